Background: an optimization exercise with open tools, aiming at small area. Do not read the settings as production practice. RTL that was checked went through simulation tests only; none was proved equivalent to the original. The runs stand in the order in which they began. Some may have run side by side, so a run need not build on the results above it, and the first need not be the original design. Not every run is shown, and edits may drop behaviour that the tests do not exercise. For runs 9 and 10, only the layout was checked, not whether the RTL still works. Power is estimated from default activity; no workload was simulated.

===== run.sh =====
#!/bin/bash
# synth_recipe.tcl (not shown) runs the flow's synth.tcl, then flattens the netlist and writes it again
# the make line also repeats each setting of config.mk as NAME=value (left out here)
make -C /OpenROAD-flow-scripts/flow DESIGN_CONFIG=/design/flow/config.mk WORK_HOME=/design/flow/orfs CLKGATE_MAP_FILE= SYNTH_SCRIPT=/design/flow/synth_recipe.tcl finish

===== config.mk =====
export PLATFORM = sky130hd
export DESIGN_NAME = vpx_brd_ctrl_core
export DESIGN_NICKNAME = vpx_brd_ctrl_core
export VERILOG_FILES = /design/flow/design.v
export SDC_FILE = /design/flow/constraint.sdc
export NUM_CORES = 4
export LEC_CHECK = 0
export CAP_MARGIN = 20
export CORE_MARGIN = 2
export CORE_UTILIZATION = 40
export SLEW_MARGIN = 20

===== constraint.sdc =====
create_clock -name core_clock -period 20.0 [get_ports {clk}]
set_input_delay 4.0000 -clock core_clock [delete_from_list [all_inputs] [get_ports {clk}]]
set_output_delay 4.0000 -clock core_clock [all_outputs]
set_load 0.01 [all_outputs]

===== design.v =====
`timescale 1ns / 1ps
`timescale 1ns / 1ps
module reset_req_s
 (
	input  wire		clk,
	input  wire		rst_n,
	input  wire		resetfull_req_n,	 
	input  wire		sreset_req_n,		 
	input  wire		cs_por_n,			 
	input  wire		cs_resetfull_n,		 
	input  wire		cs_reset_n,			 
	input  wire		cs_resetstat_n,		 
	output wire		resetfull_out_n,	 
	output wire		reset_out_n			 
 );
localparam	IDLE    = 4'd0;
localparam	RF_CHK  = 4'd1;
localparam	RF_AS0  = 4'd2;
localparam	RF_AS   = 4'd3;
localparam	RF_DLY  = 4'd4;
localparam	RF_REL0 = 4'd5;
localparam	RF_REL  = 4'd6;
localparam	SR_CHK  = 4'd7;
localparam	SR_AS0  = 4'd8;
localparam	SR_AS   = 4'd9;
localparam	SR_DLY  = 4'd10;
localparam	SR_REL0 = 4'd11;
localparam	SR_REL  = 4'd12;
reg		[3:0]	st;
reg		[14:0]	cnt;
wire	chk_done = cnt[11] & cnt[8] & cnt[7] & cnt[6] & cnt[2];			 
wire	dly_done = cnt[14] & cnt[13] & cnt[8] & cnt[7] & cnt[5] & cnt[3];	 
wire	rel_done = cnt[6] & cnt[5] & cnt[2];								 
wire	cs_run  = cs_por_n & cs_resetfull_n & cs_reset_n;
wire	cs_rel  = cs_run & cs_resetstat_n;
wire	cs_rfd  = cs_por_n & ~cs_resetfull_n & cs_reset_n & ~cs_resetstat_n;
wire	cs_srd  = cs_por_n & cs_resetfull_n & ~cs_reset_n & ~cs_resetstat_n;
assign	resetfull_out_n = ~(st == RF_AS || st == RF_DLY || st == RF_REL0);
assign	reset_out_n     = ~(st == SR_AS || st == SR_DLY || st == SR_REL0);
always @(posedge clk or negedge rst_n) begin
	if(~rst_n) begin
		st  <= IDLE;
		cnt <= 15'd0;
	end
	else begin
		case (st)
		IDLE: begin
			cnt <= 15'd0;
			if(~resetfull_req_n)
				st <= RF_CHK;
			else if(~sreset_req_n)
				st <= SR_CHK;
		end
		RF_CHK: begin
			if(cs_run) begin
				if(chk_done) begin
					st  <= RF_AS0;
					cnt <= 15'd0;
				end
				else
					cnt <= cnt + 1'b1;
			end
			else
				cnt <= 15'd0;
		end
		RF_AS0, RF_AS: begin
			cnt <= 15'd0;
			st  <= resetfull_req_n ? RF_DLY : RF_AS;
		end
		RF_DLY: begin
			if(cs_rfd) begin
				if(dly_done) begin
					st  <= RF_REL0;
					cnt <= 15'd0;
				end
				else
					cnt <= cnt + 1'b1;
			end
			else
				cnt <= 15'd0;
		end
		RF_REL0, RF_REL: begin
			st <= RF_REL;
			if(cs_rel) begin
				if(rel_done) begin
					st  <= IDLE;
					cnt <= 15'd0;
				end
				else
					cnt <= cnt + 1'b1;
			end
			else
				cnt <= 15'd0;
		end
		SR_CHK: begin
			if(~resetfull_req_n)
				st <= RF_CHK;
			else if(cs_run) begin
				if(chk_done) begin
					st  <= SR_AS0;
					cnt <= 15'd0;
				end
				else
					cnt <= cnt + 1'b1;
			end
			else
				cnt <= 15'd0;
		end
		SR_AS0, SR_AS: begin
			cnt <= 15'd0;
			st  <= sreset_req_n ? SR_DLY : SR_AS;
		end
		SR_DLY: begin
			if(cs_srd) begin
				if(dly_done) begin
					st  <= SR_REL0;
					cnt <= 15'd0;
				end
				else
					cnt <= cnt + 1'b1;
			end
			else
				cnt <= 15'd0;
		end
		SR_REL0, SR_REL: begin
			st <= SR_REL;
			if(cs_rel) begin
				if(rel_done) begin
					st  <= IDLE;
					cnt <= 15'd0;
				end
				else
					cnt <= cnt + 1'b1;
			end
			else
				cnt <= 15'd0;
		end
		default: begin
			st  <= IDLE;
			cnt <= 15'd0;
		end
		endcase
	end
end
endmodule
`timescale 1ns / 1ps
module ad9516_rom (
	input wire [6:0] r,
	input wire [4:0] b,
	output wire sa,
	output wire sb
);
function [23:0] ad_rom_a;
	input [6:0] r;
	begin
		case (r)
			7'd0: ad_rom_a = 24'h000099;
			7'd1: ad_rom_a = 24'h000100;
			7'd2: ad_rom_a = 24'h000200;
			7'd3: ad_rom_a = 24'h000341;
			7'd4: ad_rom_a = 24'h000400;
			7'd5: ad_rom_a = 24'h00107C;
			7'd6: ad_rom_a = 24'h00110A;
			7'd7: ad_rom_a = 24'h001200;
			7'd8: ad_rom_a = 24'h001300;
			7'd9: ad_rom_a = 24'h00140F;
			7'd10: ad_rom_a = 24'h001500;
			7'd11: ad_rom_a = 24'h001605;
			7'd12: ad_rom_a = 24'h001702;
			7'd13: ad_rom_a = 24'h001806;
			7'd14: ad_rom_a = 24'h001940;
			7'd15: ad_rom_a = 24'h001A00;
			7'd16: ad_rom_a = 24'h001BA0;
			7'd17: ad_rom_a = 24'h001C22;
			7'd18: ad_rom_a = 24'h001D08;
			7'd19: ad_rom_a = 24'h001E00;
			7'd20: ad_rom_a = 24'h001F00;
			7'd21: ad_rom_a = 24'h00A001;
			7'd22: ad_rom_a = 24'h00A100;
			7'd23: ad_rom_a = 24'h00A200;
			7'd24: ad_rom_a = 24'h00A301;
			7'd25: ad_rom_a = 24'h00A400;
			7'd26: ad_rom_a = 24'h00A500;
			7'd27: ad_rom_a = 24'h00A601;
			7'd28: ad_rom_a = 24'h00A700;
			7'd29: ad_rom_a = 24'h00A800;
			7'd30: ad_rom_a = 24'h00A901;
			7'd31: ad_rom_a = 24'h00AA00;
			7'd32: ad_rom_a = 24'h00AB00;
			7'd33: ad_rom_a = 24'h00F008;
			7'd34: ad_rom_a = 24'h00F108;
			7'd35: ad_rom_a = 24'h00F208;
			7'd36: ad_rom_a = 24'h00F308;
			7'd37: ad_rom_a = 24'h00F408;
			7'd38: ad_rom_a = 24'h00F508;
			7'd39: ad_rom_a = 24'h014002;
			7'd40: ad_rom_a = 24'h014102;
			7'd41: ad_rom_a = 24'h014202;
			7'd42: ad_rom_a = 24'h014302;
			7'd43: ad_rom_a = 24'h019022;
			7'd44: ad_rom_a = 24'h019100;
			7'd45: ad_rom_a = 24'h019200;
			7'd46: ad_rom_a = 24'h019311;
			7'd47: ad_rom_a = 24'h019400;
			7'd48: ad_rom_a = 24'h019500;
			7'd49: ad_rom_a = 24'h019611;
			7'd50: ad_rom_a = 24'h019700;
			7'd51: ad_rom_a = 24'h019800;
			7'd52: ad_rom_a = 24'h019911;
			7'd53: ad_rom_a = 24'h019A00;
			7'd54: ad_rom_a = 24'h019B00;
			7'd55: ad_rom_a = 24'h019C20;
			7'd56: ad_rom_a = 24'h019D00;
			7'd57: ad_rom_a = 24'h019E11;
			7'd58: ad_rom_a = 24'h019F00;
			7'd59: ad_rom_a = 24'h01A000;
			7'd60: ad_rom_a = 24'h01A120;
			7'd61: ad_rom_a = 24'h01A200;
			7'd62: ad_rom_a = 24'h01A300;
			7'd63: ad_rom_a = 24'h01E004;
			7'd64: ad_rom_a = 24'h01E102;
			7'd65: ad_rom_a = 24'h023000;
			7'd66: ad_rom_a = 24'h023100;
			7'd67: ad_rom_a = 24'h023201;
			7'd68: ad_rom_a = 24'h001807;
			7'd69: ad_rom_a = 24'h023201;
			default: ad_rom_a = 24'h000000;
		endcase
	end
endfunction
function [23:0] ad_rom_d;
	input [6:0] r;
	begin
		case (r)
			7'd8: ad_rom_d = 24'h00000A;
			7'd43: ad_rom_d = 24'h000033;
			7'd46: ad_rom_d = 24'h000003;
			7'd57: ad_rom_d = 24'h000003;
			7'd63: ad_rom_d = 24'h000006;
			default: ad_rom_d = 24'h000000;
		endcase
	end
endfunction
wire [23:0] wa = ad_rom_a(r);
wire [23:0] wd = ad_rom_d(r);
assign sa = wa[b];
assign sb = wa[b] ^ wd[b];
endmodule
`timescale 1ns / 1ps
module dsp_spi
 (
	input  wire			clk,			 
	input  wire			rst_n,
	input  wire			DSP_SSEL1,
	input  wire			DSP_SCK1,
	input  wire			DSP_MOSI1,
	output reg			DSP_MISO1,
	input  wire	[15:0]	gpio_i,			 
	input  wire			st_phy_int,		 
	input  wire	[4:0]	st_rst,			 
	input  wire	[2:0]	st_misc,		 
	output reg	[3:0]	led_reg,		 
	output reg			phy_reg,		 
	output reg	[3:0]	misc_reg		 
 );
reg			[1:0]	ssel_s;
reg			[2:0]	sck_s;
reg			[1:0]	mosi_s;
reg 		[4:0] 	spi_c;
reg					rw;
reg			[6:0]	addr;
reg			[3:0]	data_w;
reg			[2:0]	wr_cng;
reg			[7:0]	data_r_hold;
reg			[7:0]	pre_r;
wire				ssel     = ssel_s[1];
wire				sck_fall =  sck_s[2] & ~sck_s[1];
wire				sck_rise = ~sck_s[2] &  sck_s[1];
wire				mosi     = mosi_s[1];
wire				rdy          = (spi_c == 5'h8) & rw;
wire				wr_event_cng = spi_c[4] & ~rw;		 
wire				wr_event     = wr_cng[1] ^ wr_cng[2];
always @(posedge clk or negedge rst_n) begin
	if(~rst_n) begin
		ssel_s <= 2'b11;
		sck_s  <= 3'b000;
		wr_cng <= 3'b000;
	end
	else begin
		ssel_s <= {ssel_s[0], DSP_SSEL1};
		sck_s  <= {sck_s[1:0], DSP_SCK1};
		wr_cng <= {wr_cng[1:0], wr_event_cng};
	end
end
always @(posedge clk)
	mosi_s <= {mosi_s[0], DSP_MOSI1};
always @(posedge clk or negedge rst_n) begin
	if(~rst_n) begin
		spi_c  <= 5'h0;
		rw     <= 1'b0;
		addr   <= 7'h0;
		data_w <= 4'h0;
	end
	else if(ssel)
		spi_c <= 5'h0;
	else if(sck_fall) begin
		spi_c <= spi_c[4] ? 5'h0 : spi_c + 1'b1;
		if(spi_c == 5'h0) begin
			rw     <= mosi;
			addr   <= 7'h0;
			data_w <= 4'h0;
		end
		else if(spi_c[4:3] == 2'b00)
			addr <= {addr[5:0], mosi};
		else if(~spi_c[4] & ~rw)
			data_w <= {data_w[2:0], mosi};
	end
end
always @(posedge clk or negedge rst_n) begin
	if(~rst_n) begin
		led_reg  <= 4'b0;
		phy_reg  <= 1'b1;
		misc_reg <= 4'b0011;
	end
	else if(wr_event) begin
		case(addr)
			7'h0: led_reg  <= data_w;
			7'h1: phy_reg  <= data_w[1];
			7'h7: misc_reg <= data_w;
			default: ;
		endcase
	end
end
wire		[2:0]	addr_nx = sck_fall ? {addr[1:0], mosi} : addr[2:0];
always @(posedge clk) begin
	case(addr_nx)
		3'd1: pre_r <= {gpio_i[7:1], st_phy_int};
		3'd3: pre_r <= gpio_i[15:8];
		3'd6: pre_r <= {gpio_i[7:5], st_rst};
		3'd7: pre_r <= {gpio_i[7], st_misc, gpio_i[3:0]};
		default: pre_r <= gpio_i[7:0];
	endcase
end
reg			[7:0]	data_r;
always @(*) begin
	if(addr[6:3] != 4'h0)
		data_r = 8'h0;
	else begin
		case(addr[2:0])
			3'd0: data_r = {4'h0, led_reg};
			3'd1: data_r = {6'h0, phy_reg, pre_r[0]};
			3'd4: data_r = 8'h2b;
			3'd5: data_r = 8'h08;
			3'd6: data_r = {3'h0, pre_r[4:0]};
			3'd7: data_r = {1'b0, pre_r[6:4], misc_reg};
			default: data_r = pre_r;
		endcase
	end
end
always @(posedge clk or negedge rst_n) begin
	if(~rst_n)
		data_r_hold <= 8'h0;
	else if(rdy)
		data_r_hold <= data_r;
end
always @(posedge clk or negedge rst_n) begin
	if(~rst_n)
		DSP_MISO1 <= 1'b0;
	else if(ssel)
		DSP_MISO1 <= 1'b0;
	else if(sck_rise) begin
		if(spi_c[4:3] == 2'b01) begin
			if(rw)
				DSP_MISO1 <= data_r_hold[~spi_c[2:0]];
		end
		else
			DSP_MISO1 <= 1'b0;
	end
end
endmodule
`timescale 1ns / 1ps
 `timescale 1ns / 1ps
module vpx_brd_ctrl_core
 (
	clk,   						 
	rst_n,						 
	vcc1p0_pgood_i,
	vcc3p3_fmc_pgood_i,
	vcc_vadj_fmc_pgood_i,
	vcc1p2_pgood_i,
	vcc1p8_fpga_pgood_i,
	vcc1p5_fpga_pgood_i,
	vcc0p75_fpga_pgood_i,
	vcc1p0_mgtavcc_pgood_i,
	vcc1p2_mgtavtt_pgood_i,
	vcc3p3_pgood_i,
	dspa_sspcs1_i,		  			 
	dspa_sspck_i,					 
	dspa_sspmiso_o,					 
	dspa_sspmosi_i,         		 
	dspb_sspcs1_i,		  			 
	dspb_sspck_i,					 
	dspb_sspmiso_o,					 
	dspb_sspmosi_i,         		 
	vcc2p5_pgood_i,			
	vcc1p8_dsp_pgood_i,     
	vcc1p5_dsp_pgood_i,	    
	vcc0p75_dsp_pgood_i,	
	sys_pgood_o,			
	vcc2p5_en_o,			
	vcc1p8_dsp_en_o,        
	vcc1p5_dsp_en_o,				
	vcc0p75_dsp_en_o,		
	dspa_gpio_i,					 
	dspa_gpio_o,					 
	dspa_gpio_en,					 
	dspb_gpio_i,					 
	dspb_gpio_o,					 
	dspb_gpio_en,					 
	full_reset_i,					 
	dspa_warm_reset_i,				 
	dspb_warm_reset_i,				 
	fpga_rst_i,						 
	fpga_rst_o,						 
	dspa_trgrstz_i, 				 
	dspb_trgrstz_i, 				 
	dspa_debug_led_o,				 
	dspb_debug_led_o,				 
	dspa_porz_o,					 
	dspa_resetfullz_o,				 
	dspa_resetz_o,					 
	dspa_lresetz_o,					 
	dspa_coresel_o,					 
	dspa_resetstat_n_i,				 
	dspa_nmiz_o,					 
	dspa_lresetnmienz_o,			 
	dspa_bootcomplete_i,             
	dspa_paclksel_o,				 
	dspa_hout_i,					 
	dspa_sysclkout_i,				 
	dspa_timi0_o,					 
	dspb_porz_o,					 
	dspb_resetfullz_o,				 
	dspb_resetz_o,					 
	dspb_lresetz_o,					 
	dspb_coresel_o,					 
	dspb_resetstat_n_i,				 
	dspb_nmiz_o,					 
	dspb_lresetnmienz_o,			 
	dspb_bootcomplete_i,             
	dspb_paclksel_o,				 
	dspb_hout_i,					 
	dspb_sysclkout_i,				 
	dspb_timi0_o,					 
	dspa_phy_int_n_i,				 
	dspa_phy_rst_n_o,				 
	dspb_phy_int_n_i,				 
	dspb_phy_rst_n_o,				 
	dspa_ucd9222_pg1_i,				 
	dspa_ucd9222_pg2_i,				 
	dspa_ucd9222_ena1_o,   			 
	dspa_ucd9222_ena2_o,			 
	dspa_pgucd9222_i,				 
	dspa_ucd9222_rst_n_o,			 
	dspb_ucd9222_pg1_i,				 
	dspb_ucd9222_pg2_i,				 
	dspb_ucd9222_ena1_o,   			 
	dspb_ucd9222_ena2_o,			 
	dspb_pgucd9222_i,				 
	dspb_ucd9222_rst_n_o,			 
	dspa_pca9306_en_o,				 
	dspb_pca9306_en_o,				 
	dspa_nand_wp_o,					 
	dspa_nor_wp_n_o,				 
	dspa_eeprom_wp_o,				 
	dspb_nand_wp_o,					 
	dspb_nor_wp_n_o,				 
	dspb_eeprom_wp_o,				 
    dspa_vid_oe_n_o, 
	dspb_vid_oe_n_o, 
	ad9516_1_clock_reset_o,
	ad9516_1_cs_o, 
	ad9516_1_pd_o,
	ad9516_1_refsel_o,
	ad9516_1_sclk_o,
	ad9516_1_sdi_o,
	ad9516_1_ld_i,
	ad9516_2_clock_reset_o,
	ad9516_2_cs_o, 
	ad9516_2_pd_o,
	ad9516_2_refsel_o,
	ad9516_2_sclk_o,
	ad9516_2_sdi_o,
	ad9516_2_ld_i,
	sp3an_debug_led_o,
	front_led_o,
	sw_fsel_o,
	sw_qfg_o,
	srio_rst_n_o,
	sw_spd_o,
	fmc1_pg_c2m_o,
	fmc2_pg_c2m_o,
	dspa_tsip0_fsa0_o,
	dspa_tsip0_clka0_o,
	dspb_tsip0_fsa0_o,
	dspb_tsip0_clka0_o
 );
input			clk;
input			rst_n;
input   		vcc1p0_pgood_i;
input   		vcc3p3_fmc_pgood_i;
input   		vcc_vadj_fmc_pgood_i;
input   		vcc1p2_pgood_i;
input   		vcc1p8_fpga_pgood_i;
input   		vcc1p5_fpga_pgood_i;
input   		vcc0p75_fpga_pgood_i;
input   		vcc1p0_mgtavcc_pgood_i;
input   		vcc1p2_mgtavtt_pgood_i;
input   		vcc3p3_pgood_i;
input			dspa_sspcs1_i;
input			dspa_sspck_i;
output			dspa_sspmiso_o;
input			dspa_sspmosi_i;
input			dspb_sspcs1_i;
input			dspb_sspck_i;
output			dspb_sspmiso_o;
input			dspb_sspmosi_i;
input			vcc2p5_pgood_i;
input			vcc1p8_dsp_pgood_i;
input			vcc1p5_dsp_pgood_i;
input			vcc0p75_dsp_pgood_i;
output			sys_pgood_o;
output			vcc2p5_en_o;
output			vcc1p8_dsp_en_o;
output			vcc1p5_dsp_en_o;
output			vcc0p75_dsp_en_o;
reg				vcc2p5_en_o;
reg				vcc1p8_dsp_en_o;
reg				vcc1p5_dsp_en_o;
reg				vcc0p75_dsp_en_o;
input	[15:0]	dspa_gpio_i;
output	[15:0]	dspa_gpio_o;
output			dspa_gpio_en;
reg   			dspa_gpio_en;
input	[15:0]	dspb_gpio_i;
output	[15:0]	dspb_gpio_o;
output			dspb_gpio_en;
reg   			dspb_gpio_en;
input			full_reset_i;
input			dspa_warm_reset_i;
input			dspb_warm_reset_i;
input			fpga_rst_i;
input       	dspa_trgrstz_i;
input       	dspb_trgrstz_i;
output			fpga_rst_o;
wire			full_reset_i_f;
wire			dspa_warm_reset_i_f;
wire			dspb_warm_reset_i_f;
wire			fpga_rst_i_f;
output	[3:0]	dspa_debug_led_o;
output	[3:0]	dspb_debug_led_o;
output			dspa_porz_o;
output			dspa_resetfullz_o;
output			dspa_resetz_o;
output			dspa_lresetz_o;
input			dspa_resetstat_n_i;
output			dspa_lresetnmienz_o;
output	[3:0]	dspa_coresel_o;
output			dspa_nmiz_o;
output			dspa_paclksel_o;
input			dspa_hout_i;
input			dspa_bootcomplete_i;
input			dspa_sysclkout_i;
output 			dspa_timi0_o; 
output			dspb_porz_o;
output			dspb_resetfullz_o;
output			dspb_resetz_o;
output			dspb_lresetz_o;
input			dspb_resetstat_n_i;
output			dspb_lresetnmienz_o;
output	[3:0]	dspb_coresel_o;
output			dspb_nmiz_o;
output			dspb_paclksel_o;
input			dspb_hout_i;
input			dspb_bootcomplete_i;
input			dspb_sysclkout_i;
output 			dspb_timi0_o; 
input			dspa_phy_int_n_i;
output			dspa_phy_rst_n_o;
input			dspb_phy_int_n_i;
output			dspb_phy_rst_n_o;
input			dspa_ucd9222_pg1_i;
input			dspa_ucd9222_pg2_i;
output			dspa_ucd9222_ena1_o;
output			dspa_ucd9222_ena2_o;
input			dspa_pgucd9222_i;
output			dspa_ucd9222_rst_n_o;
input			dspb_ucd9222_pg1_i;
input			dspb_ucd9222_pg2_i;
output			dspb_ucd9222_ena1_o;
output			dspb_ucd9222_ena2_o;
input			dspb_pgucd9222_i;
output			dspb_ucd9222_rst_n_o;
output			dspa_pca9306_en_o;
output			dspb_pca9306_en_o;
output			dspa_nand_wp_o;
output			dspa_nor_wp_n_o;
output			dspa_eeprom_wp_o;
output			dspb_nand_wp_o;
output			dspb_nor_wp_n_o;
output			dspb_eeprom_wp_o;
output 			dspa_vid_oe_n_o;
output 			dspb_vid_oe_n_o;
output			ad9516_1_clock_reset_o;
output			ad9516_1_cs_o;
output			ad9516_1_pd_o;
output			ad9516_1_refsel_o;
output			ad9516_1_sclk_o;
output			ad9516_1_sdi_o;
input			ad9516_1_ld_i;
output			ad9516_2_clock_reset_o;
output			ad9516_2_cs_o;
output			ad9516_2_pd_o;
output			ad9516_2_refsel_o;
output			ad9516_2_sclk_o;
output			ad9516_2_sdi_o;
input			ad9516_2_ld_i;
wire			ad9516_1_cfg_done;
wire			ad9516_2_cfg_done;
output	[7:0]	sp3an_debug_led_o;
output	[1:0]	front_led_o;
output	[1:0]	sw_fsel_o;
output	[7:0]	sw_qfg_o;
output			srio_rst_n_o;
output	[2:0]	sw_spd_o;
reg				srio_rst_n_o;
output			fmc1_pg_c2m_o;
output			fmc2_pg_c2m_o;
output			dspa_tsip0_fsa0_o;
output			dspa_tsip0_clka0_o;
output			dspb_tsip0_fsa0_o;
output			dspb_tsip0_clka0_o;
reg				ir_run;			 
reg				ir_rel;			 
reg				fpga_ireset_n;
reg		[11:0]	dcnt;
wire			dcnt_wrap = dcnt[11] & dcnt[8] & dcnt[7] & dcnt[6] & dcnt[2];	 
wire			dcnt_lo0  = (dcnt[11:4] == 8'h0);
wire			dcnt_is2  = dcnt_lo0 & (dcnt[3:0] == 4'd2);
wire			dcnt_is3  = dcnt_lo0 & (dcnt[3:0] == 4'd3);
wire			dcnt_is10 = dcnt_lo0 & (dcnt[3:0] == 4'd10);
always @(posedge clk or negedge rst_n) begin
	if(~rst_n) begin
		ir_run <= 1'b0;
		ir_rel <= 1'b0;
		fpga_ireset_n <= 1'b0;
		dcnt <= 12'hfff;
	end
	else begin
		ir_run <= 1'b1;
		if(ir_run & dcnt_wrap)
			ir_rel <= 1'b1;
		if(ir_rel)
			fpga_ireset_n <= 1'b1;
		if(dcnt_wrap | (ir_rel & ~fpga_ireset_n))
			dcnt <= 12'h0;
		else
			dcnt <= dcnt + 1'b1;
	end
end
reg				dclk;
wire			sample_en = dcnt_wrap & ~dclk;
always @(posedge clk or negedge fpga_ireset_n) begin
	if(~fpga_ireset_n)
		dclk <= 1'b0;
	else if(dcnt_wrap)
		dclk <= ~dclk;
end
reg		[3:0]	smp_full, smp_wa, smp_wb, smp_frst;
always @(posedge clk or negedge fpga_ireset_n) begin
	if(~fpga_ireset_n) begin
		smp_full <= 4'hf;
		smp_wa   <= 4'hf;
		smp_wb   <= 4'hf;
		smp_frst <= 4'hf;
	end
	else if(sample_en) begin
		smp_full <= {smp_full[2:0], full_reset_i};
		smp_wa   <= {smp_wa[2:0],   dspa_warm_reset_i};
		smp_wb   <= {smp_wb[2:0],   dspb_warm_reset_i};
		smp_frst <= {smp_frst[2:0], fpga_rst_i};
	end
end
reg				resetfull_req_n;	 
reg				wra_f;				 
reg				wrb_f;				 
reg				frst_f;				 
reg				fpga_rst_o_r;		 
always @(posedge clk or negedge fpga_ireset_n) begin
	if(~fpga_ireset_n) begin
		resetfull_req_n <= 1'b1;
		wra_f <= 1'b1;
		wrb_f <= 1'b1;
		frst_f <= 1'b1;
		fpga_rst_o_r <= 1'b1;
	end
	else begin
		if(dcnt_is3)
			resetfull_req_n <= (&smp_full) | (resetfull_req_n & (|smp_full));
		if(dcnt_is2) begin
			wra_f  <= (&smp_wa)   | (wra_f  & (|smp_wa));
			wrb_f  <= (&smp_wb)   | (wrb_f  & (|smp_wb));
			frst_f <= (&smp_frst) | (frst_f & (|smp_frst));
		end
		if(dcnt_is3 & ~frst_f)
			fpga_rst_o_r <= 1'b0;
		else if(dcnt_is10 & frst_f)
			fpga_rst_o_r <= 1'b1;
	end
end
assign fpga_rst_o = fpga_rst_o_r;
reg				trga_s1, trga_s2, trgb_s1, trgb_s2;
reg				dspa_softreset_req_n, dspb_softreset_req_n;
reg		[1:0]	dspa_resetstat_nd, dspb_resetstat_nd;
always @(posedge clk or negedge fpga_ireset_n) begin
	if(~fpga_ireset_n) begin
		trga_s1 <= 1'b1;
		trga_s2 <= 1'b1;
		trgb_s1 <= 1'b1;
		trgb_s2 <= 1'b1;
		dspa_softreset_req_n <= 1'b1;
		dspb_softreset_req_n <= 1'b1;
		dspa_resetstat_nd <= 2'b00;
		dspb_resetstat_nd <= 2'b00;
	end
	else begin
		trga_s1 <= dspa_trgrstz_i;
		trga_s2 <= trga_s1;
		trgb_s1 <= dspb_trgrstz_i;
		trgb_s2 <= trgb_s1;
		dspa_softreset_req_n <= wra_f & trga_s2;
		dspb_softreset_req_n <= wrb_f & trgb_s2;
		dspa_resetstat_nd <= {dspa_resetstat_nd[0], dspa_resetstat_n_i};
		dspb_resetstat_nd <= {dspb_resetstat_nd[0], dspb_resetstat_n_i};
	end
end
reg				full_s1, frst_s1, wa_s1, wb_s1;
reg				phya_s1, phyb_s1;
reg				boota_s1, sysa_s1, houta_s1, bootb_s1, sysb_s1, houtb_s1;
always @(posedge clk) begin
	full_s1  <= full_reset_i;
	frst_s1  <= fpga_rst_i;
	wa_s1    <= dspa_warm_reset_i;
	wb_s1    <= dspb_warm_reset_i;
	phya_s1  <= dspa_phy_int_n_i;
	phyb_s1  <= dspb_phy_int_n_i;
	boota_s1 <= dspa_bootcomplete_i;
	sysa_s1  <= dspa_sysclkout_i;
	houta_s1 <= dspa_hout_i;
	bootb_s1 <= dspb_bootcomplete_i;
	sysb_s1  <= dspb_sysclkout_i;
	houtb_s1 <= dspb_hout_i;
end
reg				pgm_d0, pgm_d1;
reg				v2p5_d0, v2p5_d1, ucd_d0, ucd_d1, v1p8_d0, v1p8_d1;
reg				v1p5_d0, v1p5_d1, v075_d0, v075_d1;
reg				pg_ex_dsp, all_power;
always @(posedge clk or negedge fpga_ireset_n) begin
	if(~fpga_ireset_n) begin
		pgm_d0 <= 1'b0;  pgm_d1 <= 1'b0;
		v2p5_d0 <= 1'b0; v2p5_d1 <= 1'b0;
		ucd_d0 <= 1'b0;  ucd_d1 <= 1'b0;
		v1p8_d0 <= 1'b0; v1p8_d1 <= 1'b0;
		v1p5_d0 <= 1'b0; v1p5_d1 <= 1'b0;
		v075_d0 <= 1'b0; v075_d1 <= 1'b0;
		pg_ex_dsp <= 1'b0;
		all_power <= 1'b0;
	end
	else begin
		pgm_d0 <= vcc1p0_pgood_i & vcc3p3_fmc_pgood_i & vcc_vadj_fmc_pgood_i &
		          vcc1p2_pgood_i & vcc1p8_fpga_pgood_i & vcc1p5_fpga_pgood_i &
		          vcc0p75_fpga_pgood_i & vcc1p0_mgtavcc_pgood_i & vcc1p2_mgtavtt_pgood_i &
		          vcc3p3_pgood_i;
		pgm_d1 <= pgm_d0;
		v2p5_d0 <= vcc2p5_pgood_i;       v2p5_d1 <= v2p5_d0;
		ucd_d0 <= dspa_ucd9222_pg1_i & dspa_ucd9222_pg2_i & dspa_pgucd9222_i &
		          dspb_ucd9222_pg1_i & dspb_ucd9222_pg2_i & dspb_pgucd9222_i;
		ucd_d1 <= ucd_d0;
		v1p8_d0 <= vcc1p8_dsp_pgood_i;   v1p8_d1 <= v1p8_d0;
		v1p5_d0 <= vcc1p5_dsp_pgood_i;   v1p5_d1 <= v1p5_d0;
		v075_d0 <= vcc0p75_dsp_pgood_i;  v075_d1 <= v075_d0;
		pg_ex_dsp <= pgm_d1;
		all_power <= pgm_d1 & v2p5_d1 & ucd_d1 & v1p8_d1 & v1p5_d1 & v075_d1;
	end
end
reg		[2:0]	ce_10m_cnt;
wire			clk_10mhz_ce = ce_10m_cnt[2];	 
always @(posedge clk or negedge fpga_ireset_n) begin
	if(~fpga_ireset_n)
		ce_10m_cnt <= 3'd0;
	else if(clk_10mhz_ce)
		ce_10m_cnt <= 3'd0;
	else
		ce_10m_cnt <= ce_10m_cnt + 1'b1;
end
reg		[25:0]	debug_led_cnt;
always @(posedge clk or negedge fpga_ireset_n) begin
	if(~fpga_ireset_n)
		debug_led_cnt <= 26'b0;
	else if(clk_10mhz_ce) begin
		if(all_power)
			debug_led_cnt <= debug_led_cnt + 1'b1;
		else
			debug_led_cnt <= 26'b0;
	end
end
assign	sp3an_debug_led_o = debug_led_cnt[25:18];
always @(posedge clk or negedge fpga_ireset_n) begin
	if(~fpga_ireset_n)
		srio_rst_n_o <= 1'b0;
	else
		srio_rst_n_o <= all_power;
end
assign 	sw_fsel_o	= 	2'b11;
assign	sw_spd_o	=	3'b101;
assign  sw_qfg_o	=   8'b0;
assign	fmc1_pg_c2m_o = all_power;
assign	fmc2_pg_c2m_o = all_power;
assign	sys_pgood_o   = all_power;
assign	front_led_o[1] = all_power;
reg		[1:0]	clk_div;
reg				tsip_clk;
reg		[6:0]	fs_cnt;
reg				tsip_fs;
wire			tsip_clk_rise = clk_div[1] & ~tsip_clk;
always @(posedge clk or negedge fpga_ireset_n) begin
	if(~fpga_ireset_n) begin
		clk_div <= 2'd0;
		tsip_clk <= 1'b0;
		fs_cnt <= 7'd0;
		tsip_fs <= 1'b0;
	end
	else begin
		clk_div <= clk_div[1] ? 2'd0 : clk_div + 1'b1;
		if(clk_div[1])
			tsip_clk <= ~tsip_clk;
		if(tsip_clk_rise) begin
			fs_cnt <= fs_cnt + 1'b1;
			tsip_fs <= &fs_cnt;
		end
	end
end
assign	dspa_tsip0_clka0_o = tsip_clk;
assign	dspb_tsip0_clka0_o = tsip_clk;
assign	dspa_tsip0_fsa0_o  = tsip_fs;
assign	dspb_tsip0_fsa0_o  = tsip_fs;
parameter 		SM_IDLE	  = 4'h0;
parameter 		SM_V2P5	  = 4'h1;
parameter 		SM_PMBS_1 = 4'h2;
parameter 		SM_PMBS_2 = 4'h3;
parameter 		SM_V1P8	  = 4'h4;
parameter 		SM_V1P5	  = 4'h5;
parameter 		SM_V075	  = 4'h6;
parameter 		SM_CLKG	  = 4'h7;
parameter 		SM_PORWR  = 4'h8;
parameter 		SM_WAIT	  = 4'h9;
parameter 		SM_PWOK	  = 4'ha;
parameter 		SM_POFF1  = 4'hb;
parameter 		SM_POFF2  = 4'hc;
parameter 		SM_FAIL	  = 4'hd;
reg		[3:0]	PW_SM;
reg		[15:0]	PW_c;
reg				ucd_ena;
reg				vid_oe_n;
reg				set_ad9516;
reg		[1:0]	ld_d;
wire			c_idle_done = PW_c[15] & PW_c[14] & PW_c[9] & PW_c[8] & PW_c[6] & PW_c[4];	 
wire			c_done = PW_c[14] & PW_c[13] & PW_c[8] & PW_c[7] & PW_c[5] & PW_c[3];		 
always @(posedge clk or negedge fpga_ireset_n) begin
	if(~fpga_ireset_n) begin
		PW_SM <= SM_IDLE;
		PW_c <= 16'h0;
		ucd_ena <= 1'b0;
		vcc1p5_dsp_en_o <= 1'b0;
		vcc1p8_dsp_en_o <= 1'b0;
		vcc0p75_dsp_en_o <= 1'b0;
		vcc2p5_en_o <= 1'b0;
		set_ad9516 <= 1'b0;
		vid_oe_n <= 1'b1;
	end
	else begin
		case (PW_SM)
			SM_IDLE: begin
				if(pg_ex_dsp) begin
					if(c_idle_done) begin
						PW_SM <= SM_V2P5;
						PW_c  <= 16'h0;
					end
					else
						PW_c  <= PW_c + 1'b1;
				end
				else
					PW_c <= 16'h0;
			end
			SM_V2P5: begin
				if(pg_ex_dsp) begin
					vcc2p5_en_o <= 1'b1;
					if(v2p5_d1) begin
						if(c_done) begin
							PW_SM <= SM_PMBS_1;
							PW_c  <= 16'h0;
						end
						else
							PW_c  <= PW_c + 1'b1;
					end
					else
						PW_c <= 16'h0;
				end
				else
					PW_SM <= SM_FAIL;
			end
			SM_PMBS_1: begin
				if(pg_ex_dsp) begin
					ucd_ena <= 1'b1;
					if(c_done) begin
						PW_SM <= SM_PMBS_2;
						PW_c  <= 16'h0;
					end
					else
						PW_c  <= PW_c + 1'b1;
				end
				else
					PW_SM <= SM_FAIL;
			end
			SM_PMBS_2: begin
				if(pg_ex_dsp) begin
					if(ucd_d1) begin
						if(c_done) begin
							PW_SM <= SM_V1P8;
							PW_c  <= 16'h0;
						end
						else
							PW_c  <= PW_c + 1'b1;
					end
					else
						PW_c  <= 16'h0;
				end
				else
					PW_SM <= SM_FAIL;
			end
			SM_V1P8: begin
				if(pg_ex_dsp) begin
					vcc1p8_dsp_en_o <= 1'b1;
					if(v1p8_d1) begin
						if(c_done) begin
							PW_SM <= SM_V1P5;
							PW_c  <= 16'h0;
							set_ad9516 <= 1'b1;
						end
						else
							PW_c <= PW_c + 1'b1;
					end
					else
						PW_c  <= 16'h0;
				end
				else
					PW_SM <= SM_FAIL;
			end
			SM_V1P5: begin
				if(pg_ex_dsp) begin
					vcc1p5_dsp_en_o <= 1'b1;
					if(v1p5_d1) begin
						if(c_done) begin
							vid_oe_n <= 1'b0;
							PW_SM <= SM_V075;
							PW_c  <= 16'h0;
						end
						else
							PW_c  <= PW_c + 1'b1;
					end
					else
						PW_c  <= 16'h0;
				end
				else
					PW_SM <= SM_FAIL;
			end
			SM_V075: begin
				if(pg_ex_dsp) begin
					vcc0p75_dsp_en_o <= 1'b1;
					if(v075_d1) begin
						if(c_done) begin
							PW_SM <= SM_CLKG;
							PW_c  <= 16'h0;
						end
						else
							PW_c  <= PW_c + 1'b1;
					end
					else
						PW_c  <= 16'h0;
				end
				else
					PW_SM <= SM_FAIL;
			end
			SM_CLKG: begin
				if(all_power) begin
					if(ld_d[1]) begin
						if(c_done) begin
							PW_SM <= SM_PORWR;
							PW_c  <= 16'h0;
							set_ad9516 <= 1'b0;
						end
						else
							PW_c  <= PW_c + 1'b1;
					end
					else
						PW_c  <= 16'h0;
				end
				else
					PW_SM <= SM_POFF1;
			end
			SM_PORWR: begin
				if(all_power) begin
					if(c_done) begin
						PW_SM <= SM_WAIT;
						PW_c  <= 16'h0;
					end
					else
						PW_c  <= PW_c + 1'b1;
				end
				else
					PW_SM <= SM_POFF1;
			end
			SM_WAIT: begin
				if(all_power) begin
					if(dspa_resetstat_nd[1]) begin
						if(c_done) begin
							PW_SM <= SM_PWOK;
							PW_c  <= 16'h0;
						end
						else
							PW_c  <= PW_c + 1'b1;
					end
					else
						PW_c  <= 16'h0;
				end
				else
					PW_SM <= SM_POFF1;
			end
			SM_PWOK: begin
				if(~all_power)
					PW_SM <= SM_POFF1;
			end
			SM_POFF1: begin
				if(c_done) begin
					PW_SM <= SM_POFF2;
					PW_c  <= 16'h0;
				end
				else
					PW_c  <= PW_c + 1'b1;
			end
			default: begin	 
				ucd_ena <= 1'b0;
				vcc1p5_dsp_en_o <= 1'b0;
				vcc1p8_dsp_en_o <= 1'b0;
				vcc0p75_dsp_en_o <= 1'b0;
				vcc2p5_en_o <= 1'b0;
				PW_c <= 16'h0;
				set_ad9516 <= 1'b0;
				vid_oe_n <= 1'b1;
			end
		endcase
	end
end
assign	dspa_ucd9222_ena1_o  = ucd_ena;
assign	dspa_ucd9222_ena2_o  = ucd_ena;
assign	dspb_ucd9222_ena1_o  = ucd_ena;
assign	dspb_ucd9222_ena2_o  = ucd_ena;
assign	dspa_ucd9222_rst_n_o = 1'b1;
assign	dspb_ucd9222_rst_n_o = 1'b1;
assign	dspa_vid_oe_n_o = vid_oe_n;
assign	dspb_vid_oe_n_o = vid_oe_n;
reg		[2:0]	ad_state;
reg		[6:0]	cnt_reg;
reg		[4:0]	cnt_bit;
reg				ad_sen;
reg				ad_sclk;
reg				ad_sdata_1, ad_sdata_2;
wire			rom_1, rom_2;
ad9516_rom Inst_ad9516_rom (.r(cnt_reg), .b(cnt_bit), .sa(rom_1), .sb(rom_2));
always @(posedge clk or negedge fpga_ireset_n) begin
	if(~fpga_ireset_n) begin
		ad_state <= 3'd0;
		ad_sen <= 1'b1;
		ad_sdata_1 <= 1'b0;
		ad_sdata_2 <= 1'b0;
		ad_sclk <= 1'b0;
		cnt_reg <= 7'd0;
		cnt_bit <= 5'd23;
	end
	else if(~set_ad9516) begin
		ad_state <= 3'd0;
		ad_sen <= 1'b1;
		ad_sdata_1 <= 1'b0;
		ad_sdata_2 <= 1'b0;
		ad_sclk <= 1'b0;
		cnt_reg <= 7'd0;
		cnt_bit <= 5'd23;
	end
	else if(clk_10mhz_ce) begin
		case(ad_state)
			3'd0: begin	 
				ad_state <= 3'd1;
			end
			3'd1: begin	 
				ad_state <= 3'd2;
				ad_sclk <= 1'b0;
			end
			3'd2: begin	 
				ad_state <= 3'd3;
				ad_sen <= 1'b0;
				ad_sdata_1 <= rom_1;
				ad_sdata_2 <= rom_2;
			end
			3'd3: begin	 
				ad_state <= 3'd4;
				ad_sclk <= 1'b1;
			end
			3'd4: begin	 
				if(cnt_bit == 5'd0) begin
					ad_state <= 3'd5;
					cnt_bit <= 5'd23;
					ad_sen <= 1'b1;
				end
				else begin
					ad_state <= 3'd1;
					cnt_bit <= cnt_bit - 1'b1;
				end
			end
			3'd5: begin	 
				ad_sclk <= 1'b0;
				if(cnt_reg[6] & cnt_reg[2] & cnt_reg[0]) begin	 
					ad_state <= 3'd6;
					cnt_reg <= 7'd0;
				end
				else begin
					ad_state <= 3'd1;
					cnt_reg <= cnt_reg + 1'b1;
				end
			end
			default: begin	 
				ad_sdata_1 <= 1'b0;
				ad_sdata_2 <= 1'b0;
			end
		endcase
	end
end
assign	ad9516_1_clock_reset_o = 1'b1;
assign	ad9516_1_pd_o          = 1'b1;
assign	ad9516_1_refsel_o      = 1'b0;
assign	ad9516_1_cs_o          = ad_sen;
assign	ad9516_1_sclk_o        = ad_sclk;
assign	ad9516_1_sdi_o         = ad_sdata_1;
assign	ad9516_2_clock_reset_o = 1'b1;
assign	ad9516_2_pd_o          = 1'b1;
assign	ad9516_2_refsel_o      = 1'b0;
assign	ad9516_2_cs_o          = ad_sen;
assign	ad9516_2_sclk_o        = ad_sclk;
assign	ad9516_2_sdi_o         = ad_sdata_2;
reg		[1:0]	ld_run;
always @(posedge clk or negedge fpga_ireset_n) begin
	if(~fpga_ireset_n) begin
		ld_run <= 2'd0;
		ld_d <= 2'b00;
	end
	else begin
		if(clk_10mhz_ce) begin
			if(ad9516_1_ld_i & ad9516_2_ld_i)
				ld_run <= ld_run + {1'b0, ~&ld_run};
			else
				ld_run <= 2'd0;
		end
		ld_d <= {ld_d[0], &ld_run};
	end
end
assign	front_led_o[0] = &ld_run;
wire			dspa_resetfull_out_n, dspa_reset_out_n;
wire			dspb_resetfull_out_n, dspb_reset_out_n;
wire			sm_7_a = (PW_SM >= 4'h7 && PW_SM <= 4'ha);
wire			sm_7_b = (PW_SM >= 4'h7 && PW_SM <= 4'hb);
wire			sm_8_a = (PW_SM >= 4'h8 && PW_SM <= 4'ha);
wire			sm_9_b = (PW_SM >= 4'h9 && PW_SM <= 4'hb);
wire			sm_pwok = (PW_SM == SM_PWOK);
wire			power_fail_check = (PW_SM >= 4'hb && PW_SM <= 4'hd);
assign 	dspa_coresel_o = 4'h0;
assign 	dspb_coresel_o = 4'h0;
assign 	dspa_paclksel_o = 1'b1;
assign 	dspb_paclksel_o = 1'b1;
assign 	dspa_lresetnmienz_o = sm_7_a;
assign 	dspb_lresetnmienz_o = sm_7_a;
assign 	dspa_nmiz_o = sm_7_b;
assign 	dspb_nmiz_o = sm_7_b;
assign 	dspa_lresetz_o = sm_7_b;
assign 	dspb_lresetz_o = sm_7_b;
assign 	dspa_porz_o = sm_8_a;
assign 	dspb_porz_o = sm_8_a;
assign 	dspa_resetfullz_o = sm_9_b & dspa_resetfull_out_n;
assign 	dspb_resetfullz_o = sm_9_b & dspb_resetfull_out_n;
assign 	dspa_resetz_o = sm_7_b & dspa_reset_out_n;
assign 	dspb_resetz_o = sm_7_b & dspb_reset_out_n;
assign	dspa_gpio_o = 16'h0001;
assign	dspb_gpio_o = 16'h0001;
wire	[3:0]	dspa_led_reg, dspb_led_reg;
wire			dspa_phy_reg, dspb_phy_reg;
wire	[3:0]	dspa_misc_reg, dspb_misc_reg;
assign	dspa_debug_led_o = power_fail_check ? 4'h0 : dspa_led_reg;
assign	dspb_debug_led_o = power_fail_check ? 4'h0 : dspb_led_reg;
assign 	dspa_phy_rst_n_o = dspa_porz_o & dspa_resetfullz_o & dspa_phy_reg;
assign 	dspb_phy_rst_n_o = dspb_porz_o & dspb_resetfullz_o & dspb_phy_reg;
wire			dspa_wp_on = sm_pwok & dspa_resetstat_n_i & ~dspa_gpio_en;
wire			dspb_wp_on = sm_pwok & dspb_resetstat_n_i & ~dspb_gpio_en;
assign 	dspa_nand_wp_o   = dspa_wp_on & dspa_misc_reg[0];
assign 	dspb_nand_wp_o   = dspb_wp_on & dspb_misc_reg[0];
assign 	dspa_nor_wp_n_o  = dspa_wp_on & dspa_misc_reg[1];
assign 	dspb_nor_wp_n_o  = dspb_wp_on & dspb_misc_reg[1];
assign 	dspa_eeprom_wp_o = ~dspa_wp_on | dspa_misc_reg[2];
assign 	dspb_eeprom_wp_o = ~dspb_wp_on | dspb_misc_reg[2];
assign 	dspa_pca9306_en_o = sm_pwok & dspa_misc_reg[3];
assign 	dspb_pca9306_en_o = sm_pwok & dspb_misc_reg[3];
reset_req_s Inst_reset_req_ctrl_a
 (
    .clk				(	clk						),
    .rst_n				(	fpga_ireset_n			),
    .resetfull_req_n	(	resetfull_req_n			),
    .sreset_req_n		(	dspa_softreset_req_n	),
    .cs_por_n			(	dspa_porz_o				),
    .cs_resetfull_n		(	dspa_resetfullz_o		),
    .cs_reset_n			(	dspa_resetz_o			),
    .cs_resetstat_n		(	dspa_resetstat_nd[1]	),
    .resetfull_out_n	(	dspa_resetfull_out_n	),
    .reset_out_n		(	dspa_reset_out_n		)
 );
reset_req_s Inst_reset_req_ctrl_b
 (
    .clk				(	clk						),
    .rst_n				(	fpga_ireset_n			),
    .resetfull_req_n	(	resetfull_req_n			),
    .sreset_req_n		(	dspb_softreset_req_n	),
    .cs_por_n			(	dspb_porz_o				),
    .cs_resetfull_n		(	dspb_resetfullz_o		),
    .cs_reset_n			(	dspb_resetz_o			),
    .cs_resetstat_n		(	dspb_resetstat_nd[1]	),
    .resetfull_out_n	(	dspb_resetfull_out_n	),
    .reset_out_n		(	dspb_reset_out_n		)
 );
reg				half_clk;
reg		[3:0]	dspa_gpio_dly, dspb_gpio_dly;
always @(posedge clk or negedge fpga_ireset_n) begin
	if(~fpga_ireset_n)
		half_clk <= 1'b0;
	else
		half_clk <= ~half_clk;
end
always @(posedge clk or negedge fpga_ireset_n) begin
	if(~fpga_ireset_n) begin
		dspa_gpio_en <= 1'b1;
		dspa_gpio_dly <= 4'h0;
	end
	else if(~dspa_resetstat_nd[1] & (~dspa_porz_o | ~dspa_resetfullz_o | dspa_gpio_en)) begin
		dspa_gpio_en <= 1'b1;
		dspa_gpio_dly <= 4'h0;
	end
	else if(dspa_gpio_dly[3] & dspa_gpio_dly[1])
		dspa_gpio_en <= 1'b0;
	else begin
		dspa_gpio_en <= 1'b1;
		dspa_gpio_dly <= dspa_gpio_dly + 1'b1;
	end
end
always @(posedge clk or negedge fpga_ireset_n) begin
	if(~fpga_ireset_n) begin
		dspb_gpio_en <= 1'b1;
		dspb_gpio_dly <= 4'h0;
	end
	else if(~dspb_resetstat_nd[1] & (~dspb_porz_o | ~dspb_resetfullz_o | dspb_gpio_en)) begin
		dspb_gpio_en <= 1'b1;
		dspb_gpio_dly <= 4'h0;
	end
	else if(dspb_gpio_dly[3] & dspb_gpio_dly[1])
		dspb_gpio_en <= 1'b0;
	else begin
		dspb_gpio_en <= 1'b1;
		dspb_gpio_dly <= dspb_gpio_dly + 1'b1;
	end
end
assign	dspa_timi0_o = ~dspa_gpio_en & ~half_clk;
assign	dspb_timi0_o = ~dspb_gpio_en & ~half_clk;
dsp_spi Inst_dspa_spi
 (
    .clk			(	clk					),
    .rst_n			(	fpga_ireset_n		),
    .DSP_SSEL1		(	dspa_sspcs1_i		),
    .DSP_SCK1		(	dspa_sspck_i		),
    .DSP_MOSI1		(	dspa_sspmosi_i		),
    .DSP_MISO1		(	dspa_sspmiso_o		),
    .gpio_i			(	dspa_gpio_i			),
    .st_phy_int		(	phya_s1				),
    .st_rst			(	{trga_s1, dspa_resetstat_n_i, frst_s1, wa_s1, full_s1}	),
    .st_misc		(	{boota_s1, sysa_s1, houta_s1}	),
    .led_reg		(	dspa_led_reg		),
    .phy_reg		(	dspa_phy_reg		),
    .misc_reg		(	dspa_misc_reg		)
 );
dsp_spi Inst_dspb_spi
 (
    .clk			(	clk					),
    .rst_n			(	fpga_ireset_n		),
    .DSP_SSEL1		(	dspb_sspcs1_i		),
    .DSP_SCK1		(	dspb_sspck_i		),
    .DSP_MOSI1		(	dspb_sspmosi_i		),
    .DSP_MISO1		(	dspb_sspmiso_o		),
    .gpio_i			(	dspb_gpio_i			),
    .st_phy_int		(	phyb_s1				),
    .st_rst			(	{trgb_s1, dspb_resetstat_n_i, frst_s1, wb_s1, full_s1}	),
    .st_misc		(	{bootb_s1, sysb_s1, houtb_s1}	),
    .led_reg		(	dspb_led_reg		),
    .phy_reg		(	dspb_phy_reg		),
    .misc_reg		(	dspb_misc_reg		)
 );
endmodule

==> metrics.md, run 1 <==
| Metric | Value |
|---|---|
| Setup TNS | `0 ns` |
| Layout cell share with drive strength beyond 1 | `10.3%` |
| Area grow syn2layout | `15.8%` |
| # diodes | `0` |
| Clk slew on worst S/H paths | `around 0.06 ns` |
| DRT Wirelength | `between 40000 and 50000 um` |
| Worst-path maximum fanout | `3` |
| Main combinational cell family by area after synthesis | `simple AND/OR/NAND/NOR gates` |
| Worst-case clock buffer depth | `3` |
| Initial antenna violation count | `0` |
| DIE WIDTH | `211 um` |
| CTS tree | `built` |
| Routability cong. | `about 0.95` |
| Layout Nets | `approximately 2000` |
| Min-Delay Path Class | `reg -> reg` |
| Ys Warns | `4` |
| Final Core Density | `between 40 and 50%` |
| WS Path Type | `in -> out` |
| Distinct cells, synth | `92` |
| Largest area contributor in the synthesized netlist | `dfrtp_1` |
| Port buffer count | `148` |
| Final ANT Viol Nets | `0` |
| Post-synth top area share | `33.6%` |
| PwrDens | `around 71 nW/um^2` |
| Post-synthesis adder-cell area fraction | `between 1.5 and 2%` |
| Initial Utilization | `between 40 and 50%` |
| Slew HR | `approximately a third` |
| First-pass GRT wire length | `67100 um` |
| RSZ-0062 raised after global routing | `false` |
| Area after DPL | `between 15000 and 20000 um^2` |
| Synth area leaders | `dfrtp_1 34%, dfstp_2 8.7%, nand2_1 4.4%` |
| Placed cells | `~2400` |
| Via density | `approximately 5.5` |
| Residual overflow from global routing | `0` |
| Seq/Total Area, Yosys | `between 40% and 50%` |
| DP Worst Slack | `about 10 ns` |
| Synthesized flop and latch total | `roughly 320` |
| Detail Placement HPWL | `28400 um` |
| Max_cap viols | `0` |
| Boundary Pins | `212` |
| # setup viols final | `0` |
| Ys async rst share | `between 80 and 90%` |
| Cts hold-fix bufs | `0` |
| Gr usage total | `18.3%` |
| Initial DRC count | `roughly 1100` |
| Mapped Cells | `roughly 1900` |
| Leak | `~8.4 nW` |
| Design Area, Final | `roughly 20000 um^2` |
| CTS root buf | `clkbuf_16` |
| Vias in the first global route | `approximately 13000` |
| Htree depth | `2` |
| PnR worst setup slack | `roughly 10 ns` |
| Crit path launch type | `input port` |
| Die height | `211 um` |
| Fin cells | `~2500` |
| Final hold violations | `0` |
| Clock latency on the worst-skew pair | `0.56 ns` |
| Worst Skew | `approximately 0.023 ns` |
| Worst-margin pin slew | `between 0.9 and 1 ns` |
| Max Freq | `around 100 MHz` |
| Largest registers | `debug_led_cnt: 26 flops, PW_c: 16 flops` |
| DR vias | `13713` |
| Post-synthesis mux area share | `approximately 4.5%` |
| Final Max Slew Viols | `0` |
| # resized after CTS | `0` |
| Final Total Pwr | `roughly 1.4 mW` |
| Largest net degree at the start of global routing | `84` |
| Reg2reg setup slack | `16.54 ns` |
| Wirelength per Cell | `16.4 um` |
| Largest register FFs | `26` |
| Row count | `75` |
| Top-count cell post-synth | `dfrtp_1` |
| Critical Path RT | `16.00 ns` |
| Status | `timing/DRC/antenna clean` |
| Setup Buffers After CTS | `0` |
| CTS buffer count | `38` |
| Worst EP arrival | `between 5 and 6 ns` |
| Top_reg_cell synth | `dfrtp_1` |
| Post-synth top cells | `230 x dfrtp_1, 202 x nand2_1, 157 x nor2_1` |
| Simple-Gate Fraction of Synth Area | `about a fifth` |
| DRC Markers | `0` |
| Crit end category | `output pin` |
| Syn_area_per_cell | `between 9 and 10 um^2` |
| Mapped cell area | `between 15000 and 20000 um^2` |
| Hold Slack | `between 0.3 and 0.4 ns` |
| Final period utilization | `between 40% and 50%` |
| Die ar. | `44500 um^2` |
| First-pass detailed-route iteration total | `5` |
| XOR/XNOR share of the synthesized area | `2.71%` |
| Clock Sinks | `about 320` |
| Core ar. | `about 42000 um^2` |
| Crit path time final | `9.75 ns` |
| Maximum vdd drop | `~0.065 mV` |
| Number of synthesized flops with an enable pin | `0` |
| Post-synthesis compound-gate area fraction | `between 10% and 20%` |
| Biggest register | `debug_led_cnt` |
## worst max-delay path, cell delays in order
cell and delay, ns:
clkdlybuf4s50_1 0.52, nor3b_1 0.48, and2_1 0.21, clkdlybuf4s50_1 0.54
## logic make-up (layout without fill, tap and decap cells)
| family | Yosys count | in the layout |
|---|---|---|
| muxes | 65 | 65 |
| and+or+nand+nor | 717 | 717 |
| buffers and inverters | 246 | 291 |
| DFF | 319 | 319 |
| adders and majority gates | 25 | 25 |
| other | 2 | 64 |
| AOI/OAI and AO/OA | 431 | 431 |
| xor gates and xnor gates | 53 | 53 |
## layout by cell type (no fill, tap or decap), types with 41 or more instances in the layout
| cell type | instances |
|---|---|
| nand2_1 | 202 |
| clkdlybuf4s50_1 | 148 |
| o21ai_0 | 119 |
| conb_1 | 64 |
| a21oi_1 | 91 |
| mux2_2 | 41 |
| nand2b_1 | 49 |
| dfstp_2 | 57 |
| nor2_1 | 157 |
| inv_1 | 58 |
| nand3_1 | 65 |
| dfrtp_1 | 229 |
## final cells by class
| type | instances | area [um^2] |
|---|---|---|
| fill | 4011 | 22300 |
| multi-input combinational | 1355 | 8210 |
| sequential | 319 | 7900 |
| timing repair buffer | 160 | 1580 |
| clock buffer | 51 | 1060 |
| tap | 539 | 674 |
| inverter | 61 | 229 |
| clock inverter | 19 | 201 |
## layer usage
metal	wire length [um]	GRT usage (%)	up-vias	part of all wire [%]
li1	-	-	6627	-
met1	19100	26.0	6647	46
met2	19100	28.4	369	47
met3	2020	2.93	70	4.9
met4	903	5.97	0	2.2
met5	0	0	-	0
## power by group
| group | internal, mW | total (mW) | switching, mW | leakage [nW] |
|---|---|---|---|---|
| sequential | 0.656 | 0.667 | 0.0113 | 3.97 |
| combinational | 0.0223 | 0.0418 | 0.0195 | 3.81 |
| clock | 0.414 | 0.697 | 0.283 | 0.610 |
## path summary, 6_finish.rpt
path,from,end,cells past startpoint
max reg2reg,PW_SM[3],Inst_reset_req_ctrl_b.cnt[0],6
min in group asynchronous,fpga_ireset_n,dclk,0
max in group asynchronous,rst_n,fpga_ireset_n,1
max,dspb_resetstat_n_i,dspb_nor_wp_n_o,4
min reg2reg,Inst_dspb_spi.mosi_s[0],Inst_dspb_spi.mosi_s[1],0
min,Inst_dspb_spi.mosi_s[0],Inst_dspb_spi.mosi_s[1],0
==> run 2, diff against run 1 <==
--- a/design.v
+++ b/design.v
@@ -1,4 +1,5 @@
 `timescale 1ns / 1ps
 `timescale 1ns / 1ps
+ `timescale 1ns / 1ps
 module reset_req_s
  (
@@ -21,123 +22,70 @@
 localparam	RF_REL0 = 4'd5;
 localparam	RF_REL  = 4'd6;
-localparam	SR_CHK  = 4'd7;
-localparam	SR_AS0  = 4'd8;
-localparam	SR_AS   = 4'd9;
-localparam	SR_DLY  = 4'd10;
-localparam	SR_REL0 = 4'd11;
-localparam	SR_REL  = 4'd12;
+localparam	SR_CHK  = 4'd9;
+localparam	SR_AS0  = 4'd10;
+localparam	SR_AS   = 4'd11;
+localparam	SR_DLY  = 4'd12;
+localparam	SR_REL0 = 4'd13;
+localparam	SR_REL  = 4'd14;
 reg		[3:0]	st;
 reg		[14:0]	cnt;
-wire	chk_done = cnt[11] & cnt[8] & cnt[7] & cnt[6] & cnt[2];			 
-wire	dly_done = cnt[14] & cnt[13] & cnt[8] & cnt[7] & cnt[5] & cnt[3];	 
-wire	rel_done = cnt[6] & cnt[5] & cnt[2];								 
+wire	chk_done = ((cnt & 24'h9c4) == 24'h9c4);	 
+wire	dly_done = ((cnt & 24'h61a8) == 24'h61a8);	 
+wire	rel_done = ((cnt & 24'h64) == 24'h64);	 
 wire	cs_run  = cs_por_n & cs_resetfull_n & cs_reset_n;
 wire	cs_rel  = cs_run & cs_resetstat_n;
 wire	cs_rfd  = cs_por_n & ~cs_resetfull_n & cs_reset_n & ~cs_resetstat_n;
 wire	cs_srd  = cs_por_n & cs_resetfull_n & ~cs_reset_n & ~cs_resetstat_n;
-assign	resetfull_out_n = ~(st == RF_AS || st == RF_DLY || st == RF_REL0);
-assign	reset_out_n     = ~(st == SR_AS || st == SR_DLY || st == SR_REL0);
-always @(posedge clk or negedge rst_n) begin
-	if(~rst_n) begin
-		st  <= IDLE;
+wire	[2:0]	ph = st[2:0];
+wire			asserted = (ph == 3'd3) | (ph == 3'd4) | (ph == 3'd5);	 
+assign	resetfull_out_n = ~(asserted & ~st[3]);
+assign	reset_out_n     = ~(asserted & st[3]);
+reg				run;
+reg				done;
+always @(*) begin
+	case (ph)
+		3'd1:       begin run = cs_run; done = chk_done; end
+		3'd4:       begin run = st[3] ? cs_srd : cs_rfd; done = dly_done; end
+		3'd5, 3'd6: begin run = cs_rel; done = rel_done; end
+		default:    begin run = 1'b0;   done = 1'b0;     end
+	endcase
+end
+wire	cnt_hold = (st == SR_CHK) & ~resetfull_req_n;
+wire	cnt_inc  = run & ~done & ~cnt_hold;
+wire	step     = run & done & ~cnt_hold;
+always @(posedge clk) begin
+	if(~cnt_inc & ~cnt_hold)
 		cnt <= 15'd0;
-	end
+	else
+		cnt <= cnt + {14'd0, cnt_inc};
+end
+wire			req_n = st[3] ? sreset_req_n : resetfull_req_n;
+always @(posedge clk or negedge rst_n) begin
+	if(~rst_n)
+		st <= IDLE;
 	else begin
-		case (st)
-		IDLE: begin
-			cnt <= 15'd0;
+		case (ph)
+		3'd0: begin		 
 			if(~resetfull_req_n)
 				st <= RF_CHK;
 			else if(~sreset_req_n)
 				st <= SR_CHK;
-		end
-		RF_CHK: begin
-			if(cs_run) begin
-				if(chk_done) begin
-					st  <= RF_AS0;
-					cnt <= 15'd0;
-				end
-				else
-					cnt <= cnt + 1'b1;
-			end
 			else
-				cnt <= 15'd0;
-		end
-		RF_AS0, RF_AS: begin
-			cnt <= 15'd0;
-			st  <= resetfull_req_n ? RF_DLY : RF_AS;
+				st <= IDLE;
 		end
-		RF_DLY: begin
-			if(cs_rfd) begin
-				if(dly_done) begin
-					st  <= RF_REL0;
-					cnt <= 15'd0;
-				end
-				else
-					cnt <= cnt + 1'b1;
-			end
-			else
-				cnt <= 15'd0;
-		end
-		RF_REL0, RF_REL: begin
-			st <= RF_REL;
-			if(cs_rel) begin
-				if(rel_done) begin
-					st  <= IDLE;
-					cnt <= 15'd0;
-				end
-				else
-					cnt <= cnt + 1'b1;
-			end
-			else
-				cnt <= 15'd0;
-		end
-		SR_CHK: begin
-			if(~resetfull_req_n)
+		3'd1: begin		 
+			if(st[3] & ~resetfull_req_n)
 				st <= RF_CHK;
-			else if(cs_run) begin
-				if(chk_done) begin
-					st  <= SR_AS0;
-					cnt <= 15'd0;
-				end
-				else
-					cnt <= cnt + 1'b1;
-			end
-			else
-				cnt <= 15'd0;
-		end
-		SR_AS0, SR_AS: begin
-			cnt <= 15'd0;
-			st  <= sreset_req_n ? SR_DLY : SR_AS;
-		end
-		SR_DLY: begin
-			if(cs_srd) begin
-				if(dly_done) begin
-					st  <= SR_REL0;
-					cnt <= 15'd0;
-				end
-				else
-					cnt <= cnt + 1'b1;
-			end
-			else
-				cnt <= 15'd0;
-		end
-		SR_REL0, SR_REL: begin
-			st <= SR_REL;
-			if(cs_rel) begin
-				if(rel_done) begin
-					st  <= IDLE;
-					cnt <= 15'd0;
-				end
-				else
-					cnt <= cnt + 1'b1;
-			end
-			else
-				cnt <= 15'd0;
-		end
-		default: begin
-			st  <= IDLE;
-			cnt <= 15'd0;
+			else if(step)
+				st <= {st[3], 3'd2};
 		end
+		3'd2, 3'd3:		 
+			st <= {st[3], req_n ? 3'd4 : 3'd3};
+		3'd4:			 
+			if(step) st <= {st[3], 3'd5};
+		3'd5, 3'd6:		 
+			st <= step ? IDLE : {st[3], 3'd6};
+		default:
+			st <= IDLE;
 		endcase
 	end
@@ -285,22 +233,16 @@
 		ssel_s <= 2'b11;
 		sck_s  <= 3'b000;
-		wr_cng <= 3'b000;
 	end
 	else begin
 		ssel_s <= {ssel_s[0], DSP_SSEL1};
 		sck_s  <= {sck_s[1:0], DSP_SCK1};
-		wr_cng <= {wr_cng[1:0], wr_event_cng};
 	end
 end
-always @(posedge clk)
+always @(posedge clk) begin
 	mosi_s <= {mosi_s[0], DSP_MOSI1};
-always @(posedge clk or negedge rst_n) begin
-	if(~rst_n) begin
-		spi_c  <= 5'h0;
-		rw     <= 1'b0;
-		addr   <= 7'h0;
-		data_w <= 4'h0;
-	end
-	else if(ssel)
+	wr_cng <= {wr_cng[1:0], wr_event_cng};
+end
+always @(posedge clk) begin
+	if(ssel)
 		spi_c <= 5'h0;
 	else if(sck_fall) begin
@@ -645,5 +587,5 @@
 reg				fpga_ireset_n;
 reg		[11:0]	dcnt;
-wire			dcnt_wrap = dcnt[11] & dcnt[8] & dcnt[7] & dcnt[6] & dcnt[2];	 
+wire			dcnt_wrap = ((dcnt & 16'h9c4) == 16'h9c4);
 wire			dcnt_lo0  = (dcnt[11:4] == 8'h0);
 wire			dcnt_is2  = dcnt_lo0 & (dcnt[3:0] == 4'd2);
@@ -723,22 +665,18 @@
 reg				dspa_softreset_req_n, dspb_softreset_req_n;
 reg		[1:0]	dspa_resetstat_nd, dspb_resetstat_nd;
+always @(posedge clk) begin
+	trga_s1 <= dspa_trgrstz_i | ~fpga_ireset_n;
+	trga_s2 <= trga_s1;
+	trgb_s1 <= dspb_trgrstz_i | ~fpga_ireset_n;
+	trgb_s2 <= trgb_s1;
+	dspa_softreset_req_n <= wra_f & trga_s2;
+	dspb_softreset_req_n <= wrb_f & trgb_s2;
+end
 always @(posedge clk or negedge fpga_ireset_n) begin
 	if(~fpga_ireset_n) begin
-		trga_s1 <= 1'b1;
-		trga_s2 <= 1'b1;
-		trgb_s1 <= 1'b1;
-		trgb_s2 <= 1'b1;
-		dspa_softreset_req_n <= 1'b1;
-		dspb_softreset_req_n <= 1'b1;
 		dspa_resetstat_nd <= 2'b00;
 		dspb_resetstat_nd <= 2'b00;
 	end
 	else begin
-		trga_s1 <= dspa_trgrstz_i;
-		trga_s2 <= trga_s1;
-		trgb_s1 <= dspb_trgrstz_i;
-		trgb_s2 <= trgb_s1;
-		dspa_softreset_req_n <= wra_f & trga_s2;
-		dspb_softreset_req_n <= wrb_f & trgb_s2;
 		dspa_resetstat_nd <= {dspa_resetstat_nd[0], dspa_resetstat_n_i};
 		dspb_resetstat_nd <= {dspb_resetstat_nd[0], dspb_resetstat_n_i};
@@ -766,29 +704,28 @@
 reg				v1p5_d0, v1p5_d1, v075_d0, v075_d1;
 reg				pg_ex_dsp, all_power;
+always @(posedge clk) begin
+	pgm_d0 <= vcc1p0_pgood_i & vcc3p3_fmc_pgood_i & vcc_vadj_fmc_pgood_i &
+	          vcc1p2_pgood_i & vcc1p8_fpga_pgood_i & vcc1p5_fpga_pgood_i &
+	          vcc0p75_fpga_pgood_i & vcc1p0_mgtavcc_pgood_i & vcc1p2_mgtavtt_pgood_i &
+	          vcc3p3_pgood_i & fpga_ireset_n;
+	pgm_d1 <= pgm_d0;
+	pg_ex_dsp <= pgm_d1;
+	ucd_d0 <= dspa_ucd9222_pg1_i & dspa_ucd9222_pg2_i & dspa_pgucd9222_i &
+	          dspb_ucd9222_pg1_i & dspb_ucd9222_pg2_i & dspb_pgucd9222_i & fpga_ireset_n;
+	ucd_d1 <= ucd_d0;
+end
 always @(posedge clk or negedge fpga_ireset_n) begin
 	if(~fpga_ireset_n) begin
-		pgm_d0 <= 1'b0;  pgm_d1 <= 1'b0;
 		v2p5_d0 <= 1'b0; v2p5_d1 <= 1'b0;
-		ucd_d0 <= 1'b0;  ucd_d1 <= 1'b0;
 		v1p8_d0 <= 1'b0; v1p8_d1 <= 1'b0;
 		v1p5_d0 <= 1'b0; v1p5_d1 <= 1'b0;
 		v075_d0 <= 1'b0; v075_d1 <= 1'b0;
-		pg_ex_dsp <= 1'b0;
 		all_power <= 1'b0;
 	end
 	else begin
-		pgm_d0 <= vcc1p0_pgood_i & vcc3p3_fmc_pgood_i & vcc_vadj_fmc_pgood_i &
-		          vcc1p2_pgood_i & vcc1p8_fpga_pgood_i & vcc1p5_fpga_pgood_i &
-		          vcc0p75_fpga_pgood_i & vcc1p0_mgtavcc_pgood_i & vcc1p2_mgtavtt_pgood_i &
-		          vcc3p3_pgood_i;
-		pgm_d1 <= pgm_d0;
 		v2p5_d0 <= vcc2p5_pgood_i;       v2p5_d1 <= v2p5_d0;
-		ucd_d0 <= dspa_ucd9222_pg1_i & dspa_ucd9222_pg2_i & dspa_pgucd9222_i &
-		          dspb_ucd9222_pg1_i & dspb_ucd9222_pg2_i & dspb_pgucd9222_i;
-		ucd_d1 <= ucd_d0;
 		v1p8_d0 <= vcc1p8_dsp_pgood_i;   v1p8_d1 <= v1p8_d0;
 		v1p5_d0 <= vcc1p5_dsp_pgood_i;   v1p5_d1 <= v1p5_d0;
 		v075_d0 <= vcc0p75_dsp_pgood_i;  v075_d1 <= v075_d0;
-		pg_ex_dsp <= pgm_d1;
 		all_power <= pgm_d1 & v2p5_d1 & ucd_d1 & v1p8_d1 & v1p5_d1 & v075_d1;
 	end
@@ -796,24 +733,31 @@
 reg		[2:0]	ce_10m_cnt;
 wire			clk_10mhz_ce = ce_10m_cnt[2];	 
-always @(posedge clk or negedge fpga_ireset_n) begin
-	if(~fpga_ireset_n)
-		ce_10m_cnt <= 3'd0;
-	else if(clk_10mhz_ce)
+always @(posedge clk) begin
+	if(clk_10mhz_ce | ~fpga_ireset_n)
 		ce_10m_cnt <= 3'd0;
 	else
 		ce_10m_cnt <= ce_10m_cnt + 1'b1;
 end
-reg		[25:0]	debug_led_cnt;
+reg		[17:0]	debug_led_lo;
+reg		[7:0]	debug_led_hi;
+always @(posedge clk) begin
+	if(clk_10mhz_ce | ~fpga_ireset_n) begin
+		if(all_power)
+			debug_led_lo <= debug_led_lo + 1'b1;
+		else
+			debug_led_lo <= 18'b0;
+	end
+end
 always @(posedge clk or negedge fpga_ireset_n) begin
 	if(~fpga_ireset_n)
-		debug_led_cnt <= 26'b0;
+		debug_led_hi <= 8'b0;
 	else if(clk_10mhz_ce) begin
 		if(all_power)
-			debug_led_cnt <= debug_led_cnt + 1'b1;
+			debug_led_hi <= debug_led_hi + {7'b0, &debug_led_lo};
 		else
-			debug_led_cnt <= 26'b0;
+			debug_led_hi <= 8'b0;
 	end
 end
-assign	sp3an_debug_led_o = debug_led_cnt[25:18];
+assign	sp3an_debug_led_o = debug_led_hi;
 always @(posedge clk or negedge fpga_ireset_n) begin
 	if(~fpga_ireset_n)
@@ -834,7 +778,8 @@
 reg				tsip_fs;
 wire			tsip_clk_rise = clk_div[1] & ~tsip_clk;
+always @(posedge clk)
+	clk_div <= (clk_div[1] | ~fpga_ireset_n) ? 2'd0 : clk_div + 1'b1;
 always @(posedge clk or negedge fpga_ireset_n) begin
 	if(~fpga_ireset_n) begin
-		clk_div <= 2'd0;
 		tsip_clk <= 1'b0;
 		fs_cnt <= 7'd0;
@@ -842,5 +787,4 @@
 	end
 	else begin
-		clk_div <= clk_div[1] ? 2'd0 : clk_div + 1'b1;
 		if(clk_div[1])
 			tsip_clk <= ~tsip_clk;
@@ -875,10 +819,41 @@
 reg				set_ad9516;
 reg		[1:0]	ld_d;
-wire			c_idle_done = PW_c[15] & PW_c[14] & PW_c[9] & PW_c[8] & PW_c[6] & PW_c[4];	 
-wire			c_done = PW_c[14] & PW_c[13] & PW_c[8] & PW_c[7] & PW_c[5] & PW_c[3];		 
+wire			c_idle_done = ((PW_c & 24'hc350) == 24'hc350);
+wire			c_done = ((PW_c & 24'h61a8) == 24'h61a8);
+reg				sm_en, sm_ok;
+reg		[3:0]	sm_next;
+always @(*) begin
+	sm_en = 1'b1;
+	sm_ok = 1'b1;
+	sm_next = PW_SM;
+	case (PW_SM)
+		SM_IDLE:   begin sm_en = pg_ex_dsp; sm_next = SM_V2P5;   end
+		SM_V2P5:   begin sm_en = pg_ex_dsp; sm_ok = v2p5_d1;  sm_next = SM_PMBS_1; end
+		SM_PMBS_1: begin sm_en = pg_ex_dsp; sm_next = SM_PMBS_2; end
+		SM_PMBS_2: begin sm_en = pg_ex_dsp; sm_ok = ucd_d1;   sm_next = SM_V1P8;   end
+		SM_V1P8:   begin sm_en = pg_ex_dsp; sm_ok = v1p8_d1;  sm_next = SM_V1P5;   end
+		SM_V1P5:   begin sm_en = pg_ex_dsp; sm_ok = v1p5_d1;  sm_next = SM_V075;   end
+		SM_V075:   begin sm_en = pg_ex_dsp; sm_ok = v075_d1;  sm_next = SM_CLKG;   end
+		SM_CLKG:   begin sm_en = all_power; sm_ok = ld_d[1];  sm_next = SM_PORWR;  end
+		SM_PORWR:  begin sm_en = all_power; sm_next = SM_WAIT;   end
+		SM_WAIT:   begin sm_en = all_power; sm_ok = dspa_resetstat_nd[1]; sm_next = SM_PWOK; end
+		SM_PWOK:   begin sm_en = all_power; sm_ok = 1'b0; end
+		SM_POFF1:  begin sm_next = SM_POFF2; end
+		default:   begin sm_ok = 1'b0; end		 
+	endcase
+end
+wire			sm_done = (PW_SM == SM_IDLE) ? c_idle_done : c_done;
+wire			sm_step = sm_en & sm_ok & sm_done;
+wire			pw_inc  = sm_en & sm_ok & ~sm_done;
+wire			pw_clr  = ~pw_inc & (sm_en | (PW_SM == SM_IDLE));
+always @(posedge clk) begin
+	if(pw_clr)
+		PW_c <= 16'h0;
+	else
+		PW_c <= PW_c + {15'h0, pw_inc};
+end
 always @(posedge clk or negedge fpga_ireset_n) begin
 	if(~fpga_ireset_n) begin
 		PW_SM <= SM_IDLE;
-		PW_c <= 16'h0;
 		ucd_ena <= 1'b0;
 		vcc1p5_dsp_en_o <= 1'b0;
@@ -890,174 +865,22 @@
 	end
 	else begin
+		if(sm_step)
+			PW_SM <= sm_next;
+		else if(~sm_en)
+			PW_SM <= (PW_SM == SM_IDLE) ? SM_IDLE : (PW_SM <= SM_V075) ? SM_FAIL : SM_POFF1;
 		case (PW_SM)
-			SM_IDLE: begin
-				if(pg_ex_dsp) begin
-					if(c_idle_done) begin
-						PW_SM <= SM_V2P5;
-						PW_c  <= 16'h0;
-					end
-					else
-						PW_c  <= PW_c + 1'b1;
-				end
-				else
-					PW_c <= 16'h0;
-			end
-			SM_V2P5: begin
-				if(pg_ex_dsp) begin
-					vcc2p5_en_o <= 1'b1;
-					if(v2p5_d1) begin
-						if(c_done) begin
-							PW_SM <= SM_PMBS_1;
-							PW_c  <= 16'h0;
-						end
-						else
-							PW_c  <= PW_c + 1'b1;
-					end
-					else
-						PW_c <= 16'h0;
-				end
-				else
-					PW_SM <= SM_FAIL;
-			end
-			SM_PMBS_1: begin
-				if(pg_ex_dsp) begin
-					ucd_ena <= 1'b1;
-					if(c_done) begin
-						PW_SM <= SM_PMBS_2;
-						PW_c  <= 16'h0;
-					end
-					else
-						PW_c  <= PW_c + 1'b1;
-				end
-				else
-					PW_SM <= SM_FAIL;
-			end
-			SM_PMBS_2: begin
-				if(pg_ex_dsp) begin
-					if(ucd_d1) begin
-						if(c_done) begin
-							PW_SM <= SM_V1P8;
-							PW_c  <= 16'h0;
-						end
-						else
-							PW_c  <= PW_c + 1'b1;
-					end
-					else
-						PW_c  <= 16'h0;
-				end
-				else
-					PW_SM <= SM_FAIL;
-			end
+			SM_V2P5:   if(sm_en) vcc2p5_en_o <= 1'b1;
+			SM_PMBS_1: if(sm_en) ucd_ena <= 1'b1;
 			SM_V1P8: begin
-				if(pg_ex_dsp) begin
-					vcc1p8_dsp_en_o <= 1'b1;
-					if(v1p8_d1) begin
-						if(c_done) begin
-							PW_SM <= SM_V1P5;
-							PW_c  <= 16'h0;
-							set_ad9516 <= 1'b1;
-						end
-						else
-							PW_c <= PW_c + 1'b1;
-					end
-					else
-						PW_c  <= 16'h0;
-				end
-				else
-					PW_SM <= SM_FAIL;
+				if(sm_en) vcc1p8_dsp_en_o <= 1'b1;
+				if(sm_step) set_ad9516 <= 1'b1;
 			end
 			SM_V1P5: begin
-				if(pg_ex_dsp) begin
-					vcc1p5_dsp_en_o <= 1'b1;
-					if(v1p5_d1) begin
-						if(c_done) begin
-							vid_oe_n <= 1'b0;
-							PW_SM <= SM_V075;
-							PW_c  <= 16'h0;
-						end
-						else
-							PW_c  <= PW_c + 1'b1;
-					end
-					else
-						PW_c  <= 16'h0;
-				end
-				else
-					PW_SM <= SM_FAIL;
-			end
-			SM_V075: begin
-				if(pg_ex_dsp) begin
-					vcc0p75_dsp_en_o <= 1'b1;
-					if(v075_d1) begin
-						if(c_done) begin
-							PW_SM <= SM_CLKG;
-							PW_c  <= 16'h0;
-						end
-						else
-							PW_c  <= PW_c + 1'b1;
-					end
-					else
-						PW_c  <= 16'h0;
-				end
-				else
-					PW_SM <= SM_FAIL;
+				if(sm_en) vcc1p5_dsp_en_o <= 1'b1;
+				if(sm_step) vid_oe_n <= 1'b0;
 			end
-			SM_CLKG: begin
-				if(all_power) begin
-					if(ld_d[1]) begin
-						if(c_done) begin
-							PW_SM <= SM_PORWR;
-							PW_c  <= 16'h0;
-							set_ad9516 <= 1'b0;
-						end
-						else
-							PW_c  <= PW_c + 1'b1;
-					end
-					else
-						PW_c  <= 16'h0;
-				end
-				else
-					PW_SM <= SM_POFF1;
-			end
-			SM_PORWR: begin
-				if(all_power) begin
-					if(c_done) begin
-						PW_SM <= SM_WAIT;
-						PW_c  <= 16'h0;
-					end
-					else
-						PW_c  <= PW_c + 1'b1;
-				end
-				else
-					PW_SM <= SM_POFF1;
-			end
-			SM_WAIT: begin
-				if(all_power) begin
-					if(dspa_resetstat_nd[1]) begin
-						if(c_done) begin
-							PW_SM <= SM_PWOK;
-							PW_c  <= 16'h0;
-						end
-						else
-							PW_c  <= PW_c + 1'b1;
-					end
-					else
-						PW_c  <= 16'h0;
-				end
-				else
-					PW_SM <= SM_POFF1;
-			end
-			SM_PWOK: begin
-				if(~all_power)
-					PW_SM <= SM_POFF1;
-			end
-			SM_POFF1: begin
-				if(c_done) begin
-					PW_SM <= SM_POFF2;
-					PW_c  <= 16'h0;
-				end
-				else
-					PW_c  <= PW_c + 1'b1;
-			end
-			default: begin	 
+			SM_V075:   if(sm_en) vcc0p75_dsp_en_o <= 1'b1;
+			SM_CLKG:   if(sm_step) set_ad9516 <= 1'b0;
+			SM_POFF2, SM_FAIL: begin
 				ucd_ena <= 1'b0;
 				vcc1p5_dsp_en_o <= 1'b0;
@@ -1065,8 +888,8 @@
 				vcc0p75_dsp_en_o <= 1'b0;
 				vcc2p5_en_o <= 1'b0;
-				PW_c <= 16'h0;
 				set_ad9516 <= 1'b0;
 				vid_oe_n <= 1'b1;
 			end
+			default: ;
 		endcase
 	end
@@ -1088,68 +911,71 @@
 wire			rom_1, rom_2;
 ad9516_rom Inst_ad9516_rom (.r(cnt_reg), .b(cnt_bit), .sa(rom_1), .sb(rom_2));
+wire			ad_last_bit = (cnt_bit == 5'd0);
+wire			ad_last_reg = cnt_reg[6] & cnt_reg[2] & cnt_reg[0];	 
 always @(posedge clk or negedge fpga_ireset_n) begin
-	if(~fpga_ireset_n) begin
+	if(~fpga_ireset_n)
+		cnt_reg <= 7'd0;
+	else if(~set_ad9516)
+		cnt_reg <= 7'd0;
+	else if(clk_10mhz_ce & (ad_state == 3'd5))
+		cnt_reg <= ad_last_reg ? 7'd0 : cnt_reg + 1'b1;
+end
+always @(posedge clk) begin
+	if(~set_ad9516) begin
 		ad_state <= 3'd0;
+		cnt_bit <= 5'd23;
+	end
+	else if(clk_10mhz_ce) begin
+		case(ad_state)
+			3'd0: ad_state <= 3'd1;		 
+			3'd1: ad_state <= 3'd2;		 
+			3'd2: ad_state <= 3'd3;		 
+			3'd3: ad_state <= 3'd4;		 
+			3'd4: begin					 
+				if(ad_last_bit) begin
+					ad_state <= 3'd5;
+					cnt_bit <= 5'd23;
+				end
+				else begin
+					ad_state <= 3'd1;
+					cnt_bit <= cnt_bit - 1'b1;
+				end
+			end
+			3'd5: begin					 
+				ad_state <= ad_last_reg ? 3'd6 : 3'd1;
+			end
+			default: ;					 
+		endcase
+	end
+end
+always @(posedge clk or negedge fpga_ireset_n) begin
+	if(~fpga_ireset_n) begin
 		ad_sen <= 1'b1;
 		ad_sdata_1 <= 1'b0;
 		ad_sdata_2 <= 1'b0;
 		ad_sclk <= 1'b0;
-		cnt_reg <= 7'd0;
-		cnt_bit <= 5'd23;
 	end
 	else if(~set_ad9516) begin
-		ad_state <= 3'd0;
 		ad_sen <= 1'b1;
 		ad_sdata_1 <= 1'b0;
 		ad_sdata_2 <= 1'b0;
 		ad_sclk <= 1'b0;
-		cnt_reg <= 7'd0;
-		cnt_bit <= 5'd23;
 	end
 	else if(clk_10mhz_ce) begin
 		case(ad_state)
-			3'd0: begin	 
-				ad_state <= 3'd1;
-			end
-			3'd1: begin	 
-				ad_state <= 3'd2;
-				ad_sclk <= 1'b0;
-			end
-			3'd2: begin	 
-				ad_state <= 3'd3;
+			3'd1: ad_sclk <= 1'b0;		 
+			3'd2: begin					 
 				ad_sen <= 1'b0;
 				ad_sdata_1 <= rom_1;
 				ad_sdata_2 <= rom_2;
 			end
-			3'd3: begin	 
-				ad_state <= 3'd4;
-				ad_sclk <= 1'b1;
-			end
-			3'd4: begin	 
-				if(cnt_bit == 5'd0) begin
-					ad_state <= 3'd5;
-					cnt_bit <= 5'd23;
-					ad_sen <= 1'b1;
-				end
-				else begin
-					ad_state <= 3'd1;
-					cnt_bit <= cnt_bit - 1'b1;
-				end
-			end
-			3'd5: begin	 
-				ad_sclk <= 1'b0;
-				if(cnt_reg[6] & cnt_reg[2] & cnt_reg[0]) begin	 
-					ad_state <= 3'd6;
-					cnt_reg <= 7'd0;
-				end
-				else begin
-					ad_state <= 3'd1;
-					cnt_reg <= cnt_reg + 1'b1;
-				end
-			end
-			default: begin	 
+			3'd3: ad_sclk <= 1'b1;		 
+			3'd4: ad_sen <= ad_last_bit;	 
+			3'd5: ad_sclk <= 1'b0;		 
+			3'd6, 3'd7: begin			 
 				ad_sdata_1 <= 1'b0;
 				ad_sdata_2 <= 1'b0;
 			end
+			default: ;
 		endcase
 	end
@@ -1169,18 +995,15 @@
 reg		[1:0]	ld_run;
 always @(posedge clk or negedge fpga_ireset_n) begin
-	if(~fpga_ireset_n) begin
+	if(~fpga_ireset_n)
 		ld_run <= 2'd0;
-		ld_d <= 2'b00;
-	end
-	else begin
-		if(clk_10mhz_ce) begin
-			if(ad9516_1_ld_i & ad9516_2_ld_i)
-				ld_run <= ld_run + {1'b0, ~&ld_run};
-			else
-				ld_run <= 2'd0;
-		end
-		ld_d <= {ld_d[0], &ld_run};
+	else if(clk_10mhz_ce) begin
+		if(ad9516_1_ld_i & ad9516_2_ld_i)
+			ld_run <= ld_run + {1'b0, ~&ld_run};
+		else
+			ld_run <= 2'd0;
 	end
 end
+always @(posedge clk)
+	ld_d <= {ld_d[0], &ld_run};
 assign	front_led_o[0] = &ld_run;
 wire			dspa_resetfull_out_n, dspa_reset_out_n;
@@ -1261,35 +1084,31 @@
 		half_clk <= ~half_clk;
 end
+wire			dspa_gpio_clr = ~dspa_resetstat_nd[1] & (~dspa_porz_o | ~dspa_resetfullz_o | dspa_gpio_en);
+wire			dspa_gpio_done = ((dspa_gpio_dly & 16'h0a) == 16'h0a);
 always @(posedge clk or negedge fpga_ireset_n) begin
-	if(~fpga_ireset_n) begin
-		dspa_gpio_en <= 1'b1;
-		dspa_gpio_dly <= 4'h0;
-	end
-	else if(~dspa_resetstat_nd[1] & (~dspa_porz_o | ~dspa_resetfullz_o | dspa_gpio_en)) begin
+	if(~fpga_ireset_n)
 		dspa_gpio_en <= 1'b1;
+	else
+		dspa_gpio_en <= dspa_gpio_clr | ~dspa_gpio_done;
+end
+always @(posedge clk) begin
+	if(dspa_gpio_clr)
 		dspa_gpio_dly <= 4'h0;
-	end
-	else if(dspa_gpio_dly[3] & dspa_gpio_dly[1])
-		dspa_gpio_en <= 1'b0;
-	else begin
-		dspa_gpio_en <= 1'b1;
+	else if(~dspa_gpio_done)
 		dspa_gpio_dly <= dspa_gpio_dly + 1'b1;
-	end
 end
+wire			dspb_gpio_clr = ~dspb_resetstat_nd[1] & (~dspb_porz_o | ~dspb_resetfullz_o | dspb_gpio_en);
+wire			dspb_gpio_done = ((dspb_gpio_dly & 16'h0a) == 16'h0a);
 always @(posedge clk or negedge fpga_ireset_n) begin
-	if(~fpga_ireset_n) begin
-		dspb_gpio_en <= 1'b1;
-		dspb_gpio_dly <= 4'h0;
-	end
-	else if(~dspb_resetstat_nd[1] & (~dspb_porz_o | ~dspb_resetfullz_o | dspb_gpio_en)) begin
+	if(~fpga_ireset_n)
 		dspb_gpio_en <= 1'b1;
+	else
+		dspb_gpio_en <= dspb_gpio_clr | ~dspb_gpio_done;
+end
+always @(posedge clk) begin
+	if(dspb_gpio_clr)
 		dspb_gpio_dly <= 4'h0;
-	end
-	else if(dspb_gpio_dly[3] & dspb_gpio_dly[1])
-		dspb_gpio_en <= 1'b0;
-	else begin
-		dspb_gpio_en <= 1'b1;
+	else if(~dspb_gpio_done)
 		dspb_gpio_dly <= dspb_gpio_dly + 1'b1;
-	end
 end
 assign	dspa_timi0_o = ~dspa_gpio_en & ~half_clk;
--- a/config.mk
+++ b/config.mk
@@ -9,3 +9,6 @@
 export CORE_MARGIN = 2
 export CORE_UTILIZATION = 40
+export CTS_BUF_LIST = sky130_fd_sc_hd__clkbuf_16
+export CTS_CLUSTER_DIAMETER = 100
+export CTS_CLUSTER_SIZE = 30
 export SLEW_MARGIN = 20
==> run 2 against run 1 <==
  * Still clean
  * Worst setup slack worse by 0.21 ns
  * Final area down 8.8%
  * Sequential share of layout area up 2.3 points
  * Count of clock-buffer cells in the layout down 35
  * Utilization down 1.6 points
  * Clock skew up 0.023 ns
  * Critical endpoint is now dspa_nand_wp_o
==> metrics.md, run 2 <==
| Metric | Value |
|---|---|
| Status | `timing/DRC/antenna clean (unchanged)` |
| Die ar. | `42000 um^2 (was 44500 um^2)` |
| Slew HR | `33.0% (was 35.1%)` |
| First-pass detailed-route iteration total | `6 (was 5)` |
| Clock latency on the worst-skew pair | `0.52 ns (was 0.56 ns)` |
| Post-synth top area share | `15.9% (was 33.6%)` |
| Simple-Gate Fraction of Synth Area | `21.0% (about the same)` |
| Vias in the first global route | `11309 (was 12962)` |
| Biggest register | `debug_led_lo (was debug_led_cnt)` |
| Clock Sinks | `319 (unchanged)` |
| Fill count | `3856 (was 4011)` |
| Largest registers | `debug_led_lo: 18 flops, PW_c: 16 flops (was debug_led_cnt: 26 flops, PW_c: 16 flops)` |
| Via density | `5.27 (was 5.48)` |
| Number of synthesized flops with an enable pin | `42 (was 0)` |
| Worst EP arrival | `5.96 ns (was 5.75 ns)` |
| Final ANT Viol Nets | `0 (unchanged)` |
| Most used cell along the critical path | `clkdlybuf4s50_1 (unchanged)` |
| DRC Markers | `0 (unchanged)` |
| Ys Warns | `4 (unchanged)` |
| Crit path buf inv count | `2 (unchanged)` |
| # diodes | `0 (unchanged)` |
| RSZ-0062 raised after global routing | `false (unchanged)` |
| Crit end category | `output pin (unchanged)` |
| Area grow syn2layout | `12.1% (was 15.8%)` |
| Final Core Density | `45.5% (was 47.1%)` |
| Gr usage total | `16.8% (was 18.3%)` |
| Syn_area_per_cell | `9.44 um^2 (was 9.23 um^2)` |
| Setup Buffers After CTS | `0 (unchanged)` |
| Hold Slack | `0.284 ns (was 0.323 ns)` |
| # resized after CTS | `0 (unchanged)` |
| Wirelength per Cell | `15.5 um (was 16.4 um)` |
| Post-synth top cells | `194 x nor2_1, 140 x nand2_1, 128 x dfxtp_1 (was 230 x dfrtp_1, 202 x nand2_1, 157 x nor2_1)` |
| Mapped Cells | `1710 (was 1858)` |
| Routed length on met2 | `17200 um (was 19100 um)` |
| DR vias | `12239 (was 13713)` |
| Port buffer count | `148 (unchanged)` |
| Ys async rst share | `46.7% (was 90.0%)` |
| CTS tree | `built (unchanged)` |
| Main combinational cell family by area after synthesis | `simple AND/OR/NAND/NOR gates (unchanged)` |
| Die height | `205 um (was 211 um)` |
| Final Max Slew Viols | `0 (unchanged)` |
| Distinct cells, synth | `91 (was 92)` |
| Slowest CP cell | `nor3b_1 (was clkdlybuf4s50_1)` |
| Detail Placement HPWL | `25800 um (was 28400 um)` |
| Synth area leaders | `dfxtp_1 16%, dfrtp_1 16%, edfxtp_1 7.8% (was dfrtp_1 34%, dfstp_2 8.7%, nand2_1 4.4%)` |
| Clk slew on worst S/H paths | `0.11 ns (was 0.06 ns)` |
| Layout cell share with drive strength beyond 1 | `8.56% (was 10.3%)` |
| Top_reg_cell synth | `dfxtp_1 (was dfrtp_1)` |
| Cts hold-fix bufs | `0 (unchanged)` |
| XOR/XNOR share of the synthesized area | `4.71% (was 2.71%)` |
| Boundary Pins | `212 (unchanged)` |
| Worst-case clock buffer depth | `3 (unchanged)` |
| FF/Latch Area | `7610 um^2 (was 7900 um^2)` |
| Htree depth | `1 (was 2)` |
| Crit-path cells | `clkdlybuf4s50_1 -> nor3b_1 -> and2_1 -> clkdlybuf4s50_1 (unchanged)` |
| Post-synthesis mux area share | `4.46% (was 4.49%)` |
| Setup TNS | `0 ns (unchanged)` |
| Synthesized flop and latch total | `319 (unchanged)` |
| M1 WL | `16500 um (was 19100 um)` |
| Post-synthesis compound-gate area fraction | `12.7% (was 16.4%)` |
| Largest register FFs | `18 (was 26)` |
| Max layer used | `met4 (unchanged)` |
| Max Freq | `100 MHz (was 103 MHz)` |
| Largest net degree at the start of global routing | `60 (was 84)` |
| WS Path Type | `in -> out (unchanged)` |
| Worst-path maximum fanout | `3 (unchanged)` |
| Layout Nets | `1897 (was 2037)` |
| Critical Path RT | `16.00 ns (about the same)` |
| DRT Wirelength | `36100 um (was 41100 um)` |
| First-pass GRT wire length | `58500 um (was 67100 um)` |
| Core ar. | `39700 um^2 (was 42100 um^2)` |
| Seq/Total Area, Yosys | `47.2% (was 46.0%)` |
| Maximum vdd drop | `0.0505 mV (was 0.0652 mV)` |
| Worst Skew | `0.0458 ns (was 0.0233 ns)` |
| Crit path launch type | `input port (unchanged)` |
| Area taken by multi-input logic gates | `7540 um^2 (was 8210 um^2)` |
| CTS root buf | `clkbuf_16 (unchanged)` |
| Row count | `73 (was 75)` |
| Mapped cell area | `16100 um^2 (was 17100 um^2)` |
| Largest area contributor in the synthesized netlist | `dfxtp_1 (was dfrtp_1)` |
| Area after DPL | `17600 um^2 (was 18600 um^2)` |
| PwrDens | `59.9 nW/um^2 (was 70.8 nW/um^2)` |
| Post-synthesis adder-cell area fraction | `2.31% (was 1.81%)` |
| CTS buffer count | `15 (was 38)` |
| Design Area, Final | `18100 um^2 (was 19800 um^2)` |
| Top-count cell post-synth | `nor2_1 (was dfrtp_1)` |
| Initial Utilization | `40.6% (was 40.7%)` |
| Routability cong. | `0.882 (was 0.946)` |
| Initial antenna violation count | `0 (unchanged)` |
| Largest stage delay, worst path | `0.63 ns (was 0.54 ns)` |
| Commonest non-fill, non-tap cells in the layout | `194 x nor2_1, 148 x clkdlybuf4s50_1, 140 x nand2_1, 128 x dfxtp_1, 101 x dfrtp_1 (was 229 x dfrtp_1, 202 x nand2_1, 157 x nor2_1, 148 x clkdlybuf4s50_1, 119 x o21ai_0)` |
| Final period utilization | `49.8% (was 48.7%)` |
| DP Worst Slack | `9.95 ns (was 10.26 ns)` |
| Leak | `7.11 nW (was 8.39 nW)` |
| PnR worst setup slack | `10.04 ns (was 10.25 ns)` |
| Max_cap viols | `0 (unchanged)` |
| Final hold violations | `0 (unchanged)` |
| Min-Delay Path Class | `reg -> async (was reg -> reg)` |
| Worst-margin pin slew | `0.996 ns (was 0.974 ns)` |
| # setup viols final | `0 (unchanged)` |
| Residual overflow from global routing | `0 (unchanged)` |
| Leading cell type in the layout, fill and taps excluded | `nor2_1 (was dfrtp_1)` |
| CP delay by family, top | `buffers and inverters (unchanged)` |
| Met3 wire len | `1590 um (was 2020 um)` |
| DIE WIDTH | `205 um (was 211 um)` |
| Crit path time final | `9.96 ns (was 9.75 ns)` |
| Initial DRC count | `726 (was 1079)` |
## run 2: cell count changes in the layout (fill, tap and decap cells not counted), moves of 22 or more
cell / delta
dfrtp_1: -128
dfxtp_1: +96
nand2_1: -62
edfxtp_1: +42
o21ai_0: -39
nor2_1: +37
xor2_1: +27
nor2b_1: +23
clkbuf_16: -22
## run 2: cell families after synthesis
family / after synthesis
other: 2
buffers and inverters: 222
flip-flops: 319
adder cells (fa/ha/maj): 30
AND/OR/NAND/NOR: 680
multiplexers: 61
AO/OA/AOI/OAI: 310
XOR/XNOR: 86
## run 2: cell type report
type | count | share of cell area (%)
sequential | 319 | 42.1
multi-input combinational | 1231 | 41.7
timing repair buffer | 160 | 8.69
tap | 525 | 3.63
clock buffer | 16 | 2.21
inverter | 63 | 1.31
clock inverter | 10 | 0.422
## run 2: path summary, 6_finish.rpt
| check | cells after the start | slack, ns | to | startpoint |
|---|---|---|---|---|
| worst max-delay path | 4 | 10.04 | dspa_nand_wp_o | dspa_resetstat_n_i |
| worst min-delay path | 0 | 0.28 | dspa_resetstat_nd[1] | fpga_ireset_n |
| worst max register to register | 15 | 16.58 | Inst_reset_req_ctrl_b.cnt[14] | PW_SM[3] |
| worst min register to register | 0 | 0.28 | dspa_resetstat_nd[1] | fpga_ireset_n |
| max in group asynchronous | 1 | 15.57 | fpga_ireset_n | rst_n |
| min in group core_clock | 0 | 0.34 | Inst_dspa_spi.mosi_s[1] | Inst_dspa_spi.mosi_s[0] |
## run 2: per-layer routing
| metal | up-vias | global-route usage (%) |
|---|---|---|
| li1 | 6006 | - |
| met1 | 5899 | 23.2 |
| met2 | 285 | 27.9 |
| met3 | 49 | 2.24 |
| met4 | 0 | 4.11 |
| met5 | - | 0 |
## run 2: stage by stage
step | std cells | total power [mW]
after floorplan | 1772 | 0.716
after detailed placement | 2298 | 0.731
after global routing | 2324 | 1.13
after CTS | 2324 | 1.10
final | 2324 | 1.08
after global placement | 2298 | 0.730
## run 2: worst reg2reg max path: stages, from the launching register on
cell     delay [ns]
dfrtp_1        0.74
nor2b_1        0.37
o21ai_1        0.25
o31ai_1        0.31
a21oi_1        0.10
inv_1          0.11
nand2_1        0.06
nor2_1         0.11
ha_1           0.18
ha_1           0.18
and3_1         0.21
nand3_1        0.18
nor2_1         0.19
nand3_1        0.11
xor2_1         0.14
nor2_1         0.05
## run 2: where the power goes
| part | internal, mW | total, mW | switching [mW] | leakage [nW] |
|---|---|---|---|---|
| logic | 0.0240 | 0.0455 | 0.0216 | 3.51 |
| registers | 0.663 | 0.672 | 0.00863 | 3.35 |
| clock network | 0.152 | 0.365 | 0.213 | 0.254 |
==> run 3, diff against run 2 <==
--- a/config.mk
+++ b/config.mk
@@ -9,6 +9,6 @@
 export CORE_MARGIN = 2
 export CORE_UTILIZATION = 40
-export CTS_BUF_LIST = sky130_fd_sc_hd__clkbuf_16
-export CTS_CLUSTER_DIAMETER = 100
-export CTS_CLUSTER_SIZE = 30
+export CTS_BUF_LIST = sky130_fd_sc_hd__clkbuf_8
+export CTS_CLUSTER_DIAMETER = 50
+export CTS_CLUSTER_SIZE = 20
 export SLEW_MARGIN = 20
==> run 3 against run 2 <==
  * Area after synthesis stayed put
  * Synthesized cell count stayed put
  * Total power is 12% higher
  * Global-route usage is 0.54 points higher
  * Register-to-register slack worse by 0.05 ns
  * Fmax is 0.14% lower
  * Sequential power hardly changed
  * Critical path depth stayed put
  * Final area is 1.9% higher
  * Largest power group unchanged
  * Highest routed layer unchanged
==> metrics.md, run 3 <==
| Metric | Value |
|---|---|
| Status | `timing/DRC/antenna clean (unchanged)` |
| Vias in the first global route | `11578 (was 11309)` |
| CTS buffer count | `38 (was 15)` |
| Number of synthesized flops with an enable pin | `42 (unchanged)` |
| Residual overflow from global routing | `0 (unchanged)` |
| Initial DRC count | `722 (was 726)` |
| DRC Markers | `0 (unchanged)` |
| Via density | `5.21 (was 5.27)` |
| Largest register FFs | `18 (unchanged)` |
| Largest net degree at the start of global routing | `60 (unchanged)` |
| Worst Skew | `0.0585 ns (was 0.0458 ns)` |
| Critical Path RT | `16.00 ns (about the same)` |
| DRT Wirelength | `36700 um (was 36100 um)` |
| Die height | `205 um (unchanged)` |
| Setup TNS | `0 ns (unchanged)` |
| Max_cap viols | `0 (unchanged)` |
| Worst-case clock buffer depth | `3 (unchanged)` |
| Wirelength per Cell | `15.5 um (about the same)` |
| Htree depth | `2 (was 1)` |
| Worst-margin pin slew | `0.965 ns (was 0.996 ns)` |
| Reg2reg setup slack | `16.53 ns (was 16.58 ns)` |
| Row count | `73 (unchanged)` |
| Mapped cell area | `16100 um^2 (unchanged)` |
| RSZ-0062 raised after global routing | `false (unchanged)` |
| Die ar. | `42000 um^2 (unchanged)` |
| First-pass detailed-route iteration total | `6 (unchanged)` |
| Final ANT Viol Nets | `0 (unchanged)` |
| Gr usage total | `17.4% (was 16.8%)` |
| Layout cell share with drive strength beyond 1 | `11.0% (was 8.56%)` |
| # resized after CTS | `0 (unchanged)` |
| Cts hold-fix bufs | `0 (unchanged)` |
| Leak | `7.28 nW (was 7.11 nW)` |
| # diodes | `0 (unchanged)` |
| Area grow syn2layout | `14.3% (was 12.1%)` |
| Largest registers | `debug_led_lo: 18 flops, PW_c: 16 flops (unchanged)` |
| CTS tree | `built (unchanged)` |
| Distinct cells, synth | `91 (unchanged)` |
| Syn_area_per_cell | `9.44 um^2 (unchanged)` |
| Fin cells | `2368 (was 2324)` |
| Min-Delay Path Class | `reg -> async (unchanged)` |
| DR vias | `12330 (was 12239)` |
| # setup viols final | `0 (unchanged)` |
| Core ar. | `39700 um^2 (unchanged)` |
| Ys async rst share | `46.7% (unchanged)` |
| Port buffer count | `148 (unchanged)` |
| Crit path time final | `9.98 ns (was 9.96 ns)` |
| Largest area contributor in the synthesized netlist | `dfxtp_1 (unchanged)` |
| Placed cells | `2298 (unchanged)` |
| Max Freq | `100 MHz (about the same)` |
| Routability cong. | `0.882 (unchanged)` |
| Top_reg_cell synth | `dfxtp_1 (unchanged)` |
| Initial Utilization | `40.6% (unchanged)` |
| Setup Buffers After CTS | `0 (unchanged)` |
| DIE WIDTH | `205 um (unchanged)` |
| CTS root buf | `clkbuf_8 (was clkbuf_16)` |
| Clock Sinks | `319 (unchanged)` |
| Synth area leaders | `dfxtp_1 16%, dfrtp_1 16%, edfxtp_1 7.8% (unchanged)` |
| Clk slew on worst S/H paths | `0.08 ns (was 0.11 ns)` |
| PwrDens | `65.5 nW/um^2 (was 59.9 nW/um^2)` |
| Ys Warns | `4 (unchanged)` |
| Final hold violations | `0 (unchanged)` |
| Post-synth top area share | `15.9% (unchanged)` |
| Initial antenna violation count | `0 (unchanged)` |
| Detail Placement HPWL | `25800 um (unchanged)` |
| Top-count cell post-synth | `nor2_1 (unchanged)` |
| Worst EP arrival | `5.98 ns (was 5.96 ns)` |
| WS Path Type | `in -> out (unchanged)` |
| Crit end category | `output pin (unchanged)` |
| Layout Nets | `1920 (was 1897)` |
| Seq/Total Area, Yosys | `47.2% (unchanged)` |
| Synthesized flop and latch total | `319 (unchanged)` |
| Slew HR | `35.7% (was 33.0%)` |
| First-pass GRT wire length | `59700 um (was 58500 um)` |
| Crit path launch type | `input port (unchanged)` |
| Commonest non-fill, non-tap cells in the layout | `194 x nor2_1, 148 x clkdlybuf4s50_1, 140 x nand2_1, 128 x dfxtp_1, 101 x dfrtp_1 (unchanged)` |
| Final period utilization | `49.9% (was 49.8%)` |
| Mapped Cells | `1710 (unchanged)` |
| Boundary Pins | `212 (unchanged)` |
| Post-synth top cells | `194 x nor2_1, 140 x nand2_1, 128 x dfxtp_1 (unchanged)` |
| Worst-path maximum fanout | `3 (unchanged)` |
| Clock latency on the worst-skew pair | `0.61 ns (was 0.52 ns)` |
| Final Max Slew Viols | `0 (unchanged)` |
| Biggest register | `debug_led_lo (unchanged)` |
| Leading cell type in the layout, fill and taps excluded | `nor2_1 (unchanged)` |
| Maximum vdd drop | `0.0501 mV (was 0.0505 mV)` |
[run 3: cell counts after synthesis]
Identical to the previous run, type by type.
[run 3: final timing paths]
kind	endpoint	cells after the start	start
max	dspa_nand_wp_o	4	dspa_resetstat_n_i
min	PW_SM[2]	0	fpga_ireset_n
max reg2reg	Inst_reset_req_ctrl_b.cnt[14]	15	PW_SM[3]
min reg2reg	PW_SM[2]	0	fpga_ireset_n
max in group asynchronous	fpga_ireset_n	1	rst_n
min in group core_clock	Inst_dspa_spi.mosi_s[1]	0	Inst_dspa_spi.mosi_s[0]
[run 3: logic make-up (layout without fill, tap and decap cells)]
family                   Yosys count  after routing  synth area share, %
buffers and inverters            222            293                 7.58
XOR/XNOR                          86             86                 4.71
AND/OR/NAND/NOR                  680            680                 21.0
other                              2             64               0.0465
flip-flops                       319            319                 47.2
adder cells (fa/ha/maj)           30             30                 2.31
AO/OA/AOI/OAI                    310            310                 12.7
multiplexers                      61             61                 4.46
[run 3: layout make-up]
cell class              count  area [um^2]
fillers                  3839        21300
flip-flops and latches    319         7610
multi-input cells        1231         7540
repair buffers            160         1570
well taps                 525          657
clock buffers              42          578
clock inverters            28          250
inverters                  63          236
[run 3: critical path: stages]
cell	delay (ns)
clkdlybuf4s50_1	0.51
nor3b_1	0.64
and2_1	0.27
clkdlybuf4s50_1	0.55
[run 3: per-stage QoR]
stage | hold slack (ns) | power, mW | worst slack, ns | utilization [%] | cell area, um^2
after floorplan | 0.310 | 0.716 | 11.57 | - | 16400
after global placement | 0.304 | 0.730 | 9.92 | 44.3 | 17600
after detailed placement | 0.303 | 0.731 | 9.95 | 44.3 | 17600
after CTS | 0.294 | 1.23 | 9.93 | 46.4 | 18400
after global routing | 0.312 | 1.26 | 9.90 | 46.4 | 18400
final | 0.270 | 1.21 | 10.02 | 46.4 | 18400
[run 3: layer usage]
| metal | share of wire, % | GRT usage (%) |
|---|---|---|
| met4 | 2.9 | 6.47 |
| met1 | 45 | 23.2 |
| met2 | 47 | 28.1 |
| met5 | 0 | 0 |
| met3 | 4.8 | 3.09 |
[run 3: report_power, final]
part	leakage, nW	internal, mW	total, mW	switching [mW]
combinational	3.51	0.0240	0.0456	0.0216
clock	0.425	0.214	0.490	0.276
sequential	3.35	0.663	0.672	0.00870
total	7.28	0.901	1.21	0.306
==> run 4, diff against run 3 <==
==> flow/run.sh (new file) <==
#!/bin/bash
# Layout flow: the standard ORFS flow (standard.sh, unchanged synthesis),
# with two settings changed:
#  - input and output ports are buffered with sky130_fd_sc_hd__buf_1 instead
#    of the default port buffer cell;
#  - clock tree synthesis uses the arguments in flow/cts_args.txt.
# make's full output goes to flow.log in the work folder; ORFS writes each
# step's log under orfs/logs/.
set -euo pipefail
cts_args="$(tr '\n' ' ' < flow/cts_args.txt)"
bash standard.sh \
  "BUFFER_PORTS_ARGS=-buffer_cell sky130_fd_sc_hd__buf_1" \
  "CTS_ARGS=${cts_args}" \
  finish > flow.log 2>&1
==> flow/cts_args.txt (new file) <==
-sink_clustering_enable
-repair_clock_nets
-buf_list sky130_fd_sc_hd__clkbuf_8
-sink_clustering_size 16
-sink_clustering_max_diameter 50
-dont_use_dummy_load
==> standard.sh (new file) <==
#!/bin/bash
# synth_recipe.tcl (not shown) runs the flow's synth.tcl, then flattens the netlist and writes it again
# the make line also repeats each setting of config.mk as NAME=value (left out here)
make -C /OpenROAD-flow-scripts/flow DESIGN_CONFIG=/design/flow/config.mk WORK_HOME=/design/flow/orfs CLKGATE_MAP_FILE= SYNTH_SCRIPT=/design/flow/synth_recipe.tcl "${@:-finish}"
--- a/config.mk
+++ b/config.mk
@@ -9,6 +9,3 @@
 export CORE_MARGIN = 2
 export CORE_UTILIZATION = 40
-export CTS_BUF_LIST = sky130_fd_sc_hd__clkbuf_8
-export CTS_CLUSTER_DIAMETER = 50
-export CTS_CLUSTER_SIZE = 20
 export SLEW_MARGIN = 20
removed: run.sh
==> run 4 against run 3 <==
  * Flip-flop and latch count did not move
  * Clock skew decreased by 0.0014 ns
  * Utilization decreased by 3.1 points
  * Register-to-register slack about the same
  * Total power is 10% lower
  * Worst hold slack got worse by 0.0019 ns
  * Clock power is 23% lower
  * Synthesized cell count stayed put
  * First-iteration DRC count down 14%
  * Cell count shrank 1.4%
  * Final area is 6.7% lower
  * Via count shrank 0.79%
==> metrics.md, run 4 <==
| Metric | Value |
|---|---|
| Most used cell along the critical path | `buf_1 (was clkdlybuf4s50_1)` |
| Hold Slack | `0.268 ns (was 0.270 ns)` |
| Post-synth top cells | `194 x nor2_1, 140 x nand2_1, 128 x dfxtp_1 (unchanged)` |
| Maximum vdd drop | `0.0512 mV (was 0.0501 mV)` |
| Gr usage total | `17.3% (was 17.4%)` |
| Layout Nets | `1920 (unchanged)` |
| Worst-path maximum fanout | `3 (unchanged)` |
| First-pass GRT wire length | `59000 um (was 59700 um)` |
| DRT Wirelength | `36500 um (was 36700 um)` |
| Worst-case clock buffer depth | `3 (unchanged)` |
| Seq/Total Area, Yosys | `47.2% (unchanged)` |
| CTS tree | `built (unchanged)` |
| CP delay by family, top | `simple AND/OR/NAND/NOR gates (was buffers and inverters)` |
| Top_reg_cell synth | `dfxtp_1 (unchanged)` |
| Commonest non-fill, non-tap cells in the layout | `194 x nor2_1, 148 x buf_1, 140 x nand2_1, 128 x dfxtp_1, 101 x dfrtp_1 (was 194 x nor2_1, 148 x clkdlybuf4s50_1, 140 x nand2_1, 128 x dfxtp_1, 101 x dfrtp_1)` |
| Top-count cell post-synth | `nor2_1 (unchanged)` |
| Leading cell type in the layout, fill and taps excluded | `nor2_1 (unchanged)` |
| Port buffer count | `148 (unchanged)` |
| Clock Sinks | `319 (unchanged)` |
| Min-Delay Path Class | `reg -> async (unchanged)` |
| Max layer used | `met4 (unchanged)` |
| First-pass detailed-route iteration total | `5 (was 6)` |
| Setup Buffers After CTS | `0 (unchanged)` |
| Largest stage delay, worst path | `0.65 ns (was 0.64 ns)` |
| Initial DRC count | `623 (was 722)` |
| Synth area leaders | `dfxtp_1 16%, dfrtp_1 16%, edfxtp_1 7.8% (unchanged)` |
| Final Total Pwr | `1.09 mW (was 1.21 mW)` |
| Detail Placement HPWL | `25900 um (was 25800 um)` |
| Clk slew on worst S/H paths | `0.09 ns (was 0.08 ns)` |
| Int Pwr | `0.843 mW (was 0.901 mW)` |
| Vias in the first global route | `11461 (was 11578)` |
| Clock latency on the worst-skew pair | `0.59 ns (was 0.61 ns)` |
| Fill count | `3917 (was 3839)` |
| Placed cells | `2299 (was 2298)` |
| PwrDens | `63.2 nW/um^2 (was 65.5 nW/um^2)` |
| Final Max Slew Viols | `0 (unchanged)` |
| Routed length on met2 | `17000 um (was 17300 um)` |
| Crit path launch type | `input port (unchanged)` |
| Mapped Cells | `1710 (unchanged)` |
| Worst-margin pin slew | `1.06 ns (was 0.965 ns)` |
| # setup viols final | `0 (unchanged)` |
| Slew HR | `29.1% (was 35.7%)` |
| DIE WIDTH | `205 um (unchanged)` |
| Slowest CP cell | `nor3b_1 (unchanged)` |
| Via density | `5.24 (was 5.21)` |
| Die height | `205 um (unchanged)` |
| Comb power frac | `3.4% (was 3.8%)` |
| Max_cap viols | `0 (unchanged)` |
| Setup TNS | `0 ns (unchanged)` |
| Boundary Pins | `212 (unchanged)` |
| Part of the power in the clock network | `34.8% (was 40.6%)` |
| Net switching fraction of the power | `22.4% (was 25.3%)` |
| Crit path buf inv count | `2 (unchanged)` |
| Leak | `6.75 nW (was 7.28 nW)` |
| Reg2reg setup slack | `16.52 ns (was 16.53 ns)` |
| Fin cells | `2336 (was 2368)` |
| Worst Skew | `0.0571 ns (was 0.0585 ns)` |
| Levels on crit path | `4 (unchanged)` |
| Synthesized flop and latch total | `319 (unchanged)` |
| Ys Warns | `4 (unchanged)` |
| Max Freq | `109 MHz (was 100 MHz)` |
| DRC Markers | `0 (unchanged)` |
| Crit-path cells | `buf_1 -> nor3b_1 -> and2_1 -> buf_1 (was clkdlybuf4s50_1 -> nor3b_1 -> and2_1 -> clkdlybuf4s50_1)` |
| Die ar. | `42000 um^2 (unchanged)` |
| Ys async rst share | `46.7% (unchanged)` |
| Critical Path RT | `16.00 ns (about the same)` |
| # diodes | `0 (unchanged)` |
| Wirelength per Cell | `15.6 um (was 15.5 um)` |
| Initial antenna violation count | `0 (unchanged)` |
| M1 WL | `16700 um (was 16500 um)` |
| Htree depth | `2 (unchanged)` |
| Mapped cell area | `16100 um^2 (unchanged)` |
| RSZ-0062 raised after global routing | `false (unchanged)` |
| CTS root buf | `clkbuf_8 (unchanged)` |
| RR Endpoint | `Inst_reset_req_ctrl_b.cnt[14] (unchanged)` |
| Crit end category | `output pin (unchanged)` |
| Reg power frac | `61.9% (was 55.6%)` |
| P_sw | `0.244 mW (was 0.306 mW)` |
| Crit path time final | `9.17 ns (was 9.98 ns)` |
| Area grow syn2layout | `6.62% (was 14.3%)` |
| Final period utilization | `45.9% (was 49.9%)` |
| Biggest register | `debug_led_lo (unchanged)` |
| Initial Utilization | `40.6% (unchanged)` |
| Largest area contributor in the synthesized netlist | `dfxtp_1 (unchanged)` |
| Worst EP arrival | `5.17 ns (was 5.98 ns)` |
| Routability cong. | `0.879 (was 0.882)` |
| Layout cell share with drive strength beyond 1 | `9.44% (was 11.0%)` |
| Worst reg2reg path startpoint | `PW_SM[3] (unchanged)` |
| Worst setup path end | `dspa_nand_wp_o (unchanged)` |
| DR vias | `12233 (was 12330)` |
| Largest net degree at the start of global routing | `60 (unchanged)` |
| Met3 wire len | `2000 um (was 1760 um)` |
| Residual overflow from global routing | `0 (unchanged)` |
| Distinct cells, synth | `91 (unchanged)` |
| CTS buffer count | `37 (was 38)` |
| Core ar. | `39700 um^2 (unchanged)` |
| WS Path Type | `in -> out (unchanged)` |
| Syn_area_per_cell | `9.44 um^2 (unchanged)` |
| # resized after CTS | `0 (unchanged)` |
| Number of synthesized flops with an enable pin | `42 (unchanged)` |
| Final hold violations | `0 (unchanged)` |
| Worst R2R Path Depth | `15 (unchanged)` |
| Final ANT Viol Nets | `0 (unchanged)` |
| Final Core Density | `43.3% (was 46.4%)` |
| Row count | `73 (unchanged)` |
| Largest register FFs | `18 (unchanged)` |
| Worst setup startpoint | `dspa_resetstat_n_i (unchanged)` |
| Status | `timing/DRC/antenna clean (unchanged)` |
| Post-synth top area share | `15.9% (unchanged)` |
| Cts hold-fix bufs | `0 (unchanged)` |
| Largest registers | `debug_led_lo: 18 flops, PW_c: 16 flops (unchanged)` |
[run 4: cells by family (layout without fill, tap and decap cells)]
family	after synthesis	count (layout)	share of synthesized area, %
adder cells (fa/ha/maj)	30	30	2.31
AO/OA/AOI/OAI	310	310	12.7
other	2	64	0.0465
flip-flops	319	319	47.2
XOR/XNOR	86	86	4.71
multiplexers	61	61	4.46
buffers and inverters	222	261	7.58
AND/OR/NAND/NOR	680	680	21.0
[run 4: metrics by stage]
step | setup WS [ns] | instance area (um^2)
after floorplan | 11.57 | 16400
after global placement | 10.67 | 16700
after detailed placement | 10.70 | 16700
after CTS | 10.70 | 17200
after global routing | 10.70 | 17200
final | 10.83 | 17200
[run 4: metal layers]
metal,GRT usage (%),vias to the layer above
met3,3.69,66
met5,0,-
met2,27.8,296
li1,-,6019
met4,4.99,0
met1,23.4,5852
[run 4: how the worst min path moves through the flow]
stage	depth (start not counted)	endpoint
2_1_floorplan	0	Inst_dspa_spi.mosi_s[1]
3_3_place_gp	0	dspa_resetstat_nd[1]
3_5_place_dp	0	dspa_resetstat_nd[1]
4_1_cts	0	PW_SM[2]
5_1_grt	0	dspa_resetstat_nd[1]
6_report	0	dspa_resetstat_nd[1]
[run 4: layout make-up]
cell class | count | area [um^2] | share of cell area, %
Sequential cell | 319 | 7610 | 44.3
Multi-Input combinational cell | 1231 | 7530 | 43.8
Tap cell | 525 | 657 | 3.82
Timing Repair Buffer | 161 | 653 | 3.80
Clock buffer | 37 | 509 | 2.96
Inverter | 63 | 236 | 1.37
[run 4: power by group through the flow]
stage | clock (mW) | combinational [mW] | sequential (mW)
2_1_floorplan | 0 | 0.0355 | 0.681
3_3_place_gp | 0 | 0.0355 | 0.685
3_5_place_dp | 0 | 0.0364 | 0.685
4_1_cts | 0.398 | 0.0365 | 0.672
5_1_grt | 0.420 | 0.0419 | 0.673
6_report | 0.378 | 0.0367 | 0.672
==> run 5, diff against run 4 <==
==> flow/cts_args.txt (replaced) <==
-sink_clustering_enable
-repair_clock_nets
-buf_list sky130_fd_sc_hd__clkbuf_16
-sink_clustering_size 30
-sink_clustering_max_diameter 100
-dont_use_dummy_load
==> run 5 against run 4 <==
  * Clock skew grew 0.0060 ns
  * Die area is the same
  * Largest power group unchanged
  * Synthesized cell count is the same
  * Critical endpoint unchanged
  * Sequential share of layout area grew 0.35 points
  * Worst hold slack gained 0.0095 ns
  * Global-route usage shrank 0.48 points
  * Total power shrank 4.4%
  * Non-clock buffer count is the same
  * Still clean
  * Critical path type unchanged
==> metrics.md, run 5 <==
| Metric | Value |
|---|---|
| Worst Skew | `0.0631 ns (was 0.0571 ns)` |
| XOR/XNOR share of the synthesized area | `4.71% (unchanged)` |
| DP Worst Slack | `10.70 ns (unchanged)` |
| WS Path Type | `in -> out (unchanged)` |
| Ys Warns | `4 (unchanged)` |
| CTS buffer count | `15 (was 37)` |
| Number of synthesized flops with an enable pin | `42 (unchanged)` |
| Mapped cell area | `16100 um^2 (unchanged)` |
| # setup viols final | `0 (unchanged)` |
| Cts hold-fix bufs | `0 (unchanged)` |
| CTS tree | `built (unchanged)` |
| Htree depth | `1 (was 2)` |
| Simple-Gate Fraction of Synth Area | `21.0% (unchanged)` |
| Core ar. | `39700 um^2 (unchanged)` |
| DIE WIDTH | `205 um (unchanged)` |
| Ys async rst share | `46.7% (unchanged)` |
| DRT Wirelength | `36000 um (was 36500 um)` |
| Worst EP arrival | `5.21 ns (was 5.17 ns)` |
| Critical Path RT | `16.00 ns (about the same)` |
| Worst-path maximum fanout | `3 (unchanged)` |
| Row count | `73 (unchanged)` |
| Synth area leaders | `dfxtp_1 16%, dfrtp_1 16%, edfxtp_1 7.8% (unchanged)` |
| Layout cell share with drive strength beyond 1 | `8.33% (was 9.44%)` |
| Worst-case clock buffer depth | `3 (unchanged)` |
| Slew HR | `28.9% (was 29.1%)` |
| Largest register FFs | `18 (unchanged)` |
| Max Freq | `109 MHz (about the same)` |
| Largest net degree at the start of global routing | `60 (unchanged)` |
| Clock latency on the worst-skew pair | `0.52 ns (was 0.59 ns)` |
| Setup Buffers After CTS | `0 (unchanged)` |
| RSZ-0062 raised after global routing | `false (unchanged)` |
| Seq/Total Area, Yosys | `47.2% (unchanged)` |
| Fill count | `3915 (was 3917)` |
| Crit end category | `output pin (unchanged)` |
| Initial DRC count | `612 (was 623)` |
| Area grow syn2layout | `5.79% (was 6.62%)` |
| Commonest non-fill, non-tap cells in the layout | `194 x nor2_1, 148 x buf_1, 140 x nand2_1, 128 x dfxtp_1, 101 x dfrtp_1 (unchanged)` |
| Boundary Pins | `212 (unchanged)` |
| Post-synth top cells | `194 x nor2_1, 140 x nand2_1, 128 x dfxtp_1 (unchanged)` |
| Largest registers | `debug_led_lo: 18 flops, PW_c: 16 flops (unchanged)` |
| Clk slew on worst S/H paths | `0.11 ns (was 0.09 ns)` |
| Final ANT Viol Nets | `0 (unchanged)` |
| Worst-margin pin slew | `1.06 ns (about the same)` |
| Min-Delay Path Class | `reg -> async (unchanged)` |
| Synthesized flop and latch total | `319 (unchanged)` |
| Final hold violations | `0 (unchanged)` |
| Distinct cells, synth | `91 (unchanged)` |
| # resized after CTS | `0 (unchanged)` |
| First-pass GRT wire length | `58200 um (was 59000 um)` |
| PwrDens | `60.9 nW/um^2 (was 63.2 nW/um^2)` |
| Die ar. | `42000 um^2 (unchanged)` |
| Initial Utilization | `40.6% (unchanged)` |
| Detail Placement HPWL | `25900 um (unchanged)` |
| DRC Markers | `0 (unchanged)` |
| Layout Nets | `1898 (was 1920)` |
| Status | `timing/DRC/antenna clean (unchanged)` |
| Main combinational cell family by area after synthesis | `simple AND/OR/NAND/NOR gates (unchanged)` |
| Final Max Slew Viols | `0 (unchanged)` |
| Mapped Cells | `1710 (unchanged)` |
| # diodes | `0 (unchanged)` |
| Top_reg_cell synth | `dfxtp_1 (unchanged)` |
| Hold Slack | `0.278 ns (was 0.268 ns)` |
| Via density | `5.20 (was 5.24)` |
| Vias in the first global route | `11285 (was 11461)` |
| Fin cells | `2314 (was 2336)` |
| Post-synth top area share | `15.9% (unchanged)` |
| Final period utilization | `46.0% (was 45.9%)` |
| Leading cell type in the layout, fill and taps excluded | `nor2_1 (unchanged)` |
| Placed cells | `2299 (unchanged)` |
| Crit path launch type | `input port (unchanged)` |
| Syn_area_per_cell | `9.44 um^2 (unchanged)` |
| Routability cong. | `0.879 (unchanged)` |
| Residual overflow from global routing | `0 (unchanged)` |
| Post-synthesis adder-cell area fraction | `2.31% (unchanged)` |
| Gr usage total | `16.8% (was 17.3%)` |
| Top-count cell post-synth | `nor2_1 (unchanged)` |
| Wirelength per Cell | `15.5 um (was 15.6 um)` |
| Post-synthesis compound-gate area fraction | `12.7% (unchanged)` |
| Biggest register | `debug_led_lo (unchanged)` |
| CTS root buf | `clkbuf_16 (was clkbuf_8)` |
| Port buffer count | `148 (unchanged)` |
| Maximum vdd drop | `0.0671 mV (was 0.0512 mV)` |
| Clock Sinks | `319 (unchanged)` |
| Leak | `6.67 nW (was 6.75 nW)` |
| Setup TNS | `0 ns (unchanged)` |
| Max_cap viols | `0 (unchanged)` |
| Crit path time final | `9.21 ns (was 9.17 ns)` |
| Post-synthesis mux area share | `4.46% (unchanged)` |
| Die height | `205 um (unchanged)` |
| Largest area contributor in the synthesized netlist | `dfxtp_1 (unchanged)` |
| DR vias | `12041 (was 12233)` |
| Initial antenna violation count | `0 (unchanged)` |
| PnR worst setup slack | `10.79 ns (was 10.83 ns)` |
| First-pass detailed-route iteration total | `5 (unchanged)` |
## run 5: critical path: stages
cell	delay, ns
buf_1	0.13
nor3b_1	0.68
and2_1	0.24
buf_1	0.16
## run 5: area by class of cell
cell class	count	area, um^2	share of cell area (%)
Sequential cell	319	7610	44.6
Timing Repair Buffer	161	653	3.83
Clock buffer	15	375	2.20
Multi-Input combinational cell	1231	7530	44.1
Tap cell	525	657	3.85
Inverter	63	236	1.39
## run 5: worst paths after layout
| kind | startpoint | to | slack [ns] | cells past startpoint |
|---|---|---|---|---|
| worst min register to register | fpga_ireset_n | dspa_resetstat_nd[1] | 0.28 | 0 |
| worst max-delay path | dspa_resetstat_n_i | dspa_nand_wp_o | 10.79 | 4 |
| min in group core_clock | Inst_dspa_spi.mosi_s[0] | Inst_dspa_spi.mosi_s[1] | 0.34 | 0 |
| max in group asynchronous | rst_n | fpga_ireset_n | 15.87 | 1 |
| worst min-delay path | fpga_ireset_n | dspa_resetstat_nd[1] | 0.28 | 0 |
| worst max register to register | PW_SM[3] | Inst_reset_req_ctrl_b.cnt[14] | 16.51 | 15 |
## run 5: metal layers
layer / wire (um) / track usage [%]
met3: 1670 / 2.27
met4: 665 / 4.01
met2: 16900 / 27.6
met1: 16800 / 23.5
met5: 0 / 0
## run 5: logic make-up (layout without fill, tap and decap cells)
kind of cell	Yosys count	count (layout)
flip-flops	319	319
XOR/XNOR	86	86
buffers and inverters	222	239
other	2	64
multiplexers	61	61
adder cells (fa/ha/maj)	30	30
AO/OA/AOI/OAI	310	310
AND/OR/NAND/NOR	680	680
## run 5: report_power, final
group | switching (mW) | total, mW | internal [mW] | leakage, nW
clock network | 0.194 | 0.330 | 0.136 | 0.185
registers | 0.00835 | 0.672 | 0.663 | 3.35
logic | 0.0224 | 0.0366 | 0.0142 | 3.14
## run 5: stage by stage
stage	total power [mW]	instance area, um^2	util, %
3_3_place_gp	0.720	16700	42.0
3_5_place_dp	0.722	16700	42.0
4_1_cts	1.06	17100	43.0
6_report	1.04	17100	43.0
5_1_grt	1.08	17100	43.0
2_1_floorplan	0.716	16400	-
==> run 6, diff against run 5 <==
==> flow/run.sh (replaced) <==
#!/bin/bash
# Layout flow: the standard ORFS flow (standard.sh), with these changes:
#  - after the standard synthesis, the logic between the registers is
#    re-mapped by ABC for area (flow/remap.tcl, flow/remap.abc); registers keep
#    their names and cell types, and the new netlist is proven equal to the
#    standard one (flow/equiv.tcl) before it is used (else the standard
#    netlist is kept);
#  - input and output ports are buffered with sky130_fd_sc_hd__buf_1;
#  - clock tree synthesis uses the arguments in flow/cts_args.txt.
# Each tool's output goes to its own log in the work folder (ORFS also writes
# each step's log under orfs/logs/).
set -euo pipefail
cts_args="$(tr '\n' ' ' < flow/cts_args.txt)"
knobs=("BUFFER_PORTS_ARGS=-buffer_cell sky130_fd_sc_hd__buf_1" "CTS_ARGS=${cts_args}")
res=orfs/results/${FLOW_PLATFORM}/vpx_brd_ctrl_core/base
bash standard.sh "${knobs[@]}" synth > make_synth.log 2>&1

YOSYS=yosys
[[ -x "${FLOW_HOME}/../tools/install/yosys/bin/yosys" ]] && YOSYS="${FLOW_HOME}/../tools/install/yosys/bin/yosys"
export REMAP_LIB="${FLOW_HOME}/platforms/${FLOW_PLATFORM}/lib/sky130_fd_sc_hd__tt_025C_1v80.lib"
export REMAP_IN="$PWD/1_2_yosys_standard.v"
export REMAP_OUT="$PWD/1_2_yosys_remap.v"
export REMAP_DONT_USE="$PWD/flow/dont_use.txt"
export REMAP_ABC="$PWD/flow/remap.abc"
cp "$res/1_2_yosys.v" "$REMAP_IN"
if "$YOSYS" -c flow/remap.tcl > yosys_remap.log 2>&1 && \
   "$YOSYS" -c flow/equiv.tcl > yosys_equiv.log 2>&1; then
  cp "$REMAP_OUT" "$res/1_2_yosys.v"
  echo "re-mapped netlist used" > remap_result.txt
else
  echo "re-map failed or not proven: standard netlist kept" > remap_result.txt
fi
bash standard.sh "${knobs[@]}" do-1_synth > make_synth_odb.log 2>&1
bash standard.sh "${knobs[@]}" finish > make_finish.log 2>&1
==> flow/dont_use.txt (new file) <==
sky130_fd_sc_hd__lpflow_bleeder_1
sky130_fd_sc_hd__lpflow_clkbufkapwr_1
sky130_fd_sc_hd__lpflow_clkbufkapwr_16
sky130_fd_sc_hd__lpflow_clkbufkapwr_2
sky130_fd_sc_hd__lpflow_clkbufkapwr_4
sky130_fd_sc_hd__lpflow_clkbufkapwr_8
sky130_fd_sc_hd__lpflow_clkinvkapwr_1
sky130_fd_sc_hd__lpflow_clkinvkapwr_16
sky130_fd_sc_hd__lpflow_clkinvkapwr_2
sky130_fd_sc_hd__lpflow_clkinvkapwr_4
sky130_fd_sc_hd__lpflow_clkinvkapwr_8
sky130_fd_sc_hd__lpflow_decapkapwr_12
sky130_fd_sc_hd__lpflow_decapkapwr_3
sky130_fd_sc_hd__lpflow_decapkapwr_4
sky130_fd_sc_hd__lpflow_decapkapwr_6
sky130_fd_sc_hd__lpflow_decapkapwr_8
sky130_fd_sc_hd__lpflow_inputiso0n_1
sky130_fd_sc_hd__lpflow_inputiso0p_1
sky130_fd_sc_hd__lpflow_inputiso1n_1
sky130_fd_sc_hd__lpflow_inputiso1p_1
sky130_fd_sc_hd__lpflow_inputisolatch_1
sky130_fd_sc_hd__lpflow_isobufsrc_1
sky130_fd_sc_hd__lpflow_isobufsrc_16
sky130_fd_sc_hd__lpflow_isobufsrc_2
sky130_fd_sc_hd__lpflow_isobufsrc_4
sky130_fd_sc_hd__lpflow_isobufsrc_8
sky130_fd_sc_hd__lpflow_isobufsrckapwr_16
sky130_fd_sc_hd__lpflow_lsbuf_lh_hl_isowell_tap_1
sky130_fd_sc_hd__lpflow_lsbuf_lh_hl_isowell_tap_2
sky130_fd_sc_hd__lpflow_lsbuf_lh_hl_isowell_tap_4
sky130_fd_sc_hd__lpflow_lsbuf_lh_isowell_4
sky130_fd_sc_hd__lpflow_lsbuf_lh_isowell_tap_1
sky130_fd_sc_hd__lpflow_lsbuf_lh_isowell_tap_2
sky130_fd_sc_hd__lpflow_lsbuf_lh_isowell_tap_4
sky130_fd_sc_hd__probe_p_8
sky130_fd_sc_hd__probec_p_8
==> flow/equiv.tcl (new file) <==
# Prove the re-mapped netlist equal to the standard one, register by register.
yosys -import
read_liberty -ignore_miss_func $::env(REMAP_LIB)
read_verilog $::env(REMAP_IN)
yosys rename vpx_brd_ctrl_core gold
read_verilog $::env(REMAP_OUT)
yosys rename vpx_brd_ctrl_core gate
hierarchy -check
flatten
opt_clean
async2sync
equiv_make gold gate eq
hierarchy -top eq
equiv_simple -seq 2
equiv_induct
equiv_status -assert
==> flow/remap.abc (new file) <==
strash
dc2
strash
&get -n
&dch -f
&nf -R 1000
&put
topo
stime -p
==> flow/remap.tcl (new file) <==
# Re-map the combinational logic of the standard synthesis netlist for area.
# Registers (and tie cells) are kept as they are, with their names and cell
# types; only the logic between them is re-mapped by ABC.
# Environment: REMAP_LIB (liberty), REMAP_IN, REMAP_OUT (netlists),
# REMAP_DONT_USE (file with one don't-use cell per line), REMAP_ABC (script).
yosys -import
set lib $::env(REMAP_LIB)
set du {}
foreach c [split [string trim [read [open $::env(REMAP_DONT_USE)]]] "\n"] { lappend du -dont_use $c }
read_liberty -ignore_miss_func $lib
read_verilog $::env(REMAP_IN)
hierarchy -top vpx_brd_ctrl_core
blackbox sky130_fd_sc_hd__*df* sky130_fd_sc_hd__dl* sky130_fd_sc_hd__conb*
flatten
opt_clean
abc -script $::env(REMAP_ABC) -liberty $lib {*}$du
opt_clean -purge
hilomap -singleton -hicell sky130_fd_sc_hd__conb_1 HI -locell sky130_fd_sc_hd__conb_1 LO
insbuf -buf sky130_fd_sc_hd__buf_4 A X
splitnets
opt_clean -purge
hierarchy -top vpx_brd_ctrl_core
check -assert -mapped
tee -o remap_stat.txt stat -liberty $lib
write_verilog -noattr -nohex -nodec $::env(REMAP_OUT)
==> run 6 against run 5 <==
  * Area after synthesis stayed put
  * Clock power hardly changed
  * Still clean on timing, DRC and antenna
  * Die area stayed put
  * Worst setup slack stayed put
  * Sequential share of layout area stayed put
  * Fmax stayed put
==> metrics.md, run 6 <==
| Metric | Value |
|---|---|
| Setup Buffers After CTS | `0 (unchanged)` |
| Final hold violations | `0 (unchanged)` |
| Leak | `6.67 nW (unchanged)` |
| Layout cell share with drive strength beyond 1 | `8.33% (unchanged)` |
| Largest stage delay, worst path | `0.68 ns (about the same)` |
| Initial DRC count | `612 (unchanged)` |
| Clock latency on the worst-skew pair | `0.52 ns (about the same)` |
| Boundary Pins | `212 (unchanged)` |
| Top_reg_cell synth | `dfxtp_1 (unchanged)` |
| Worst Skew | `0.0631 ns (unchanged)` |
| Status | `timing/DRC/antenna clean (unchanged)` |
| Via density | `5.20 (unchanged)` |
| Biggest register | `debug_led_lo (unchanged)` |
| DRT Wirelength | `36000 um (unchanged)` |
| Slew HR | `28.9% (unchanged)` |
| Leading cell type in the layout, fill and taps excluded | `nor2_1 (unchanged)` |
| Vias in the first global route | `11285 (unchanged)` |
| Port buffer count | `148 (unchanged)` |
| Synthesized flop and latch total | `319 (unchanged)` |
| Wirelength per Cell | `15.5 um (unchanged)` |
| Largest register FFs | `18 (unchanged)` |
| Crit path buf inv count | `2 (unchanged)` |
| CTS root buf | `clkbuf_16 (unchanged)` |
| Routability cong. | `0.879 (unchanged)` |
| Setup TNS | `0 ns (unchanged)` |
| # diodes | `0 (unchanged)` |
| Final Max Slew Viols | `0 (unchanged)` |
| Commonest non-fill, non-tap cells in the layout | `194 x nor2_1, 148 x buf_1, 140 x nand2_1, 128 x dfxtp_1, 101 x dfrtp_1 (unchanged)` |
| Crit-path cells | `buf_1 -> nor3b_1 -> and2_1 -> buf_1 (unchanged)` |
| Mapped Cells | `1710 (unchanged)` |
| Worst-case clock buffer depth | `3 (unchanged)` |
| Max Freq | `109 MHz (unchanged)` |
| WS Path Type | `in -> out (unchanged)` |
| Part of the power in the clock network | `31.8% (about the same)` |
| Clock Sinks | `319 (unchanged)` |
| Die ar. | `42000 um^2 (unchanged)` |
| Top-count cell post-synth | `nor2_1 (unchanged)` |
| PwrDens | `60.9 nW/um^2 (unchanged)` |
| Design Area, Final | `17100 um^2 (unchanged)` |
| Ys async rst share | `46.7% (unchanged)` |
| Clk slew on worst S/H paths | `0.11 ns (about the same)` |
| Crit path time final | `9.21 ns (unchanged)` |
| DRC Markers | `0 (unchanged)` |
| DR vias | `12041 (unchanged)` |
| Post-synth top area share | `15.9% (unchanged)` |
| Int Pwr | `0.814 mW (unchanged)` |
| Seq/Total Area, Yosys | `47.2% (unchanged)` |
| First-pass GRT wire length | `58200 um (unchanged)` |
| Placed cells | `2299 (unchanged)` |
| Crit path launch type | `input port (unchanged)` |
| Mapped cell area | `16100 um^2 (unchanged)` |
| Layout Nets | `1898 (unchanged)` |
| Initial antenna violation count | `0 (unchanged)` |
| Largest area contributor in the synthesized netlist | `dfxtp_1 (unchanged)` |
| CP delay by family, top | `simple AND/OR/NAND/NOR gates (unchanged)` |
| Syn_area_per_cell | `9.44 um^2 (unchanged)` |
| # setup viols final | `0 (unchanged)` |
| Worst EP arrival | `5.21 ns (about the same)` |
| Worst-path maximum fanout | `3 (unchanged)` |
| Cts hold-fix bufs | `0 (unchanged)` |
| Maximum vdd drop | `0.0671 mV (unchanged)` |
| Largest registers | `debug_led_lo: 18 flops, PW_c: 16 flops (unchanged)` |
| Row count | `73 (unchanged)` |
| Post-synth top cells | `194 x nor2_1, 140 x nand2_1, 128 x dfxtp_1 (unchanged)` |
| Reg power frac | `64.7% (about the same)` |
| Detail Placement HPWL | `25900 um (unchanged)` |
| Worst-margin pin slew | `1.06 ns (unchanged)` |
| CTS buffer count | `15 (unchanged)` |
| Core ar. | `39700 um^2 (unchanged)` |
| Die height | `205 um (unchanged)` |
| Ys Warns | `4 (unchanged)` |
| Comb power frac | `3.5% (about the same)` |
| Min-Delay Path Class | `reg -> async (unchanged)` |
| DIE WIDTH | `205 um (unchanged)` |
| Synth area leaders | `dfxtp_1 16%, dfrtp_1 16%, edfxtp_1 7.8% (unchanged)` |
| Distinct cells, synth | `91 (unchanged)` |
| Crit end category | `output pin (unchanged)` |
| # resized after CTS | `0 (unchanged)` |
| Initial Utilization | `40.6% (unchanged)` |
| Htree depth | `1 (unchanged)` |
| Number of synthesized flops with an enable pin | `42 (unchanged)` |
| RSZ-0062 raised after global routing | `false (unchanged)` |
| Final period utilization | `46.0% (unchanged)` |
| Area after DPL | `16700 um^2 (unchanged)` |
| Net switching fraction of the power | `21.7% (unchanged)` |
| First-pass detailed-route iteration total | `5 (unchanged)` |
| CTS tree | `built (unchanged)` |
| Gr usage total | `16.8% (unchanged)` |
| P_sw | `0.225 mW (unchanged)` |
| Area grow syn2layout | `5.79% (unchanged)` |
| Max_cap viols | `0 (unchanged)` |
| Critical Path RT | `16.00 ns (about the same)` |
| Fin cells | `2314 (unchanged)` |
| Most used cell along the critical path | `buf_1 (unchanged)` |
| Final ANT Viol Nets | `0 (unchanged)` |
| Residual overflow from global routing | `0 (unchanged)` |
| Slowest CP cell | `nor3b_1 (unchanged)` |
| Largest net degree at the start of global routing | `60 (unchanged)` |
-- run 6: cell counts in the layout (fill, tap and decap cells not counted) --
Identical to the previous run, type by type.
-- run 6: layer usage --
layer / GRT usage, % / share of wire [%] / vias up
li1: - / - / 5968
met4: 4.01 / 1.8 / 0
met3: 2.27 / 4.6 / 43
met5: 0 / 0 / -
met1: 23.5 / 47 / 5758
met2: 27.6 / 47 / 272
-- run 6: worst paths after layout --
kind / cells past startpoint / start / endpoint / slack, ns
setup / recovery: 4 / dspa_resetstat_n_i / dspa_nand_wp_o / 10.79
hold / removal: 0 / fpga_ireset_n / dspa_resetstat_nd[1] / 0.28
setup reg to reg: 15 / PW_SM[3] / Inst_reset_req_ctrl_b.cnt[14] / 16.51
hold reg to reg: 0 / fpga_ireset_n / dspa_resetstat_nd[1] / 0.28
max in group asynchronous: 1 / rst_n / fpga_ireset_n / 15.87
min in group core_clock: 0 / Inst_dspa_spi.mosi_s[0] / Inst_dspa_spi.mosi_s[1] / 0.34
-- run 6: per-stage QoR --
stage               total power, mW  utilization (%)  hold WS (ns)  setup WS (ns)
detailed placement            0.722             42.0         0.294          10.70
CTS                            1.06             43.0         0.305          10.70
global route                   1.08             43.0         0.331          10.65
floorplan                     0.716                -         0.310          11.57
global placement              0.720             42.0         0.295          10.67
finish                         1.04             43.0         0.278          10.79
-- run 6: power by group through the flow --
stage	clock (mW)	combinational, mW	sequential, mW
global placement	0	0.0355	0.685
CTS	0.348	0.0365	0.672
finish	0.330	0.0366	0.672
floorplan	0	0.0355	0.681
detailed placement	0	0.0364	0.685
global route	0.367	0.0419	0.674
-- run 6: logic make-up (layout without fill, tap and decap cells) --
logic type,after synthesis,after routing,share of synthesized area (%)
xor+xnor,86,86,4.71
fa+ha+maj,30,30,2.31
simple gates,680,680,21.0
other cells,2,64,0.0465
compound gates,310,310,12.7
buf+inv,222,239,7.58
flops,319,319,47.2
mux,61,61,4.46
-- run 6: final cells by class --
class | instances | area [um^2]
repair buffers | 161 | 653
flip-flops and latches | 319 | 7610
inverters | 63 | 236
clock buffers | 15 | 375
fillers | 3915 | 22700
well taps | 525 | 657
multi-input cells | 1231 | 7530
==> run 7, diff against run 6 <==
==> flow/remap.abc (replaced) <==
strash
dc2
&get -n
&deepsyn -T 90
&dch -f
&nf -R 1000
&put
topo
stime -p
--- a/flow/remap.tcl
+++ b/flow/remap.tcl
@@ -20,6 +20,10 @@
 splitnets
 opt_clean -purge
+tee -o remap_stat.txt stat -liberty $lib
+write_verilog -noattr -nohex -nodec $::env(REMAP_OUT)
+# read the result back against the cell library alone and check it
+design -reset
+read_liberty -lib $lib
+read_verilog $::env(REMAP_OUT)
 hierarchy -top vpx_brd_ctrl_core
 check -assert -mapped
-tee -o remap_stat.txt stat -liberty $lib
-write_verilog -noattr -nohex -nodec $::env(REMAP_OUT)
==> run 7 against run 6 <==
  * Still clean on timing, DRC and antenna
  * Die area is 13% lower
  * Non-clock buffer count fell by 8
  * Synthesized cell count shrank 19%
  * Critical path type unchanged
  * Critical endpoint is now dspb_eeprom_wp_o
  * Largest power group unchanged
==> metrics.md, run 7 <==
| Metric | Value |
|---|---|
| Wirelength per Cell | `15.3 um (was 15.5 um)` |
| Via density | `5.25 (was 5.20)` |
| Min-Delay Path Class | `reg -> reg (was reg -> async)` |
| Final Total Pwr | `1.02 mW (was 1.04 mW)` |
| Worst reg2reg path startpoint | `PW_SM[2] (was PW_SM[3])` |
| Core ar. | `34500 um^2 (was 39700 um^2)` |
| Area taken by multi-input logic gates | `5810 um^2 (was 7530 um^2)` |
| Max Freq | `115 MHz (was 109 MHz)` |
| Vias in the first global route | `9738 (was 11285)` |
| First-pass detailed-route iteration total | `5 (unchanged)` |
| Cts hold-fix bufs | `0 (unchanged)` |
| Clk slew on worst S/H paths | `0.10 ns (was 0.11 ns)` |
| Initial antenna violation count | `2 (was 0)` |
| Die height | `191 um (was 205 um)` |
| Routability cong. | `0.845 (was 0.879)` |
| Initial Utilization | `40.5% (was 40.6%)` |
| Final hold violations | `0 (unchanged)` |
| Commonest non-fill, non-tap cells in the layout | `149 x nor2_1, 148 x buf_1, 128 x dfxtp_1, 119 x nand2_1, 110 x a21oi_1 (was 194 x nor2_1, 148 x buf_1, 140 x nand2_1, 128 x dfxtp_1, 101 x dfrtp_1)` |
| Maximum vdd drop | `0.0534 mV (was 0.0671 mV)` |
| DRT Wirelength | `30400 um (was 36000 um)` |
| # setup viols final | `0 (unchanged)` |
| DIE WIDTH | `191 um (was 205 um)` |
| Mapped cell area | `13900 um^2 (was 16100 um^2)` |
| RSZ-0062 raised after global routing | `false (unchanged)` |
| Syn_area_per_cell | `10.0 um^2 (was 9.44 um^2)` |
| DR vias | `10466 (was 12041)` |
| Fill count | `3327 (was 3915)` |
| Design Area, Final | `15100 um^2 (was 17100 um^2)` |
| Layout cell share with drive strength beyond 1 | `4.75% (was 8.33%)` |
| Row count | `68 (was 73)` |
| Setup Buffers After CTS | `0 (unchanged)` |
| Clock Sinks | `319 (unchanged)` |
| Die ar. | `36400 um^2 (was 42000 um^2)` |
| # resized after CTS | `0 (unchanged)` |
| Worst setup startpoint | `dspb_resetstat_n_i (was dspa_resetstat_n_i)` |
| Worst Skew | `0.0361 ns (was 0.0631 ns)` |
| Leading cell type in the layout, fill and taps excluded | `nor2_1 (unchanged)` |
| Biggest register | `debug_led_lo (unchanged)` |
| WS Path Type | `in -> out (unchanged)` |
| PwrDens | `67.9 nW/um^2 (was 60.9 nW/um^2)` |
| Final Max Slew Viols | `0 (unchanged)` |
| Port buffer count | `148 (unchanged)` |
| Status | `timing/DRC/antenna clean (unchanged)` |
| Reg2reg setup slack | `15.18 ns (was 16.51 ns)` |
| Hold Path Sink | `Inst_dspa_spi.mosi_s[1]` |
| Leak | `5.95 nW (was 6.67 nW)` |
| RR Endpoint | `PW_c[14] (was Inst_reset_req_ctrl_b.cnt[14])` |
| FF/Latch Area | `7610 um^2 (unchanged)` |
| Worst-margin pin slew | `1.02 ns (was 1.06 ns)` |
| Crit path time final | `8.66 ns (was 9.21 ns)` |
| DRC Markers | `0 (unchanged)` |
| Largest registers | `debug_led_lo: 18 flops, PW_c: 16 flops (unchanged)` |
| Worst-path maximum fanout | `3 (unchanged)` |
| Min-Delay Startpoint | `Inst_dspa_spi.mosi_s[0]` |
| Mapped Cells | `1391 (was 1710)` |
| Boundary Pins | `212 (unchanged)` |
| Area grow syn2layout | `8.23% (was 5.79%)` |
| Crit path launch type | `input port (unchanged)` |
| Detail Placement HPWL | `22300 um (was 25900 um)` |
| Crit end category | `output pin (unchanged)` |
| Worst R2R Path Depth | `18 (was 15)` |
| Layout Nets | `1616 (was 1898)` |
| Area after DPL | `14700 um^2 (was 16700 um^2)` |
| Max_cap viols | `0 (unchanged)` |
| Ys Warns | `4 (unchanged)` |
| Largest register FFs | `18 (unchanged)` |
| CTS tree | `built (unchanged)` |
| Final ANT Viol Nets | `0 (unchanged)` |
| First-pass GRT wire length | `49500 um (was 58200 um)` |
| Slew HR | `31.1% (was 28.9%)` |
| Clock latency on the worst-skew pair | `0.50 ns (was 0.52 ns)` |
| Setup TNS | `0 ns (unchanged)` |
| Largest net degree at the start of global routing | `80 (was 60)` |
| CTS root buf | `clkbuf_16 (unchanged)` |
| Worst EP arrival | `4.66 ns (was 5.21 ns)` |
| Gr usage total | `16.5% (was 16.8%)` |
| CTS buffer count | `15 (unchanged)` |
| Final period utilization | `43.3% (was 46.0%)` |
| Initial DRC count | `744 (was 612)` |
| Htree depth | `1 (unchanged)` |
| Cell count of the worst hold path | `0` |
| Critical Path RT | `16.00 ns (about the same)` |
| Worst-case clock buffer depth | `3 (unchanged)` |
| Residual overflow from global routing | `0 (unchanged)` |
## run 7: cell type report
cell class	instances	share of cell area [%]
Antenna cell	1	0.0166
Clock buffer	15	2.49
Inverter	33	0.821
Multi-Input combinational cell	1016	38.5
Sequential cell	319	50.5
Tap cell	455	3.77
Timing Repair Buffer	153	3.95
## run 7: critical path: stages
cell     delay, ns
buf_1         0.13
nand2_1       0.08
or3_1         0.32
buf_1         0.13
## run 7: routing by layer
layer  vias to the layer above  share of wire [%]  GRT usage, %
li1                       5156                  -             -
met1                      5034                 47          23.5
met2                       235                 47          27.0
met3                        39                4.6          2.23
met4                         2                1.7          3.67
met5                         -              0.046             0
## run 7: worst max-delay path by stage
stage | slack [ns] | endpoint | cells past startpoint
6_report | 11.34 | dspb_eeprom_wp_o | 4
5_1_grt | 11.29 | dspb_eeprom_wp_o | 4
3_3_place_gp | 11.37 | dspa_eeprom_wp_o | 4
2_1_floorplan | 11.61 | dspa_eeprom_wp_o | 2
4_1_cts | 11.33 | dspb_eeprom_wp_o | 4
3_5_place_dp | 11.33 | dspb_eeprom_wp_o | 4
## run 7: power by group
part | internal (mW) | switching (mW) | total (mW) | leakage, nW
registers | 0.663 | 0.00709 | 0.670 | 3.35
clock network | 0.136 | 0.188 | 0.324 | 0.185
logic | 0.0110 | 0.0195 | 0.0305 | 2.41
total | 0.810 | 0.214 | 1.02 | 5.95
## run 7: stage by stage
stage	setup slack [ns]	hold slack (ns)	instances	util, %
final	11.34	0.337	1992	43.8
after detailed placement	11.33	0.312	1976	42.7
after floorplan	11.61	0.310	1453	-
after global placement	11.37	0.311	1975	42.7
after CTS	11.33	0.338	1991	43.8
after global routing	11.29	0.346	1991	43.8
==> run 8, diff against run 7 <==
--- a/flow/run.sh
+++ b/flow/run.sh
@@ -12,5 +12,5 @@
 set -euo pipefail
 cts_args="$(tr '\n' ' ' < flow/cts_args.txt)"
-knobs=("BUFFER_PORTS_ARGS=-buffer_cell sky130_fd_sc_hd__buf_1" "CTS_ARGS=${cts_args}")
+knobs=("BUFFER_PORTS_ARGS=-buffer_cell sky130_fd_sc_hd__buf_1" "CTS_ARGS=${cts_args}" "SKIP_REPAIR_TIE_FANOUT=1")
 res=orfs/results/${FLOW_PLATFORM}/vpx_brd_ctrl_core/base
 bash standard.sh "${knobs[@]}" synth > make_synth.log 2>&1
==> run 8 against run 7 <==
  * Still clean
  * Worst setup slack lost 0.18 ns
  * Cell count fell by 3.0%
  * Final area fell by 1.5%
  * Register-to-register slack worse by 0.07 ns
  * Via count fell by 0.52%
  * Utilization down 0.65 points
  * Critical path depth is 1 higher
  * Synthesized cell count did not move
  * Worst hold slack worse by 0.0016 ns
  * Largest power group unchanged
  * Highest routed layer is now met4
==> metrics.md, run 8 <==
| Metric | Value |
|---|---|
| Vias in the first global route | `9712 (was 9738)` |
| Crit-path cells | `buf_1 -> nand2_1 -> nor2_1 -> and2_0 -> buf_1 (was buf_1 -> nand2_1 -> or3_1 -> buf_1)` |
| Maximum vdd drop | `0.0588 mV (was 0.0534 mV)` |
| RR Endpoint | `PW_c[14] (unchanged)` |
| Status | `timing/DRC/antenna clean (unchanged)` |
| RSZ-0062 raised after global routing | `false (unchanged)` |
| Largest stage delay, worst path | `0.22 ns (was 0.32 ns)` |
| Final Total Pwr | `1.03 mW (was 1.02 mW)` |
| Crit end category | `output pin (unchanged)` |
| Leading cell type in the layout, fill and taps excluded | `nor2_1 (unchanged)` |
| Slew HR | `34.6% (was 31.1%)` |
| Met1 Use GR | `24.0% (was 23.5%)` |
| Cts hold-fix bufs | `0 (unchanged)` |
| Setup TNS | `0 ns (unchanged)` |
| Commonest non-fill, non-tap cells in the layout | `149 x nor2_1, 148 x buf_1, 128 x dfxtp_1, 119 x nand2_1, 110 x a21oi_1 (unchanged)` |
| Die height | `191 um (unchanged)` |
| Initial antenna violation count | `1 (was 2)` |
| Max Freq | `113 MHz (was 115 MHz)` |
| Met3 usage | `2.23% (unchanged)` |
| Port buffer count | `148 (unchanged)` |
| Largest net degree at the start of global routing | `84 (was 80)` |
| Mapped Cells | `1391 (unchanged)` |
| DRC Markers | `0 (unchanged)` |
| Min-Delay Path Class | `reg -> reg (unchanged)` |
| Detail Placement HPWL | `22300 um (about the same)` |
| Int Pwr | `0.810 mW (about the same)` |
| Slowest CP cell | `nor2_1 (was or3_1)` |
| Hold Slack | `0.335 ns (was 0.337 ns)` |
| Min-Delay Startpoint | `ld_d[0] (was Inst_dspa_spi.mosi_s[0])` |
| Final ANT Viol Nets | `0 (unchanged)` |
| Largest registers | `debug_led_lo: 18 flops, PW_c: 16 flops (unchanged)` |
| Cell count of the worst hold path | `0 (unchanged)` |
| Layout Nets | `1555 (was 1616)` |
| Net switching fraction of the power | `21.2% (was 20.9%)` |
| First-pass detailed-route iteration total | `5 (unchanged)` |
| Reg power frac | `65.2% (was 65.4%)` |
| DRT Wirelength | `30600 um (was 30400 um)` |
| Crit path time final | `8.85 ns (was 8.66 ns)` |
| Worst-case clock buffer depth | `3 (unchanged)` |
| Core ar. | `34500 um^2 (unchanged)` |
| Reg2reg setup slack | `15.11 ns (was 15.18 ns)` |
| Ys Warns | `4 (unchanged)` |
| Final Core Density | `43.2% (was 43.8%)` |
| Max_cap viols | `0 (unchanged)` |
| Htree depth | `1 (unchanged)` |
| # setup viols final | `0 (unchanged)` |
| Boundary Pins | `212 (unchanged)` |
| Clock latency on the worst-skew pair | `0.51 ns (was 0.50 ns)` |
| DIE WIDTH | `191 um (unchanged)` |
| Largest register FFs | `18 (unchanged)` |
| Hold Path Sink | `ld_d[1] (was Inst_dspa_spi.mosi_s[1])` |
| Part of the power in the clock network | `31.8% (was 31.6%)` |
| Setup Buffers After CTS | `0 (unchanged)` |
| Leak | `5.75 nW (was 5.95 nW)` |
| Row count | `68 (unchanged)` |
| CTS root buf | `clkbuf_16 (unchanged)` |
| Routability cong. | `0.873 (was 0.845)` |
| Wirelength per Cell | `15.9 um (was 15.3 um)` |
| Worst reg2reg path startpoint | `PW_SM[2] (unchanged)` |
| Met2 Resource Use GR | `26.9% (was 27.0%)` |
| Critical Path RT | `16.00 ns (about the same)` |
| Worst-path maximum fanout | `3 (unchanged)` |
| P_sw | `0.218 mW (was 0.214 mW)` |
| Area grow syn2layout | `6.63% (was 8.23%)` |
| Layout cell share with drive strength beyond 1 | `5.02% (was 4.75%)` |
| Worst R2R Path Depth | `18 (unchanged)` |
| Comb power frac | `3.0% (about the same)` |
| Residual overflow from global routing | `0 (unchanged)` |
| PwrDens | `69.1 nW/um^2 (was 67.9 nW/um^2)` |
| Clock Sinks | `319 (unchanged)` |
| Final Max Slew Viols | `0 (unchanged)` |
| Syn_area_per_cell | `10.0 um^2 (unchanged)` |
| Worst Skew | `0.0448 ns (was 0.0361 ns)` |
| Gr usage total | `16.7% (was 16.5%)` |
| First-pass GRT wire length | `49900 um (was 49500 um)` |
| Gr busiest metal | `met2 (unchanged)` |
| Final period utilization | `44.2% (was 43.3%)` |
| # resized after CTS | `0 (unchanged)` |
| Biggest register | `debug_led_lo (unchanged)` |
| CTS tree | `built (unchanged)` |
| Initial Utilization | `40.5% (unchanged)` |
| DR vias | `10412 (was 10466)` |
| Crit path launch type | `input port (unchanged)` |
| Worst EP arrival | `4.85 ns (was 4.66 ns)` |
| Die ar. | `36400 um^2 (unchanged)` |
| Final hold violations | `0 (unchanged)` |
| Most used cell along the critical path | `buf_1 (unchanged)` |
| Clk slew on worst S/H paths | `0.11 ns (was 0.10 ns)` |
| Initial DRC count | `605 (was 744)` |
| Via density | `5.39 (was 5.25)` |
| Worst-margin pin slew | `0.981 ns (was 1.02 ns)` |
| CTS buffer count | `15 (unchanged)` |
| Mapped cell area | `13900 um^2 (unchanged)` |
| WS Path Type | `in -> out (unchanged)` |
==> run 8: critical path: cells and delay by family <==
kind / cells / cell delay, ns
simple gates: 3 / 0.50
buf+inv: 2 / 0.35
==> run 8: final cells by class <==
class | instances | area, um^2
diodes | 2 | 5.00
inverters | 33 | 124
multi-input cells | 954 | 5580
fillers | 3308 | 19600
clock buffers | 15 | 375
repair buffers | 154 | 604
well taps | 455 | 569
flip-flops and latches | 319 | 7610
==> run 8: how the worst max path moves through the flow <==
stage                             from               end  slack (ns)  depth (start not counted)
finish              dspa_resetstat_n_i    dspa_nand_wp_o       11.15                          5
CTS                 dspa_resetstat_n_i   dspa_nor_wp_n_o       11.17                          5
global route        dspa_resetstat_n_i   dspa_nor_wp_n_o       11.09                          5
global placement    dspa_resetstat_n_i   dspa_nor_wp_n_o       11.17                          5
detailed placement  dspa_resetstat_n_i   dspa_nor_wp_n_o       11.18                          5
floorplan           dspa_resetstat_n_i  dspa_eeprom_wp_o       11.61                          2
==> run 8: per-layer routing <==
metal,routed length [um],part of all wire (%)
met4,493,1.6
met3,1270,4.1
met5,0,0
met2,14100,46
met1,14700,48
==> run 8: power by group through the flow <==
| stage | clock network, mW | registers, mW | logic, mW |
|---|---|---|---|
| 2_1_floorplan | 0 | 0.681 | 0.0288 |
| 3_3_place_gp | 0 | 0.683 | 0.0301 |
| 3_5_place_dp | 0 | 0.684 | 0.0306 |
| 4_1_cts | 0.342 | 0.670 | 0.0307 |
| 5_1_grt | 0.362 | 0.672 | 0.0347 |
| 6_report | 0.327 | 0.670 | 0.0306 |
==> run 8: stage by stage <==
stage	cells	worst slack [ns]	cell area, um^2
floorplan	1391	11.61	13900
global placement	1914	11.17	14500
detailed placement	1914	11.18	14500
CTS	1929	11.17	14800
global route	1930	11.09	14900
finish	1932	11.15	14900
==> run 9, diff against run 8 <==
--- a/design.v
+++ b/design.v
@@ -217,5 +217,6 @@
 reg 		[4:0] 	spi_c;
 reg					rw;
-reg			[6:0]	addr;
+reg			[2:0]	addr;			 
+reg					addr_hi;		 
 reg			[3:0]	data_w;
 reg			[2:0]	wr_cng;
@@ -249,10 +250,13 @@
 		spi_c <= spi_c[4] ? 5'h0 : spi_c + 1'b1;
 		if(spi_c == 5'h0) begin
-			rw     <= mosi;
-			addr   <= 7'h0;
-			data_w <= 4'h0;
+			rw      <= mosi;
+			addr    <= 3'h0;
+			addr_hi <= 1'b0;
+			data_w  <= 4'h0;
+		end
+		else if(spi_c[4:3] == 2'b00) begin
+			addr    <= {addr[1:0], mosi};
+			addr_hi <= addr_hi | addr[2];
 		end
-		else if(spi_c[4:3] == 2'b00)
-			addr <= {addr[5:0], mosi};
 		else if(~spi_c[4] & ~rw)
 			data_w <= {data_w[2:0], mosi};
@@ -266,8 +270,8 @@
 	end
 	else if(wr_event) begin
-		case(addr)
-			7'h0: led_reg  <= data_w;
-			7'h1: phy_reg  <= data_w[1];
-			7'h7: misc_reg <= data_w;
+		case({addr_hi, addr})
+			4'h0: led_reg  <= data_w;
+			4'h1: phy_reg  <= data_w[1];
+			4'h7: misc_reg <= data_w;
 			default: ;
 		endcase
@@ -286,5 +290,5 @@
 reg			[7:0]	data_r;
 always @(*) begin
-	if(addr[6:3] != 4'h0)
+	if(addr_hi)
 		data_r = 8'h0;
 	else begin
@@ -619,17 +623,26 @@
 		dclk <= ~dclk;
 end
-reg		[3:0]	smp_full, smp_wa, smp_wb, smp_frst;
+reg		[3:0]	smp_v;			 
+reg		[7:0]	smp_run;		 
+wire	[3:0]	smp_in = {fpga_rst_i, dspb_warm_reset_i, dspa_warm_reset_i, full_reset_i};
+reg		[3:0]	smp_all1, smp_all0;
+reg		[7:0]	smp_run_nx;
+integer			si;
+always @(*) begin
+	for(si = 0; si < 4; si = si + 1) begin
+		smp_all1[si] =  smp_v[si] & (&smp_run[2*si +: 2]);
+		smp_all0[si] = ~smp_v[si] & (&smp_run[2*si +: 2]);
+		smp_run_nx[2*si +: 2] = (smp_in[si] == smp_v[si]) ?
+			(smp_run[2*si +: 2] + {1'b0, ~&smp_run[2*si +: 2]}) : 2'd0;
+	end
+end
 always @(posedge clk or negedge fpga_ireset_n) begin
 	if(~fpga_ireset_n) begin
-		smp_full <= 4'hf;
-		smp_wa   <= 4'hf;
-		smp_wb   <= 4'hf;
-		smp_frst <= 4'hf;
+		smp_v   <= 4'hf;
+		smp_run <= 8'hff;
 	end
 	else if(sample_en) begin
-		smp_full <= {smp_full[2:0], full_reset_i};
-		smp_wa   <= {smp_wa[2:0],   dspa_warm_reset_i};
-		smp_wb   <= {smp_wb[2:0],   dspb_warm_reset_i};
-		smp_frst <= {smp_frst[2:0], fpga_rst_i};
+		smp_v   <= smp_in;
+		smp_run <= smp_run_nx;
 	end
 end
@@ -649,9 +662,9 @@
 	else begin
 		if(dcnt_is3)
-			resetfull_req_n <= (&smp_full) | (resetfull_req_n & (|smp_full));
+			resetfull_req_n <= smp_all1[0] | (resetfull_req_n & ~smp_all0[0]);
 		if(dcnt_is2) begin
-			wra_f  <= (&smp_wa)   | (wra_f  & (|smp_wa));
-			wrb_f  <= (&smp_wb)   | (wrb_f  & (|smp_wb));
-			frst_f <= (&smp_frst) | (frst_f & (|smp_frst));
+			wra_f  <= smp_all1[1] | (wra_f  & ~smp_all0[1]);
+			wrb_f  <= smp_all1[2] | (wrb_f  & ~smp_all0[2]);
+			frst_f <= smp_all1[3] | (frst_f & ~smp_all0[3]);
 		end
 		if(dcnt_is3 & ~frst_f)
==> run 9 against run 8 <==
  * Clock skew up 0.014 ns
  * Cell count down 0.93%
  * Still clean
  * Register-to-register slack worse by 0.29 ns
  * Critical path type unchanged
  * Sequential power down 0.6%
  * Via count down 4.0%
  * Combinational power up 54%
  * Largest power group unchanged
==> metrics.md, run 9 <==
| Metric | Value |
|---|---|
| Design Area, Final | `14400 um^2 (was 14900 um^2)` |
| Crit path time final | `8.74 ns (was 8.85 ns)` |
| Placed cells | `1900 (was 1914)` |
| Vias in the first global route | `9513 (was 9712)` |
| Mapped cell area | `13500 um^2 (was 13900 um^2)` |
| Comb power frac | `4.6% (was 3.0%)` |
| Biggest register | `debug_led_lo (unchanged)` |
| Status | `timing/DRC/antenna clean (unchanged)` |
| Min-Delay Path Class | `reg -> async (was reg -> reg)` |
| Area grow syn2layout | `6.42% (was 6.63%)` |
| RSZ-0062 raised after global routing | `false (unchanged)` |
| Final ANT Viol Nets | `0 (unchanged)` |
| Core ar. | `33400 um^2 (was 34500 um^2)` |
| Leak | `5.67 nW (was 5.75 nW)` |
| PnR worst setup slack | `11.26 ns (was 11.15 ns)` |
| Int Pwr | `0.798 mW (was 0.810 mW)` |
| Largest net degree at the start of global routing | `69 (was 84)` |
| First-pass GRT wire length | `47400 um (was 49900 um)` |
| Reg2reg setup slack | `14.82 ns (was 15.11 ns)` |
| DRT Wirelength | `28900 um (was 30600 um)` |
| Die ar. | `35400 um^2 (was 36400 um^2)` |
| Worst EP arrival | `4.74 ns (was 4.85 ns)` |
| Row count | `67 (was 68)` |
| Final Total Pwr | `1.03 mW (about the same)` |
| Clock latency on the worst-skew pair | `0.51 ns (about the same)` |
| Final period utilization | `43.7% (was 44.2%)` |
| CTS root buf | `clkbuf_16 (unchanged)` |
| DR vias | `9997 (was 10412)` |
| Crit end category | `output pin (unchanged)` |
| Crit path launch type | `input port (unchanged)` |
| Worst setup path end | `dspb_nor_wp_n_o (was dspa_nand_wp_o)` |
| Boundary Pins | `212 (unchanged)` |
| Final Core Density | `43.1% (was 43.2%)` |
| Final Max Slew Viols | `0 (unchanged)` |
| Net switching fraction of the power | `22.3% (was 21.2%)` |
| Worst Skew | `0.0592 ns (was 0.0448 ns)` |
| Cts hold-fix bufs | `0 (unchanged)` |
| Initial antenna violation count | `0 (was 1)` |
| Area after DPL | `14100 um^2 (was 14500 um^2)` |
| Worst-case clock buffer depth | `3 (unchanged)` |
| Syn_area_per_cell | `9.79 um^2 (was 10.0 um^2)` |
| Layout cell share with drive strength beyond 1 | `4.57% (was 5.02%)` |
| Maximum vdd drop | `0.0644 mV (was 0.0588 mV)` |
| Wirelength per Cell | `15.1 um (was 15.9 um)` |
| Fin cells | `1914 (was 1932)` |
| Worst R2R Path Depth | `17 (was 18)` |
| Part of the power in the clock network | `30.5% (was 31.8%)` |
| Initial DRC count | `616 (was 605)` |
| DIE WIDTH | `188 um (was 191 um)` |
| Detail Placement HPWL | `21000 um (was 22300 um)` |
| Via density | `5.22 (was 5.39)` |
| Max_cap viols | `0 (unchanged)` |
| WS Path Type | `in -> out (unchanged)` |
| Routability cong. | `0.871 (was 0.873)` |
| Critical Path RT | `16.00 ns (about the same)` |
| PwrDens | `71.2 nW/um^2 (was 69.1 nW/um^2)` |
| RR Endpoint | `PW_c[14] (unchanged)` |
| Residual overflow from global routing | `0 (unchanged)` |
| # setup viols final | `0 (unchanged)` |
| # resized after CTS | `0 (unchanged)` |
| Clock Sinks | `309 (was 319)` |
| Layout Nets | `1546 (was 1555)` |
| Initial Utilization | `40.5% (about the same)` |
| Mapped Cells | `1384 (was 1391)` |
| Worst setup startpoint | `dspb_resetstat_n_i (was dspa_resetstat_n_i)` |
| Die height | `188 um (was 191 um)` |
| Largest register FFs | `18 (unchanged)` |
| Slew HR | `27.3% (was 34.6%)` |
| Worst-path maximum fanout | `3 (unchanged)` |
| CTS buffer count | `14 (was 15)` |
| Port buffer count | `148 (unchanged)` |
| Clk slew on worst S/H paths | `0.11 ns (about the same)` |
| CTS tree | `built (unchanged)` |
| Final hold violations | `0 (unchanged)` |
| P_sw | `0.228 mW (was 0.218 mW)` |
| Setup Buffers After CTS | `0 (unchanged)` |
| Hold Slack | `0.249 ns (was 0.335 ns)` |
| Ys Warns | `4 (unchanged)` |
| DP Worst Slack | `11.23 ns (was 11.18 ns)` |
| Worst-margin pin slew | `1.08 ns (was 0.981 ns)` |
| Reg power frac | `64.9% (was 65.2%)` |
| First-pass detailed-route iteration total | `5 (unchanged)` |
| Htree depth | `1 (unchanged)` |
| Gr usage total | `16.1% (was 16.7%)` |
| # diodes | `0 (was 2)` |
| Commonest non-fill, non-tap cells in the layout | `169 x nor2_1, 148 x buf_1, 128 x dfxtp_1, 118 x nand2_1, 103 x a21oi_1 (was 149 x nor2_1, 148 x buf_1, 128 x dfxtp_1, 119 x nand2_1, 110 x a21oi_1)` |
| Setup TNS | `0 ns (unchanged)` |
| Largest registers | `debug_led_lo: 18 flops, PW_c: 16 flops (unchanged)` |
| Max Freq | `114 MHz (was 113 MHz)` |
| DRC Markers | `0 (unchanged)` |
| Leading cell type in the layout, fill and taps excluded | `nor2_1 (unchanged)` |
| Worst reg2reg path startpoint | `PW_SM[3] (was PW_SM[2])` |
[run 9: worst min path at each step]
stage / startpoint / endpoint / slack, ns / depth (start not counted)
after global routing: fpga_ireset_n / v1p8_d0 / 0.29 / 0
after global placement: fpga_ireset_n / tsip_clk / 0.29 / 0
after detailed placement: fpga_ireset_n / tsip_clk / 0.29 / 0
after CTS: fpga_ireset_n / debug_led_hi[0] / 0.26 / 0
after floorplan: Inst_dspa_spi.mosi_s[0] / Inst_dspa_spi.mosi_s[1] / 0.31 / 0
final: fpga_ireset_n / srio_rst_n_o / 0.25 / 0
[run 9: power by group through the flow]
stage | combinational, mW | clock, mW | sequential (mW)
after global routing | 0.0547 | 0.348 | 0.669
after global placement | 0.0467 | 0 | 0.679
after CTS | 0.0476 | 0.326 | 0.667
after detailed placement | 0.0473 | 0 | 0.680
final | 0.0471 | 0.313 | 0.666
after floorplan | 0.0428 | 0 | 0.674
[run 9: final cells by class]
type,instances,area [um^2]
repair buffers,153,593
well taps,448,561
multi-input cells,961,5470
flip-flops and latches,309,7330
fillers,3247,19000
inverters,29,109
clock buffers,14,350
[run 9: per-layer routing]
layer	up-vias	GRT usage, %	wire length (um)
li1	5007	-	-
met1	4737	22.8	13900
met2	222	26.3	13200
met3	31	2.25	1300
met4	0	3.36	429
met5	-	0	0
[run 9: worst max-delay path, stage by stage]
cell and delay (ns):
buf_1 0.18, and3_1 0.26, and2_0 0.14, buf_1 0.15
==> run 10, diff against run 9 <==
--- a/design.v
+++ b/design.v
@@ -754,21 +754,19 @@
 reg		[17:0]	debug_led_lo;
 reg		[7:0]	debug_led_hi;
+wire			debug_led_clr = ~all_power & (clk_10mhz_ce | ~fpga_ireset_n);
+wire			debug_led_inc = all_power & clk_10mhz_ce;
 always @(posedge clk) begin
-	if(clk_10mhz_ce | ~fpga_ireset_n) begin
-		if(all_power)
-			debug_led_lo <= debug_led_lo + 1'b1;
-		else
-			debug_led_lo <= 18'b0;
-	end
+	if(debug_led_clr)
+		debug_led_lo <= 18'b0;
+	else
+		debug_led_lo <= debug_led_lo + {17'b0, debug_led_inc};
 end
 always @(posedge clk or negedge fpga_ireset_n) begin
 	if(~fpga_ireset_n)
 		debug_led_hi <= 8'b0;
-	else if(clk_10mhz_ce) begin
-		if(all_power)
-			debug_led_hi <= debug_led_hi + {7'b0, &debug_led_lo};
-		else
-			debug_led_hi <= 8'b0;
-	end
+	else if(debug_led_clr)
+		debug_led_hi <= 8'b0;
+	else
+		debug_led_hi <= debug_led_hi + {7'b0, debug_led_inc & (&debug_led_lo)};
 end
 assign	sp3an_debug_led_o = debug_led_hi;
==> run 10 against run 9 <==
  * Via count increased by 3.3%
  * Total power decreased by 0.45%
  * Highest routed layer unchanged
  * Clock skew decreased by 0.012 ns
  * Wire length increased by 2.6%
  * Register-to-register slack improved by 0.59 ns
  * Final area decreased by 0.55%
  * Sequential share of layout area decreased by 0.98 points
  * Worst hold slack improved by 0.079 ns
  * Cell count increased by 1.6%
  * Area after synthesis decreased by 0.73%
  * Die area decreased by 0.71%
  * First-iteration DRC count increased by 22%
==> metrics.md, run 10 <==
| Metric | Value |
|---|---|
| # setup viols final | `0 (unchanged)` |
| Critical Path RT | `16.00 ns (about the same)` |
| Crit end category | `output pin (unchanged)` |
| Gr usage total | `16.6% (was 16.1%)` |
| PwrDens | `71.2 nW/um^2 (about the same)` |
| Worst-margin pin slew | `0.966 ns (was 1.08 ns)` |
| Initial DRC count | `750 (was 616)` |
| Cts hold-fix bufs | `0 (unchanged)` |
| Core ar. | `33300 um^2 (was 33400 um^2)` |
| Final Max Slew Viols | `0 (unchanged)` |
| Layout Nets | `1576 (was 1546)` |
| Detail Placement HPWL | `21600 um (was 21000 um)` |
| Mapped Cells | `1415 (was 1384)` |
| Mapped cell area | `13400 um^2 (was 13500 um^2)` |
| # diodes | `0 (unchanged)` |
| CTS tree | `built (unchanged)` |
| Clock Sinks | `309 (unchanged)` |
| Area grow syn2layout | `6.62% (was 6.42%)` |
| Via density | `5.31 (was 5.22)` |
| Layout cell share with drive strength beyond 1 | `4.41% (was 4.57%)` |
| Crit path time final | `8.93 ns (was 8.74 ns)` |
| Initial Utilization | `40.4% (was 40.5%)` |
| First-pass GRT wire length | `48800 um (was 47400 um)` |
| Min-Delay Path Class | `reg -> async (unchanged)` |
| CTS root buf | `clkbuf_16 (unchanged)` |
| CTS buffer count | `15 (was 14)` |
| DR vias | `10322 (was 9997)` |
| Vias in the first global route | `9606 (was 9513)` |
| Final hold violations | `0 (unchanged)` |
| DRC Markers | `0 (unchanged)` |
| WS Path Type | `in -> out (unchanged)` |
| Setup TNS | `0 ns (unchanged)` |
| Htree depth | `1 (unchanged)` |
| Die height | `187 um (was 188 um)` |
| Maximum vdd drop | `0.0458 mV (was 0.0644 mV)` |
| Ys Warns | `4 (unchanged)` |
| Worst-path maximum fanout | `3 (unchanged)` |
| Residual overflow from global routing | `0 (unchanged)` |
| Met1 Use GR | `23.1% (was 22.8%)` |
| Wirelength per Cell | `15.2 um (was 15.1 um)` |
| DIE WIDTH | `187 um (was 188 um)` |
| First-pass detailed-route iteration total | `5 (unchanged)` |
| Biggest register | `debug_led_lo (unchanged)` |
| Largest net degree at the start of global routing | `59 (was 69)` |
| # resized after CTS | `0 (unchanged)` |
| Clk slew on worst S/H paths | `0.11 ns (about the same)` |
| Leading cell type in the layout, fill and taps excluded | `nor2_1 (unchanged)` |
| Commonest non-fill, non-tap cells in the layout | `173 x nor2_1, 148 x buf_1, 146 x dfxtp_1, 121 x nand2_1, 104 x a21oi_1 (was 169 x nor2_1, 148 x buf_1, 128 x dfxtp_1, 118 x nand2_1, 103 x a21oi_1)` |
| Largest registers | `debug_led_lo: 18 flops, PW_c: 16 flops (unchanged)` |
| Initial antenna violation count | `0 (unchanged)` |
| Status | `timing/DRC/antenna clean (unchanged)` |
| Max_cap viols | `0 (unchanged)` |
| Port buffer count | `148 (unchanged)` |
| Slew HR | `35.0% (was 27.3%)` |
| Leak | `5.59 nW (was 5.67 nW)` |
| RSZ-0062 raised after global routing | `false (unchanged)` |
| Clock latency on the worst-skew pair | `0.50 ns (was 0.51 ns)` |
| Met2 Resource Use GR | `27.3% (was 26.3%)` |
| Gr busiest metal | `met2 (unchanged)` |
| Crit path launch type | `input port (unchanged)` |
| Die ar. | `35100 um^2 (was 35400 um^2)` |
| Final ANT Viol Nets | `0 (unchanged)` |
| Boundary Pins | `212 (unchanged)` |
| Largest register FFs | `18 (unchanged)` |
| DRT Wirelength | `29600 um (was 28900 um)` |
| Syn_area_per_cell | `9.50 um^2 (was 9.79 um^2)` |
| Worst setup startpoint | `dspa_resetstat_n_i (was dspb_resetstat_n_i)` |
| Setup Buffers After CTS | `0 (unchanged)` |
| Hold Slack | `0.327 ns (was 0.249 ns)` |
| Met3 usage | `2.25% (about the same)` |
| Worst reg2reg path startpoint | `ce_10m_cnt[2] (was PW_SM[3])` |
| Worst Skew | `0.0470 ns (was 0.0592 ns)` |
| Worst EP arrival | `4.93 ns (was 4.74 ns)` |
| Final period utilization | `44.6% (was 43.7%)` |
| Row count | `67 (unchanged)` |
| Worst-case clock buffer depth | `3 (unchanged)` |
| Routability cong. | `0.891 (was 0.871)` |
| Max Freq | `112 MHz (was 114 MHz)` |
run 10: worst max-delay path: stages:
cell,delay [ns]
buf_1,0.22
nand2_1,0.10
nor2_1,0.18
and2_0,0.23
buf_1,0.19
run 10: cell type report:
| type | count | area, um^2 |
|---|---|---|
| Tap cell | 448 | 561 |
| Fill cell | 3300 | 18900 |
| Multi-Input combinational cell | 986 | 5540 |
| Timing Repair Buffer | 151 | 578 |
| Clock buffer | 15 | 375 |
| Sequential cell | 309 | 7150 |
| Inverter | 35 | 131 |
run 10: routing by layer:
metal  vias up  wire length, um  part of all wire, %
li1       5104                -                    -
met1      4953            13900                   47
met2       225            13800                   47
met3        40             1180                  4.0
met4         0              692                  2.3
met5         -                0                    0
run 10: path summary, 6_finish.rpt:
kind / endpoint / slack (ns) / cells past startpoint
worst min-delay path: dspa_resetstat_nd[0] / 0.33 / 0
max in group asynchronous: fpga_ireset_n / 15.84 / 1
min in group core_clock: pgm_d1 / 0.33 / 0
worst max-delay path: dspa_nand_wp_o / 11.07 / 5
worst min register to register: dspa_resetstat_nd[0] / 0.33 / 0
worst max register to register: debug_led_hi[7] / 15.41 / 18
run 10: power by group:
group | leakage, nW | switching, mW | internal (mW) | total (mW)
Combinational | 2.24 | 0.0260 | 0.0173 | 0.0433
Sequential | 3.17 | 0.0125 | 0.643 | 0.655
Clock | 0.185 | 0.187 | 0.136 | 0.323
Total | 5.59 | 0.226 | 0.796 | 1.02
run 10: stage by stage:
stage	cell area [um^2]	total power [mW]	cells	util (%)	setup slack [ns]
after floorplan	13400	0.703	1415	-	11.60
after global placement	14000	0.710	1929	41.9	11.10
after detailed placement	14000	0.711	1929	41.9	11.09
after CTS	14300	1.04	1944	43.0	11.09
after global routing	14300	1.07	1944	43.1	11.00
final	14300	1.02	1944	43.1	11.07
==> run 11, diff against run 10 <==
--- a/design.v
+++ b/design.v
@@ -61,5 +61,5 @@
 end
 wire			req_n = st[3] ? sreset_req_n : resetfull_req_n;
-always @(posedge clk or negedge rst_n) begin
+always @(posedge clk) begin
 	if(~rst_n)
 		st <= IDLE;
@@ -230,5 +230,5 @@
 wire				wr_event_cng = spi_c[4] & ~rw;		 
 wire				wr_event     = wr_cng[1] ^ wr_cng[2];
-always @(posedge clk or negedge rst_n) begin
+always @(posedge clk) begin
 	if(~rst_n) begin
 		ssel_s <= 2'b11;
@@ -304,5 +304,5 @@
 	end
 end
-always @(posedge clk or negedge rst_n) begin
+always @(posedge clk) begin
 	if(~rst_n)
 		data_r_hold <= 8'h0;
@@ -617,5 +617,5 @@
 reg				dclk;
 wire			sample_en = dcnt_wrap & ~dclk;
-always @(posedge clk or negedge fpga_ireset_n) begin
+always @(posedge clk) begin
 	if(~fpga_ireset_n)
 		dclk <= 1'b0;
@@ -637,5 +637,5 @@
 	end
 end
-always @(posedge clk or negedge fpga_ireset_n) begin
+always @(posedge clk) begin
 	if(~fpga_ireset_n) begin
 		smp_v   <= 4'hf;
@@ -652,5 +652,5 @@
 reg				frst_f;				 
 reg				fpga_rst_o_r;		 
-always @(posedge clk or negedge fpga_ireset_n) begin
+always @(posedge clk) begin
 	if(~fpga_ireset_n) begin
 		resetfull_req_n <= 1'b1;
@@ -658,5 +658,4 @@
 		wrb_f <= 1'b1;
 		frst_f <= 1'b1;
-		fpga_rst_o_r <= 1'b1;
 	end
 	else begin
@@ -668,4 +667,10 @@
 			frst_f <= smp_all1[3] | (frst_f & ~smp_all0[3]);
 		end
+	end
+end
+always @(posedge clk or negedge fpga_ireset_n) begin
+	if(~fpga_ireset_n)
+		fpga_rst_o_r <= 1'b1;
+	else begin
 		if(dcnt_is3 & ~frst_f)
 			fpga_rst_o_r <= 1'b0;
@@ -686,5 +691,5 @@
 	dspb_softreset_req_n <= wrb_f & trgb_s2;
 end
-always @(posedge clk or negedge fpga_ireset_n) begin
+always @(posedge clk) begin
 	if(~fpga_ireset_n) begin
 		dspa_resetstat_nd <= 2'b00;
@@ -728,19 +733,15 @@
 	ucd_d1 <= ucd_d0;
 end
+always @(posedge clk) begin
+	v2p5_d0 <= vcc2p5_pgood_i & fpga_ireset_n;       v2p5_d1 <= v2p5_d0;
+	v1p8_d0 <= vcc1p8_dsp_pgood_i & fpga_ireset_n;   v1p8_d1 <= v1p8_d0;
+	v1p5_d0 <= vcc1p5_dsp_pgood_i & fpga_ireset_n;   v1p5_d1 <= v1p5_d0;
+	v075_d0 <= vcc0p75_dsp_pgood_i & fpga_ireset_n;  v075_d1 <= v075_d0;
+end
 always @(posedge clk or negedge fpga_ireset_n) begin
-	if(~fpga_ireset_n) begin
-		v2p5_d0 <= 1'b0; v2p5_d1 <= 1'b0;
-		v1p8_d0 <= 1'b0; v1p8_d1 <= 1'b0;
-		v1p5_d0 <= 1'b0; v1p5_d1 <= 1'b0;
-		v075_d0 <= 1'b0; v075_d1 <= 1'b0;
+	if(~fpga_ireset_n)
 		all_power <= 1'b0;
-	end
-	else begin
-		v2p5_d0 <= vcc2p5_pgood_i;       v2p5_d1 <= v2p5_d0;
-		v1p8_d0 <= vcc1p8_dsp_pgood_i;   v1p8_d1 <= v1p8_d0;
-		v1p5_d0 <= vcc1p5_dsp_pgood_i;   v1p5_d1 <= v1p5_d0;
-		v075_d0 <= vcc0p75_dsp_pgood_i;  v075_d1 <= v075_d0;
+	else
 		all_power <= pgm_d1 & v2p5_d1 & ucd_d1 & v1p8_d1 & v1p5_d1 & v075_d1;
-	end
 end
 reg		[2:0]	ce_10m_cnt;
@@ -791,8 +792,13 @@
 always @(posedge clk)
 	clk_div <= (clk_div[1] | ~fpga_ireset_n) ? 2'd0 : clk_div + 1'b1;
+always @(posedge clk) begin
+	if(~fpga_ireset_n)
+		fs_cnt <= 7'd0;
+	else if(tsip_clk_rise)
+		fs_cnt <= fs_cnt + 1'b1;
+end
 always @(posedge clk or negedge fpga_ireset_n) begin
 	if(~fpga_ireset_n) begin
 		tsip_clk <= 1'b0;
-		fs_cnt <= 7'd0;
 		tsip_fs <= 1'b0;
 	end
@@ -800,8 +806,6 @@
 		if(clk_div[1])
 			tsip_clk <= ~tsip_clk;
-		if(tsip_clk_rise) begin
-			fs_cnt <= fs_cnt + 1'b1;
+		if(tsip_clk_rise)
 			tsip_fs <= &fs_cnt;
-		end
 	end
 end
@@ -1089,10 +1093,6 @@
 reg				half_clk;
 reg		[3:0]	dspa_gpio_dly, dspb_gpio_dly;
-always @(posedge clk or negedge fpga_ireset_n) begin
-	if(~fpga_ireset_n)
-		half_clk <= 1'b0;
-	else
-		half_clk <= ~half_clk;
-end
+always @(posedge clk)
+	half_clk <= ~half_clk & fpga_ireset_n;
 wire			dspa_gpio_clr = ~dspa_resetstat_nd[1] & (~dspa_porz_o | ~dspa_resetfullz_o | dspa_gpio_en);
 wire			dspa_gpio_done = ((dspa_gpio_dly & 16'h0a) == 16'h0a);
==> run 11 against run 10 <==
  * Area after synthesis down 1.9%
  * Register-to-register slack got worse by 0.20 ns
  * Count of clock-buffer cells in the layout unchanged
  * Cell count rose by 0.77%
  * Wire length fell by 0.58%
  * Highest routed layer unchanged
==> metrics.md, run 11 <==
| Metric | Value |
|---|---|
| # setup viols final | `0 (unchanged)` |
| First-pass GRT wire length | `48900 um (was 48800 um)` |
| Commonest non-fill, non-tap cells in the layout | `217 x dfxtp_1, 156 x nor2_1, 148 x buf_1, 126 x nand2_1, 112 x a21oi_1 (was 173 x nor2_1, 148 x buf_1, 146 x dfxtp_1, 121 x nand2_1, 104 x a21oi_1)` |
| CTS root buf | `clkbuf_16 (unchanged)` |
| Largest stage delay, worst path | `0.34 ns (was 0.23 ns)` |
| Port buffer count | `148 (unchanged)` |
| Largest registers | `debug_led_lo: 18 flops, PW_c: 16 flops (unchanged)` |
| Worst EP arrival | `4.86 ns (was 4.93 ns)` |
| Wirelength per Cell | `15.0 um (was 15.2 um)` |
| Syn_area_per_cell | `9.20 um^2 (was 9.50 um^2)` |
| Via density | `5.26 (was 5.31)` |
| # resized after CTS | `0 (unchanged)` |
| Htree depth | `1 (unchanged)` |
| First-pass detailed-route iteration total | `5 (unchanged)` |
| Status | `timing/DRC/antenna clean (unchanged)` |
| Crit path buf inv count | `2 (unchanged)` |
| Crit path time final | `8.86 ns (was 8.93 ns)` |
| Worst Skew | `0.0442 ns (was 0.0470 ns)` |
| Worst reg2reg path startpoint | `PW_SM[0] (was ce_10m_cnt[2])` |
| Area grow syn2layout | `6.75% (was 6.62%)` |
| CP delay by family, top | `simple AND/OR/NAND/NOR gates (unchanged)` |
| Levels on crit path | `4 (was 5)` |
| DIE WIDTH | `186 um (was 187 um)` |
| Worst setup path end | `dspa_eeprom_wp_o (was dspa_nand_wp_o)` |
| Detail Placement HPWL | `21600 um (about the same)` |
| Final hold violations | `0 (unchanged)` |
| Setup TNS | `0 ns (unchanged)` |
| Final ANT Viol Nets | `0 (unchanged)` |
| Area taken by multi-input logic gates | `5700 um^2 (was 5540 um^2)` |
| Max Freq | `113 MHz (was 112 MHz)` |
| Crit-path cells | `buf_1 -> nand2_1 -> or3_1 -> buf_1 (was buf_1 -> nand2_1 -> nor2_1 -> and2_0 -> buf_1)` |
| Row count | `66 (was 67)` |
| DR vias | `10302 (was 10322)` |
| Core ar. | `32500 um^2 (was 33300 um^2)` |
| Initial antenna violation count | `0 (unchanged)` |
| Crit end category | `output pin (unchanged)` |
| DRC Markers | `0 (unchanged)` |
| FF/Latch Area | `6770 um^2 (was 7150 um^2)` |
| Worst-path maximum fanout | `3 (unchanged)` |
| Initial DRC count | `798 (was 750)` |
| Largest register FFs | `18 (unchanged)` |
| RR Endpoint | `PW_c[15] (was debug_led_hi[7])` |
| Mapped cell area | `13200 um^2 (was 13400 um^2)` |
| Slowest CP cell | `or3_1 (was and2_0)` |
| # diodes | `0 (unchanged)` |
| Residual overflow from global routing | `0 (unchanged)` |
| Routability cong. | `0.933 (was 0.891)` |
| Max_cap viols | `0 (unchanged)` |
| Final period utilization | `44.3% (was 44.6%)` |
| Worst-case clock buffer depth | `3 (unchanged)` |
| Min-Delay Path Class | `reg -> async (unchanged)` |
| Ys Warns | `4 (unchanged)` |
| Biggest register | `debug_led_lo (unchanged)` |
| Slew HR | `29.4% (was 35.0%)` |
| Setup Buffers After CTS | `0 (unchanged)` |
| Final Max Slew Viols | `0 (unchanged)` |
| Mapped Cells | `1434 (was 1415)` |
| Fill count | `3286 (was 3300)` |
| Clock Sinks | `309 (unchanged)` |
| Most used cell along the critical path | `buf_1 (unchanged)` |
| RSZ-0062 raised after global routing | `false (unchanged)` |
| Layout cell share with drive strength beyond 1 | `2.97% (was 4.41%)` |
| Largest net degree at the start of global routing | `50 (was 59)` |
| Die height | `186 um (was 187 um)` |
| WS Path Type | `in -> out (unchanged)` |
| Boundary Pins | `212 (unchanged)` |
| Die ar. | `34500 um^2 (was 35100 um^2)` |
| Worst-margin pin slew | `1.05 ns (was 0.966 ns)` |
| Worst R2R Path Depth | `20 (was 18)` |
| Critical Path RT | `16.00 ns (about the same)` |
| Leading cell type in the layout, fill and taps excluded | `dfxtp_1 (was nor2_1)` |
| Gr usage total | `17.2% (was 16.6%)` |
| Worst setup startpoint | `dspa_resetstat_n_i (unchanged)` |
| CTS buffer count | `15 (unchanged)` |
| Clk slew on worst S/H paths | `0.11 ns (about the same)` |
| Vias in the first global route | `9564 (was 9606)` |
| Cts hold-fix bufs | `0 (unchanged)` |
| Initial Utilization | `40.6% (was 40.4%)` |
| Reg2reg setup slack | `15.21 ns (was 15.41 ns)` |
| Layout Nets | `1597 (was 1576)` |
| DRT Wirelength | `29400 um (was 29600 um)` |
| Crit path launch type | `input port (unchanged)` |
| CTS tree | `built (unchanged)` |
| Clock latency on the worst-skew pair | `0.50 ns (about the same)` |
==> run 11: worst min path at each step <==
| stage | slack (ns) | startpoint | endpoint |
|---|---|---|---|
| after floorplan | 0.31 | Inst_dspa_spi.mosi_s[0] | Inst_dspa_spi.mosi_s[1] |
| after global placement | 0.26 | fpga_ireset_n | Inst_dspa_spi.DSP_MISO1 |
| after detailed placement | 0.27 | fpga_ireset_n | Inst_dspa_spi.DSP_MISO1 |
| after CTS | 0.29 | fpga_ireset_n | Inst_dspa_spi.DSP_MISO1 |
| after global routing | 0.31 | fpga_ireset_n | Inst_dspa_spi.DSP_MISO1 |
| final | 0.27 | fpga_ireset_n | Inst_dspa_spi.DSP_MISO1 |
==> run 11: through the flow <==
stage | hold slack (ns) | setup WS, ns | cell area, um^2 | instances | utilization [%]
after floorplan | 0.310 | 11.61 | 13200 | 1434 | -
after global placement | 0.258 | 11.12 | 13700 | 1943 | 42.1
after detailed placement | 0.269 | 11.13 | 13700 | 1944 | 42.1
after CTS | 0.286 | 11.12 | 14100 | 1959 | 43.3
after global routing | 0.306 | 11.09 | 14100 | 1959 | 43.3
final | 0.269 | 11.14 | 14100 | 1959 | 43.3
==> run 11: layout make-up <==
class                           instances  area share [%]
Sequential cell                       309            48.1
Multi-Input combinational cell       1015            40.5
Inverter                               25           0.666
Timing Repair Buffer                  153            4.21
Clock buffer                           15            2.66
Tap cell                              442            3.93
==> run 11: per-layer routing <==
layer / vias to the layer above / part of all wire, % / global-route usage, %
met2: 241 / 45 / 27.9
met3: 27 / 4.3 / 1.88
met5: - / 0 / 0
met4: 0 / 1.5 / 3.37
met1: 4804 / 49 / 25.0
li1: 5230 / - / -
Power of run 11 is not shown: the default activity estimate is doubtful for this run.
==> run 12, diff against run 11 <==
==> flow/cts_args.txt (replaced) <==
-sink_clustering_enable
-repair_clock_nets
-buf_list sky130_fd_sc_hd__clkbuf_16
-sink_clustering_size 34
-sink_clustering_max_diameter 100
-dont_use_dummy_load
==> run 12 against run 11 <==
  * Area after synthesis did not move
  * Flip-flop and latch count did not move
  * Wire length barely moved
  * Still clean on timing, DRC and antenna
  * Critical path type unchanged
==> metrics.md, run 12 <==
| Metric | Value |
|---|---|
| Status | `timing/DRC/antenna clean (unchanged)` |
| RSZ-0062 raised after global routing | `false (unchanged)` |
| Reg2reg setup slack | `15.20 ns (was 15.21 ns)` |
| Crit-path cells | `buf_1 -> nand2_1 -> or3_1 -> buf_1 (unchanged)` |
| Largest net degree at the start of global routing | `50 (unchanged)` |
| Initial Utilization | `40.6% (unchanged)` |
| DR vias | `10303 (was 10302)` |
| Max_cap viols | `0 (unchanged)` |
| # setup viols final | `0 (unchanged)` |
| Largest stage delay, worst path | `0.34 ns (about the same)` |
| Area grow syn2layout | `6.56% (was 6.75%)` |
| Clock latency on the worst-skew pair | `0.51 ns (was 0.50 ns)` |
| CP delay by family, top | `simple AND/OR/NAND/NOR gates (unchanged)` |
| DIE WIDTH | `186 um (unchanged)` |
| Port buffer count | `148 (unchanged)` |
| Gr usage total | `17.2% (about the same)` |
| Crit path buf inv count | `2 (unchanged)` |
| Crit end category | `output pin (unchanged)` |
| Worst setup startpoint | `dspa_resetstat_n_i (unchanged)` |
| Levels on crit path | `4 (unchanged)` |
| Final ANT Viol Nets | `0 (unchanged)` |
| Fill count | `3282 (was 3286)` |
| Biggest register | `debug_led_lo (unchanged)` |
| Worst-case clock buffer depth | `3 (unchanged)` |
| Ys Warns | `4 (unchanged)` |
| First-pass GRT wire length | `48900 um (about the same)` |
| Crit path launch type | `input port (unchanged)` |
| Hold Slack | `0.255 ns (was 0.269 ns)` |
| Syn_area_per_cell | `9.20 um^2 (unchanged)` |
| Die height | `186 um (unchanged)` |
| Worst EP arrival | `4.84 ns (was 4.86 ns)` |
| Mapped Cells | `1434 (unchanged)` |
| Worst reg2reg path startpoint | `PW_SM[0] (unchanged)` |
| Cts hold-fix bufs | `0 (unchanged)` |
| CTS buffer count | `14 (was 15)` |
| Layout cell share with drive strength beyond 1 | `2.90% (was 2.97%)` |
| Setup Buffers After CTS | `0 (unchanged)` |
| CTS tree | `built (unchanged)` |
| Slowest CP cell | `or3_1 (unchanged)` |
| Detail Placement HPWL | `21600 um (unchanged)` |
| Boundary Pins | `212 (unchanged)` |
| Initial DRC count | `763 (was 798)` |
| Setup TNS | `0 ns (unchanged)` |
| Slew HR | `29.5% (was 29.4%)` |
| Clk slew on worst S/H paths | `0.12 ns (was 0.11 ns)` |
| Leading cell type in the layout, fill and taps excluded | `dfxtp_1 (unchanged)` |
| Wirelength per Cell | `15.0 um (about the same)` |
| Initial antenna violation count | `0 (unchanged)` |
| Clock Sinks | `309 (unchanged)` |
| Via density | `5.26 (about the same)` |
| Most used cell along the critical path | `buf_1 (unchanged)` |
| CTS root buf | `clkbuf_16 (unchanged)` |
| Worst Skew | `0.0724 ns (was 0.0442 ns)` |
| Worst R2R Path Depth | `20 (unchanged)` |
| DRC Markers | `0 (unchanged)` |
| Fin cells | `1958 (was 1959)` |
| Max Freq | `113 MHz (about the same)` |
| Die ar. | `34500 um^2 (unchanged)` |
| Largest registers | `debug_led_lo: 18 flops, PW_c: 16 flops (unchanged)` |
| Largest register FFs | `18 (unchanged)` |
| RR Endpoint | `PW_c[15] (unchanged)` |
| Final period utilization | `44.2% (was 44.3%)` |
| Core ar. | `32500 um^2 (unchanged)` |
| # diodes | `0 (unchanged)` |
| Critical Path RT | `16.00 ns (about the same)` |
| Worst setup path end | `dspa_eeprom_wp_o (unchanged)` |
| Mapped cell area | `13200 um^2 (unchanged)` |
| First-pass detailed-route iteration total | `5 (unchanged)` |
| Vias in the first global route | `9571 (was 9564)` |
| # resized after CTS | `0 (unchanged)` |
| Routability cong. | `0.933 (unchanged)` |
| Placed cells | `1944 (unchanged)` |
| WS Path Type | `in -> out (unchanged)` |
| Worst-path maximum fanout | `3 (unchanged)` |
| Htree depth | `1 (unchanged)` |
| Final hold violations | `0 (unchanged)` |
| Row count | `66 (unchanged)` |
| DRT Wirelength | `29400 um (about the same)` |
| Worst-margin pin slew | `1.05 ns (about the same)` |
| Residual overflow from global routing | `0 (unchanged)` |
| Crit path time final | `8.84 ns (was 8.86 ns)` |
| Min-Delay Path Class | `reg -> async (unchanged)` |
| Layout Nets | `1596 (was 1597)` |
| Final Max Slew Viols | `0 (unchanged)` |
| Commonest non-fill, non-tap cells in the layout | `217 x dfxtp_1, 156 x nor2_1, 148 x buf_1, 126 x nand2_1, 112 x a21oi_1 (unchanged)` |
==> run 12: area by class of cell <==
class / instances / area, um^2 / share of cell area [%]
tap: 442 / 553 / 3.93
inverter: 25 / 93.8 / 0.667
timing repair buffer: 153 / 593 / 4.22
multi-input combinational: 1015 / 5700 / 40.5
clock buffer: 14 / 350 / 2.49
sequential: 309 / 6770 / 48.1
==> run 12: how the worst min path moves through the flow <==
stage          cells past startpoint                      end  slack (ns)                    start
3_5_place_dp                       0  Inst_dspa_spi.DSP_MISO1        0.27            fpga_ireset_n
6_report                           0             srio_rst_n_o        0.26            fpga_ireset_n
2_1_floorplan                      0  Inst_dspa_spi.mosi_s[1]        0.31  Inst_dspa_spi.mosi_s[0]
4_1_cts                            0          debug_led_hi[6]        0.27            fpga_ireset_n
3_3_place_gp                       0  Inst_dspa_spi.DSP_MISO1        0.26            fpga_ireset_n
5_1_grt                            0          debug_led_hi[4]        0.29            fpga_ireset_n
==> run 12: metrics by stage <==
step	utilization [%]	worst slack [ns]	area [um^2]
3_5_place_dp	42.1	11.13	13700
4_1_cts	43.2	11.12	14100
3_3_place_gp	42.1	11.12	13700
6_report	43.2	11.16	14100
5_1_grt	43.2	11.09	14100
2_1_floorplan	-	11.61	13200
==> run 12: per-layer routing <==
layer	vias to the layer above	wire [um]	GRT usage, %
met2	253	13400	27.9
met4	0	437	3.06
met5	-	0	0
met3	28	1350	1.92
met1	4792	14300	24.9
li1	5230	-	-
Power of run 12 is not shown: the default activity estimate is doubtful for this run.
==> run 13, diff against run 12 <==
--- a/design.v
+++ b/design.v
@@ -601,5 +601,5 @@
 		ir_rel <= 1'b0;
 		fpga_ireset_n <= 1'b0;
-		dcnt <= 12'hfff;
+		dcnt <= 12'h0;
 	end
 	else begin
@@ -609,5 +609,5 @@
 		if(ir_rel)
 			fpga_ireset_n <= 1'b1;
-		if(dcnt_wrap | (ir_rel & ~fpga_ireset_n))
+		if(~ir_run | dcnt_wrap | (ir_rel & ~fpga_ireset_n))
 			dcnt <= 12'h0;
 		else
==> flow/cts_args.txt (replaced) <==
-sink_clustering_enable
-repair_clock_nets
-buf_list sky130_fd_sc_hd__clkbuf_16
-sink_clustering_size 30
-sink_clustering_max_diameter 100
-dont_use_dummy_load
==> flow/remap.abc (replaced) <==
strash
dc2
&get -n
&deepsyn -T 90
&dch -f
&nf -R 1000
&put
mfs2
strash
&get -n
&dch -f
&nf -R 1000
&put
topo
stime -p
==> run 13 against run 12 <==
  * Cell count fell by 0.41%
  * Critical path depth did not move
  * Worst hold slack improved by 0.056 ns
  * Critical endpoint unchanged
  * Still clean on timing, DRC and antenna
==> metrics.md, run 13 <==
| Metric | Value |
|---|---|
| Crit end category | `output pin (unchanged)` |
| Die height | `186 um (about the same)` |
| # resized after CTS | `0 (unchanged)` |
| Wirelength per Cell | `15.3 um (was 15.0 um)` |
| # setup viols final | `0 (unchanged)` |
| Largest net degree at the start of global routing | `73 (was 50)` |
| CTS tree | `built (unchanged)` |
| Gr usage total | `17.0% (was 17.2%)` |
| Syn_area_per_cell | `9.24 um^2 (was 9.20 um^2)` |
| Vias in the first global route | `9394 (was 9571)` |
| Crit path launch type | `input port (unchanged)` |
| Final Max Slew Viols | `0 (unchanged)` |
| Worst-path maximum fanout | `3 (unchanged)` |
| Biggest register | `debug_led_lo (unchanged)` |
| Cts hold-fix bufs | `0 (unchanged)` |
| Via density | `5.28 (was 5.26)` |
| DP Worst Slack | `11.18 ns (was 11.13 ns)` |
| Worst EP arrival | `4.81 ns (was 4.84 ns)` |
| PnR worst setup slack | `11.19 ns (was 11.16 ns)` |
| Routability cong. | `0.895 (was 0.933)` |
| Largest stage delay, worst path | `0.32 ns (was 0.34 ns)` |
| Worst Skew | `0.0463 ns (was 0.0724 ns)` |
| DIE WIDTH | `186 um (about the same)` |
| Placed cells | `1934 (was 1944)` |
| DR vias | `10291 (was 10303)` |
| Worst-case clock buffer depth | `3 (unchanged)` |
| Most used cell along the critical path | `buf_1 (unchanged)` |
| CTS root buf | `clkbuf_16 (unchanged)` |
| Row count | `66 (unchanged)` |
| Mapped cell area | `13200 um^2 (about the same)` |
| Min-Delay Path Class | `reg -> reg (was reg -> async)` |
| DRC Markers | `0 (unchanged)` |
| Fin cells | `1950 (was 1958)` |
| Slew HR | `30.3% (was 29.5%)` |
| Initial antenna violation count | `0 (unchanged)` |
| Crit path time final | `8.81 ns (was 8.84 ns)` |
| Layout cell share with drive strength beyond 1 | `2.12% (was 2.90%)` |
| WS Path Type | `in -> out (unchanged)` |
| Mapped Cells | `1428 (was 1434)` |
| Crit-path cells | `buf_1 -> nand2_1 -> or3_1 -> buf_1 (unchanged)` |
| RSZ-0062 raised after global routing | `false (unchanged)` |
| Core ar. | `32500 um^2 (unchanged)` |
| Final hold violations | `0 (unchanged)` |
| Reg2reg setup slack | `15.53 ns (was 15.20 ns)` |
| CTS buffer count | `15 (was 14)` |
| Boundary Pins | `212 (unchanged)` |
| Largest register FFs | `18 (unchanged)` |
| Initial DRC count | `681 (was 763)` |
| Initial Utilization | `40.6% (about the same)` |
| Critical Path RT | `16.00 ns (about the same)` |
| Detail Placement HPWL | `21400 um (was 21600 um)` |
| Ys Warns | `4 (unchanged)` |
| Slowest CP cell | `or3_1 (unchanged)` |
| Die ar. | `34500 um^2 (about the same)` |
| First-pass GRT wire length | `48100 um (was 48900 um)` |
| Htree depth | `1 (unchanged)` |
| Clock latency on the worst-skew pair | `0.51 ns (about the same)` |
| Status | `timing/DRC/antenna clean (unchanged)` |
| Leading cell type in the layout, fill and taps excluded | `dfxtp_1 (unchanged)` |
| Max_cap viols | `0 (unchanged)` |
| Clock Sinks | `309 (unchanged)` |
| Final period utilization | `44.1% (was 44.2%)` |
| Maximum vdd drop | `0.0550 mV` |
| First-pass detailed-route iteration total | `6 (was 5)` |
| Clk slew on worst S/H paths | `0.10 ns (was 0.12 ns)` |
| DRT Wirelength | `29800 um (was 29400 um)` |
| Layout Nets | `1587 (was 1596)` |
| Commonest non-fill, non-tap cells in the layout | `217 x dfxtp_1, 155 x nor2_1, 148 x buf_1, 122 x nand2_1, 121 x a21oi_1 (was 217 x dfxtp_1, 156 x nor2_1, 148 x buf_1, 126 x nand2_1, 112 x a21oi_1)` |
| Final ANT Viol Nets | `0 (unchanged)` |
| PwrDens | `a little under 70 nW/um^2` |
| Setup TNS | `0 ns (unchanged)` |
| Worst-margin pin slew | `1.04 ns (was 1.05 ns)` |
| Area grow syn2layout | `6.51% (was 6.56%)` |
| Leak | `slightly above 5 nW` |
| Port buffer count | `148 (unchanged)` |
| Largest registers | `debug_led_lo: 18 flops, PW_c: 16 flops (unchanged)` |
| Setup Buffers After CTS | `0 (unchanged)` |
| Residual overflow from global routing | `0 (unchanged)` |
| Max Freq | `113 MHz (about the same)` |
==> run 13: cell types whose count changed in the layout (fill, tap and decap cells not counted), sizes merged, moves of 5 or more <==
| cell | previous run | this run |
|---|---|---|
| and2 | 62 | 47 |
| dfrtp | 51 | 63 |
| dfstp | 23 | 11 |
| xnor2 | 19 | 30 |
| o21a | 13 | 3 |
| nor3 | 78 | 69 |
| a21oi | 113 | 121 |
| nor2b | 36 | 43 |
| a31oi | 15 | 20 |
| o41ai | 5 | 0 |
==> run 13: through the flow <==
| step | instance area (um^2) | total power [mW] | util (%) | hold slack, ns |
|---|---|---|---|---|
| 2_1_floorplan | 13200 | 0.661 | - | 0.310 |
| 3_3_place_gp | 13700 | 0.660 | 42.0 | 0.311 |
| 3_5_place_dp | 13700 | 0.661 | 42.0 | 0.312 |
| 4_1_cts | 14100 | 0.991 | 43.2 | 0.314 |
| 5_1_grt | 14100 | 1.01 | 43.2 | 0.315 |
| 6_report | 14100 | 0.975 | 43.2 | 0.312 |
==> run 13: worst paths after layout <==
check / startpoint / end / cells past startpoint
hold reg to reg: v1p5_d0 / v1p5_d1 / 0
setup / recovery: dspa_resetstat_n_i / dspa_eeprom_wp_o / 4
hold / removal: v1p5_d0 / v1p5_d1 / 0
setup reg to reg: PW_SM[2] / PW_c[14] / 17
max in group asynchronous: rst_n / fpga_ireset_n / 1
min in group asynchronous: fpga_ireset_n / Inst_dspa_spi.led_reg[2] / 0
==> run 13: cell type report <==
cell class | instances | area [um^2]
multi-input combinational | 1006 | 5700
tap | 442 | 553
timing repair buffer | 149 | 563
inverter | 28 | 105
antenna | 1 | 2.50
clock buffer | 15 | 375
sequential | 309 | 6750
fill | 3244 | 18500
==> run 13: report_power, final <==
| part | switching, mW | internal (mW) | total, mW |
|---|---|---|---|
| logic | 0.0118 | 0.00647 | 0.0183 |
| registers | 0.00229 | 0.626 | 0.629 |
| clock network | 0.192 | 0.136 | 0.328 |
==> run 13: layer usage <==
metal | GRT usage, % | up-vias | wire length, um
met5 | 0 | - | 0
met4 | 3.78 | 0 | 509
met3 | 1.92 | 40 | 1430
met2 | 27.9 | 264 | 13400
met1 | 24.0 | 4823 | 14500
li1 | - | 5164 | -
==> run 13: worst max-delay path: cells and delay by family <==
family                 cells  cell delay [ns]
buffers and inverters      2             0.38
and+or+nand+nor            2             0.43

==> static timing again, ports no longer ideal <==
No port has a modelled driver above. Below, the same layouts with a new extraction and two added sets of constraints.
Step 1 assumes that a clkbuf_16 drives the clock port and a buf_2 every other input.
Step 2 moves the port delays by t, midway between the first and last clock arrival at a register: inputs arrive t later, outputs are due t later. That takes back most of the time a late clock gives input paths.
a / b / c = ideal / step 1 / step 2; a / b = the first two.
run	t (ns)	setup slack, ns	worst register clock-pin slew, ns
run 1	0.599	10.251 / 10.178 / 10.178	0.07 / 0.07
run 2	0.561	10.037 / 10.013 / 10.013	0.12 / 0.12
run 3	0.639	10.023 / 9.999 / 9.999	0.11 / 0.11
run 4	0.615	10.825 / 10.804 / 10.804	0.10 / 0.10
run 5	0.539	10.792 / 10.771 / 10.771	0.11 / 0.11
run 6	0.539	10.792 / 10.771 / 10.771	0.11 / 0.11
run 7	0.532	11.337 / 11.312 / 11.312	0.11 / 0.11
run 8	0.534	11.154 / 11.130 / 11.130	0.11 / 0.11
run 9	0.532	11.258 / 11.228 / 11.228	0.11 / 0.11
run 10	0.530	11.075 / 11.054 / 11.054	0.11 / 0.11
run 11	0.530	11.136 / 11.106 / 11.106	0.11 / 0.11
run 12	0.526	11.156 / 11.127 / 11.127	0.12 / 0.12
run 13	0.534	11.186 / 11.162 / 11.162	0.11 / 0.11
After both steps every run listed still meets setup and hold. The setup slack of run 1, which loses most, moves by -0.073 ns with the drivers and by -0.073 ns with both steps.
